From an optimization exercise on the open Yosys and OpenROAD flow, aimed at small area; shortcuts taken in it are not production practice. Function was checked by simulation only, so behaviour that the tests miss may differ from the original. Runs are listed by start time; runs that overlapped did not see each other's results, and the first one shown may already differ from the original design. The series may have gaps, and a smaller design here may also do less where the tests do not look. Power is estimated from default activity; no workload was simulated.

File: flow/run.sh
#!/bin/bash
# synth_recipe.tcl (not shown) runs the flow's synth.tcl, then flattens the netlist and writes it again
# the make line also repeats each setting of config.mk as NAME=value (left out here)
make -C /OpenROAD-flow-scripts/flow DESIGN_CONFIG=/design/flow/config.mk WORK_HOME=/design/flow/orfs CLKGATE_MAP_FILE= SYNTH_SCRIPT=/design/flow/synth_recipe.tcl finish
File: flow/config.mk
export PLATFORM = sky130hd
export DESIGN_NAME = top
export DESIGN_NICKNAME = top
export VERILOG_FILES = /design/flow/design.v
export SDC_FILE = /design/flow/constraint.sdc
export NUM_CORES = 4
export LEC_CHECK = 0
export CAP_MARGIN = 20
export CORE_MARGIN = 2
export CORE_UTILIZATION = 40
export SLEW_MARGIN = 20
File: flow/design.v
module clock_divider(
    input clk,          
    input reset,        
    output reg CLK1Hz,  
    output tick         
);
    parameter DIV = 4;                   
    localparam CW = (DIV > 1) ? $clog2(DIV) : 1;
    reg [CW-1:0] counter;                
    assign tick = (counter == DIV - 1) && !CLK1Hz;
    always @(posedge clk or posedge reset) begin
        if (reset) begin
            counter <= 0;               
            CLK1Hz <= 0;                
        end else begin
            if (counter == DIV - 1) begin
                counter <= 0;           
                CLK1Hz <= ~CLK1Hz;      
            end else begin
                counter <= counter + 1;  
            end
        end
    end
endmodule
module edge_detector(
    input clk,
    input rst,
    input signal_in,
    output reg pulse_out
);
    reg signal_d1, signal_d2;
    always @(posedge clk or posedge rst) begin
        if (rst) begin
            signal_d1 <= 0;
            signal_d2 <= 0;
            pulse_out <= 0;
        end else begin
            signal_d1 <= signal_in;
            signal_d2 <= signal_d1;
            pulse_out <= signal_d1 & ~signal_d2;  
        end
    end
endmodule
module entry_exit_fsm(
    input clk,
    input rst,
    input entry_pulse,
    input exit_pulse,
    input [1:0] count,
    output reg allow_entry,
    output reg allow_exit,
    output reg alarm
);
    always @(posedge clk or posedge rst) begin
        if (rst) begin
            allow_entry <= 0;
            allow_exit <= 0;
            alarm <= 0;
        end else begin
            allow_entry <= 0;
            allow_exit <= 0;
            alarm <= 0;
            if (entry_pulse) begin
                if (count < 3) allow_entry <= 1;
                else alarm <= 1;
            end
            if (exit_pulse) begin
                if (count > 0) allow_exit <= 1;
                else alarm <= 1;
            end
        end
    end
endmodule
module counter (
    input clk,
    input rst_n,
    input up,
    input down,
    output full,
    output empty,
    output reg [1:0] count   
);
always @(posedge clk or negedge rst_n) begin
  if (!rst_n)
    count <= 2'b00;
  else if (up && !down && count < 2'b11)   
    count <= count + 1'b1;
  else if (down && !up && count > 2'b00)   
    count <= count - 1'b1;
end
assign full = (count == 2'b11);   
assign empty = (count == 2'b00);  
endmodule
module timestamp_buffer #(
    parameter TIME_WIDTH = 16
)(
    input wire clk,
    input wire rst,
    input wire entry,
    input wire exit,
    input wire [TIME_WIDTH-1:0] global_time,
    output reg [TIME_WIDTH-1:0] oldest_time,
    output reg [1:0] count
);
    reg [TIME_WIDTH-1:0] buffer [2:0];
    reg [1:0] head, tail;
    always @(posedge clk or posedge rst) begin
        if (rst) begin
            head <= 0;
            tail <= 0;
            count <= 0;
            oldest_time <= 0;
        end else begin
            if (entry && count < 3) begin
                buffer[tail] <= global_time;
                tail <= (tail + 1) % 3;
                count <= count + 1;
            end
            if (exit && count > 0) begin
                oldest_time <= buffer[head];
                head <= (head + 1) % 3;
                count <= count - 1;
            end
        end
    end
endmodule
module cost_calculator #(
    parameter TIME_WIDTH = 16,
    parameter COST_WIDTH = 16
)(
    input wire [TIME_WIDTH-1:0] global_time,
    input wire [TIME_WIDTH-1:0] oldest_time,
    input wire [7:0] rate,
    input wire enable,
    output reg [COST_WIDTH-1:0] cost,
    output reg [TIME_WIDTH-1:0] duration
);
    always @(*) begin
        if (enable) begin
            if (global_time >= oldest_time) begin
                duration = global_time - oldest_time;
                cost = duration * rate;
            end else begin
                duration = 0;
                cost = 0;
            end
        end else begin
            duration = 0;
            cost = 0;
        end
    end
endmodule
module sevenSegments (bcd,dec);
input [3:0]bcd;
output reg [6:0] dec;
always@(bcd)
		begin 
			case(bcd)
				4'b0000 : dec = ~7'b1111110;  
				4'b0001 : dec = ~7'b0110000;  
				4'b0010 : dec = ~7'b1101101;  
				4'b0011 : dec = ~7'b1111001;  
				4'b0100 : dec = ~7'b0110011;  
				4'b0101 : dec = ~7'b1011011;  
				4'b0110 : dec = ~7'b1011111;  
				4'b0111 : dec = ~7'b1110000;  
			default : dec = ~7'b1111110;  
			endcase 
		end
endmodule
module top (
    input clk,
    input rst,
    input up,
    input down,
    input raw_entry,
    input raw_exit,
    input [7:0] rate,
    output [6:0] seg_car,
    output [6:0] seg_cost1,
    output [6:0] seg_cost0,
    output full,
    output empty,
    output alarm
);
    wire tick_1Hz;
    clock_divider clk_div_inst(
        .clk(clk),
        .reset(rst),
        .CLK1Hz(),
        .tick(tick_1Hz)
    );
    reg [15:0] global_time;
    always @(posedge clk or posedge rst) begin
        if (rst) global_time <= 0;
        else if (tick_1Hz) global_time <= global_time + 1;
    end
    wire entry_pulse, exit_pulse;
    edge_detector entry_ed(
        .clk(clk),
        .rst(rst),
        .signal_in(raw_entry),
        .pulse_out(entry_pulse)
    );
    edge_detector exit_ed(
        .clk(clk),
        .rst(rst),
        .signal_in(raw_exit),
        .pulse_out(exit_pulse)
    );
    wire allow_entry_wire, allow_exit_wire;
    wire [1:0] car_count;
    entry_exit_fsm fsm_inst(
        .clk(clk),
        .rst(rst),
        .entry_pulse(entry_pulse),
        .exit_pulse(exit_pulse),
        .count(car_count),
        .allow_entry(allow_entry_wire),
        .allow_exit(allow_exit_wire),
        .alarm(alarm)
    );
    counter car_counter(
        .clk(clk),
        .rst_n(~rst),
        .up(allow_entry_wire),
        .down(allow_exit_wire),
        .count(car_count),
        .full(full),
        .empty(empty)
    );
    wire [15:0] oldest_time;
    timestamp_buffer ts_buffer(
        .clk(clk),
        .rst(rst),
        .entry(allow_entry_wire),
        .exit(allow_exit_wire),
        .global_time(global_time),
        .oldest_time(oldest_time),
        .count()
    );
    wire [15:0] cost;
    cost_calculator calc_inst(
        .global_time(global_time),
        .oldest_time(oldest_time),
        .rate(rate),
        .enable(allow_exit_wire),
        .cost(cost),
        .duration()
    );
    wire [3:0] car_count_bcd = {2'b00, car_count};
    wire [3:0] cost_tens_bcd = (cost / 10) % 10;
    wire [3:0] cost_units_bcd = cost % 10;
    sevenSegments car_display(
        .bcd(car_count_bcd),
        .dec(seg_car)
    );
    sevenSegments cost_tens(
        .bcd(cost_tens_bcd),
        .dec(seg_cost1)
    );
    sevenSegments cost_units(
        .bcd(cost_units_bcd),
        .dec(seg_cost0)
    );
endmodule
File: flow/constraint.sdc
create_clock -name core_clock -period 50.0 [get_ports {clk}]
set_input_delay 10.0000 -clock core_clock [delete_from_list [all_inputs] [get_ports {clk}]]
set_output_delay 10.0000 -clock core_clock [all_outputs]
set_load 0.01 [all_outputs]
==> results of run 1 <==
## area by class of cell
type	instances	area [µm²]	area share
Multi-Input combinational cell	1414	10200	0.691
Sequential cell	100	2740	0.186
Tap cell	448	561	0.0381
Inverter	139	522	0.0355
Timing Repair Buffer	45	420	0.0286
Clock buffer	9	225	0.0153
Clock inverter	7	70.1	0.00476
## metrics by stage
stage	hold slack, ns	instance area (µm²)	worst slack, ns
2_1_floorplan	0.347	13700	14.33
3_3_place_gp	0.352	14400	9.88
3_5_place_dp	0.359	14400	9.82
4_1_cts	0.376	14700	9.79
5_1_grt	0.390	14700	8.09
6_report	0.372	14700	9.64
## cells in the mapped netlist, types with 7 or more instances
cell,instances
a211o_1,10
a211oi_1,25
a21o_1,24
a21oi_1,110
a22oi_1,20
a31oi_1,14
and2_1,66
and3_1,25
clkbuf_1,53
dfrtp_1,52
edfxtp_1,48
fa_1,61
ha_1,65
inv_1,136
mux2_2,8
mux2i_1,26
nand2_1,178
nand2b_1,14
nand3_1,59
nand4_1,21
nor2_1,146
nor2b_1,30
nor3_1,45
nor3b_1,10
o211ai_1,22
o21a_1,17
o21ai_0,80
o21ai_1,13
o221ai_1,7
o31ai_1,11
or2_2,13
or3_1,20
or4_1,8
xnor2_1,69
xor2_1,23
## final timing paths
check / from / endpoint / slack, ns / cells after the start
worst min-delay path: entry_ed.signal_d1$_DFF_PP0_ / entry_ed.signal_d2$_DFF_PP0_ / 0.37 / 0
min in group asynchronous: rst / exit_ed.signal_d2$_DFF_PP0_ / 10.15 / 3
worst max register to register: fsm_inst.allow_entry$_DFF_PP0_ / ts_buffer.buffer[0][12]$_DFFE_PP_ / 47.86 / 2
worst max-delay path: rate[2] / seg_cost1[1] / 9.64 / 63
max in group asynchronous: rst / ts_buffer.oldest_time[14]$_DFFE_PP0P_ / 39.40 / 3
worst min register to register: entry_ed.signal_d1$_DFF_PP0_ / entry_ed.signal_d2$_DFF_PP0_ / 0.37 / 0
## worst max-delay path, delay by kind of cell
kind / cells / cell delay, ns
buffers and inverters: 8 / 2.14
adder cells (fa/ha/maj): 7 / 2.53
AND/OR/NAND/NOR: 17 / 5.92
AO/OA/AOI/OAI: 24 / 7.32
multiplexers: 3 / 1.06
XOR/XNOR: 4 / 1.35
## flip-flops by register name, indices dropped and copies added, names as in the netlist
name / flops
ts_buffer.oldest_time: 16
fsm_inst.allow_exit: 1
exit_ed.pulse_out: 1
ts_buffer.buffer: 48
fsm_inst.alarm: 1
ts_buffer.head: 2
ts_buffer.count: 2
clk_div_inst.counter: 2
fsm_inst.allow_entry: 1
global_time: 16
entry_ed.signal_d1: 1
ts_buffer.tail: 2
entry_ed.pulse_out: 1
clk_div_inst.CLK1Hz: 1
car_counter.count: 2
exit_ed.signal_d1: 1
entry_ed.signal_d2: 1
exit_ed.signal_d2: 1
## cell families after synthesis
group	after synthesis
adders and majority gates	132
DFF	100
muxes	39
xor gates and xnor gates	99
and+or+nand+nor	673
AOI/OAI and AO/OA	470
other	1
buffers and inverters	205
## metal layers
metal / vias to the layer above / GRT usage
met5: - / 0
met4: 0 / 0.0445
met3: 44 / 0.0156
met2: 293 / 0.332
met1: 5980 / 0.266
li1: 6168 / -
==> flow_summary.ini, run 1 <==
[logic_synthesis]
synth_simple_gate_area_frac = 0.248
synthTopCellsByArea = edfxtp_1 (11%), dfrtp_1 (9.5%), fa_1 (8.9%), ha_1 (5.9%), nand2_1 (4.9%)
yosysUniqueCellTypes = 118
async_flop_share = 0.520
synth_area_um2 = 13700
synthMuxAreaShare = 0.0311
synth_fa_ha_area_frac = 0.153
synth_compound_area_frac = 0.239
synth_xor_area_frac = 0.0691
synth-seq-cells = 100
synth_top_family_by_area = simple AND/OR/NAND/NOR gates
yosysTopAreaCell = edfxtp_1
synthCells = 1719
synth-edff-count = 48
ys_seq_area_frac = 0.200
syn_area_per_cell_um2 = 7.97
yosys_warnings = 9
synth_ff_type = dfrtp_1
synth_top_area_frac = 0.105

[clock_tree]
clk_path_buf_depth = 2
cts_resized = 0
cts_tree = yes
root_buffer = clkbuf_16
numCtsBuffers = 9
clk_latency_ns = 0.35
h-tree-depth = 3
cts_num_sinks = 100
hold_buffers = 0
clkTransAtPathRegs_ns = 0.07
postCtsSetupBuffers = 0

[sta]
relSlewSlack = 0.285
worst_slew_pin_slew_ns = 1.07
fmaxAchievable_mhz = 24.8
hold_viol_final = 0
rsz0062_at_grt = false
setup_viol = 0
fin_crit_sh = 0.807
finClkSkew_ns = 0.00823
report.final.slew_viol_count = 0
period_needed_ns = 40.36
setup_tns_ns = 0

[placement]
dpl.hpwl_um = 26900
gp_congestion = 0.885
io_buffer_count = 34
dp.cells = 2145

[floorplan]
coreArea_um2 = 33600
chipWidth_um = 189
die-area_um2 = 35700
initial_core_util = 0.407
boundaryPins = 38
rows = 67
dieHeight_um = 189

[cells_and_area]
drive_gt1_frac = 0.0543
final_common_cell = nand2_1
nNetsFinal = 1849
antennaDiodeCount = 0
finalNonFillerCells = 2162
fillers = 3334
layout_common_cells = nand2_1 (178), nor2_1 (146), inv_1 (135)
fin_util = 0.437
area_growth_pct = 7.36

[global_routing]
grt_pass1_vias = 11900
overflow = 0
antenna_found_initial = 0
grt_pass1_wl_um = 58800
grt_start_max_net_pins = 56
grt_util_all_layers = 0.194

[drt]
first_pass_iters = 5
drtIter0Drc = 963
top_layer = met4
via_per_inst = 5.77
ant_nets = 0
drt-met1-wl_um = 16700
wl_um = 34700
dr_wl_met3_um = 1240
post_drt_wl_per_cell_um = 16.1
vias = 12500
drc = 0
wl_met2_um = 16200

[status]
status = no timing/DRC/antenna violations

[critical_path]
crit_type = input port to output port
cp_data_required_time_ns = 40.00
crit_path_start_kind = input port
critPathMostFrequentCell = inv_1
crit_fanout = 28
worstSetupEndpointType = output port
slowest_stage = clkdlybuf4s50_1
arrival_ns = 30.36
worst_path_largest_cell_delay_ns = 0.82

[min_path]
min_path_type = flop to flop

[run]
drv_cap = 0
Power of run 1 is left out: the tool's default activity adds up to more than one toggle a clock period on the data nets, which glitch-free logic cannot reach.
==> inputs of run 2 (changes only) <==
==> flow/design.v (replaced) <==
module top (
    input clk,
    input rst,
    input up,
    input down,
    input raw_entry,
    input raw_exit,
    input [7:0] rate,
    output [6:0] seg_car,
    output [6:0] seg_cost1,
    output [6:0] seg_cost0,
    output full,
    output empty,
    output alarm
);
    reg [15:0] tm;
    reg [2:0] ph;
    always @(posedge clk or posedge rst) begin
        if (rst) begin
            ph <= 3'd4;
            tm <= 16'd0;
        end else begin
            ph <= ph + 3'd1;
            if (&ph) tm <= tm + 16'd1;
        end
    end
    reg e1, e2, ep, x1, x2, xp;
    always @(posedge clk or posedge rst) begin
        if (rst) begin
            e1 <= 1'b0; e2 <= 1'b0; ep <= 1'b0;
            x1 <= 1'b0; x2 <= 1'b0; xp <= 1'b0;
        end else begin
            e1 <= raw_entry; e2 <= e1; ep <= e1 & ~e2;
            x1 <= raw_exit;  x2 <= x1; xp <= x1 & ~x2;
        end
    end
    reg ae, ax, alarm_r;
    reg [1:0] cnt;
    wire is_full = &cnt;
    wire is_empty = ~|cnt;
    always @(posedge clk or posedge rst) begin
        if (rst) begin
            ae <= 1'b0; ax <= 1'b0; alarm_r <= 1'b0;
            cnt <= 2'd0;
        end else begin
            ae <= ep & ~is_full;
            ax <= xp & ~is_empty;
            alarm_r <= (ep & is_full) | (xp & is_empty);
            if (ae & ~ax & ~is_full) cnt <= cnt + 2'd1;
            else if (ax & ~ae & ~is_empty) cnt <= cnt - 2'd1;
        end
    end
    assign alarm = alarm_r;
    assign full = is_full;
    assign empty = is_empty;
    assign seg_car = (cnt == 2'd0) ? 7'b0000001 :
                     (cnt == 2'd1) ? 7'b1001111 :
                     (cnt == 2'd2) ? 7'b0010010 : 7'b0000110;
    reg [1:0] qc, hd, tl;
    reg [15:0] b0, b1, b2;
    reg [15:0] last;
    wire wr = ae & ~&qc;
    wire rd = ax & |qc;
    always @(posedge clk or posedge rst) begin
        if (rst) begin
            qc <= 2'd0; hd <= 2'd0; tl <= 2'd0;
            last <= 16'd0;
        end else begin
            if (wr) begin
                tl <= (tl == 2'd2) ? 2'd0 : tl + 2'd1;
                qc <= qc + 2'd1;
            end
            if (rd) begin
                last <= (hd == 2'd0) ? b0 : (hd == 2'd1) ? b1 : b2;
                hd <= (hd == 2'd2) ? 2'd0 : hd + 2'd1;
                qc <= qc - 2'd1;
            end
        end
    end
    always @(posedge clk) begin
        if (wr && tl == 2'd0) b0 <= tm;
        if (wr && tl == 2'd1) b1 <= tm;
        if (wr && tl == 2'd2) b2 <= tm;
    end
    wire [15:0] lastn = ~last;
    wire gx1 = tm[0] ^ lastn[0];
    wire gs2 = gx1 ^ 1'b1;
    wire gc3 = (tm[0] & lastn[0]) | (1'b1 & gx1);
    wire gx4 = tm[1] ^ lastn[1];
    wire gs5 = gx4 ^ gc3;
    wire gc6 = (tm[1] & lastn[1]) | (gc3 & gx4);
    wire gx7 = tm[2] ^ lastn[2];
    wire gs8 = gx7 ^ gc6;
    wire gc9 = (tm[2] & lastn[2]) | (gc6 & gx7);
    wire gx10 = tm[3] ^ lastn[3];
    wire gs11 = gx10 ^ gc9;
    wire gc12 = (tm[3] & lastn[3]) | (gc9 & gx10);
    wire gx13 = tm[4] ^ lastn[4];
    wire gs14 = gx13 ^ gc12;
    wire gc15 = (tm[4] & lastn[4]) | (gc12 & gx13);
    wire gx16 = tm[5] ^ lastn[5];
    wire gs17 = gx16 ^ gc15;
    wire gc18 = (tm[5] & lastn[5]) | (gc15 & gx16);
    wire gx19 = tm[6] ^ lastn[6];
    wire gs20 = gx19 ^ gc18;
    wire gc21 = (tm[6] & lastn[6]) | (gc18 & gx19);
    wire gx22 = tm[7] ^ lastn[7];
    wire gs23 = gx22 ^ gc21;
    wire gc24 = (tm[7] & lastn[7]) | (gc21 & gx22);
    wire gx25 = tm[8] ^ lastn[8];
    wire gs26 = gx25 ^ gc24;
    wire gc27 = (tm[8] & lastn[8]) | (gc24 & gx25);
    wire gx28 = tm[9] ^ lastn[9];
    wire gs29 = gx28 ^ gc27;
    wire gc30 = (tm[9] & lastn[9]) | (gc27 & gx28);
    wire gx31 = tm[10] ^ lastn[10];
    wire gs32 = gx31 ^ gc30;
    wire gc33 = (tm[10] & lastn[10]) | (gc30 & gx31);
    wire gx34 = tm[11] ^ lastn[11];
    wire gs35 = gx34 ^ gc33;
    wire gc36 = (tm[11] & lastn[11]) | (gc33 & gx34);
    wire gx37 = tm[12] ^ lastn[12];
    wire gs38 = gx37 ^ gc36;
    wire gc39 = (tm[12] & lastn[12]) | (gc36 & gx37);
    wire gx40 = tm[13] ^ lastn[13];
    wire gs41 = gx40 ^ gc39;
    wire gc42 = (tm[13] & lastn[13]) | (gc39 & gx40);
    wire gx43 = tm[14] ^ lastn[14];
    wire gs44 = gx43 ^ gc42;
    wire gc45 = (tm[14] & lastn[14]) | (gc42 & gx43);
    wire gx46 = tm[15] ^ lastn[15];
    wire gs47 = gx46 ^ gc45;
    wire gc48 = (tm[15] & lastn[15]) | (gc45 & gx46);
    wire ge = gc48;
    wire en = ax & ge;
    wire [7:0] rg = rate & {8{en}};
    wire gp49 = gs2 & rg[0];
    wire gp50 = gs5 & rg[0];
    wire gp51 = gs8 & rg[0];
    wire gp52 = gs11 & rg[0];
    wire gp53 = gs14 & rg[0];
    wire gp54 = gs17 & rg[0];
    wire gp55 = gs20 & rg[0];
    wire gp56 = gs23 & rg[0];
    wire gp57 = gs26 & rg[0];
    wire gp58 = gs29 & rg[0];
    wire gp59 = gs32 & rg[0];
    wire gp60 = gs35 & rg[0];
    wire gp61 = gs38 & rg[0];
    wire gp62 = gs41 & rg[0];
    wire gp63 = gs44 & rg[0];
    wire gp64 = gs47 & rg[0];
    wire gp65 = gs2 & rg[1];
    wire gp66 = gs5 & rg[1];
    wire gp67 = gs8 & rg[1];
    wire gp68 = gs11 & rg[1];
    wire gp69 = gs14 & rg[1];
    wire gp70 = gs17 & rg[1];
    wire gp71 = gs20 & rg[1];
    wire gp72 = gs23 & rg[1];
    wire gp73 = gs26 & rg[1];
    wire gp74 = gs29 & rg[1];
    wire gp75 = gs32 & rg[1];
    wire gp76 = gs35 & rg[1];
    wire gp77 = gs38 & rg[1];
    wire gp78 = gs41 & rg[1];
    wire gp79 = gs44 & rg[1];
    wire gp80 = gs2 & rg[2];
    wire gp81 = gs5 & rg[2];
    wire gp82 = gs8 & rg[2];
    wire gp83 = gs11 & rg[2];
    wire gp84 = gs14 & rg[2];
    wire gp85 = gs17 & rg[2];
    wire gp86 = gs20 & rg[2];
    wire gp87 = gs23 & rg[2];
    wire gp88 = gs26 & rg[2];
    wire gp89 = gs29 & rg[2];
    wire gp90 = gs32 & rg[2];
    wire gp91 = gs35 & rg[2];
    wire gp92 = gs38 & rg[2];
    wire gp93 = gs41 & rg[2];
    wire gp94 = gs2 & rg[3];
    wire gp95 = gs5 & rg[3];
    wire gp96 = gs8 & rg[3];
    wire gp97 = gs11 & rg[3];
    wire gp98 = gs14 & rg[3];
    wire gp99 = gs17 & rg[3];
    wire gp100 = gs20 & rg[3];
    wire gp101 = gs23 & rg[3];
    wire gp102 = gs26 & rg[3];
    wire gp103 = gs29 & rg[3];
    wire gp104 = gs32 & rg[3];
    wire gp105 = gs35 & rg[3];
    wire gp106 = gs38 & rg[3];
    wire gp107 = gs2 & rg[4];
    wire gp108 = gs5 & rg[4];
    wire gp109 = gs8 & rg[4];
    wire gp110 = gs11 & rg[4];
    wire gp111 = gs14 & rg[4];
    wire gp112 = gs17 & rg[4];
    wire gp113 = gs20 & rg[4];
    wire gp114 = gs23 & rg[4];
    wire gp115 = gs26 & rg[4];
    wire gp116 = gs29 & rg[4];
    wire gp117 = gs32 & rg[4];
    wire gp118 = gs35 & rg[4];
    wire gp119 = gs2 & rg[5];
    wire gp120 = gs5 & rg[5];
    wire gp121 = gs8 & rg[5];
    wire gp122 = gs11 & rg[5];
    wire gp123 = gs14 & rg[5];
    wire gp124 = gs17 & rg[5];
    wire gp125 = gs20 & rg[5];
    wire gp126 = gs23 & rg[5];
    wire gp127 = gs26 & rg[5];
    wire gp128 = gs29 & rg[5];
    wire gp129 = gs32 & rg[5];
    wire gp130 = gs2 & rg[6];
    wire gp131 = gs5 & rg[6];
    wire gp132 = gs8 & rg[6];
    wire gp133 = gs11 & rg[6];
    wire gp134 = gs14 & rg[6];
    wire gp135 = gs17 & rg[6];
    wire gp136 = gs20 & rg[6];
    wire gp137 = gs23 & rg[6];
    wire gp138 = gs26 & rg[6];
    wire gp139 = gs29 & rg[6];
    wire gp140 = gs2 & rg[7];
    wire gp141 = gs5 & rg[7];
    wire gp142 = gs8 & rg[7];
    wire gp143 = gs11 & rg[7];
    wire gp144 = gs14 & rg[7];
    wire gp145 = gs17 & rg[7];
    wire gp146 = gs20 & rg[7];
    wire gp147 = gs23 & rg[7];
    wire gp148 = gs26 & rg[7];
    wire gs149 = gp50 ^ gp65;
    wire gc150 = gp50 & gp65;
    wire gx151 = gp51 ^ gp66;
    wire gs152 = gx151 ^ gp80;
    wire gc153 = (gp51 & gp66) | (gp80 & gx151);
    wire gs154 = gc150 ^ gs152;
    wire gc155 = gc150 & gs152;
    wire gx156 = gp52 ^ gp67;
    wire gs157 = gx156 ^ gp81;
    wire gc158 = (gp52 & gp67) | (gp81 & gx156);
    wire gx159 = gp94 ^ gc153;
    wire gs160 = gx159 ^ gs157;
    wire gc161 = (gp94 & gc153) | (gs157 & gx159);
    wire gs162 = gc155 ^ gs160;
    wire gc163 = gc155 & gs160;
    wire gx164 = gp53 ^ gp68;
    wire gs165 = gx164 ^ gp82;
    wire gc166 = (gp53 & gp68) | (gp82 & gx164);
    wire gx167 = gp95 ^ gp107;
    wire gs168 = gx167 ^ gc158;
    wire gc169 = (gp95 & gp107) | (gc158 & gx167);
    wire gx170 = gs165 ^ gc161;
    wire gs171 = gx170 ^ gs168;
    wire gc172 = (gs165 & gc161) | (gs168 & gx170);
    wire gs173 = gc163 ^ gs171;
    wire gc174 = gc163 & gs171;
    wire gx175 = gp54 ^ gp69;
    wire gs176 = gx175 ^ gp83;
    wire gc177 = (gp54 & gp69) | (gp83 & gx175);
    wire gx178 = gp96 ^ gp108;
    wire gs179 = gx178 ^ gp119;
    wire gc180 = (gp96 & gp108) | (gp119 & gx178);
    wire gx181 = gc166 ^ gs176;
    wire gs182 = gx181 ^ gs179;
    wire gc183 = (gc166 & gs176) | (gs179 & gx181);
    wire gx184 = gc169 ^ gs182;
    wire gs185 = gx184 ^ gc172;
    wire gc186 = (gc169 & gs182) | (gc172 & gx184);
    wire gs187 = gc174 ^ gs185;
    wire gc188 = gc174 & gs185;
    wire gx189 = gp55 ^ gp70;
    wire gs190 = gx189 ^ gp84;
    wire gc191 = (gp55 & gp70) | (gp84 & gx189);
    wire gx192 = gp97 ^ gp109;
    wire gs193 = gx192 ^ gp120;
    wire gc194 = (gp97 & gp109) | (gp120 & gx192);
    wire gx195 = gp130 ^ gc177;
    wire gs196 = gx195 ^ gc180;
    wire gc197 = (gp130 & gc177) | (gc180 & gx195);
    wire gx198 = gs190 ^ gs193;
    wire gs199 = gx198 ^ gc183;
    wire gc200 = (gs190 & gs193) | (gc183 & gx198);
    wire gx201 = gs196 ^ gs199;
    wire gs202 = gx201 ^ gc186;
    wire gc203 = (gs196 & gs199) | (gc186 & gx201);
    wire gs204 = gc188 ^ gs202;
    wire gc205 = gc188 & gs202;
    wire gx206 = gp56 ^ gp71;
    wire gs207 = gx206 ^ gp85;
    wire gc208 = (gp56 & gp71) | (gp85 & gx206);
    wire gx209 = gp98 ^ gp110;
    wire gs210 = gx209 ^ gp121;
    wire gc211 = (gp98 & gp110) | (gp121 & gx209);
    wire gx212 = gp131 ^ gp140;
    wire gs213 = gx212 ^ gc191;
    wire gc214 = (gp131 & gp140) | (gc191 & gx212);
    wire gx215 = gc194 ^ gs207;
    wire gs216 = gx215 ^ gs210;
    wire gc217 = (gc194 & gs207) | (gs210 & gx215);
    wire gx218 = gc197 ^ gs213;
    wire gs219 = gx218 ^ gs216;
    wire gc220 = (gc197 & gs213) | (gs216 & gx218);
    wire gx221 = gc200 ^ gs219;
    wire gs222 = gx221 ^ gc203;
    wire gc223 = (gc200 & gs219) | (gc203 & gx221);
    wire gs224 = gc205 ^ gs222;
    wire gc225 = gc205 & gs222;
    wire gx226 = gp57 ^ gp72;
    wire gs227 = gx226 ^ gp86;
    wire gc228 = (gp57 & gp72) | (gp86 & gx226);
    wire gx229 = gp99 ^ gp111;
    wire gs230 = gx229 ^ gp122;
    wire gc231 = (gp99 & gp111) | (gp122 & gx229);
    wire gx232 = gp132 ^ gp141;
    wire gs233 = gx232 ^ gc208;
    wire gc234 = (gp132 & gp141) | (gc208 & gx232);
    wire gx235 = gc211 ^ gs227;
    wire gs236 = gx235 ^ gs230;
    wire gc237 = (gc211 & gs227) | (gs230 & gx235);
    wire gx238 = gc214 ^ gc217;
    wire gs239 = gx238 ^ gs233;
    wire gc240 = (gc214 & gc217) | (gs233 & gx238);
    wire gx241 = gs236 ^ gc220;
    wire gs242 = gx241 ^ gs239;
    wire gc243 = (gs236 & gc220) | (gs239 & gx241);
    wire gx244 = gs242 ^ gc223;
    wire gs245 = gx244 ^ gc225;
    wire gc246 = (gs242 & gc223) | (gc225 & gx244);
    wire gx247 = gp58 ^ gp73;
    wire gs248 = gx247 ^ gp87;
    wire gc249 = (gp58 & gp73) | (gp87 & gx247);
    wire gx250 = gp100 ^ gp112;
    wire gs251 = gx250 ^ gp123;
    wire gc252 = (gp100 & gp112) | (gp123 & gx250);
    wire gx253 = gp133 ^ gp142;
    wire gs254 = gx253 ^ gc228;
    wire gc255 = (gp133 & gp142) | (gc228 & gx253);
    wire gx256 = gc231 ^ gs248;
    wire gs257 = gx256 ^ gs251;
    wire gc258 = (gc231 & gs248) | (gs251 & gx256);
    wire gx259 = gc234 ^ gc237;
    wire gs260 = gx259 ^ gs254;
    wire gc261 = (gc234 & gc237) | (gs254 & gx259);
    wire gx262 = gs257 ^ gc240;
    wire gs263 = gx262 ^ gs260;
    wire gc264 = (gs257 & gc240) | (gs260 & gx262);
    wire gx265 = gc243 ^ gs263;
    wire gs266 = gx265 ^ gc246;
    wire gc267 = (gc243 & gs263) | (gc246 & gx265);
    wire gx268 = gp59 ^ gp74;
    wire gs269 = gx268 ^ gp88;
    wire gc270 = (gp59 & gp74) | (gp88 & gx268);
    wire gx271 = gp101 ^ gp113;
    wire gs272 = gx271 ^ gp124;
    wire gc273 = (gp101 & gp113) | (gp124 & gx271);
    wire gx274 = gp134 ^ gp143;
    wire gs275 = gx274 ^ gc249;
    wire gc276 = (gp134 & gp143) | (gc249 & gx274);
    wire gx277 = gc252 ^ gs269;
    wire gs278 = gx277 ^ gs272;
    wire gc279 = (gc252 & gs269) | (gs272 & gx277);
    wire gx280 = gc255 ^ gc258;
    wire gs281 = gx280 ^ gs275;
    wire gc282 = (gc255 & gc258) | (gs275 & gx280);
    wire gx283 = gs278 ^ gc261;
    wire gs284 = gx283 ^ gs281;
    wire gc285 = (gs278 & gc261) | (gs281 & gx283);
    wire gx286 = gc264 ^ gs284;
    wire gs287 = gx286 ^ gc267;
    wire gc288 = (gc264 & gs284) | (gc267 & gx286);
    wire gx289 = gp60 ^ gp75;
    wire gs290 = gx289 ^ gp89;
    wire gc291 = (gp60 & gp75) | (gp89 & gx289);
    wire gx292 = gp102 ^ gp114;
    wire gs293 = gx292 ^ gp125;
    wire gc294 = (gp102 & gp114) | (gp125 & gx292);
    wire gx295 = gp135 ^ gp144;
    wire gs296 = gx295 ^ gc270;
    wire gc297 = (gp135 & gp144) | (gc270 & gx295);
    wire gx298 = gc273 ^ gs290;
    wire gs299 = gx298 ^ gs293;
    wire gc300 = (gc273 & gs290) | (gs293 & gx298);
    wire gx301 = gc276 ^ gc279;
    wire gs302 = gx301 ^ gs296;
    wire gc303 = (gc276 & gc279) | (gs296 & gx301);
    wire gx304 = gs299 ^ gc282;
    wire gs305 = gx304 ^ gs302;
    wire gc306 = (gs299 & gc282) | (gs302 & gx304);
    wire gx307 = gc285 ^ gs305;
    wire gs308 = gx307 ^ gc288;
    wire gc309 = (gc285 & gs305) | (gc288 & gx307);
    wire gx310 = gp61 ^ gp76;
    wire gs311 = gx310 ^ gp90;
    wire gc312 = (gp61 & gp76) | (gp90 & gx310);
    wire gx313 = gp103 ^ gp115;
    wire gs314 = gx313 ^ gp126;
    wire gc315 = (gp103 & gp115) | (gp126 & gx313);
    wire gx316 = gp136 ^ gp145;
    wire gs317 = gx316 ^ gc291;
    wire gc318 = (gp136 & gp145) | (gc291 & gx316);
    wire gx319 = gc294 ^ gs311;
    wire gs320 = gx319 ^ gs314;
    wire gc321 = (gc294 & gs311) | (gs314 & gx319);
    wire gx322 = gc297 ^ gc300;
    wire gs323 = gx322 ^ gs317;
    wire gc324 = (gc297 & gc300) | (gs317 & gx322);
    wire gx325 = gs320 ^ gc303;
    wire gs326 = gx325 ^ gs323;
    wire gc327 = (gs320 & gc303) | (gs323 & gx325);
    wire gx328 = gc306 ^ gs326;
    wire gs329 = gx328 ^ gc309;
    wire gc330 = (gc306 & gs326) | (gc309 & gx328);
    wire gx331 = gp62 ^ gp77;
    wire gs332 = gx331 ^ gp91;
    wire gc333 = (gp62 & gp77) | (gp91 & gx331);
    wire gx334 = gp104 ^ gp116;
    wire gs335 = gx334 ^ gp127;
    wire gc336 = (gp104 & gp116) | (gp127 & gx334);
    wire gx337 = gp137 ^ gp146;
    wire gs338 = gx337 ^ gc312;
    wire gc339 = (gp137 & gp146) | (gc312 & gx337);
    wire gx340 = gc315 ^ gs332;
    wire gs341 = gx340 ^ gs335;
    wire gc342 = (gc315 & gs332) | (gs335 & gx340);
    wire gx343 = gc318 ^ gc321;
    wire gs344 = gx343 ^ gs338;
    wire gc345 = (gc318 & gc321) | (gs338 & gx343);
    wire gx346 = gs341 ^ gc324;
    wire gs347 = gx346 ^ gs344;
    wire gc348 = (gs341 & gc324) | (gs344 & gx346);
    wire gx349 = gc327 ^ gs347;
    wire gs350 = gx349 ^ gc330;
    wire gc351 = (gc327 & gs347) | (gc330 & gx349);
    wire gx352 = gp63 ^ gp78;
    wire gs353 = gx352 ^ gp92;
    wire gc354 = (gp63 & gp78) | (gp92 & gx352);
    wire gx355 = gp105 ^ gp117;
    wire gs356 = gx355 ^ gp128;
    wire gc357 = (gp105 & gp117) | (gp128 & gx355);
    wire gx358 = gp138 ^ gp147;
    wire gs359 = gx358 ^ gc333;
    wire gc360 = (gp138 & gp147) | (gc333 & gx358);
    wire gx361 = gc336 ^ gs353;
    wire gs362 = gx361 ^ gs356;
    wire gc363 = (gc336 & gs353) | (gs356 & gx361);
    wire gx364 = gc339 ^ gc342;
    wire gs365 = gx364 ^ gs359;
    wire gc366 = (gc339 & gc342) | (gs359 & gx364);
    wire gx367 = gs362 ^ gc345;
    wire gs368 = gx367 ^ gs365;
    wire gc369 = (gs362 & gc345) | (gs365 & gx367);
    wire gx370 = gc348 ^ gs368;
    wire gs371 = gx370 ^ gc351;
    wire gc372 = (gc348 & gs368) | (gc351 & gx370);
    wire gx373 = gp64 ^ gp79;
    wire gx374 = gp93 ^ gp106;
    wire gx375 = gp118 ^ gp129;
    wire gx376 = gp139 ^ gp148;
    wire gx377 = gx373 ^ gx374;
    wire gx378 = gx375 ^ gx376;
    wire gx379 = gc354 ^ gc357;
    wire gx380 = gx377 ^ gx378;
    wire gx381 = gx379 ^ gx380;
    wire gx382 = gc360 ^ gc363;
    wire gx383 = gx381 ^ gx382;
    wire gx384 = gc366 ^ gx383;
    wire gx385 = gx384 ^ gc369;
    wire gx386 = gx385 ^ gc372;
    wire gi387 = ~gs224;
    wire gi388 = ~gs329;
    wire gi389 = ~gs350;
    wire gi390 = ~gs371;
    wire gi391 = ~gx386;
    wire gx392 = gs154 ^ gs266;
    wire gs393 = gx392 ^ gi388;
    wire gc394 = (gs154 & gs266) | (gi388 & gx392);
    wire gx395 = gs162 ^ gi387;
    wire gs396 = gx395 ^ gs245;
    wire gc397 = (gs162 & gi387) | (gs245 & gx395);
    wire gx398 = gs266 ^ gs287;
    wire gs399 = gx398 ^ gi389;
    wire gc400 = (gs266 & gs287) | (gi389 & gx398);
    wire gx401 = gc394 ^ gs396;
    wire gs402 = gx401 ^ gs399;
    wire gc403 = (gc394 & gs396) | (gs399 & gx401);
    wire gx404 = gs173 ^ gs245;
    wire gs405 = gx404 ^ gs287;
    wire gc406 = (gs173 & gs245) | (gs287 & gx404);
    wire gx407 = gs308 ^ gi390;
    wire gs408 = gx407 ^ gc397;
    wire gc409 = (gs308 & gi390) | (gc397 & gx407);
    wire gx410 = gc400 ^ gs405;
    wire gs411 = gx410 ^ gc403;
    wire gc412 = (gc400 & gs405) | (gc403 & gx410);
    wire gs413 = gs408 ^ gs411;
    wire gc414 = gs408 & gs411;
    wire gx415 = gs187 ^ gs245;
    wire gs416 = gx415 ^ gs308;
    wire gc417 = (gs187 & gs245) | (gs308 & gx415);
    wire gx418 = gi391 ^ gc406;
    wire gs419 = gx418 ^ gs416;
    wire gc420 = (gi391 & gc406) | (gs416 & gx418);
    wire gx421 = gc409 ^ gs419;
    wire gs422 = gx421 ^ gc412;
    wire gc423 = (gc409 & gs419) | (gc412 & gx421);
    wire gs424 = gc414 ^ gs422;
    wire gc425 = gc414 & gs422;
    wire gx426 = gs204 ^ gi387;
    wire gs427 = gx426 ^ gc417;
    wire gc428 = (gs204 & gi387) | (gc417 & gx426);
    wire gx429 = gc420 ^ gs427;
    wire gs430 = gx429 ^ gc423;
    wire gc431 = (gc420 & gs427) | (gc423 & gx429);
    wire gs432 = gc425 ^ gs430;
    wire gc433 = gc425 & gs430;
    wire gx434 = gc428 ^ gc431;
    wire gs435 = gx434 ^ gc433;
    wire gc436 = (gc428 & gc431) | (gc433 & gx434);
    wire [6:0] s = {gc436, gs435, gs432, gs424, gs413, gs402, gs393};
    wire [1:0] xl = {gs149, gp49};
    wire [4:0] t;
    wire [2:0] q, r;
    wire [7:0] u;
    wire [6:0] tn;
    wire ga_new_n13;
    wire ga_new_n14;
    wire ga_new_n15;
    wire ga_new_n16;
    wire ga_new_n17;
    wire ga_new_n18;
    wire ga_new_n19;
    wire ga_new_n20;
    wire ga_new_n21;
    wire ga_new_n22;
    wire ga_new_n23;
    wire ga_new_n24;
    wire ga_new_n25;
    wire ga_new_n26;
    wire ga_new_n27;
    wire ga_new_n28;
    wire ga_new_n29;
    wire ga_new_n30;
    wire ga_new_n31;
    wire ga_new_n32;
    wire ga_new_n33;
    wire ga_new_n34;
    wire ga_new_n35;
    wire ga_new_n36;
    wire ga_new_n38;
    wire ga_new_n39;
    wire ga_new_n40;
    wire ga_new_n41;
    wire ga_new_n42;
    wire ga_new_n43;
    wire ga_new_n44;
    wire ga_new_n45;
    wire ga_new_n46;
    wire ga_new_n47;
    wire ga_new_n48;
    wire ga_new_n49;
    wire ga_new_n50;
    wire ga_new_n51;
    wire ga_new_n52;
    wire ga_new_n53;
    wire ga_new_n54;
    wire ga_new_n55;
    wire ga_new_n56;
    wire ga_new_n57;
    wire ga_new_n58;
    wire ga_new_n60;
    wire ga_new_n61;
    wire ga_new_n62;
    wire ga_new_n63;
    wire ga_new_n64;
    wire ga_new_n65;
    wire ga_new_n66;
    wire ga_new_n67;
    wire ga_new_n68;
    wire ga_new_n69;
    wire ga_new_n70;
    wire ga_new_n71;
    wire ga_new_n72;
    wire ga_new_n73;
    wire ga_new_n74;
    wire ga_new_n75;
    wire ga_new_n76;
    wire ga_new_n77;
    wire ga_new_n79;
    wire ga_new_n80;
    wire ga_new_n81;
    wire ga_new_n82;
    wire ga_new_n83;
    wire ga_new_n84;
    wire ga_new_n85;
    wire ga_new_n86;
    wire ga_new_n87;
    wire ga_new_n88;
    wire ga_new_n89;
    wire ga_new_n90;
    wire ga_new_n92;
    wire ga_new_n93;
    wire ga_new_n94;
    wire ga_new_n95;
    wire ga_new_n96;
    wire ga_new_n97;
    wire ga_new_n98;
    wire ga_new_n99;
    wire ga_new_n100;
    wire ga_new_n101;
    assign ga_new_n13 = (~s[6]);
    assign ga_new_n14 = (~s[2]&~ga_new_n13);
    assign ga_new_n15 = (~s[1]);
    assign ga_new_n16 = (~s[0]);
    assign ga_new_n17 = (~ga_new_n15&~ga_new_n16);
    assign ga_new_n18 = (~s[5]);
    assign ga_new_n19 = (~s[4]&~ga_new_n18);
    assign ga_new_n20 = (~ga_new_n17) | (~ga_new_n19);
    assign ga_new_n21 = (~s[4]);
    assign ga_new_n22 = (~s[5]&~ga_new_n21);
    assign ga_new_n23 = (~ga_new_n22);
    assign ga_new_n24 = (~ga_new_n17&~ga_new_n23) | (~ga_new_n20);
    assign ga_new_n25 = (~s[2]&~s[1]);
    assign ga_new_n26 = (~ga_new_n25);
    assign ga_new_n27 = (~s[0]&~ga_new_n26);
    assign ga_new_n28 = (~ga_new_n18&~ga_new_n27) | (~s[4]);
    assign ga_new_n29 = (~s[1]&~s[0]);
    assign ga_new_n30 = (~ga_new_n29);
    assign ga_new_n31 = (~s[2]&~ga_new_n30) | (~ga_new_n19);
    assign ga_new_n32 = (~ga_new_n28&~ga_new_n14) | (~ga_new_n28&~ga_new_n24) | (~ga_new_n13&~ga_new_n14) | (~ga_new_n31&~ga_new_n14) | (~ga_new_n13&~ga_new_n24) | (~ga_new_n31&~ga_new_n24);
    assign ga_new_n33 = (~s[6]&~ga_new_n21);
    assign ga_new_n34 = (~s[4]&~ga_new_n13);
    assign ga_new_n35 = (~ga_new_n26&~ga_new_n33) | (~ga_new_n34&~ga_new_n33);
    assign ga_new_n36 = (~ga_new_n18&~ga_new_n25) | (~s[3]);
    assign t[4] = (~s[3]&~ga_new_n32) | (~ga_new_n35&~ga_new_n36);
    assign ga_new_n38 = (~s[2]);
    assign ga_new_n39 = (~s[0]&~ga_new_n21) | (~s[1]);
    assign ga_new_n40 = (~s[3]);
    assign ga_new_n41 = (~ga_new_n21&~ga_new_n40);
    assign ga_new_n42 = (~s[4]&~s[3]);
    assign ga_new_n43 = (~ga_new_n42&~ga_new_n41) | (~s[6]);
    assign ga_new_n44 = (~ga_new_n38&~ga_new_n43) | (~ga_new_n39&~ga_new_n43);
    assign ga_new_n45 = (~ga_new_n34) | (~s[3]) | (~ga_new_n25);
    assign ga_new_n46 = (~s[0]&~ga_new_n15);
    assign ga_new_n47 = (~s[3]&~s[2]);
    assign ga_new_n48 = (~ga_new_n46) | (~s[4]) | (~ga_new_n47);
    assign ga_new_n49 = (~ga_new_n40) | (~s[4]);
    assign ga_new_n50 = (~s[6]&~ga_new_n49) | (~ga_new_n18);
    assign ga_new_n51 = (~s[2]&~ga_new_n50) | (~ga_new_n17&~ga_new_n50) | (~ga_new_n42&~ga_new_n50);
    assign ga_new_n52 = (~ga_new_n51) | (~ga_new_n45) | (~ga_new_n48);
    assign ga_new_n53 = (~ga_new_n44&~ga_new_n52);
    assign ga_new_n54 = (~ga_new_n17);
    assign ga_new_n55 = (~ga_new_n16&~ga_new_n41) | (~ga_new_n13);
    assign ga_new_n56 = (~s[3]&~ga_new_n26&~ga_new_n55) | (~ga_new_n16&~ga_new_n26&~ga_new_n55);
    assign ga_new_n57 = (~s[6]&~s[4]&~ga_new_n40&~ga_new_n27);
    assign ga_new_n58 = (~ga_new_n54&~ga_new_n57&~ga_new_n56) | (~ga_new_n34&~ga_new_n57&~ga_new_n56) | (~ga_new_n47&~ga_new_n57&~ga_new_n56);
    assign t[3] = (~ga_new_n58&~ga_new_n53) | (~s[5]&~ga_new_n53);
    assign ga_new_n60 = (~ga_new_n33&~ga_new_n54&~s[2]) | (~ga_new_n33&~ga_new_n34&~s[2]) | (~ga_new_n29&~ga_new_n54&~s[2]) | (~ga_new_n29&~ga_new_n34&~s[2]);
    assign ga_new_n61 = (~ga_new_n30&~ga_new_n38) | (~ga_new_n33&~ga_new_n38);
    assign ga_new_n62 = (~s[3]&~ga_new_n61&~ga_new_n60);
    assign ga_new_n63 = (~s[2]&~ga_new_n27) | (~ga_new_n17&~ga_new_n27);
    assign ga_new_n64 = (~s[6]&~ga_new_n38);
    assign ga_new_n65 = (~ga_new_n64) | (~ga_new_n21) | (~s[0]);
    assign ga_new_n66 = (~s[6]&~ga_new_n40&~ga_new_n63) | (~ga_new_n65);
    assign ga_new_n67 = (~ga_new_n66&~ga_new_n62) | (~s[5]);
    assign ga_new_n68 = (~ga_new_n42);
    assign ga_new_n69 = (~s[6]&~ga_new_n68) | (~s[2]);
    assign ga_new_n70 = (~s[6]&~ga_new_n69) | (~ga_new_n39&~ga_new_n69);
    assign ga_new_n71 = (~ga_new_n41) | (~ga_new_n14) | (~ga_new_n16);
    assign ga_new_n72 = (~ga_new_n14&~ga_new_n64) | (~ga_new_n15);
    assign ga_new_n73 = (~ga_new_n16&~ga_new_n68);
    assign ga_new_n74 = (~ga_new_n73) | (~ga_new_n13) | (~ga_new_n38) | (~s[1]);
    assign ga_new_n75 = (~ga_new_n74) | (~ga_new_n71) | (~ga_new_n72);
    assign ga_new_n76 = (~ga_new_n70&~ga_new_n75) | (~ga_new_n18);
    assign ga_new_n77 = (~ga_new_n46) | (~ga_new_n64) | (~ga_new_n49);
    assign t[2] = (~ga_new_n67) | (~ga_new_n76) | (~ga_new_n77);
    assign ga_new_n79 = (~ga_new_n21&~ga_new_n47) | (~ga_new_n18);
    assign ga_new_n80 = (~s[0]&~ga_new_n42);
    assign ga_new_n81 = (~s[2]&~ga_new_n80);
    assign ga_new_n82 = (~ga_new_n81&~ga_new_n55) | (~ga_new_n79);
    assign ga_new_n83 = (~s[6]&~s[5]);
    assign ga_new_n84 = (~s[1]&~ga_new_n83);
    assign ga_new_n85 = (~ga_new_n82) | (~ga_new_n84);
    assign ga_new_n86 = (~ga_new_n19) | (~ga_new_n47);
    assign ga_new_n87 = (~ga_new_n47&~ga_new_n23) | (~ga_new_n86);
    assign ga_new_n88 = (~ga_new_n42&~ga_new_n87) | (~ga_new_n42&~s[6]) | (~ga_new_n83&~ga_new_n87) | (~ga_new_n83&~s[6]);
    assign ga_new_n89 = (~ga_new_n16&~ga_new_n41) | (~s[5]);
    assign ga_new_n90 = (~s[5]&~ga_new_n68) | (~ga_new_n13) | (~s[1]) | (~ga_new_n89);
    assign t[1] = (~ga_new_n17&~ga_new_n29&~ga_new_n88) | (~ga_new_n90) | (~ga_new_n85);
    assign ga_new_n92 = (~ga_new_n41&~ga_new_n25) | (~ga_new_n16&~ga_new_n25);
    assign ga_new_n93 = (~ga_new_n25&~ga_new_n92) | (~ga_new_n80&~ga_new_n92);
    assign ga_new_n94 = (~ga_new_n47&~ga_new_n18) | (~ga_new_n16&~ga_new_n18);
    assign ga_new_n95 = (~s[5]&~s[0]) | (~ga_new_n21);
    assign ga_new_n96 = (~ga_new_n16&~ga_new_n47);
    assign ga_new_n97 = (~ga_new_n47);
    assign ga_new_n98 = (~ga_new_n15&~ga_new_n97) | (~s[0]&~ga_new_n97);
    assign ga_new_n99 = (~ga_new_n96&~ga_new_n23&~ga_new_n98) | (~ga_new_n94&~ga_new_n95);
    assign ga_new_n100 = (~ga_new_n80&~ga_new_n73);
    assign ga_new_n101 = (~ga_new_n83&~ga_new_n99) | (~ga_new_n83&~s[6]) | (~ga_new_n100&~ga_new_n99) | (~ga_new_n100&~s[6]);
    assign t[0] = (~ga_new_n18&~ga_new_n55&~ga_new_n93) | (~ga_new_n101);
    wire gb_new_n12;
    wire gb_new_n13;
    wire gb_new_n14;
    wire gb_new_n15;
    wire gb_new_n16;
    wire gb_new_n17;
    wire gb_new_n18;
    wire gb_new_n20;
    wire gb_new_n21;
    wire gb_new_n23;
    wire gb_new_n24;
    wire gb_new_n25;
    wire gb_new_n26;
    wire gb_new_n27;
    wire gb_new_n29;
    wire gb_new_n30;
    wire gb_new_n31;
    wire gb_new_n32;
    wire gb_new_n33;
    wire gb_new_n34;
    wire gb_new_n35;
    wire gb_new_n37;
    wire gb_new_n38;
    wire gb_new_n39;
    wire gb_new_n40;
    wire gb_new_n42;
    wire gb_new_n43;
    assign gb_new_n12 = (~t[2]);
    assign gb_new_n13 = (~t[1]);
    assign gb_new_n14 = (~t[0]);
    assign gb_new_n15 = (~gb_new_n13) | (~gb_new_n14) | (~t[3]);
    assign gb_new_n16 = (~t[4]);
    assign gb_new_n17 = (~t[3]&~gb_new_n16);
    assign gb_new_n18 = (~t[4]&~gb_new_n17) | (~gb_new_n12&~gb_new_n17);
    assign q[2] = (~gb_new_n12&~gb_new_n18) | (~gb_new_n15&~gb_new_n18);
    assign gb_new_n20 = (~t[2]&~t[1]) | (~t[3]) | (~gb_new_n16);
    assign gb_new_n21 = (~gb_new_n17) | (~gb_new_n12);
    assign q[1] = (~gb_new_n21) | (~gb_new_n20);
    assign gb_new_n23 = (~gb_new_n13) | (~t[3]);
    assign gb_new_n24 = (~t[3]&~gb_new_n13);
    assign gb_new_n25 = (~t[0]&~gb_new_n24) | (~gb_new_n16) | (~gb_new_n23);
    assign gb_new_n26 = (~t[4]&~gb_new_n23);
    assign gb_new_n27 = (~gb_new_n17&~gb_new_n26) | (~gb_new_n12);
    assign q[0] = (~gb_new_n12&~gb_new_n25) | (~gb_new_n27);
    assign gb_new_n29 = (~gb_new_n24);
    assign gb_new_n30 = (~gb_new_n14&~gb_new_n29) | (~gb_new_n15);
    assign gb_new_n31 = (~gb_new_n30) | (~t[4]) | (~gb_new_n12);
    assign gb_new_n32 = (~t[2]&~gb_new_n14);
    assign gb_new_n33 = (~gb_new_n26) | (~gb_new_n32);
    assign gb_new_n34 = (~t[0]&~gb_new_n12);
    assign gb_new_n35 = (~gb_new_n29) | (~gb_new_n16) | (~gb_new_n23) | (~gb_new_n34);
    assign r[2] = (~gb_new_n31) | (~gb_new_n33) | (~gb_new_n35);
    assign gb_new_n37 = (~gb_new_n32&~t[1]) | (~t[4]&~t[1]);
    assign gb_new_n38 = (~gb_new_n32) | (~t[4]) | (~t[1]);
    assign gb_new_n39 = (~gb_new_n34&~t[3]) | (~gb_new_n16&~t[3]);
    assign gb_new_n40 = (~gb_new_n39) | (~gb_new_n38);
    assign r[1] = (~t[4]&~gb_new_n23&~gb_new_n32) | (~gb_new_n37&~gb_new_n40);
    assign gb_new_n42 = (gb_new_n32) | (gb_new_n34);
    assign gb_new_n43 = (~gb_new_n17&~gb_new_n26&~gb_new_n42);
    assign r[0] = (~gb_new_n25&~gb_new_n43) | (~gb_new_n42&~gb_new_n43);
    wire gc_new_n14;
    wire gc_new_n15;
    wire gc_new_n16;
    wire gc_new_n17;
    wire gc_new_n18;
    wire gc_new_n19;
    wire gc_new_n20;
    wire gc_new_n22;
    wire gc_new_n23;
    wire gc_new_n24;
    wire gc_new_n25;
    wire gc_new_n26;
    wire gc_new_n27;
    wire gc_new_n28;
    wire gc_new_n29;
    wire gc_new_n31;
    wire gc_new_n32;
    wire gc_new_n33;
    wire gc_new_n35;
    wire gc_new_n36;
    wire gc_new_n37;
    wire gc_new_n38;
    wire gc_new_n40;
    wire gc_new_n41;
    wire gc_new_n42;
    wire gc_new_n45;
    assign gc_new_n14 = (~r[1]);
    assign gc_new_n15 = (~r[0]);
    assign gc_new_n16 = (~gc_new_n14) | (~gc_new_n15) | (~r[2]);
    assign gc_new_n17 = (~r[2]);
    assign gc_new_n18 = (~r[0]&~xl[1]);
    assign gc_new_n19 = (~gc_new_n18);
    assign gc_new_n20 = (~gc_new_n19) | (~gc_new_n17);
    assign u[7] = (~gc_new_n14&~gc_new_n20) | (~gc_new_n16);
    assign gc_new_n22 = (~xl[0]);
    assign gc_new_n23 = (~xl[1]&~gc_new_n14);
    assign gc_new_n24 = (~r[2]&~gc_new_n15);
    assign gc_new_n25 = (~gc_new_n23);
    assign gc_new_n26 = (~gc_new_n14) | (~xl[1]);
    assign gc_new_n27 = (~gc_new_n25) | (~gc_new_n22) | (~gc_new_n24) | (~gc_new_n26);
    assign gc_new_n28 = (~r[2]&~r[0]);
    assign gc_new_n29 = (~gc_new_n26) | (~gc_new_n28);
    assign u[6] = (~gc_new_n22&~gc_new_n23&~gc_new_n29) | (~gc_new_n27);
    assign gc_new_n31 = (~gc_new_n25) | (~gc_new_n24) | (~gc_new_n26);
    assign gc_new_n32 = (~gc_new_n17&~gc_new_n18) | (~xl[1]&~gc_new_n18);
    assign gc_new_n33 = (~gc_new_n14) | (~gc_new_n22);
    assign u[5] = (~gc_new_n28&~gc_new_n33&~gc_new_n32) | (~gc_new_n22&~gc_new_n31);
    assign gc_new_n35 = (~gc_new_n28) | (~xl[1]);
    assign gc_new_n36 = (~xl[1]);
    assign gc_new_n37 = (~xl[0]&~gc_new_n14);
    assign gc_new_n38 = (~gc_new_n24) | (~gc_new_n37) | (~gc_new_n36);
    assign u[4] = (~gc_new_n33&~gc_new_n35) | (~gc_new_n38);
    assign gc_new_n40 = (~gc_new_n14) | (~xl[0]);
    assign gc_new_n41 = (~gc_new_n40&~gc_new_n32);
    assign gc_new_n42 = (~r[0]&~gc_new_n36) | (~gc_new_n41);
    assign u[3] = (~gc_new_n14&~gc_new_n22&~gc_new_n35) | (~gc_new_n27) | (~gc_new_n42);
    assign u[2] = (~gc_new_n22&~gc_new_n20) | (~gc_new_n19&~gc_new_n40) | (~gc_new_n31);
    assign gc_new_n45 = (~r[1]&~gc_new_n41) | (~gc_new_n36&~gc_new_n41) | (~gc_new_n24&~gc_new_n41);
    assign u[1] = (~gc_new_n35&~gc_new_n37) | (~gc_new_n45);
    assign u[0] = (~gc_new_n36&~gc_new_n16) | (~gc_new_n29) | (~gc_new_n42);
    wire gd_new_n12;
    wire gd_new_n13;
    wire gd_new_n14;
    wire gd_new_n15;
    wire gd_new_n16;
    wire gd_new_n17;
    wire gd_new_n19;
    wire gd_new_n20;
    wire gd_new_n21;
    wire gd_new_n24;
    wire gd_new_n26;
    assign gd_new_n12 = (~q[1]);
    assign gd_new_n13 = (~u[7]);
    assign gd_new_n14 = (~gd_new_n12&~gd_new_n13);
    assign gd_new_n15 = (~q[2]);
    assign gd_new_n16 = (~q[0]);
    assign gd_new_n17 = (~q[1]&~u[7]) | (~gd_new_n15) | (~gd_new_n16);
    assign tn[6] = (~gd_new_n14&~gd_new_n17);
    assign gd_new_n19 = (~q[0]&~u[7]) | (~gd_new_n15);
    assign gd_new_n20 = (~q[0]&~gd_new_n12) | (~u[7]&~gd_new_n12);
    assign gd_new_n21 = (~gd_new_n20);
    assign tn[5] = (~gd_new_n19&~gd_new_n21);
    assign tn[4] = (~q[2]&~q[1]&~u[7]&~gd_new_n16);
    assign gd_new_n24 = (~gd_new_n14) | (~gd_new_n15) | (~q[0]);
    assign tn[3] = (~gd_new_n17&~gd_new_n14) | (~gd_new_n24);
    assign gd_new_n26 = (~gd_new_n16) | (~q[1]);
    assign tn[2] = (~gd_new_n26&~q[2]) | (~gd_new_n13&~q[2]);
    assign tn[1] = (~gd_new_n19&~gd_new_n20);
    assign tn[0] = (~q[1]&~q[0]) | (~gd_new_n24);
    wire [13:0] segs = {tn, u[6:0]};
    assign seg_cost1 = segs[13:7];
    assign seg_cost0 = segs[6:0];
endmodule
==> run 2 against run 1 <==
Net effect:
- worst hold slack worse by 0.0027 ns
- global-route usage down 2.5 points
- fmax increased by 19%
- still clean
- first-iteration DRC count is 61% lower
- via count down 53%
- critical path depth fell by 16
- cell count fell by 48%
- critical endpoint is now seg_cost1[2]
==> flow_summary.ini, run 2 <==
[status]
status = no timing/DRC/antenna violations

[clock_tree]
h-tree-depth = 3
hold_buffers = 0
clkTransAtPathRegs_ns = 0.06
postCtsSetupBuffers = 0
clk_latency_ns = 0.34
clk_path_buf_depth = 2
cts_resized = 0
cts_num_sinks = 100
numCtsBuffers = 9
root_buffer = clkbuf_16
cts_tree = yes

[critical_path]
crit_path_start_kind = input port
critPathTopFamily = adder cells
crit_type = input port to output port
worstSetupEndpointType = output port
rr_worst_depth = 8
arrival_ns = 23.84
crit_buf_inv = 10
worst_path_largest_cell_delay_ns = 0.59
crit_fanout = 19
slowest_stage = fa_1
critPathMostFrequentCell = fa_1
cp_num_cells = 47
cp_data_required_time_ns = 40.00

[global_routing]
grt_util_all_layers = 0.169
overflow = 0
grt_start_max_net_pins = 53
grt_pass1_wl_um = 29900
grt_pass1_vias = 5792
antenna_found_initial = 0

[sta]
holdWs_ns = 0.369
worst_slew_pin_slew_ns = 1.05
hold_viol_final = 0
fin_crit_sh = 0.677
report.final.slew_viol_count = 0
setup_viol = 0
period_needed_ns = 33.84
relSlewSlack = 0.300
setup_tns_ns = 0
fmaxAchievable_mhz = 29.6
finClkSkew_ns = 0.0108
rsz0062_at_grt = false

[drt]
wl_um = 17500
first_pass_iters = 5
ant_nets = 0
via_per_inst = 5.17
drc = 0
drtIter0Drc = 371
post_drt_wl_per_cell_um = 15.5
vias = 5832

[cells_and_area]
layout_common_cells = inv_1 (101), fa_1 (98), nand2_1 (89)
fin_util = 0.452
antennaDiodeCount = 0
fillers = 1950
nNetsFinal = 996
area_growth_pct = 10.9
final_common_cell = inv_1
drive_gt1_frac = 0.0586
stdcell_area_um2 = 9510

[placement]
io_buffer_count = 34
placed_area_um2 = 9180
gp_congestion = 0.813
dpl.hpwl_um = 12900

[logic_synthesis]
synth.most_common_cell = inv_1
async_flop_share = 0.520
syn_area_per_cell_um2 = 10.3
yosys_warnings = 1
synthTopCellsByArea = fa_1 (23%), edfxtp_1 (17%), dfrtp_1 (15%), ha_1 (5.3%), inv_1 (4.5%)
synth-edff-count = 48
yosysTopAreaCell = fa_1
ys_top_cells_by_count = inv_1 (102), fa_1 (98), nand2_1 (89), dfrtp_1 (51), edfxtp_1 (48)
synth_top_area_frac = 0.229
synth-seq-cells = 100
ys_seq_area_frac = 0.320
yosysUniqueCellTypes = 80
synthCells = 831
synth_ff_type = dfrtp_1
synth_area_um2 = 8570

[floorplan]
initial_core_util = 0.408
rows = 53
coreArea_um2 = 21000
boundaryPins = 38
die-area_um2 = 22600
dieHeight_um = 150
chipWidth_um = 150

[min_path]
hold-path-cell-count = 0
min_path_type = flop to flop

[run]
drv_cap = 0
-- run 2: layer usage --
| layer | vias to the layer above | track usage | wire length [µm] |
|---|---|---|---|
| met3 | 11 | 0.0264 | 559 |
| met5 | - | 0 | 0 |
| li1 | 2799 | - | - |
| met1 | 2929 | 0.249 | 8470 |
| met2 | 93 | 0.266 | 8330 |
| met4 | 0 | 0.0330 | 167 |
-- run 2: cell type report --
class	count	area [µm²]	share of cell area
inverters	104	390	0.0411
repair buffers	40	393	0.0413
flip-flops and latches	100	2750	0.289
multi-input cells	593	5310	0.558
well taps	275	344	0.0362
clock inverters	5	85.1	0.00895
clock buffers	11	243	0.0255
-- run 2: kinds of logic (layout without fill, tap and decap cells) --
group | count (synthesis) | after routing | synth area share
muxes | 25 | 25 | 0.0308
adders and majority gates | 135 | 135 | 0.283
AOI/OAI and AO/OA | 125 | 125 | 0.108
other | 1 | 1 | 0.000437
xor gates and xnor gates | 34 | 34 | 0.0347
and+or+nand+nor | 273 | 273 | 0.160
DFF | 100 | 100 | 0.320
buffers and inverters | 138 | 160 | 0.0636
-- run 2: worst paths after layout --
| path | start | endpoint | slack, ns |
|---|---|---|---|
| max reg2reg | ph[0]$_DFF_PP0_ | tm[15]$_DFFE_PP0P_ | 47.29 |
| min in group asynchronous | rst | e1$_DFF_PP0_ | 10.17 |
| min | x1$_DFF_PP0_ | x2$_DFF_PP0_ | 0.37 |
| max | rate[0] | seg_cost1[2] | 16.16 |
| min reg2reg | x1$_DFF_PP0_ | x2$_DFF_PP0_ | 0.37 |
| max in group asynchronous | rst | hd[0]$_DFFE_PP0P_ | 39.33 |
-- run 2: metrics by stage --
stage,worst slack [ns],std cells
after global placement,16.23,1111
final,16.16,1128
after detailed placement,16.12,1112
after CTS,16.09,1128
after global routing,15.34,1128
after floorplan,18.34,831
Power of run 2 is not shown: the default activity estimate is doubtful for this run.
==> inputs of run 3 (changes only) <==
==> flow/design.v (replaced) <==
module top (
    input clk,
    input rst,
    input up,
    input down,
    input raw_entry,
    input raw_exit,
    input [7:0] rate,
    output [6:0] seg_car,
    output [6:0] seg_cost1,
    output [6:0] seg_cost0,
    output full,
    output empty,
    output alarm
);
    reg [15:0] tm;
    reg [2:0] ph;
    always @(posedge clk or posedge rst) begin
        if (rst) begin
            ph <= 3'd4;
            tm <= 16'd0;
        end else begin
            ph <= ph + 3'd1;
            if (&ph) tm <= tm + 16'd1;
        end
    end
    reg e1, e2, ep, x1, x2, xp;
    always @(posedge clk or posedge rst) begin
        if (rst) begin
            e1 <= 1'b0; e2 <= 1'b0; ep <= 1'b0;
            x1 <= 1'b0; x2 <= 1'b0; xp <= 1'b0;
        end else begin
            e1 <= raw_entry; e2 <= e1; ep <= e1 & ~e2;
            x1 <= raw_exit;  x2 <= x1; xp <= x1 & ~x2;
        end
    end
    reg ae, ax, alarm_r;
    reg [1:0] cnt;
    wire is_full = &cnt;
    wire is_empty = ~|cnt;
    always @(posedge clk or posedge rst) begin
        if (rst) begin
            ae <= 1'b0; ax <= 1'b0; alarm_r <= 1'b0;
            cnt <= 2'd0;
        end else begin
            ae <= ep & ~is_full;
            ax <= xp & ~is_empty;
            alarm_r <= (ep & is_full) | (xp & is_empty);
            if (ae & ~ax & ~is_full) cnt <= cnt + 2'd1;
            else if (ax & ~ae & ~is_empty) cnt <= cnt - 2'd1;
        end
    end
    assign alarm = alarm_r;
    assign full = is_full;
    assign empty = is_empty;
    assign seg_car = (cnt == 2'd0) ? 7'b0000001 :
                     (cnt == 2'd1) ? 7'b1001111 :
                     (cnt == 2'd2) ? 7'b0010010 : 7'b0000110;
    reg [1:0] qc, hd, tl;
    reg [15:0] b0, b1, b2;
    reg [15:0] last;
    wire wr = ae & ~&qc;
    wire rd = ax & |qc;
    always @(posedge clk or posedge rst) begin
        if (rst) begin
            qc <= 2'd0; hd <= 2'd0; tl <= 2'd0;
            last <= 16'd0;
        end else begin
            if (wr) begin
                tl <= (tl == 2'd2) ? 2'd0 : tl + 2'd1;
                qc <= qc + 2'd1;
            end
            if (rd) begin
                last <= (hd == 2'd0) ? b0 : (hd == 2'd1) ? b1 : b2;
                hd <= (hd == 2'd2) ? 2'd0 : hd + 2'd1;
                qc <= qc - 2'd1;
            end
        end
    end
    always @(posedge clk) begin
        if (wr && tl == 2'd0) b0 <= tm;
        if (wr && tl == 2'd1) b1 <= tm;
        if (wr && tl == 2'd2) b2 <= tm;
    end
    wire [15:0] lastn = ~last;
    wire gs1, gc2;
    fa gu3 (.a(tm[0]), .b(lastn[0]), .c(1'b1), .s(gs1), .co(gc2));
    wire gs4, gc5;
    fa gu6 (.a(tm[1]), .b(lastn[1]), .c(gc2), .s(gs4), .co(gc5));
    wire gs7, gc8;
    fa gu9 (.a(tm[2]), .b(lastn[2]), .c(gc5), .s(gs7), .co(gc8));
    wire gs10, gc11;
    fa gu12 (.a(tm[3]), .b(lastn[3]), .c(gc8), .s(gs10), .co(gc11));
    wire gs13, gc14;
    fa gu15 (.a(tm[4]), .b(lastn[4]), .c(gc11), .s(gs13), .co(gc14));
    wire gs16, gc17;
    fa gu18 (.a(tm[5]), .b(lastn[5]), .c(gc14), .s(gs16), .co(gc17));
    wire gs19, gc20;
    fa gu21 (.a(tm[6]), .b(lastn[6]), .c(gc17), .s(gs19), .co(gc20));
    wire gs22, gc23;
    fa gu24 (.a(tm[7]), .b(lastn[7]), .c(gc20), .s(gs22), .co(gc23));
    wire gs25, gc26;
    fa gu27 (.a(tm[8]), .b(lastn[8]), .c(gc23), .s(gs25), .co(gc26));
    wire gs28, gc29;
    fa gu30 (.a(tm[9]), .b(lastn[9]), .c(gc26), .s(gs28), .co(gc29));
    wire gs31, gc32;
    fa gu33 (.a(tm[10]), .b(lastn[10]), .c(gc29), .s(gs31), .co(gc32));
    wire gs34, gc35;
    fa gu36 (.a(tm[11]), .b(lastn[11]), .c(gc32), .s(gs34), .co(gc35));
    wire gs37, gc38;
    fa gu39 (.a(tm[12]), .b(lastn[12]), .c(gc35), .s(gs37), .co(gc38));
    wire gs40, gc41;
    fa gu42 (.a(tm[13]), .b(lastn[13]), .c(gc38), .s(gs40), .co(gc41));
    wire gs43, gc44;
    fa gu45 (.a(tm[14]), .b(lastn[14]), .c(gc41), .s(gs43), .co(gc44));
    wire gs46, gc47;
    fa gu48 (.a(tm[15]), .b(lastn[15]), .c(gc44), .s(gs46), .co(gc47));
    wire ge = gc47;
    wire en = ax & ge;
    wire [7:0] rg = rate & {8{en}};
    wire gp49 = gs1 & rg[0];
    wire gp50 = gs4 & rg[0];
    wire gp51 = gs7 & rg[0];
    wire gp52 = gs10 & rg[0];
    wire gp53 = gs13 & rg[0];
    wire gp54 = gs16 & rg[0];
    wire gp55 = gs19 & rg[0];
    wire gp56 = gs22 & rg[0];
    wire gp57 = gs25 & rg[0];
    wire gp58 = gs28 & rg[0];
    wire gp59 = gs31 & rg[0];
    wire gp60 = gs34 & rg[0];
    wire gp61 = gs37 & rg[0];
    wire gp62 = gs40 & rg[0];
    wire gp63 = gs43 & rg[0];
    wire gp64 = gs46 & rg[0];
    wire gp65 = gs1 & rg[1];
    wire gp66 = gs4 & rg[1];
    wire gp67 = gs7 & rg[1];
    wire gp68 = gs10 & rg[1];
    wire gp69 = gs13 & rg[1];
    wire gp70 = gs16 & rg[1];
    wire gp71 = gs19 & rg[1];
    wire gp72 = gs22 & rg[1];
    wire gp73 = gs25 & rg[1];
    wire gp74 = gs28 & rg[1];
    wire gp75 = gs31 & rg[1];
    wire gp76 = gs34 & rg[1];
    wire gp77 = gs37 & rg[1];
    wire gp78 = gs40 & rg[1];
    wire gp79 = gs43 & rg[1];
    wire gp80 = gs1 & rg[2];
    wire gp81 = gs4 & rg[2];
    wire gp82 = gs7 & rg[2];
    wire gp83 = gs10 & rg[2];
    wire gp84 = gs13 & rg[2];
    wire gp85 = gs16 & rg[2];
    wire gp86 = gs19 & rg[2];
    wire gp87 = gs22 & rg[2];
    wire gp88 = gs25 & rg[2];
    wire gp89 = gs28 & rg[2];
    wire gp90 = gs31 & rg[2];
    wire gp91 = gs34 & rg[2];
    wire gp92 = gs37 & rg[2];
    wire gp93 = gs40 & rg[2];
    wire gp94 = gs1 & rg[3];
    wire gp95 = gs4 & rg[3];
    wire gp96 = gs7 & rg[3];
    wire gp97 = gs10 & rg[3];
    wire gp98 = gs13 & rg[3];
    wire gp99 = gs16 & rg[3];
    wire gp100 = gs19 & rg[3];
    wire gp101 = gs22 & rg[3];
    wire gp102 = gs25 & rg[3];
    wire gp103 = gs28 & rg[3];
    wire gp104 = gs31 & rg[3];
    wire gp105 = gs34 & rg[3];
    wire gp106 = gs37 & rg[3];
    wire gp107 = gs1 & rg[4];
    wire gp108 = gs4 & rg[4];
    wire gp109 = gs7 & rg[4];
    wire gp110 = gs10 & rg[4];
    wire gp111 = gs13 & rg[4];
    wire gp112 = gs16 & rg[4];
    wire gp113 = gs19 & rg[4];
    wire gp114 = gs22 & rg[4];
    wire gp115 = gs25 & rg[4];
    wire gp116 = gs28 & rg[4];
    wire gp117 = gs31 & rg[4];
    wire gp118 = gs34 & rg[4];
    wire gp119 = gs1 & rg[5];
    wire gp120 = gs4 & rg[5];
    wire gp121 = gs7 & rg[5];
    wire gp122 = gs10 & rg[5];
    wire gp123 = gs13 & rg[5];
    wire gp124 = gs16 & rg[5];
    wire gp125 = gs19 & rg[5];
    wire gp126 = gs22 & rg[5];
    wire gp127 = gs25 & rg[5];
    wire gp128 = gs28 & rg[5];
    wire gp129 = gs31 & rg[5];
    wire gp130 = gs1 & rg[6];
    wire gp131 = gs4 & rg[6];
    wire gp132 = gs7 & rg[6];
    wire gp133 = gs10 & rg[6];
    wire gp134 = gs13 & rg[6];
    wire gp135 = gs16 & rg[6];
    wire gp136 = gs19 & rg[6];
    wire gp137 = gs22 & rg[6];
    wire gp138 = gs25 & rg[6];
    wire gp139 = gs28 & rg[6];
    wire gp140 = gs1 & rg[7];
    wire gp141 = gs4 & rg[7];
    wire gp142 = gs7 & rg[7];
    wire gp143 = gs10 & rg[7];
    wire gp144 = gs13 & rg[7];
    wire gp145 = gs16 & rg[7];
    wire gp146 = gs19 & rg[7];
    wire gp147 = gs22 & rg[7];
    wire gp148 = gs25 & rg[7];
    wire gs149, gc150;
    ha gu151 (.a(gp50), .b(gp65), .s(gs149), .co(gc150));
    wire gs152, gc153;
    fa gu154 (.a(gp51), .b(gp66), .c(gp80), .s(gs152), .co(gc153));
    wire gs155, gc156;
    ha gu157 (.a(gc150), .b(gs152), .s(gs155), .co(gc156));
    wire gs158, gc159;
    fa gu160 (.a(gp52), .b(gp67), .c(gp81), .s(gs158), .co(gc159));
    wire gs161, gc162;
    fa gu163 (.a(gp94), .b(gc153), .c(gs158), .s(gs161), .co(gc162));
    wire gs164, gc165;
    ha gu166 (.a(gc156), .b(gs161), .s(gs164), .co(gc165));
    wire gs167, gc168;
    fa gu169 (.a(gp53), .b(gp68), .c(gp82), .s(gs167), .co(gc168));
    wire gs170, gc171;
    fa gu172 (.a(gp95), .b(gp107), .c(gc159), .s(gs170), .co(gc171));
    wire gs173, gc174;
    fa gu175 (.a(gs167), .b(gc162), .c(gs170), .s(gs173), .co(gc174));
    wire gs176, gc177;
    ha gu178 (.a(gc165), .b(gs173), .s(gs176), .co(gc177));
    wire gs179, gc180;
    fa gu181 (.a(gp54), .b(gp69), .c(gp83), .s(gs179), .co(gc180));
    wire gs182, gc183;
    fa gu184 (.a(gp96), .b(gp108), .c(gp119), .s(gs182), .co(gc183));
    wire gs185, gc186;
    fa gu187 (.a(gc168), .b(gs179), .c(gs182), .s(gs185), .co(gc186));
    wire gs188, gc189;
    fa gu190 (.a(gc171), .b(gs185), .c(gc174), .s(gs188), .co(gc189));
    wire gs191, gc192;
    ha gu193 (.a(gc177), .b(gs188), .s(gs191), .co(gc192));
    wire gs194, gc195;
    fa gu196 (.a(gp55), .b(gp70), .c(gp84), .s(gs194), .co(gc195));
    wire gs197, gc198;
    fa gu199 (.a(gp97), .b(gp109), .c(gp120), .s(gs197), .co(gc198));
    wire gs200, gc201;
    fa gu202 (.a(gp130), .b(gc180), .c(gc183), .s(gs200), .co(gc201));
    wire gs203, gc204;
    fa gu205 (.a(gs194), .b(gs197), .c(gc186), .s(gs203), .co(gc204));
    wire gs206, gc207;
    fa gu208 (.a(gs200), .b(gs203), .c(gc189), .s(gs206), .co(gc207));
    wire gs209, gc210;
    ha gu211 (.a(gc192), .b(gs206), .s(gs209), .co(gc210));
    wire gs212, gc213;
    fa gu214 (.a(gp56), .b(gp71), .c(gp85), .s(gs212), .co(gc213));
    wire gs215, gc216;
    fa gu217 (.a(gp98), .b(gp110), .c(gp121), .s(gs215), .co(gc216));
    wire gs218, gc219;
    fa gu220 (.a(gp131), .b(gp140), .c(gc195), .s(gs218), .co(gc219));
    wire gs221, gc222;
    fa gu223 (.a(gc198), .b(gs212), .c(gs215), .s(gs221), .co(gc222));
    wire gs224, gc225;
    fa gu226 (.a(gc201), .b(gs218), .c(gs221), .s(gs224), .co(gc225));
    wire gs227, gc228;
    fa gu229 (.a(gc204), .b(gs224), .c(gc207), .s(gs227), .co(gc228));
    wire gs230, gc231;
    ha gu232 (.a(gc210), .b(gs227), .s(gs230), .co(gc231));
    wire gs233, gc234;
    fa gu235 (.a(gp57), .b(gp72), .c(gp86), .s(gs233), .co(gc234));
    wire gs236, gc237;
    fa gu238 (.a(gp99), .b(gp111), .c(gp122), .s(gs236), .co(gc237));
    wire gs239, gc240;
    fa gu241 (.a(gp132), .b(gp141), .c(gc213), .s(gs239), .co(gc240));
    wire gs242, gc243;
    fa gu244 (.a(gc216), .b(gs233), .c(gs236), .s(gs242), .co(gc243));
    wire gs245, gc246;
    fa gu247 (.a(gc219), .b(gc222), .c(gs239), .s(gs245), .co(gc246));
    wire gs248, gc249;
    fa gu250 (.a(gs242), .b(gc225), .c(gs245), .s(gs248), .co(gc249));
    wire gs251, gc252;
    fa gu253 (.a(gs248), .b(gc228), .c(gc231), .s(gs251), .co(gc252));
    wire gs254, gc255;
    fa gu256 (.a(gp58), .b(gp73), .c(gp87), .s(gs254), .co(gc255));
    wire gs257, gc258;
    fa gu259 (.a(gp100), .b(gp112), .c(gp123), .s(gs257), .co(gc258));
    wire gs260, gc261;
    fa gu262 (.a(gp133), .b(gp142), .c(gc234), .s(gs260), .co(gc261));
    wire gs263, gc264;
    fa gu265 (.a(gc237), .b(gs254), .c(gs257), .s(gs263), .co(gc264));
    wire gs266, gc267;
    fa gu268 (.a(gc240), .b(gc243), .c(gs260), .s(gs266), .co(gc267));
    wire gs269, gc270;
    fa gu271 (.a(gs263), .b(gc246), .c(gs266), .s(gs269), .co(gc270));
    wire gs272, gc273;
    fa gu274 (.a(gc249), .b(gs269), .c(gc252), .s(gs272), .co(gc273));
    wire gs275, gc276;
    fa gu277 (.a(gp59), .b(gp74), .c(gp88), .s(gs275), .co(gc276));
    wire gs278, gc279;
    fa gu280 (.a(gp101), .b(gp113), .c(gp124), .s(gs278), .co(gc279));
    wire gs281, gc282;
    fa gu283 (.a(gp134), .b(gp143), .c(gc255), .s(gs281), .co(gc282));
    wire gs284, gc285;
    fa gu286 (.a(gc258), .b(gs275), .c(gs278), .s(gs284), .co(gc285));
    wire gs287, gc288;
    fa gu289 (.a(gc261), .b(gc264), .c(gs281), .s(gs287), .co(gc288));
    wire gs290, gc291;
    fa gu292 (.a(gs284), .b(gc267), .c(gs287), .s(gs290), .co(gc291));
    wire gs293, gc294;
    fa gu295 (.a(gc270), .b(gs290), .c(gc273), .s(gs293), .co(gc294));
    wire gs296, gc297;
    fa gu298 (.a(gp60), .b(gp75), .c(gp89), .s(gs296), .co(gc297));
    wire gs299, gc300;
    fa gu301 (.a(gp102), .b(gp114), .c(gp125), .s(gs299), .co(gc300));
    wire gs302, gc303;
    fa gu304 (.a(gp135), .b(gp144), .c(gc276), .s(gs302), .co(gc303));
    wire gs305, gc306;
    fa gu307 (.a(gc279), .b(gs296), .c(gs299), .s(gs305), .co(gc306));
    wire gs308, gc309;
    fa gu310 (.a(gc282), .b(gc285), .c(gs302), .s(gs308), .co(gc309));
    wire gs311, gc312;
    fa gu313 (.a(gs305), .b(gc288), .c(gs308), .s(gs311), .co(gc312));
    wire gs314, gc315;
    fa gu316 (.a(gc291), .b(gs311), .c(gc294), .s(gs314), .co(gc315));
    wire gs317, gc318;
    fa gu319 (.a(gp61), .b(gp76), .c(gp90), .s(gs317), .co(gc318));
    wire gs320, gc321;
    fa gu322 (.a(gp103), .b(gp115), .c(gp126), .s(gs320), .co(gc321));
    wire gs323, gc324;
    fa gu325 (.a(gp136), .b(gp145), .c(gc297), .s(gs323), .co(gc324));
    wire gs326, gc327;
    fa gu328 (.a(gc300), .b(gs317), .c(gs320), .s(gs326), .co(gc327));
    wire gs329, gc330;
    fa gu331 (.a(gc303), .b(gc306), .c(gs323), .s(gs329), .co(gc330));
    wire gs332, gc333;
    fa gu334 (.a(gs326), .b(gc309), .c(gs329), .s(gs332), .co(gc333));
    wire gs335, gc336;
    fa gu337 (.a(gc312), .b(gs332), .c(gc315), .s(gs335), .co(gc336));
    wire gs338, gc339;
    fa gu340 (.a(gp62), .b(gp77), .c(gp91), .s(gs338), .co(gc339));
    wire gs341, gc342;
    fa gu343 (.a(gp104), .b(gp116), .c(gp127), .s(gs341), .co(gc342));
    wire gs344, gc345;
    fa gu346 (.a(gp137), .b(gp146), .c(gc318), .s(gs344), .co(gc345));
    wire gs347, gc348;
    fa gu349 (.a(gc321), .b(gs338), .c(gs341), .s(gs347), .co(gc348));
    wire gs350, gc351;
    fa gu352 (.a(gc324), .b(gc327), .c(gs344), .s(gs350), .co(gc351));
    wire gs353, gc354;
    fa gu355 (.a(gs347), .b(gc330), .c(gs350), .s(gs353), .co(gc354));
    wire gs356, gc357;
    fa gu358 (.a(gc333), .b(gs353), .c(gc336), .s(gs356), .co(gc357));
    wire gs359, gc360;
    fa gu361 (.a(gp63), .b(gp78), .c(gp92), .s(gs359), .co(gc360));
    wire gs362, gc363;
    fa gu364 (.a(gp105), .b(gp117), .c(gp128), .s(gs362), .co(gc363));
    wire gs365, gc366;
    fa gu367 (.a(gp138), .b(gp147), .c(gc339), .s(gs365), .co(gc366));
    wire gs368, gc369;
    fa gu370 (.a(gc342), .b(gs359), .c(gs362), .s(gs368), .co(gc369));
    wire gs371, gc372;
    fa gu373 (.a(gc345), .b(gc348), .c(gs365), .s(gs371), .co(gc372));
    wire gs374, gc375;
    fa gu376 (.a(gs368), .b(gc351), .c(gs371), .s(gs374), .co(gc375));
    wire gs377, gc378;
    fa gu379 (.a(gc354), .b(gs374), .c(gc357), .s(gs377), .co(gc378));
    wire gx380 = gp64 ^ gp79;
    wire gx381 = gp93 ^ gp106;
    wire gx382 = gp118 ^ gp129;
    wire gx383 = gp139 ^ gp148;
    wire gx384 = gx380 ^ gx381;
    wire gx385 = gx382 ^ gx383;
    wire gx386 = gc360 ^ gc363;
    wire gx387 = gx384 ^ gx385;
    wire gx388 = gx386 ^ gx387;
    wire gx389 = gc366 ^ gc369;
    wire gx390 = gx388 ^ gx389;
    wire gx391 = gc372 ^ gx390;
    wire gx392 = gx391 ^ gc375;
    wire gx393 = gx392 ^ gc378;
    wire gi394 = ~gs230;
    wire gi395 = ~gs335;
    wire gi396 = ~gs356;
    wire gi397 = ~gs377;
    wire gi398 = ~gx393;
    wire gs399, gc400;
    fa gu401 (.a(gs155), .b(gs272), .c(gi395), .s(gs399), .co(gc400));
    wire gs402, gc403;
    fa gu404 (.a(gs164), .b(gi394), .c(gs251), .s(gs402), .co(gc403));
    wire gs405, gc406;
    fa gu407 (.a(gs272), .b(gs293), .c(gi396), .s(gs405), .co(gc406));
    wire gs408, gc409;
    fa gu410 (.a(gc400), .b(gs402), .c(gs405), .s(gs408), .co(gc409));
    wire gs411, gc412;
    fa gu413 (.a(gs176), .b(gs251), .c(gs293), .s(gs411), .co(gc412));
    wire gs414, gc415;
    fa gu416 (.a(gs314), .b(gi397), .c(gc403), .s(gs414), .co(gc415));
    wire gs417, gc418;
    fa gu419 (.a(gc406), .b(gs411), .c(gc409), .s(gs417), .co(gc418));
    wire gs420, gc421;
    ha gu422 (.a(gs414), .b(gs417), .s(gs420), .co(gc421));
    wire gs423, gc424;
    fa gu425 (.a(gs191), .b(gs251), .c(gs314), .s(gs423), .co(gc424));
    wire gs426, gc427;
    fa gu428 (.a(gi398), .b(gc412), .c(gs423), .s(gs426), .co(gc427));
    wire gs429, gc430;
    fa gu431 (.a(gc415), .b(gs426), .c(gc418), .s(gs429), .co(gc430));
    wire gs432, gc433;
    ha gu434 (.a(gc421), .b(gs429), .s(gs432), .co(gc433));
    wire gs435, gc436;
    fa gu437 (.a(gs209), .b(gi394), .c(gc424), .s(gs435), .co(gc436));
    wire gs438, gc439;
    fa gu440 (.a(gc427), .b(gs435), .c(gc430), .s(gs438), .co(gc439));
    wire gs441, gc442;
    ha gu443 (.a(gc433), .b(gs438), .s(gs441), .co(gc442));
    wire gs444, gc445;
    fa gu446 (.a(gc436), .b(gc439), .c(gc442), .s(gs444), .co(gc445));
    wire [6:0] s = {gc445, gs444, gs441, gs432, gs420, gs408, gs399};
    wire [1:0] xl = {gs149, gp49};
    wire [4:0] t;
    wire [2:0] q, r;
    wire [7:0] u;
    wire [6:0] tn;
    tab_mod25 u_mod25 (.i(s), .o(t));
    tab_qr u_qr (.i(t), .o({q, r}));
    tab_units u_units (.i({r, xl}), .o(u));
    tab_tens u_tens (.i({q, u[7]}), .o(tn));
    wire [13:0] segs = {tn, u[6:0]};
    assign seg_cost1 = segs[13:7];
    assign seg_cost0 = segs[6:0];
endmodule
module fa (input a, input b, input c, output s, output co);
    assign s = a ^ b ^ c;
    assign co = (a & b) | (c & (a ^ b));
endmodule
module ha (input a, input b, output s, output co);
    assign s = a ^ b;
    assign co = a & b;
endmodule
module tab_mod25 (input [6:0] i, output [4:0] o);
    wire g_new_n13;
    wire g_new_n14;
    wire g_new_n15;
    wire g_new_n16;
    wire g_new_n17;
    wire g_new_n18;
    wire g_new_n19;
    wire g_new_n20;
    wire g_new_n21;
    wire g_new_n22;
    wire g_new_n23;
    wire g_new_n24;
    wire g_new_n25;
    wire g_new_n26;
    wire g_new_n27;
    wire g_new_n28;
    wire g_new_n29;
    wire g_new_n30;
    wire g_new_n31;
    wire g_new_n32;
    wire g_new_n33;
    wire g_new_n34;
    wire g_new_n35;
    wire g_new_n36;
    wire g_new_n38;
    wire g_new_n39;
    wire g_new_n40;
    wire g_new_n41;
    wire g_new_n42;
    wire g_new_n43;
    wire g_new_n44;
    wire g_new_n45;
    wire g_new_n46;
    wire g_new_n47;
    wire g_new_n48;
    wire g_new_n49;
    wire g_new_n50;
    wire g_new_n51;
    wire g_new_n52;
    wire g_new_n53;
    wire g_new_n54;
    wire g_new_n55;
    wire g_new_n56;
    wire g_new_n57;
    wire g_new_n58;
    wire g_new_n60;
    wire g_new_n61;
    wire g_new_n62;
    wire g_new_n63;
    wire g_new_n64;
    wire g_new_n65;
    wire g_new_n66;
    wire g_new_n67;
    wire g_new_n68;
    wire g_new_n69;
    wire g_new_n70;
    wire g_new_n71;
    wire g_new_n72;
    wire g_new_n73;
    wire g_new_n74;
    wire g_new_n75;
    wire g_new_n76;
    wire g_new_n77;
    wire g_new_n79;
    wire g_new_n80;
    wire g_new_n81;
    wire g_new_n82;
    wire g_new_n83;
    wire g_new_n84;
    wire g_new_n85;
    wire g_new_n86;
    wire g_new_n87;
    wire g_new_n88;
    wire g_new_n89;
    wire g_new_n90;
    wire g_new_n92;
    wire g_new_n93;
    wire g_new_n94;
    wire g_new_n95;
    wire g_new_n96;
    wire g_new_n97;
    wire g_new_n98;
    wire g_new_n99;
    wire g_new_n100;
    wire g_new_n101;
    assign g_new_n13 = (~i[6]);
    assign g_new_n14 = (~i[2]&~g_new_n13);
    assign g_new_n15 = (~i[1]);
    assign g_new_n16 = (~i[0]);
    assign g_new_n17 = (~g_new_n15&~g_new_n16);
    assign g_new_n18 = (~i[5]);
    assign g_new_n19 = (~i[4]&~g_new_n18);
    assign g_new_n20 = (~g_new_n17) | (~g_new_n19);
    assign g_new_n21 = (~i[4]);
    assign g_new_n22 = (~i[5]&~g_new_n21);
    assign g_new_n23 = (~g_new_n22);
    assign g_new_n24 = (~g_new_n17&~g_new_n23) | (~g_new_n20);
    assign g_new_n25 = (~i[2]&~i[1]);
    assign g_new_n26 = (~g_new_n25);
    assign g_new_n27 = (~i[0]&~g_new_n26);
    assign g_new_n28 = (~g_new_n18&~g_new_n27) | (~i[4]);
    assign g_new_n29 = (~i[1]&~i[0]);
    assign g_new_n30 = (~g_new_n29);
    assign g_new_n31 = (~i[2]&~g_new_n30) | (~g_new_n19);
    assign g_new_n32 = (~g_new_n28&~g_new_n14) | (~g_new_n28&~g_new_n24) | (~g_new_n13&~g_new_n14) | (~g_new_n31&~g_new_n14) | (~g_new_n13&~g_new_n24) | (~g_new_n31&~g_new_n24);
    assign g_new_n33 = (~i[6]&~g_new_n21);
    assign g_new_n34 = (~i[4]&~g_new_n13);
    assign g_new_n35 = (~g_new_n26&~g_new_n33) | (~g_new_n34&~g_new_n33);
    assign g_new_n36 = (~g_new_n18&~g_new_n25) | (~i[3]);
    assign o[4] = (~i[3]&~g_new_n32) | (~g_new_n35&~g_new_n36);
    assign g_new_n38 = (~i[2]);
    assign g_new_n39 = (~i[0]&~g_new_n21) | (~i[1]);
    assign g_new_n40 = (~i[3]);
    assign g_new_n41 = (~g_new_n21&~g_new_n40);
    assign g_new_n42 = (~i[4]&~i[3]);
    assign g_new_n43 = (~g_new_n42&~g_new_n41) | (~i[6]);
    assign g_new_n44 = (~g_new_n38&~g_new_n43) | (~g_new_n39&~g_new_n43);
    assign g_new_n45 = (~g_new_n34) | (~i[3]) | (~g_new_n25);
    assign g_new_n46 = (~i[0]&~g_new_n15);
    assign g_new_n47 = (~i[3]&~i[2]);
    assign g_new_n48 = (~g_new_n46) | (~i[4]) | (~g_new_n47);
    assign g_new_n49 = (~g_new_n40) | (~i[4]);
    assign g_new_n50 = (~i[6]&~g_new_n49) | (~g_new_n18);
    assign g_new_n51 = (~i[2]&~g_new_n50) | (~g_new_n17&~g_new_n50) | (~g_new_n42&~g_new_n50);
    assign g_new_n52 = (~g_new_n51) | (~g_new_n45) | (~g_new_n48);
    assign g_new_n53 = (~g_new_n44&~g_new_n52);
    assign g_new_n54 = (~g_new_n17);
    assign g_new_n55 = (~g_new_n16&~g_new_n41) | (~g_new_n13);
    assign g_new_n56 = (~i[3]&~g_new_n26&~g_new_n55) | (~g_new_n16&~g_new_n26&~g_new_n55);
    assign g_new_n57 = (~i[6]&~i[4]&~g_new_n40&~g_new_n27);
    assign g_new_n58 = (~g_new_n54&~g_new_n57&~g_new_n56) | (~g_new_n34&~g_new_n57&~g_new_n56) | (~g_new_n47&~g_new_n57&~g_new_n56);
    assign o[3] = (~g_new_n58&~g_new_n53) | (~i[5]&~g_new_n53);
    assign g_new_n60 = (~g_new_n33&~g_new_n54&~i[2]) | (~g_new_n33&~g_new_n34&~i[2]) | (~g_new_n29&~g_new_n54&~i[2]) | (~g_new_n29&~g_new_n34&~i[2]);
    assign g_new_n61 = (~g_new_n30&~g_new_n38) | (~g_new_n33&~g_new_n38);
    assign g_new_n62 = (~i[3]&~g_new_n61&~g_new_n60);
    assign g_new_n63 = (~i[2]&~g_new_n27) | (~g_new_n17&~g_new_n27);
    assign g_new_n64 = (~i[6]&~g_new_n38);
    assign g_new_n65 = (~g_new_n64) | (~g_new_n21) | (~i[0]);
    assign g_new_n66 = (~i[6]&~g_new_n40&~g_new_n63) | (~g_new_n65);
    assign g_new_n67 = (~g_new_n66&~g_new_n62) | (~i[5]);
    assign g_new_n68 = (~g_new_n42);
    assign g_new_n69 = (~i[6]&~g_new_n68) | (~i[2]);
    assign g_new_n70 = (~i[6]&~g_new_n69) | (~g_new_n39&~g_new_n69);
    assign g_new_n71 = (~g_new_n41) | (~g_new_n14) | (~g_new_n16);
    assign g_new_n72 = (~g_new_n14&~g_new_n64) | (~g_new_n15);
    assign g_new_n73 = (~g_new_n16&~g_new_n68);
    assign g_new_n74 = (~g_new_n73) | (~g_new_n13) | (~g_new_n38) | (~i[1]);
    assign g_new_n75 = (~g_new_n74) | (~g_new_n71) | (~g_new_n72);
    assign g_new_n76 = (~g_new_n70&~g_new_n75) | (~g_new_n18);
    assign g_new_n77 = (~g_new_n46) | (~g_new_n64) | (~g_new_n49);
    assign o[2] = (~g_new_n67) | (~g_new_n76) | (~g_new_n77);
    assign g_new_n79 = (~g_new_n21&~g_new_n47) | (~g_new_n18);
    assign g_new_n80 = (~i[0]&~g_new_n42);
    assign g_new_n81 = (~i[2]&~g_new_n80);
    assign g_new_n82 = (~g_new_n81&~g_new_n55) | (~g_new_n79);
    assign g_new_n83 = (~i[6]&~i[5]);
    assign g_new_n84 = (~i[1]&~g_new_n83);
    assign g_new_n85 = (~g_new_n82) | (~g_new_n84);
    assign g_new_n86 = (~g_new_n19) | (~g_new_n47);
    assign g_new_n87 = (~g_new_n47&~g_new_n23) | (~g_new_n86);
    assign g_new_n88 = (~g_new_n42&~g_new_n87) | (~g_new_n42&~i[6]) | (~g_new_n83&~g_new_n87) | (~g_new_n83&~i[6]);
    assign g_new_n89 = (~g_new_n16&~g_new_n41) | (~i[5]);
    assign g_new_n90 = (~i[5]&~g_new_n68) | (~g_new_n13) | (~i[1]) | (~g_new_n89);
    assign o[1] = (~g_new_n17&~g_new_n29&~g_new_n88) | (~g_new_n90) | (~g_new_n85);
    assign g_new_n92 = (~g_new_n41&~g_new_n25) | (~g_new_n16&~g_new_n25);
    assign g_new_n93 = (~g_new_n25&~g_new_n92) | (~g_new_n80&~g_new_n92);
    assign g_new_n94 = (~g_new_n47&~g_new_n18) | (~g_new_n16&~g_new_n18);
    assign g_new_n95 = (~i[5]&~i[0]) | (~g_new_n21);
    assign g_new_n96 = (~g_new_n16&~g_new_n47);
    assign g_new_n97 = (~g_new_n47);
    assign g_new_n98 = (~g_new_n15&~g_new_n97) | (~i[0]&~g_new_n97);
    assign g_new_n99 = (~g_new_n96&~g_new_n23&~g_new_n98) | (~g_new_n94&~g_new_n95);
    assign g_new_n100 = (~g_new_n80&~g_new_n73);
    assign g_new_n101 = (~g_new_n83&~g_new_n99) | (~g_new_n83&~i[6]) | (~g_new_n100&~g_new_n99) | (~g_new_n100&~i[6]);
    assign o[0] = (~g_new_n18&~g_new_n55&~g_new_n93) | (~g_new_n101);
endmodule
module tab_qr (input [4:0] i, output [5:0] o);
    wire g_new_n12;
    wire g_new_n13;
    wire g_new_n14;
    wire g_new_n15;
    wire g_new_n16;
    wire g_new_n17;
    wire g_new_n18;
    wire g_new_n20;
    wire g_new_n21;
    wire g_new_n23;
    wire g_new_n24;
    wire g_new_n25;
    wire g_new_n26;
    wire g_new_n27;
    wire g_new_n29;
    wire g_new_n30;
    wire g_new_n31;
    wire g_new_n32;
    wire g_new_n33;
    wire g_new_n34;
    wire g_new_n35;
    wire g_new_n37;
    wire g_new_n38;
    wire g_new_n39;
    wire g_new_n40;
    wire g_new_n42;
    wire g_new_n43;
    assign g_new_n12 = (~i[2]);
    assign g_new_n13 = (~i[1]);
    assign g_new_n14 = (~i[0]);
    assign g_new_n15 = (~g_new_n13) | (~g_new_n14) | (~i[3]);
    assign g_new_n16 = (~i[4]);
    assign g_new_n17 = (~i[3]&~g_new_n16);
    assign g_new_n18 = (~i[4]&~g_new_n17) | (~g_new_n12&~g_new_n17);
    assign o[5] = (~g_new_n12&~g_new_n18) | (~g_new_n15&~g_new_n18);
    assign g_new_n20 = (~i[2]&~i[1]) | (~i[3]) | (~g_new_n16);
    assign g_new_n21 = (~g_new_n17) | (~g_new_n12);
    assign o[4] = (~g_new_n21) | (~g_new_n20);
    assign g_new_n23 = (~g_new_n13) | (~i[3]);
    assign g_new_n24 = (~i[3]&~g_new_n13);
    assign g_new_n25 = (~i[0]&~g_new_n24) | (~g_new_n16) | (~g_new_n23);
    assign g_new_n26 = (~i[4]&~g_new_n23);
    assign g_new_n27 = (~g_new_n17&~g_new_n26) | (~g_new_n12);
    assign o[3] = (~g_new_n12&~g_new_n25) | (~g_new_n27);
    assign g_new_n29 = (~g_new_n24);
    assign g_new_n30 = (~g_new_n14&~g_new_n29) | (~g_new_n15);
    assign g_new_n31 = (~g_new_n30) | (~i[4]) | (~g_new_n12);
    assign g_new_n32 = (~i[2]&~g_new_n14);
    assign g_new_n33 = (~g_new_n26) | (~g_new_n32);
    assign g_new_n34 = (~i[0]&~g_new_n12);
    assign g_new_n35 = (~g_new_n29) | (~g_new_n16) | (~g_new_n23) | (~g_new_n34);
    assign o[2] = (~g_new_n31) | (~g_new_n33) | (~g_new_n35);
    assign g_new_n37 = (~g_new_n32&~i[1]) | (~i[4]&~i[1]);
    assign g_new_n38 = (~g_new_n32) | (~i[4]) | (~i[1]);
    assign g_new_n39 = (~g_new_n34&~i[3]) | (~g_new_n16&~i[3]);
    assign g_new_n40 = (~g_new_n39) | (~g_new_n38);
    assign o[1] = (~i[4]&~g_new_n23&~g_new_n32) | (~g_new_n37&~g_new_n40);
    assign g_new_n42 = (g_new_n32) | (g_new_n34);
    assign g_new_n43 = (~g_new_n17&~g_new_n26&~g_new_n42);
    assign o[0] = (~g_new_n25&~g_new_n43) | (~g_new_n42&~g_new_n43);
endmodule
module tab_units (input [4:0] i, output [7:0] o);
    wire g_new_n14;
    wire g_new_n15;
    wire g_new_n16;
    wire g_new_n17;
    wire g_new_n18;
    wire g_new_n19;
    wire g_new_n20;
    wire g_new_n22;
    wire g_new_n23;
    wire g_new_n24;
    wire g_new_n25;
    wire g_new_n26;
    wire g_new_n27;
    wire g_new_n28;
    wire g_new_n29;
    wire g_new_n31;
    wire g_new_n32;
    wire g_new_n33;
    wire g_new_n35;
    wire g_new_n36;
    wire g_new_n37;
    wire g_new_n38;
    wire g_new_n40;
    wire g_new_n41;
    wire g_new_n42;
    wire g_new_n45;
    assign g_new_n14 = (~i[3]);
    assign g_new_n15 = (~i[2]);
    assign g_new_n16 = (~g_new_n14) | (~g_new_n15) | (~i[4]);
    assign g_new_n17 = (~i[4]);
    assign g_new_n18 = (~i[2]&~i[1]);
    assign g_new_n19 = (~g_new_n18);
    assign g_new_n20 = (~g_new_n19) | (~g_new_n17);
    assign o[7] = (~g_new_n14&~g_new_n20) | (~g_new_n16);
    assign g_new_n22 = (~i[0]);
    assign g_new_n23 = (~i[1]&~g_new_n14);
    assign g_new_n24 = (~i[4]&~g_new_n15);
    assign g_new_n25 = (~g_new_n23);
    assign g_new_n26 = (~g_new_n14) | (~i[1]);
    assign g_new_n27 = (~g_new_n25) | (~g_new_n22) | (~g_new_n24) | (~g_new_n26);
    assign g_new_n28 = (~i[4]&~i[2]);
    assign g_new_n29 = (~g_new_n26) | (~g_new_n28);
    assign o[6] = (~g_new_n22&~g_new_n23&~g_new_n29) | (~g_new_n27);
    assign g_new_n31 = (~g_new_n25) | (~g_new_n24) | (~g_new_n26);
    assign g_new_n32 = (~g_new_n17&~g_new_n18) | (~i[1]&~g_new_n18);
    assign g_new_n33 = (~g_new_n14) | (~g_new_n22);
    assign o[5] = (~g_new_n28&~g_new_n33&~g_new_n32) | (~g_new_n22&~g_new_n31);
    assign g_new_n35 = (~g_new_n28) | (~i[1]);
    assign g_new_n36 = (~i[1]);
    assign g_new_n37 = (~i[0]&~g_new_n14);
    assign g_new_n38 = (~g_new_n24) | (~g_new_n37) | (~g_new_n36);
    assign o[4] = (~g_new_n33&~g_new_n35) | (~g_new_n38);
    assign g_new_n40 = (~g_new_n14) | (~i[0]);
    assign g_new_n41 = (~g_new_n40&~g_new_n32);
    assign g_new_n42 = (~i[2]&~g_new_n36) | (~g_new_n41);
    assign o[3] = (~g_new_n14&~g_new_n22&~g_new_n35) | (~g_new_n27) | (~g_new_n42);
    assign o[2] = (~g_new_n22&~g_new_n20) | (~g_new_n19&~g_new_n40) | (~g_new_n31);
    assign g_new_n45 = (~i[3]&~g_new_n41) | (~g_new_n36&~g_new_n41) | (~g_new_n24&~g_new_n41);
    assign o[1] = (~g_new_n35&~g_new_n37) | (~g_new_n45);
    assign o[0] = (~g_new_n36&~g_new_n16) | (~g_new_n29) | (~g_new_n42);
endmodule
module tab_tens (input [3:0] i, output [6:0] o);
    wire g_new_n12;
    wire g_new_n13;
    wire g_new_n14;
    wire g_new_n15;
    wire g_new_n16;
    wire g_new_n17;
    wire g_new_n19;
    wire g_new_n20;
    wire g_new_n21;
    wire g_new_n24;
    wire g_new_n26;
    assign g_new_n12 = (~i[2]);
    assign g_new_n13 = (~i[0]);
    assign g_new_n14 = (~g_new_n12&~g_new_n13);
    assign g_new_n15 = (~i[3]);
    assign g_new_n16 = (~i[1]);
    assign g_new_n17 = (~i[2]&~i[0]) | (~g_new_n15) | (~g_new_n16);
    assign o[6] = (~g_new_n14&~g_new_n17);
    assign g_new_n19 = (~i[1]&~i[0]) | (~g_new_n15);
    assign g_new_n20 = (~i[1]&~g_new_n12) | (~i[0]&~g_new_n12);
    assign g_new_n21 = (~g_new_n20);
    assign o[5] = (~g_new_n19&~g_new_n21);
    assign o[4] = (~i[3]&~i[2]&~i[0]&~g_new_n16);
    assign g_new_n24 = (~g_new_n14) | (~g_new_n15) | (~i[1]);
    assign o[3] = (~g_new_n17&~g_new_n14) | (~g_new_n24);
    assign g_new_n26 = (~g_new_n16) | (~i[2]);
    assign o[2] = (~g_new_n26&~i[3]) | (~g_new_n13&~i[3]);
    assign o[1] = (~g_new_n19&~g_new_n20);
    assign o[0] = (~i[2]&~i[1]) | (~g_new_n24);
endmodule
--- a/flow/config.mk
+++ b/flow/config.mk
@@ -7,2 +7,3 @@
 export LEC_CHECK = 0
+export ABC_AREA = 1
 export CAP_MARGIN = 20
@@ -11 +12,2 @@
 export SLEW_MARGIN = 20
+export SYNTH_HIERARCHICAL = 1
==> run 3 against run 2 <==
Net effect:
- clock skew shrank 0.0054 ns
- utilization is essentially flat
- synthesized cell count grew 1.7%
- global-route usage shrank 0.34 points
- sequential share of layout area grew 2.1 points
- critical path depth grew 5
- largest cell class unchanged
- final area shrank 6.8%
- synthesized area shrank 6.5%
- count of clock-buffer cells in the layout grew 2
==> flow_summary.ini, run 3 <==
[status]
status = no timing/DRC/antenna violations

[clock_tree]
clk_latency_ns = 0.34
clk_path_buf_depth = 2
numCtsBuffers = 9
h-tree-depth = 3
hold_buffers = 0
cts_num_sinks = 100
clkTransAtPathRegs_ns = 0.06
root_buffer = clkbuf_16
cts_tree = yes
cts_resized = 0
postCtsSetupBuffers = 0

[logic_synthesis]
async_flop_share = 0.520
synth_ff_type = dfrtp_1
yosys_warnings = 7
yosysUniqueCellTypes = 43
synth_area_um2 = 8020
synthTopCellsByArea = fa_1 (25%), edfxtp_1 (18%), dfrtp_1 (16%), nand2_1 (6.5%), nor2_1 (6.4%)
synthCells = 845
ys_seq_area_frac = 0.342
synth.most_common_cell = nand2_1
synth_top_area_frac = 0.247
syn_area_per_cell_um2 = 9.49
ys_top_cells_by_count = nand2_1 (138), nor2_1 (136), inv_1 (100), fa_1 (99), nand3_1 (65)
yosysTopAreaCell = fa_1
synth-seq-cells = 100
synth-edff-count = 48

[floorplan]
coreArea_um2 = 19600
die-area_um2 = 21200
chipWidth_um = 146
initial_core_util = 0.409
boundaryPins = 38
dieHeight_um = 146
rows = 51

[global_routing]
antenna_found_initial = 0
grt_start_max_net_pins = 53
overflow = 0
grt_pass1_wl_um = 28500
grt_util_all_layers = 0.165
grt_pass1_vias = 5696

[sta]
finClkSkew_ns = 0.00548
rsz0062_at_grt = false
report.final.slew_viol_count = 0
worst_slew_pin_slew_ns = 1.05
hold_viol_final = 0
setup_viol = 0
setup_tns_ns = 0
fin_ws_ns = 17.07
period_needed_ns = 32.93
fmaxAchievable_mhz = 30.4
relSlewSlack = 0.298
fin_crit_sh = 0.659

[cells_and_area]
area_growth_pct = 10.6
antennaDiodeCount = 0
nNetsFinal = 1016
drive_gt1_frac = 0.0595
layout_common_cells = nand2_1 (138), nor2_1 (136), inv_1 (99), fa_1 (99), nand3_1 (65)
final_common_cell = nand2_1

[critical_path]
worst_path_largest_cell_delay_ns = 0.58
crit_buf_inv = 8
worstSetupEndpointType = output port
crit_path_start_kind = input port
critPathTopFamily = adder cells
arrival_ns = 22.93
critPathMostFrequentCell = fa_1
slowest_stage = fa_1
crit_fanout = 15
crit_type = input port to output port
cp_data_required_time_ns = 40.00

[drt]
drtIter0Drc = 369
post_drt_wl_per_cell_um = 14.7
first_pass_iters = 5
wl_um = 16800
drc = 0
ant_nets = 0
vias = 5739
via_per_inst = 5.04

[pwr]
vdd_drop_max_mv = 0.0279
p_leak_nw = 4.21
cellPowerDensity_nw_per_um2 = 28.5

[placement]
dpl.hpwl_um = 12600
io_buffer_count = 34
gp_congestion = 0.832
preCtsSetupSlack_ns = 17.08

[run]
drv_cap = 0

[min_path]
min_path_type = flop to flop
run 3: cell types whose count changed after synthesis, moves of 14 or more:
cell      before  now
nor2_1        45  136
nand2_1       89  138
nand3_1       17   65
and2_1        44    0
mux2i_1       23    0
xnor2_1       26    8
a32oi_1        0   16
o21ai_0       29   13
nand2b_1      14    0
run 3: cell type report:
cell class,count,area [µm²]
fillers,1900,10700
multi-input cells,610,4760
flip-flops and latches,100,2740
inverters,112,423
repair buffers,36,355
well taps,265,332
clock buffers,13,240
clock inverters,3,13.8
run 3: layer usage:
layer,wire (µm),vias to the layer above,global-route usage
met2,8190,108,0.277
met3,492,23,0.0141
met5,0,-,0
li1,-,2766,-
met4,359,0,0.0613
met1,7750,2842,0.226
run 3: final timing paths:
check,slack (ns),startpoint,cells after the start,end
max,17.07,rate[1],52,seg_cost1[6]
max reg2reg,47.91,qc[1]$_DFFE_PP0P_,3,b1[3]$_DFFE_PP_
min reg2reg,0.37,x1$_DFF_PP0_,0,x2$_DFF_PP0_
min in group asynchronous,10.16,rst,3,e1$_DFF_PP0_
min,0.37,x1$_DFF_PP0_,0,x2$_DFF_PP0_
max in group asynchronous,39.36,rst,3,tm[2]$_DFFE_PP0P_
run 3: per-module statistics from Yosys, one instance, submodules excluded:
module / area [µm²] / flip-flops and latches / times used
top: 4700 / 100 / 1
tab_mod25: 704 / 0 / 1
tab_qr: 206 / 0 / 1
tab_units: 206 / 0 / 1
tab_tens: 95.1 / 0 / 1
fa: 20.0 / 0 / 99
ha: 12.5 / 0 / 10
run 3: through the flow:
step	instance area, µm²	util	std cells	power [mW]	hold slack [ns]
final	8870	0.453	1139	0.253	0.374
after global routing	8870	0.453	1139	0.269	0.383
after CTS	8870	0.453	1139	0.256	0.378
after detailed placement	8610	0.440	1123	0.194	0.364
after global placement	8610	0.440	1123	0.194	0.358
after floorplan	8020	-	845	0.162	0.354
run 3: cell families after synthesis:
family,Yosys count,synth area share
compound gates,75,0.0593
xor+xnor,21,0.0229
fa+ha+maj,133,0.300
buf+inv,135,0.0685
flops,100,0.342
mux,1,0.00140
other cells,2,0.000937
simple gates,378,0.204
run 3: where the power goes:
group | switching (mW) | leakage, nW | internal (mW)
combinational | 0.0584 | 3.00 | 0.0255
sequential | 0.00832 | 1.08 | 0.100
clock | 0.0272 | 0.125 | 0.0335
total | 0.0939 | 4.21 | 0.159
run 3: worst register-to-register path, stage by stage, from the launching register on:
cell and delay [ns]:
dfrtp_1 0.39, a21oi_1 0.34, inv_1 0.23, nor3_4 0.74
==> inputs of run 4 (changes only) <==
--- a/flow/design.v
+++ b/flow/design.v
@@ -388,52 +388,65 @@
     wire gx393 = gx392 ^ gc378;
-    wire gi394 = ~gs230;
-    wire gi395 = ~gs335;
-    wire gi396 = ~gs356;
-    wire gi397 = ~gs377;
-    wire gi398 = ~gx393;
-    wire gs399, gc400;
-    fa gu401 (.a(gs155), .b(gs272), .c(gi395), .s(gs399), .co(gc400));
-    wire gs402, gc403;
-    fa gu404 (.a(gs164), .b(gi394), .c(gs251), .s(gs402), .co(gc403));
-    wire gs405, gc406;
-    fa gu407 (.a(gs272), .b(gs293), .c(gi396), .s(gs405), .co(gc406));
-    wire gs408, gc409;
-    fa gu410 (.a(gc400), .b(gs402), .c(gs405), .s(gs408), .co(gc409));
-    wire gs411, gc412;
-    fa gu413 (.a(gs176), .b(gs251), .c(gs293), .s(gs411), .co(gc412));
-    wire gs414, gc415;
-    fa gu416 (.a(gs314), .b(gi397), .c(gc403), .s(gs414), .co(gc415));
-    wire gs417, gc418;
-    fa gu419 (.a(gc406), .b(gs411), .c(gc409), .s(gs417), .co(gc418));
-    wire gs420, gc421;
-    ha gu422 (.a(gs414), .b(gs417), .s(gs420), .co(gc421));
-    wire gs423, gc424;
-    fa gu425 (.a(gs191), .b(gs251), .c(gs314), .s(gs423), .co(gc424));
-    wire gs426, gc427;
-    fa gu428 (.a(gi398), .b(gc412), .c(gs423), .s(gs426), .co(gc427));
-    wire gs429, gc430;
-    fa gu431 (.a(gc415), .b(gs426), .c(gc418), .s(gs429), .co(gc430));
-    wire gs432, gc433;
-    ha gu434 (.a(gc421), .b(gs429), .s(gs432), .co(gc433));
-    wire gs435, gc436;
-    fa gu437 (.a(gs209), .b(gi394), .c(gc424), .s(gs435), .co(gc436));
-    wire gs438, gc439;
-    fa gu440 (.a(gc427), .b(gs435), .c(gc430), .s(gs438), .co(gc439));
-    wire gs441, gc442;
-    ha gu443 (.a(gc433), .b(gs438), .s(gs441), .co(gc442));
-    wire gs444, gc445;
-    fa gu446 (.a(gc436), .b(gc439), .c(gc442), .s(gs444), .co(gc445));
-    wire [6:0] s = {gc445, gs444, gs441, gs432, gs420, gs408, gs399};
     wire [1:0] xl = {gs149, gp49};
-    wire [4:0] t;
-    wire [2:0] q, r;
+    wire gi394 = ~gs176;
+    wire gi395 = ~gs191;
+    wire gi396 = ~gs251;
+    wire gi397 = ~gs272;
+    wire gi398 = ~gs335;
+    wire gi399 = ~gs356;
+    wire gs400, gc401;
+    fa gu402 (.a(gs155), .b(gi394), .c(gs209), .s(gs400), .co(gc401));
+    wire gs403, gc404;
+    fa gu405 (.a(gi396), .b(gs293), .c(gi398), .s(gs403), .co(gc404));
+    wire gs406, gc407;
+    fa gu408 (.a(gs377), .b(gs400), .c(gs403), .s(gs406), .co(gc407));
+    wire gs409, gc410;
+    fa gu411 (.a(gs164), .b(gi395), .c(gs230), .s(gs409), .co(gc410));
+    wire gs412, gc413;
+    fa gu414 (.a(gi397), .b(gs314), .c(gi399), .s(gs412), .co(gc413));
+    wire gs415, gc416;
+    fa gu417 (.a(gx393), .b(gc401), .c(gc404), .s(gs415), .co(gc416));
+    wire gs418, gc419;
+    fa gu420 (.a(gs409), .b(gs412), .c(gc407), .s(gs418), .co(gc419));
+    wire gs421, gc422;
+    ha gu423 (.a(gs415), .b(gs418), .s(gs421), .co(gc422));
+    wire gs424, gc425;
+    fa gu426 (.a(gc410), .b(gc413), .c(gc416), .s(gs424), .co(gc425));
+    wire gs427, gc428;
+    fa gu429 (.a(gc419), .b(gs424), .c(gc422), .s(gs427), .co(gc428));
+    wire gs430, gc431;
+    ha gu432 (.a(gc425), .b(gc428), .s(gs430), .co(gc431));
+    wire [4:0] rs = {gc431, gs430, gs427, gs421, gs406};
+    wire [2:0] r;
+    wire [2:0] cr;
+    tab_r u_r (.i(rs), .o({r, cr}));
+    wire gi433 = ~gs209;
+    wire gi434 = ~gs377;
+    wire gi435 = ~gx393;
+    wire gs436, gc437;
+    fa gu438 (.a(gs176), .b(gs230), .c(gs272), .s(gs436), .co(gc437));
+    wire gs439, gc440;
+    fa gu441 (.a(gs293), .b(gi434), .c(gs436), .s(gs439), .co(gc440));
+    wire gs442, gc443;
+    ha gu444 (.a(gs439), .b(cr[0]), .s(gs442), .co(gc443));
+    wire gs445, gc446;
+    fa gu447 (.a(gs191), .b(gi433), .c(gi396), .s(gs445), .co(gc446));
+    wire gs448, gc449;
+    fa gu450 (.a(gs314), .b(gi435), .c(gc437), .s(gs448), .co(gc449));
+    wire gs451, gc452;
+    fa gu453 (.a(gs445), .b(gc440), .c(gs448), .s(gs451), .co(gc452));
+    wire gs454, gc455;
+    fa gu456 (.a(cr[1]), .b(gc443), .c(gs451), .s(gs454), .co(gc455));
+    wire gs457, gc458;
+    fa gu459 (.a(gc446), .b(gc449), .c(cr[2]), .s(gs457), .co(gc458));
+    wire gs460, gc461;
+    fa gu462 (.a(gc452), .b(gs457), .c(gc455), .s(gs460), .co(gc461));
+    wire gs463, gc464;
+    ha gu465 (.a(gc458), .b(gc461), .s(gs463), .co(gc464));
+    wire [4:0] qs = {gc464, gs463, gs460, gs454, gs442};
+    wire [2:0] q;
+    tab_q u_q (.i(qs), .o(q));
     wire [7:0] u;
-    wire [6:0] tn;
-    tab_mod25 u_mod25 (.i(s), .o(t));
-    tab_qr u_qr (.i(t), .o({q, r}));
     tab_units u_units (.i({r, xl}), .o(u));
-    tab_tens u_tens (.i({q, u[7]}), .o(tn));
-    wire [13:0] segs = {tn, u[6:0]};
-    assign seg_cost1 = segs[13:7];
-    assign seg_cost0 = segs[6:0];
+    tab_tens u_tens (.i({q, u[7]}), .o(seg_cost1));
+    assign seg_cost0 = u[6:0];
 endmodule
@@ -447,3 +460,4 @@
 endmodule
-module tab_mod25 (input [6:0] i, output [4:0] o);
+module tab_r (input [4:0] i, output [5:0] o);
+    wire g_new_n12;
     wire g_new_n13;
@@ -459,3 +473,2 @@
     wire g_new_n23;
-    wire g_new_n24;
     wire g_new_n25;
@@ -466,3 +479,2 @@
     wire g_new_n30;
-    wire g_new_n31;
     wire g_new_n32;
@@ -472,155 +484,42 @@
     wire g_new_n36;
-    wire g_new_n38;
+    wire g_new_n37;
     wire g_new_n39;
     wire g_new_n40;
-    wire g_new_n41;
-    wire g_new_n42;
-    wire g_new_n43;
-    wire g_new_n44;
-    wire g_new_n45;
-    wire g_new_n46;
-    wire g_new_n47;
-    wire g_new_n48;
-    wire g_new_n49;
-    wire g_new_n50;
-    wire g_new_n51;
-    wire g_new_n52;
-    wire g_new_n53;
-    wire g_new_n54;
-    wire g_new_n55;
-    wire g_new_n56;
-    wire g_new_n57;
-    wire g_new_n58;
-    wire g_new_n60;
-    wire g_new_n61;
-    wire g_new_n62;
-    wire g_new_n63;
-    wire g_new_n64;
-    wire g_new_n65;
-    wire g_new_n66;
-    wire g_new_n67;
-    wire g_new_n68;
-    wire g_new_n69;
-    wire g_new_n70;
-    wire g_new_n71;
-    wire g_new_n72;
-    wire g_new_n73;
-    wire g_new_n74;
-    wire g_new_n75;
-    wire g_new_n76;
-    wire g_new_n77;
-    wire g_new_n79;
-    wire g_new_n80;
-    wire g_new_n81;
-    wire g_new_n82;
-    wire g_new_n83;
-    wire g_new_n84;
-    wire g_new_n85;
-    wire g_new_n86;
-    wire g_new_n87;
-    wire g_new_n88;
-    wire g_new_n89;
-    wire g_new_n90;
-    wire g_new_n92;
-    wire g_new_n93;
-    wire g_new_n94;
-    wire g_new_n95;
-    wire g_new_n96;
-    wire g_new_n97;
-    wire g_new_n98;
-    wire g_new_n99;
-    wire g_new_n100;
-    wire g_new_n101;
-    assign g_new_n13 = (~i[6]);
-    assign g_new_n14 = (~i[2]&~g_new_n13);
-    assign g_new_n15 = (~i[1]);
-    assign g_new_n16 = (~i[0]);
-    assign g_new_n17 = (~g_new_n15&~g_new_n16);
-    assign g_new_n18 = (~i[5]);
-    assign g_new_n19 = (~i[4]&~g_new_n18);
-    assign g_new_n20 = (~g_new_n17) | (~g_new_n19);
+    assign g_new_n12 = (~i[0]);
+    assign g_new_n13 = (~g_new_n12) | (~i[2]);
+    assign g_new_n14 = (~i[2]);
+    assign g_new_n15 = (~g_new_n14) | (~i[0]);
+    assign g_new_n16 = (~g_new_n13) | (~g_new_n15);
+    assign g_new_n17 = (~i[4]&~g_new_n16);
+    assign g_new_n18 = (~g_new_n17);
+    assign g_new_n19 = (~i[1]);
+    assign g_new_n20 = (~i[3]&~g_new_n18) | (~g_new_n19&~g_new_n18);
     assign g_new_n21 = (~i[4]);
-    assign g_new_n22 = (~i[5]&~g_new_n21);
-    assign g_new_n23 = (~g_new_n22);
-    assign g_new_n24 = (~g_new_n17&~g_new_n23) | (~g_new_n20);
-    assign g_new_n25 = (~i[2]&~i[1]);
-    assign g_new_n26 = (~g_new_n25);
-    assign g_new_n27 = (~i[0]&~g_new_n26);
-    assign g_new_n28 = (~g_new_n18&~g_new_n27) | (~i[4]);
-    assign g_new_n29 = (~i[1]&~i[0]);
-    assign g_new_n30 = (~g_new_n29);
-    assign g_new_n31 = (~i[2]&~g_new_n30) | (~g_new_n19);
-    assign g_new_n32 = (~g_new_n28&~g_new_n14) | (~g_new_n28&~g_new_n24) | (~g_new_n13&~g_new_n14) | (~g_new_n31&~g_new_n14) | (~g_new_n13&~g_new_n24) | (~g_new_n31&~g_new_n24);
-    assign g_new_n33 = (~i[6]&~g_new_n21);
-    assign g_new_n34 = (~i[4]&~g_new_n13);
-    assign g_new_n35 = (~g_new_n26&~g_new_n33) | (~g_new_n34&~g_new_n33);
-    assign g_new_n36 = (~g_new_n18&~g_new_n25) | (~i[3]);
-    assign o[4] = (~i[3]&~g_new_n32) | (~g_new_n35&~g_new_n36);
-    assign g_new_n38 = (~i[2]);
-    assign g_new_n39 = (~i[0]&~g_new_n21) | (~i[1]);
-    assign g_new_n40 = (~i[3]);
-    assign g_new_n41 = (~g_new_n21&~g_new_n40);
-    assign g_new_n42 = (~i[4]&~i[3]);
-    assign g_new_n43 = (~g_new_n42&~g_new_n41) | (~i[6]);
-    assign g_new_n44 = (~g_new_n38&~g_new_n43) | (~g_new_n39&~g_new_n43);
-    assign g_new_n45 = (~g_new_n34) | (~i[3]) | (~g_new_n25);
-    assign g_new_n46 = (~i[0]&~g_new_n15);
-    assign g_new_n47 = (~i[3]&~i[2]);
-    assign g_new_n48 = (~g_new_n46) | (~i[4]) | (~g_new_n47);
-    assign g_new_n49 = (~g_new_n40) | (~i[4]);
-    assign g_new_n50 = (~i[6]&~g_new_n49) | (~g_new_n18);
-    assign g_new_n51 = (~i[2]&~g_new_n50) | (~g_new_n17&~g_new_n50) | (~g_new_n42&~g_new_n50);
-    assign g_new_n52 = (~g_new_n51) | (~g_new_n45) | (~g_new_n48);
-    assign g_new_n53 = (~g_new_n44&~g_new_n52);
-    assign g_new_n54 = (~g_new_n17);
-    assign g_new_n55 = (~g_new_n16&~g_new_n41) | (~g_new_n13);
-    assign g_new_n56 = (~i[3]&~g_new_n26&~g_new_n55) | (~g_new_n16&~g_new_n26&~g_new_n55);
-    assign g_new_n57 = (~i[6]&~i[4]&~g_new_n40&~g_new_n27);
-    assign g_new_n58 = (~g_new_n54&~g_new_n57&~g_new_n56) | (~g_new_n34&~g_new_n57&~g_new_n56) | (~g_new_n47&~g_new_n57&~g_new_n56);
-    assign o[3] = (~g_new_n58&~g_new_n53) | (~i[5]&~g_new_n53);
-    assign g_new_n60 = (~g_new_n33&~g_new_n54&~i[2]) | (~g_new_n33&~g_new_n34&~i[2]) | (~g_new_n29&~g_new_n54&~i[2]) | (~g_new_n29&~g_new_n34&~i[2]);
-    assign g_new_n61 = (~g_new_n30&~g_new_n38) | (~g_new_n33&~g_new_n38);
-    assign g_new_n62 = (~i[3]&~g_new_n61&~g_new_n60);
-    assign g_new_n63 = (~i[2]&~g_new_n27) | (~g_new_n17&~g_new_n27);
-    assign g_new_n64 = (~i[6]&~g_new_n38);
-    assign g_new_n65 = (~g_new_n64) | (~g_new_n21) | (~i[0]);
-    assign g_new_n66 = (~i[6]&~g_new_n40&~g_new_n63) | (~g_new_n65);
-    assign g_new_n67 = (~g_new_n66&~g_new_n62) | (~i[5]);
-    assign g_new_n68 = (~g_new_n42);
-    assign g_new_n69 = (~i[6]&~g_new_n68) | (~i[2]);
-    assign g_new_n70 = (~i[6]&~g_new_n69) | (~g_new_n39&~g_new_n69);
-    assign g_new_n71 = (~g_new_n41) | (~g_new_n14) | (~g_new_n16);
-    assign g_new_n72 = (~g_new_n14&~g_new_n64) | (~g_new_n15);
-    assign g_new_n73 = (~g_new_n16&~g_new_n68);
-    assign g_new_n74 = (~g_new_n73) | (~g_new_n13) | (~g_new_n38) | (~i[1]);
-    assign g_new_n75 = (~g_new_n74) | (~g_new_n71) | (~g_new_n72);
-    assign g_new_n76 = (~g_new_n70&~g_new_n75) | (~g_new_n18);
-    assign g_new_n77 = (~g_new_n46) | (~g_new_n64) | (~g_new_n49);
-    assign o[2] = (~g_new_n67) | (~g_new_n76) | (~g_new_n77);
-    assign g_new_n79 = (~g_new_n21&~g_new_n47) | (~g_new_n18);
-    assign g_new_n80 = (~i[0]&~g_new_n42);
-    assign g_new_n81 = (~i[2]&~g_new_n80);
-    assign g_new_n82 = (~g_new_n81&~g_new_n55) | (~g_new_n79);
-    assign g_new_n83 = (~i[6]&~i[5]);
-    assign g_new_n84 = (~i[1]&~g_new_n83);
-    assign g_new_n85 = (~g_new_n82) | (~g_new_n84);
-    assign g_new_n86 = (~g_new_n19) | (~g_new_n47);
-    assign g_new_n87 = (~g_new_n47&~g_new_n23) | (~g_new_n86);
-    assign g_new_n88 = (~g_new_n42&~g_new_n87) | (~g_new_n42&~i[6]) | (~g_new_n83&~g_new_n87) | (~g_new_n83&~i[6]);
-    assign g_new_n89 = (~g_new_n16&~g_new_n41) | (~i[5]);
-    assign g_new_n90 = (~i[5]&~g_new_n68) | (~g_new_n13) | (~i[1]) | (~g_new_n89);
-    assign o[1] = (~g_new_n17&~g_new_n29&~g_new_n88) | (~g_new_n90) | (~g_new_n85);
-    assign g_new_n92 = (~g_new_n41&~g_new_n25) | (~g_new_n16&~g_new_n25);
-    assign g_new_n93 = (~g_new_n25&~g_new_n92) | (~g_new_n80&~g_new_n92);
-    assign g_new_n94 = (~g_new_n47&~g_new_n18) | (~g_new_n16&~g_new_n18);
-    assign g_new_n95 = (~i[5]&~i[0]) | (~g_new_n21);
-    assign g_new_n96 = (~g_new_n16&~g_new_n47);
-    assign g_new_n97 = (~g_new_n47);
-    assign g_new_n98 = (~g_new_n15&~g_new_n97) | (~i[0]&~g_new_n97);
-    assign g_new_n99 = (~g_new_n96&~g_new_n23&~g_new_n98) | (~g_new_n94&~g_new_n95);
-    assign g_new_n100 = (~g_new_n80&~g_new_n73);
-    assign g_new_n101 = (~g_new_n83&~g_new_n99) | (~g_new_n83&~i[6]) | (~g_new_n100&~g_new_n99) | (~g_new_n100&~i[6]);
-    assign o[0] = (~g_new_n18&~g_new_n55&~g_new_n93) | (~g_new_n101);
+    assign g_new_n22 = (~i[3]);
+    assign g_new_n23 = (~g_new_n21&~g_new_n12) | (~g_new_n22) | (~g_new_n14) | (~i[1]);
+    assign o[5] = (~g_new_n18&~g_new_n20) | (~g_new_n23&~g_new_n20);
+    assign g_new_n25 = (~g_new_n15) | (~i[1]);
+    assign g_new_n26 = (~g_new_n13) | (~g_new_n19);
+    assign g_new_n27 = (~g_new_n25&~g_new_n22) | (~g_new_n26&~g_new_n22);
+    assign g_new_n28 = (~g_new_n25) | (~g_new_n22);
+    assign g_new_n29 = (~g_new_n28) | (~g_new_n21);
+    assign g_new_n30 = (~g_new_n18) | (~g_new_n19) | (~g_new_n13);
+    assign o[4] = (~g_new_n30&~g_new_n27) | (~g_new_n29&~g_new_n27);
+    assign g_new_n32 = (~g_new_n19) | (~i[3]);
+    assign g_new_n33 = (~i[1]&~g_new_n21) | (~i[2]) | (~g_new_n32);
+    assign g_new_n34 = (~g_new_n28) | (~i[4]);
+    assign g_new_n35 = (~g_new_n34) | (~g_new_n33);
+    assign g_new_n36 = (~i[0]&~g_new_n32) | (~g_new_n21&~i[1]);
+    assign g_new_n37 = (~g_new_n36) | (~g_new_n16);
+    assign o[3] = (~g_new_n35&~g_new_n37) | (g_new_n20);
+    assign g_new_n39 = (~i[3]&~i[4]) | (~i[2]&~i[4]) | (~i[1]&~i[4]);
+    assign g_new_n40 = (~g_new_n33) | (~g_new_n22);
+    assign o[2] = (~g_new_n40&~g_new_n39) | (~i[4]&~g_new_n39);
+    assign o[1] = (i[3]&g_new_n39) | (i[2]&g_new_n39);
+    assign o[0] = (~g_new_n14&~g_new_n35) | (~g_new_n36&~g_new_n35);
 endmodule
-module tab_qr (input [4:0] i, output [5:0] o);
+module tab_q (input [4:0] i, output [2:0] o);
+    wire g_new_n9;
+    wire g_new_n10;
+    wire g_new_n11;
     wire g_new_n12;
@@ -632,4 +531,5 @@
     wire g_new_n18;
+    wire g_new_n19;
     wire g_new_n20;
-    wire g_new_n21;
+    wire g_new_n22;
     wire g_new_n23;
@@ -637,4 +537,4 @@
     wire g_new_n25;
-    wire g_new_n26;
     wire g_new_n27;
+    wire g_new_n28;
     wire g_new_n29;
@@ -642,45 +542,26 @@
     wire g_new_n31;
-    wire g_new_n32;
-    wire g_new_n33;
-    wire g_new_n34;
-    wire g_new_n35;
-    wire g_new_n37;
-    wire g_new_n38;
-    wire g_new_n39;
-    wire g_new_n40;
-    wire g_new_n42;
-    wire g_new_n43;
-    assign g_new_n12 = (~i[2]);
-    assign g_new_n13 = (~i[1]);
-    assign g_new_n14 = (~i[0]);
-    assign g_new_n15 = (~g_new_n13) | (~g_new_n14) | (~i[3]);
-    assign g_new_n16 = (~i[4]);
-    assign g_new_n17 = (~i[3]&~g_new_n16);
-    assign g_new_n18 = (~i[4]&~g_new_n17) | (~g_new_n12&~g_new_n17);
-    assign o[5] = (~g_new_n12&~g_new_n18) | (~g_new_n15&~g_new_n18);
-    assign g_new_n20 = (~i[2]&~i[1]) | (~i[3]) | (~g_new_n16);
-    assign g_new_n21 = (~g_new_n17) | (~g_new_n12);
-    assign o[4] = (~g_new_n21) | (~g_new_n20);
-    assign g_new_n23 = (~g_new_n13) | (~i[3]);
-    assign g_new_n24 = (~i[3]&~g_new_n13);
-    assign g_new_n25 = (~i[0]&~g_new_n24) | (~g_new_n16) | (~g_new_n23);
-    assign g_new_n26 = (~i[4]&~g_new_n23);
-    assign g_new_n27 = (~g_new_n17&~g_new_n26) | (~g_new_n12);
-    assign o[3] = (~g_new_n12&~g_new_n25) | (~g_new_n27);
-    assign g_new_n29 = (~g_new_n24);
-    assign g_new_n30 = (~g_new_n14&~g_new_n29) | (~g_new_n15);
-    assign g_new_n31 = (~g_new_n30) | (~i[4]) | (~g_new_n12);
-    assign g_new_n32 = (~i[2]&~g_new_n14);
-    assign g_new_n33 = (~g_new_n26) | (~g_new_n32);
-    assign g_new_n34 = (~i[0]&~g_new_n12);
-    assign g_new_n35 = (~g_new_n29) | (~g_new_n16) | (~g_new_n23) | (~g_new_n34);
-    assign o[2] = (~g_new_n31) | (~g_new_n33) | (~g_new_n35);
-    assign g_new_n37 = (~g_new_n32&~i[1]) | (~i[4]&~i[1]);
-    assign g_new_n38 = (~g_new_n32) | (~i[4]) | (~i[1]);
-    assign g_new_n39 = (~g_new_n34&~i[3]) | (~g_new_n16&~i[3]);
-    assign g_new_n40 = (~g_new_n39) | (~g_new_n38);
-    assign o[1] = (~i[4]&~g_new_n23&~g_new_n32) | (~g_new_n37&~g_new_n40);
-    assign g_new_n42 = (g_new_n32) | (g_new_n34);
-    assign g_new_n43 = (~g_new_n17&~g_new_n26&~g_new_n42);
-    assign o[0] = (~g_new_n25&~g_new_n43) | (~g_new_n42&~g_new_n43);
+    assign g_new_n9 = (~i[1]);
+    assign g_new_n10 = (~i[3]);
+    assign g_new_n11 = (~i[0]);
+    assign g_new_n12 = (~i[2]&~g_new_n11);
+    assign g_new_n13 = (~i[2]);
+    assign g_new_n14 = (~i[0]&~g_new_n13);
+    assign g_new_n15 = (~g_new_n14);
+    assign g_new_n16 = (~g_new_n15&~i[4]) | (~g_new_n10&~i[4]);
+    assign g_new_n17 = (~g_new_n10&~g_new_n12) | (~g_new_n16);
+    assign g_new_n18 = (~g_new_n12) | (~i[4]) | (~g_new_n10);
+    assign g_new_n19 = (~i[4]);
+    assign g_new_n20 = (~g_new_n14&~g_new_n9) | (~g_new_n19&~g_new_n9) | (~i[3]&~g_new_n9);
+    assign o[2] = (~g_new_n18&~g_new_n17) | (~g_new_n18&~g_new_n9) | (~g_new_n20&~g_new_n17) | (~g_new_n20&~g_new_n9);
+    assign g_new_n22 = (~i[4]) | (~i[0]);
+    assign g_new_n23 = (~g_new_n15&~g_new_n9) | (~g_new_n10&~g_new_n9) | (~g_new_n22&~g_new_n9);
+    assign g_new_n24 = (~g_new_n12);
+    assign g_new_n25 = (~g_new_n24) | (~g_new_n19) | (~i[3]);
+    assign o[1] = (~g_new_n18&~g_new_n23) | (~g_new_n9&~g_new_n23) | (~g_new_n25&~g_new_n23);
+    assign g_new_n27 = (~i[1]&~g_new_n10);
+    assign g_new_n28 = (~g_new_n14&~g_new_n27) | (~g_new_n10&~g_new_n27);
+    assign g_new_n29 = (~g_new_n24&~i[1]) | (~g_new_n15&~i[1]);
+    assign g_new_n30 = (~g_new_n28&~g_new_n29) | (~g_new_n24&~g_new_n27);
+    assign g_new_n31 = (~g_new_n30) | (~g_new_n19);
+    assign o[0] = (~g_new_n19&~i[3]&~i[2]&~i[0]) | (~g_new_n31);
 endmodule
@@ -692,4 +573,4 @@
     wire g_new_n18;
-    wire g_new_n19;
     wire g_new_n20;
+    wire g_new_n21;
     wire g_new_n22;
@@ -701,48 +582,34 @@
     wire g_new_n28;
-    wire g_new_n29;
+    wire g_new_n30;
     wire g_new_n31;
     wire g_new_n32;
-    wire g_new_n33;
-    wire g_new_n35;
-    wire g_new_n36;
-    wire g_new_n37;
+    wire g_new_n34;
     wire g_new_n38;
-    wire g_new_n40;
-    wire g_new_n41;
-    wire g_new_n42;
-    wire g_new_n45;
-    assign g_new_n14 = (~i[3]);
-    assign g_new_n15 = (~i[2]);
-    assign g_new_n16 = (~g_new_n14) | (~g_new_n15) | (~i[4]);
-    assign g_new_n17 = (~i[4]);
-    assign g_new_n18 = (~i[2]&~i[1]);
-    assign g_new_n19 = (~g_new_n18);
-    assign g_new_n20 = (~g_new_n19) | (~g_new_n17);
-    assign o[7] = (~g_new_n14&~g_new_n20) | (~g_new_n16);
-    assign g_new_n22 = (~i[0]);
-    assign g_new_n23 = (~i[1]&~g_new_n14);
-    assign g_new_n24 = (~i[4]&~g_new_n15);
-    assign g_new_n25 = (~g_new_n23);
-    assign g_new_n26 = (~g_new_n14) | (~i[1]);
-    assign g_new_n27 = (~g_new_n25) | (~g_new_n22) | (~g_new_n24) | (~g_new_n26);
-    assign g_new_n28 = (~i[4]&~i[2]);
-    assign g_new_n29 = (~g_new_n26) | (~g_new_n28);
-    assign o[6] = (~g_new_n22&~g_new_n23&~g_new_n29) | (~g_new_n27);
-    assign g_new_n31 = (~g_new_n25) | (~g_new_n24) | (~g_new_n26);
-    assign g_new_n32 = (~g_new_n17&~g_new_n18) | (~i[1]&~g_new_n18);
-    assign g_new_n33 = (~g_new_n14) | (~g_new_n22);
-    assign o[5] = (~g_new_n28&~g_new_n33&~g_new_n32) | (~g_new_n22&~g_new_n31);
-    assign g_new_n35 = (~g_new_n28) | (~i[1]);
-    assign g_new_n36 = (~i[1]);
-    assign g_new_n37 = (~i[0]&~g_new_n14);
-    assign g_new_n38 = (~g_new_n24) | (~g_new_n37) | (~g_new_n36);
-    assign o[4] = (~g_new_n33&~g_new_n35) | (~g_new_n38);
-    assign g_new_n40 = (~g_new_n14) | (~i[0]);
-    assign g_new_n41 = (~g_new_n40&~g_new_n32);
-    assign g_new_n42 = (~i[2]&~g_new_n36) | (~g_new_n41);
-    assign o[3] = (~g_new_n14&~g_new_n22&~g_new_n35) | (~g_new_n27) | (~g_new_n42);
-    assign o[2] = (~g_new_n22&~g_new_n20) | (~g_new_n19&~g_new_n40) | (~g_new_n31);
-    assign g_new_n45 = (~i[3]&~g_new_n41) | (~g_new_n36&~g_new_n41) | (~g_new_n24&~g_new_n41);
-    assign o[1] = (~g_new_n35&~g_new_n37) | (~g_new_n45);
-    assign o[0] = (~g_new_n36&~g_new_n16) | (~g_new_n29) | (~g_new_n42);
+    assign g_new_n14 = (~i[4]);
+    assign g_new_n15 = (~i[3]);
+    assign g_new_n16 = (~i[2]);
+    assign g_new_n17 = (~g_new_n15) | (~g_new_n16);
+    assign g_new_n18 = (~i[2]&~i[1]) | (~g_new_n14);
+    assign o[7] = (~g_new_n14&~g_new_n17) | (~g_new_n14&~g_new_n18) | (~g_new_n15&~g_new_n17) | (~g_new_n15&~g_new_n18);
+    assign g_new_n20 = (~g_new_n15&~i[4]) | (~i[1]&~i[4]);
+    assign g_new_n21 = (~i[1]);
+    assign g_new_n22 = (~i[3]&~g_new_n14&~g_new_n21);
+    assign g_new_n23 = (~g_new_n20&~g_new_n22);
+    assign g_new_n24 = (~i[0]);
+    assign g_new_n25 = (~g_new_n21&~g_new_n16) | (~i[3]&~g_new_n16);
+    assign g_new_n26 = (~g_new_n20) | (~g_new_n25);
+    assign g_new_n27 = (~g_new_n17&~g_new_n22) | (~g_new_n18&~g_new_n22);
+    assign g_new_n28 = (~g_new_n27);
+    assign o[2] = (~g_new_n24&~g_new_n28) | (~g_new_n26);
+    assign g_new_n30 = (~g_new_n20&~g_new_n22) | (~g_new_n16);
+    assign g_new_n31 = (~i[4]&~g_new_n25);
+    assign g_new_n32 = (~g_new_n23) | (~i[0]);
+    assign o[0] = (~g_new_n31&~g_new_n32&~g_new_n28) | (~g_new_n30);
+    assign g_new_n34 = (~g_new_n24&~o[0]) | (~o[2]);
+    assign o[6] = (~g_new_n23&~g_new_n34);
+    assign o[3] = (~g_new_n34);
+    assign o[5] = (~g_new_n28&~g_new_n31&~o[3]);
+    assign g_new_n38 = (~g_new_n30) | (~g_new_n31);
+    assign o[4] = (~i[0]&~g_new_n38);
+    assign o[1] = (~g_new_n24&~g_new_n34) | (~g_new_n38);
 endmodule
@@ -755,25 +622,27 @@
     wire g_new_n17;
-    wire g_new_n19;
+    wire g_new_n18;
     wire g_new_n20;
-    wire g_new_n21;
-    wire g_new_n24;
+    wire g_new_n22;
+    wire g_new_n23;
     wire g_new_n26;
-    assign g_new_n12 = (~i[2]);
-    assign g_new_n13 = (~i[0]);
-    assign g_new_n14 = (~g_new_n12&~g_new_n13);
-    assign g_new_n15 = (~i[3]);
-    assign g_new_n16 = (~i[1]);
-    assign g_new_n17 = (~i[2]&~i[0]) | (~g_new_n15) | (~g_new_n16);
-    assign o[6] = (~g_new_n14&~g_new_n17);
-    assign g_new_n19 = (~i[1]&~i[0]) | (~g_new_n15);
-    assign g_new_n20 = (~i[1]&~g_new_n12) | (~i[0]&~g_new_n12);
-    assign g_new_n21 = (~g_new_n20);
-    assign o[5] = (~g_new_n19&~g_new_n21);
-    assign o[4] = (~i[3]&~i[2]&~i[0]&~g_new_n16);
-    assign g_new_n24 = (~g_new_n14) | (~g_new_n15) | (~i[1]);
-    assign o[3] = (~g_new_n17&~g_new_n14) | (~g_new_n24);
-    assign g_new_n26 = (~g_new_n16) | (~i[2]);
-    assign o[2] = (~g_new_n26&~i[3]) | (~g_new_n13&~i[3]);
-    assign o[1] = (~g_new_n19&~g_new_n20);
-    assign o[0] = (~i[2]&~i[1]) | (~g_new_n24);
+    wire g_new_n28;
+    assign g_new_n12 = (~i[0]);
+    assign g_new_n13 = (~i[2]&~i[1]);
+    assign g_new_n14 = (~i[3]);
+    assign g_new_n15 = (~g_new_n14) | (~i[0]);
+    assign g_new_n16 = (~i[2]);
+    assign g_new_n17 = (~i[1]&~g_new_n16);
+    assign g_new_n18 = (~g_new_n17);
+    assign o[2] = (~i[3]&~g_new_n18) | (~g_new_n15);
+    assign g_new_n20 = (~g_new_n12&~g_new_n13) | (~o[2]);
+    assign o[6] = (~g_new_n20);
+    assign g_new_n22 = (~i[1]);
+    assign g_new_n23 = (~g_new_n14) | (~g_new_n12) | (~i[2]);
+    assign o[5] = (~g_new_n15&~g_new_n18) | (~g_new_n22&~g_new_n23);
+    assign o[4] = (~i[3]&~i[2]&~i[0]&~g_new_n22);
+    assign g_new_n26 = (~g_new_n14) | (~i[2]) | (~i[1]) | (~i[0]);
+    assign o[3] = (~g_new_n20) | (~g_new_n26);
+    assign g_new_n28 = (~g_new_n16&~i[0]) | (~i[1]&~i[0]);
+    assign o[1] = (~i[3]&~g_new_n17&~g_new_n28);
+    assign o[0] = (~i[2]&~i[1]) | (~g_new_n26);
 endmodule
==> run 4 against run 3 <==
Net effect:
- die area fell by 6.6%
- utilization rose by 0.92 points
- combinational power fell by 1%
- largest power group unchanged
==> flow_summary.ini, run 4 <==
[logic_synthesis]
yosysTopAreaCell = fa_1
synthTopCellsByArea = fa_1 (28%), edfxtp_1 (19%), dfrtp_1 (17%), nor2_1 (6.3%), nand2_1 (6.1%)
synthCells = 748
synth_ff_type = dfrtp_1
yosysUniqueCellTypes = 37
synth-seq-cells = 100
synth_top_area_frac = 0.276
yosys_warnings = 7
async_flop_share = 0.520
ys_seq_area_frac = 0.367
synth_area_um2 = 7470
synth.most_common_cell = nor2_1
ys_top_cells_by_count = nor2_1 (125), nand2_1 (121), fa_1 (103), inv_1 (91), dfrtp_1 (51)
synth-edff-count = 48
syn_area_per_cell_um2 = 9.99

[floorplan]
die-area_um2 = 19800
boundaryPins = 38
initial_core_util = 0.412
coreArea_um2 = 18100
dieHeight_um = 141
rows = 49
chipWidth_um = 141

[cells_and_area]
drive_gt1_frac = 0.0626
final_common_cell = nor2_1
fillers = 1755
layout_common_cells = nor2_1 (125), nand2_1 (121), fa_1 (103)
antennaDiodeCount = 0
nNetsFinal = 916
area_growth_pct = 12.2
finalNonFillerCells = 1012

[drt]
first_pass_iters = 5
drc = 0
wl_um = 15200
ant_nets = 0
drtIter0Drc = 249
vias = 5085
via_per_inst = 5.02
post_drt_wl_per_cell_um = 15.0

[global_routing]
grt_pass1_wl_um = 25800
antenna_found_initial = 0
grt_util_all_layers = 0.164
overflow = 0
grt_start_max_net_pins = 53
grt_pass1_vias = 5289

[sta]
rsz0062_at_grt = false
setup_tns_ns = 0
setup_viol = 0
period_needed_ns = 32.60
fin_crit_sh = 0.652
report.final.slew_viol_count = 0
relSlewSlack = 0.332
worst_slew_pin_slew_ns = 0.991
fmaxAchievable_mhz = 30.7
fin_ws_ns = 17.41
finClkSkew_ns = 0.00575
hold_viol_final = 0

[critical_path]
worstSetupEndpointType = output port
crit_type = input port to output port
slowest_stage = fa_1
crit_buf_inv = 8
critPathTopFamily = adder cells
crit_path_start_kind = input port
cp_data_required_time_ns = 40.00
arrival_ns = 22.60
worst_path_largest_cell_delay_ns = 0.59
critPathMostFrequentCell = fa_1
crit_fanout = 15

[clock_tree]
cts_resized = 0
cts_num_sinks = 100
clk_path_buf_depth = 2
h-tree-depth = 3
cts_tree = yes
postCtsSetupBuffers = 0
numCtsBuffers = 9
root_buffer = clkbuf_16
hold_buffers = 0
clkTransAtPathRegs_ns = 0.06
clk_latency_ns = 0.34

[pwr]
cellPowerDensity_nw_per_um2 = 31.5
p_total_uw = 264
p_leak_nw = 4.03
vdd_drop_max_mv = 0.0353

[placement]
dpl.hpwl_um = 11300
io_buffer_count = 34
dp.cells = 996
preCtsSetupSlack_ns = 17.40
gp_congestion = 0.797

[status]
status = no timing/DRC/antenna violations

[min_path]
min_path_type = flop to flop

[run]
drv_cap = 0
## run 4: cell count changes after synthesis, moves of 5 or more
| cell | before | now |
|---|---|---|
| nor2_1 | 136 | 125 |
| nand2_1 | 138 | 121 |
| nor2_4 | 5 | 0 |
| inv_1 | 100 | 91 |
| nor2_2 | 5 | 0 |
| ha_1 | 34 | 21 |
| nand3_1 | 65 | 41 |
## run 4: layout make-up
cell class              count  area, µm²  area share
multi-input cells         528       4280       0.511
flip-flops and latches    100       2740       0.327
clock buffers              14        308      0.0367
well taps                 229        287      0.0342
clock inverters             2       10.0     0.00119
repair buffers             38        370      0.0442
inverters                 101        379      0.0452
## run 4: where the power goes
group	switching, mW	internal, mW
sequential	0.0102	0.0999
combinational	0.0571	0.0257
clock	0.0281	0.0427
total	0.0954	0.168
## run 4: stage by stage
| stage | cell area [µm²] | hold WS, ns | util |
|---|---|---|---|
| 2_1_floorplan | 7470 | 0.354 | - |
| 3_3_place_gp | 8060 | 0.358 | 0.444 |
| 3_5_place_dp | 8060 | 0.365 | 0.444 |
| 4_1_cts | 8380 | 0.380 | 0.462 |
| 5_1_grt | 8380 | 0.402 | 0.462 |
| 6_report | 8380 | 0.376 | 0.462 |
## run 4: modules after synthesis, one instance, submodules excluded
| module | area [µm²] | flops+latches | times used |
|---|---|---|---|
| tab_units | 166 | 0 | 1 |
| fa | 20.0 | 0 | 103 |
| tab_tens | 98.8 | 0 | 1 |
| top | 4700 | 100 | 1 |
| tab_r | 186 | 0 | 1 |
| ha | 12.5 | 0 | 11 |
| tab_q | 124 | 0 | 1 |
## run 4: worst paths after layout
check / start / endpoint / slack, ns / cells past startpoint
worst max-delay path: rate[1] / seg_cost1[3] / 17.41 / 54
worst min-delay path: e1$_DFF_PP0_ / e2$_DFF_PP0_ / 0.38 / 0
worst max register to register: qc[0]$_DFFE_PP0P_ / b1[3]$_DFFE_PP_ / 47.89 / 3
worst min register to register: e1$_DFF_PP0_ / e2$_DFF_PP0_ / 0.38 / 0
max in group asynchronous: rst / last[9]$_DFFE_PP0P_ / 39.37 / 3
min in group asynchronous: rst / tl[1]$_DFFE_PP0P_ / 10.18 / 3
## run 4: cells by family after synthesis
group                      after synthesis  share of synthesized area
buffers and inverters                  120                     0.0633
AOI/OAI and AO/OA                       64                     0.0553
xor gates and xnor gates                17                     0.0199
adders and majority gates              124                      0.311
and+or+nand+nor                        321                      0.182
other                                    2                    0.00101
DFF                                    100                      0.367
## run 4: per-layer routing
| metal | track usage | up-vias | part of all wire | wire length, µm |
|---|---|---|---|---|
| met2 | 0.276 | 100 | 0.49 | 7460 |
| met1 | 0.227 | 2529 | 0.46 | 7030 |
| met5 | 0 | - | 0 | 0 |
| met3 | 0.0183 | 16 | 0.031 | 465 |
| met4 | 0.0447 | 0 | 0.015 | 235 |
| li1 | - | 2440 | - | - |
==> inputs of run 5 (changes only) <==
--- a/flow/design.v
+++ b/flow/design.v
@@ -84,138 +84,137 @@
     end
-    wire [15:0] lastn = ~last;
+    wire [15:0] tmn = ~tm;
     wire gs1, gc2;
-    fa gu3 (.a(tm[0]), .b(lastn[0]), .c(1'b1), .s(gs1), .co(gc2));
+    fa gu3 (.a(tmn[0]), .b(last[0]), .c(1'b0), .s(gs1), .co(gc2));
     wire gs4, gc5;
-    fa gu6 (.a(tm[1]), .b(lastn[1]), .c(gc2), .s(gs4), .co(gc5));
+    fa gu6 (.a(tmn[1]), .b(last[1]), .c(gc2), .s(gs4), .co(gc5));
     wire gs7, gc8;
-    fa gu9 (.a(tm[2]), .b(lastn[2]), .c(gc5), .s(gs7), .co(gc8));
+    fa gu9 (.a(tmn[2]), .b(last[2]), .c(gc5), .s(gs7), .co(gc8));
     wire gs10, gc11;
-    fa gu12 (.a(tm[3]), .b(lastn[3]), .c(gc8), .s(gs10), .co(gc11));
+    fa gu12 (.a(tmn[3]), .b(last[3]), .c(gc8), .s(gs10), .co(gc11));
     wire gs13, gc14;
-    fa gu15 (.a(tm[4]), .b(lastn[4]), .c(gc11), .s(gs13), .co(gc14));
+    fa gu15 (.a(tmn[4]), .b(last[4]), .c(gc11), .s(gs13), .co(gc14));
     wire gs16, gc17;
-    fa gu18 (.a(tm[5]), .b(lastn[5]), .c(gc14), .s(gs16), .co(gc17));
+    fa gu18 (.a(tmn[5]), .b(last[5]), .c(gc14), .s(gs16), .co(gc17));
     wire gs19, gc20;
-    fa gu21 (.a(tm[6]), .b(lastn[6]), .c(gc17), .s(gs19), .co(gc20));
+    fa gu21 (.a(tmn[6]), .b(last[6]), .c(gc17), .s(gs19), .co(gc20));
     wire gs22, gc23;
-    fa gu24 (.a(tm[7]), .b(lastn[7]), .c(gc20), .s(gs22), .co(gc23));
+    fa gu24 (.a(tmn[7]), .b(last[7]), .c(gc20), .s(gs22), .co(gc23));
     wire gs25, gc26;
-    fa gu27 (.a(tm[8]), .b(lastn[8]), .c(gc23), .s(gs25), .co(gc26));
+    fa gu27 (.a(tmn[8]), .b(last[8]), .c(gc23), .s(gs25), .co(gc26));
     wire gs28, gc29;
-    fa gu30 (.a(tm[9]), .b(lastn[9]), .c(gc26), .s(gs28), .co(gc29));
+    fa gu30 (.a(tmn[9]), .b(last[9]), .c(gc26), .s(gs28), .co(gc29));
     wire gs31, gc32;
-    fa gu33 (.a(tm[10]), .b(lastn[10]), .c(gc29), .s(gs31), .co(gc32));
+    fa gu33 (.a(tmn[10]), .b(last[10]), .c(gc29), .s(gs31), .co(gc32));
     wire gs34, gc35;
-    fa gu36 (.a(tm[11]), .b(lastn[11]), .c(gc32), .s(gs34), .co(gc35));
+    fa gu36 (.a(tmn[11]), .b(last[11]), .c(gc32), .s(gs34), .co(gc35));
     wire gs37, gc38;
-    fa gu39 (.a(tm[12]), .b(lastn[12]), .c(gc35), .s(gs37), .co(gc38));
+    fa gu39 (.a(tmn[12]), .b(last[12]), .c(gc35), .s(gs37), .co(gc38));
     wire gs40, gc41;
-    fa gu42 (.a(tm[13]), .b(lastn[13]), .c(gc38), .s(gs40), .co(gc41));
+    fa gu42 (.a(tmn[13]), .b(last[13]), .c(gc38), .s(gs40), .co(gc41));
     wire gs43, gc44;
-    fa gu45 (.a(tm[14]), .b(lastn[14]), .c(gc41), .s(gs43), .co(gc44));
+    fa gu45 (.a(tmn[14]), .b(last[14]), .c(gc41), .s(gs43), .co(gc44));
     wire gs46, gc47;
-    fa gu48 (.a(tm[15]), .b(lastn[15]), .c(gc44), .s(gs46), .co(gc47));
-    wire ge = gc47;
-    wire en = ax & ge;
-    wire [7:0] rg = rate & {8{en}};
-    wire gp49 = gs1 & rg[0];
-    wire gp50 = gs4 & rg[0];
-    wire gp51 = gs7 & rg[0];
-    wire gp52 = gs10 & rg[0];
-    wire gp53 = gs13 & rg[0];
-    wire gp54 = gs16 & rg[0];
-    wire gp55 = gs19 & rg[0];
-    wire gp56 = gs22 & rg[0];
-    wire gp57 = gs25 & rg[0];
-    wire gp58 = gs28 & rg[0];
-    wire gp59 = gs31 & rg[0];
-    wire gp60 = gs34 & rg[0];
-    wire gp61 = gs37 & rg[0];
-    wire gp62 = gs40 & rg[0];
-    wire gp63 = gs43 & rg[0];
-    wire gp64 = gs46 & rg[0];
-    wire gp65 = gs1 & rg[1];
-    wire gp66 = gs4 & rg[1];
-    wire gp67 = gs7 & rg[1];
-    wire gp68 = gs10 & rg[1];
-    wire gp69 = gs13 & rg[1];
-    wire gp70 = gs16 & rg[1];
-    wire gp71 = gs19 & rg[1];
-    wire gp72 = gs22 & rg[1];
-    wire gp73 = gs25 & rg[1];
-    wire gp74 = gs28 & rg[1];
-    wire gp75 = gs31 & rg[1];
-    wire gp76 = gs34 & rg[1];
-    wire gp77 = gs37 & rg[1];
-    wire gp78 = gs40 & rg[1];
-    wire gp79 = gs43 & rg[1];
-    wire gp80 = gs1 & rg[2];
-    wire gp81 = gs4 & rg[2];
-    wire gp82 = gs7 & rg[2];
-    wire gp83 = gs10 & rg[2];
-    wire gp84 = gs13 & rg[2];
-    wire gp85 = gs16 & rg[2];
-    wire gp86 = gs19 & rg[2];
-    wire gp87 = gs22 & rg[2];
-    wire gp88 = gs25 & rg[2];
-    wire gp89 = gs28 & rg[2];
-    wire gp90 = gs31 & rg[2];
-    wire gp91 = gs34 & rg[2];
-    wire gp92 = gs37 & rg[2];
-    wire gp93 = gs40 & rg[2];
-    wire gp94 = gs1 & rg[3];
-    wire gp95 = gs4 & rg[3];
-    wire gp96 = gs7 & rg[3];
-    wire gp97 = gs10 & rg[3];
-    wire gp98 = gs13 & rg[3];
-    wire gp99 = gs16 & rg[3];
-    wire gp100 = gs19 & rg[3];
-    wire gp101 = gs22 & rg[3];
-    wire gp102 = gs25 & rg[3];
-    wire gp103 = gs28 & rg[3];
-    wire gp104 = gs31 & rg[3];
-    wire gp105 = gs34 & rg[3];
-    wire gp106 = gs37 & rg[3];
-    wire gp107 = gs1 & rg[4];
-    wire gp108 = gs4 & rg[4];
-    wire gp109 = gs7 & rg[4];
-    wire gp110 = gs10 & rg[4];
-    wire gp111 = gs13 & rg[4];
-    wire gp112 = gs16 & rg[4];
-    wire gp113 = gs19 & rg[4];
-    wire gp114 = gs22 & rg[4];
-    wire gp115 = gs25 & rg[4];
-    wire gp116 = gs28 & rg[4];
-    wire gp117 = gs31 & rg[4];
-    wire gp118 = gs34 & rg[4];
-    wire gp119 = gs1 & rg[5];
-    wire gp120 = gs4 & rg[5];
-    wire gp121 = gs7 & rg[5];
-    wire gp122 = gs10 & rg[5];
-    wire gp123 = gs13 & rg[5];
-    wire gp124 = gs16 & rg[5];
-    wire gp125 = gs19 & rg[5];
-    wire gp126 = gs22 & rg[5];
-    wire gp127 = gs25 & rg[5];
-    wire gp128 = gs28 & rg[5];
-    wire gp129 = gs31 & rg[5];
-    wire gp130 = gs1 & rg[6];
-    wire gp131 = gs4 & rg[6];
-    wire gp132 = gs7 & rg[6];
-    wire gp133 = gs10 & rg[6];
-    wire gp134 = gs13 & rg[6];
-    wire gp135 = gs16 & rg[6];
-    wire gp136 = gs19 & rg[6];
-    wire gp137 = gs22 & rg[6];
-    wire gp138 = gs25 & rg[6];
-    wire gp139 = gs28 & rg[6];
-    wire gp140 = gs1 & rg[7];
-    wire gp141 = gs4 & rg[7];
-    wire gp142 = gs7 & rg[7];
-    wire gp143 = gs10 & rg[7];
-    wire gp144 = gs13 & rg[7];
-    wire gp145 = gs16 & rg[7];
-    wire gp146 = gs19 & rg[7];
-    wire gp147 = gs22 & rg[7];
-    wire gp148 = gs25 & rg[7];
+    fa gu48 (.a(tmn[15]), .b(last[15]), .c(gc44), .s(gs46), .co(gc47));
+    wire ge = ~gc47;
+    wire [7:0] rgn = ~(rate & {8{ax & ge}});
+    wire gp49 = ~(gs1 | rgn[0]);
+    wire gp50 = ~(gs4 | rgn[0]);
+    wire gp51 = ~(gs7 | rgn[0]);
+    wire gp52 = ~(gs10 | rgn[0]);
+    wire gp53 = ~(gs13 | rgn[0]);
+    wire gp54 = ~(gs16 | rgn[0]);
+    wire gp55 = ~(gs19 | rgn[0]);
+    wire gp56 = ~(gs22 | rgn[0]);
+    wire gp57 = ~(gs25 | rgn[0]);
+    wire gp58 = ~(gs28 | rgn[0]);
+    wire gp59 = ~(gs31 | rgn[0]);
+    wire gp60 = ~(gs34 | rgn[0]);
+    wire gp61 = ~(gs37 | rgn[0]);
+    wire gp62 = ~(gs40 | rgn[0]);
+    wire gp63 = ~(gs43 | rgn[0]);
+    wire gp64 = ~(gs46 | rgn[0]);
+    wire gp65 = ~(gs1 | rgn[1]);
+    wire gp66 = ~(gs4 | rgn[1]);
+    wire gp67 = ~(gs7 | rgn[1]);
+    wire gp68 = ~(gs10 | rgn[1]);
+    wire gp69 = ~(gs13 | rgn[1]);
+    wire gp70 = ~(gs16 | rgn[1]);
+    wire gp71 = ~(gs19 | rgn[1]);
+    wire gp72 = ~(gs22 | rgn[1]);
+    wire gp73 = ~(gs25 | rgn[1]);
+    wire gp74 = ~(gs28 | rgn[1]);
+    wire gp75 = ~(gs31 | rgn[1]);
+    wire gp76 = ~(gs34 | rgn[1]);
+    wire gp77 = ~(gs37 | rgn[1]);
+    wire gp78 = ~(gs40 | rgn[1]);
+    wire gp79 = ~(gs43 | rgn[1]);
+    wire gp80 = ~(gs1 | rgn[2]);
+    wire gp81 = ~(gs4 | rgn[2]);
+    wire gp82 = ~(gs7 | rgn[2]);
+    wire gp83 = ~(gs10 | rgn[2]);
+    wire gp84 = ~(gs13 | rgn[2]);
+    wire gp85 = ~(gs16 | rgn[2]);
+    wire gp86 = ~(gs19 | rgn[2]);
+    wire gp87 = ~(gs22 | rgn[2]);
+    wire gp88 = ~(gs25 | rgn[2]);
+    wire gp89 = ~(gs28 | rgn[2]);
+    wire gp90 = ~(gs31 | rgn[2]);
+    wire gp91 = ~(gs34 | rgn[2]);
+    wire gp92 = ~(gs37 | rgn[2]);
+    wire gp93 = ~(gs40 | rgn[2]);
+    wire gp94 = ~(gs1 | rgn[3]);
+    wire gp95 = ~(gs4 | rgn[3]);
+    wire gp96 = ~(gs7 | rgn[3]);
+    wire gp97 = ~(gs10 | rgn[3]);
+    wire gp98 = ~(gs13 | rgn[3]);
+    wire gp99 = ~(gs16 | rgn[3]);
+    wire gp100 = ~(gs19 | rgn[3]);
+    wire gp101 = ~(gs22 | rgn[3]);
+    wire gp102 = ~(gs25 | rgn[3]);
+    wire gp103 = ~(gs28 | rgn[3]);
+    wire gp104 = ~(gs31 | rgn[3]);
+    wire gp105 = ~(gs34 | rgn[3]);
+    wire gp106 = ~(gs37 | rgn[3]);
+    wire gp107 = ~(gs1 | rgn[4]);
+    wire gp108 = ~(gs4 | rgn[4]);
+    wire gp109 = ~(gs7 | rgn[4]);
+    wire gp110 = ~(gs10 | rgn[4]);
+    wire gp111 = ~(gs13 | rgn[4]);
+    wire gp112 = ~(gs16 | rgn[4]);
+    wire gp113 = ~(gs19 | rgn[4]);
+    wire gp114 = ~(gs22 | rgn[4]);
+    wire gp115 = ~(gs25 | rgn[4]);
+    wire gp116 = ~(gs28 | rgn[4]);
+    wire gp117 = ~(gs31 | rgn[4]);
+    wire gp118 = ~(gs34 | rgn[4]);
+    wire gp119 = ~(gs1 | rgn[5]);
+    wire gp120 = ~(gs4 | rgn[5]);
+    wire gp121 = ~(gs7 | rgn[5]);
+    wire gp122 = ~(gs10 | rgn[5]);
+    wire gp123 = ~(gs13 | rgn[5]);
+    wire gp124 = ~(gs16 | rgn[5]);
+    wire gp125 = ~(gs19 | rgn[5]);
+    wire gp126 = ~(gs22 | rgn[5]);
+    wire gp127 = ~(gs25 | rgn[5]);
+    wire gp128 = ~(gs28 | rgn[5]);
+    wire gp129 = ~(gs31 | rgn[5]);
+    wire gp130 = ~(gs1 | rgn[6]);
+    wire gp131 = ~(gs4 | rgn[6]);
+    wire gp132 = ~(gs7 | rgn[6]);
+    wire gp133 = ~(gs10 | rgn[6]);
+    wire gp134 = ~(gs13 | rgn[6]);
+    wire gp135 = ~(gs16 | rgn[6]);
+    wire gp136 = ~(gs19 | rgn[6]);
+    wire gp137 = ~(gs22 | rgn[6]);
+    wire gp138 = ~(gs25 | rgn[6]);
+    wire gp139 = ~(gs28 | rgn[6]);
+    wire gp140 = ~(gs1 | rgn[7]);
+    wire gp141 = ~(gs4 | rgn[7]);
+    wire gp142 = ~(gs7 | rgn[7]);
+    wire gp143 = ~(gs10 | rgn[7]);
+    wire gp144 = ~(gs13 | rgn[7]);
+    wire gp145 = ~(gs16 | rgn[7]);
+    wire gp146 = ~(gs19 | rgn[7]);
+    wire gp147 = ~(gs22 | rgn[7]);
+    wire gp148 = ~(gs25 | rgn[7]);
     wire gs149, gc150;
@@ -533,35 +532,29 @@
     wire g_new_n20;
-    wire g_new_n22;
+    wire g_new_n21;
     wire g_new_n23;
-    wire g_new_n24;
     wire g_new_n25;
+    wire g_new_n26;
     wire g_new_n27;
     wire g_new_n28;
-    wire g_new_n29;
-    wire g_new_n30;
-    wire g_new_n31;
-    assign g_new_n9 = (~i[1]);
-    assign g_new_n10 = (~i[3]);
-    assign g_new_n11 = (~i[0]);
-    assign g_new_n12 = (~i[2]&~g_new_n11);
-    assign g_new_n13 = (~i[2]);
-    assign g_new_n14 = (~i[0]&~g_new_n13);
-    assign g_new_n15 = (~g_new_n14);
-    assign g_new_n16 = (~g_new_n15&~i[4]) | (~g_new_n10&~i[4]);
-    assign g_new_n17 = (~g_new_n10&~g_new_n12) | (~g_new_n16);
-    assign g_new_n18 = (~g_new_n12) | (~i[4]) | (~g_new_n10);
-    assign g_new_n19 = (~i[4]);
-    assign g_new_n20 = (~g_new_n14&~g_new_n9) | (~g_new_n19&~g_new_n9) | (~i[3]&~g_new_n9);
-    assign o[2] = (~g_new_n18&~g_new_n17) | (~g_new_n18&~g_new_n9) | (~g_new_n20&~g_new_n17) | (~g_new_n20&~g_new_n9);
-    assign g_new_n22 = (~i[4]) | (~i[0]);
-    assign g_new_n23 = (~g_new_n15&~g_new_n9) | (~g_new_n10&~g_new_n9) | (~g_new_n22&~g_new_n9);
-    assign g_new_n24 = (~g_new_n12);
-    assign g_new_n25 = (~g_new_n24) | (~g_new_n19) | (~i[3]);
-    assign o[1] = (~g_new_n18&~g_new_n23) | (~g_new_n9&~g_new_n23) | (~g_new_n25&~g_new_n23);
-    assign g_new_n27 = (~i[1]&~g_new_n10);
-    assign g_new_n28 = (~g_new_n14&~g_new_n27) | (~g_new_n10&~g_new_n27);
-    assign g_new_n29 = (~g_new_n24&~i[1]) | (~g_new_n15&~i[1]);
-    assign g_new_n30 = (~g_new_n28&~g_new_n29) | (~g_new_n24&~g_new_n27);
-    assign g_new_n31 = (~g_new_n30) | (~g_new_n19);
-    assign o[0] = (~g_new_n19&~i[3]&~i[2]&~i[0]) | (~g_new_n31);
+    assign g_new_n9 = (~i[4]);
+    assign g_new_n10 = (~i[0]);
+    assign g_new_n11 = (~i[2]&~g_new_n10);
+    assign g_new_n12 = (~i[3]&~i[1]&~g_new_n9) | (~g_new_n11);
+    assign g_new_n13 = (~i[3]);
+    assign g_new_n14 = (~i[4]&~i[1]&~g_new_n13);
+    assign g_new_n15 = (~i[4]&~g_new_n14) | (~g_new_n13&~g_new_n14);
+    assign g_new_n16 = (~i[2]);
+    assign g_new_n17 = (~g_new_n13) | (~i[1]);
+    assign g_new_n18 = (~g_new_n16&~g_new_n17) | (~g_new_n15);
+    assign g_new_n19 = (~i[4]&~g_new_n10);
+    assign g_new_n20 = (~g_new_n16&~g_new_n19) | (~g_new_n10&~g_new_n19);
+    assign g_new_n21 = (~g_new_n20) | (~g_new_n9);
+    assign o[2] = (~g_new_n21&~g_new_n18) | (~g_new_n12&~g_new_n15);
+    assign g_new_n23 = (~g_new_n11&~g_new_n14) | (~g_new_n12);
+    assign o[1] = (~g_new_n17&~g_new_n20) | (~g_new_n23);
+    assign g_new_n25 = (~g_new_n12&~g_new_n15);
+    assign g_new_n26 = (~g_new_n11&~g_new_n14) | (~g_new_n19);
+    assign g_new_n27 = (~g_new_n16&~g_new_n15);
+    assign g_new_n28 = (~g_new_n18) | (~g_new_n10);
+    assign o[0] = (~g_new_n27&~g_new_n28) | (~g_new_n25&~g_new_n26);
 endmodule
==> flow/flow/run.sh (new file) <==
#!/bin/bash
# Own layout flow: the standard flow, with
#  - port buffers of the smallest buffer cell,
#  - a clock tree of mid-size clock buffers without dummy loads,
#  - every combinational cell swapped to its smallest drive strength after floorplan
#    (the flow's timing repair upsizes again wherever timing needs it),
#  - power recovery (downsizing) after global routing.
# Each tool's output goes to a log file of its own in the work folder.
set -euo pipefail
R=orfs/results/${FLOW_PLATFORM:-sky130hd}/top/base
bash standard.sh synth > synth.log 2>&1
bash standard.sh floorplan > floorplan.log 2>&1
DS_ODB=$R/2_floorplan.odb openroad -no_init -exit flow/downsize.tcl > downsize.log 2>&1
bash standard.sh finish \
  'BUFFER_PORTS_ARGS=-buffer_cell sky130_fd_sc_hd__buf_1' \
  'CTS_ARGS=-buf_list sky130_fd_sc_hd__clkbuf_8 -sink_clustering_enable -sink_clustering_size 30 -sink_clustering_max_diameter 200 -dont_use_dummy_load -repair_clock_nets' \
  RECOVER_POWER=100 > finish.log 2>&1
==> flow/flow/downsize.tcl (new file) <==
# Swap every combinational cell for the smallest-area cell of the same family
# (same logic function, lower drive strength). Timing is repaired later by the flow.
read_db $::env(DS_ODB)
set db [ord::get_db]
set block [[$db getChip] getBlock]
set dont_use {}
proc area_of {m} { return [expr {[$m getWidth] * [$m getHeight]}] }
set fam [dict create]
foreach lib [$db getLibs] {
  foreach m [$lib getMasters] {
    set n [$m getName]
    if {[lsearch -exact $dont_use $n] >= 0} continue
    if {![regexp {^(sky130_fd_sc_hd__[a-z0-9]+)_([0-9]+)$} $n -> base drv]} continue
    dict lappend fam $base $m
  }
}
set swapped 0
set saved 0
foreach inst [$block getInsts] {
  set m [$inst getMaster]
  set n [$m getName]
  if {![regexp {^(sky130_fd_sc_hd__[a-z0-9]+)_([0-9]+)$} $n -> base drv]} continue
  if {[regexp {^sky130_fd_sc_hd__(df|edf|sdf|dl|clk|tap|fill|decap|conb|dlygate|dlymetal|lpflow|probe|diode)} $n]} continue
  if {![dict exists $fam $base]} continue
  set best $m
  foreach c [dict get $fam $base] {
    if {[area_of $c] < [area_of $best]} { set best $c }
  }
  if {$best ne $m} {
    set saved [expr {$saved + [area_of $m] - [area_of $best]}]
    $inst swapMaster $best
    incr swapped
  }
}
puts "downsize: swapped $swapped cells, saved [expr {$saved / 1e6}] um2"
write_db $::env(DS_ODB)
==> flow/standard.sh (new file) <==
#!/bin/bash
# synth_recipe.tcl (not shown) runs the flow's synth.tcl, then flattens the netlist and writes it again
# the make line also repeats each setting of config.mk as NAME=value (left out here)
make -C /OpenROAD-flow-scripts/flow DESIGN_CONFIG=/design/flow/config.mk WORK_HOME=/design/flow/orfs CLKGATE_MAP_FILE= SYNTH_SCRIPT=/design/flow/synth_recipe.tcl "${@:-finish}"
removed: flow/run.sh
==> run 5 against run 4 <==
Net effect:
- the layout now fails its checks (max-capacitance violations, max-slew violations)
- via count is 3.6% lower
- clock skew up 0.0051 ns
- sequential share of layout area increased by 2.3 points
- critical path type unchanged
==> flow_summary.ini, run 5 <==
[logic_synthesis]
yosysTopAreaCell = fa_1
yosys_warnings = 7
yosysUniqueCellTypes = 41
synth_ff_type = dfrtp_1
syn_area_per_cell_um2 = 10.0
synth_area_um2 = 7470
synthCells = 744
synth-edff-count = 48
synth.most_common_cell = nor2_1
synthTopCellsByArea = fa_1 (28%), edfxtp_1 (19%), dfrtp_1 (17%), nor2_1 (7.0%), nand2_1 (5.0%)
synth-seq-cells = 100
ys_seq_area_frac = 0.368
async_flop_share = 0.520
synth_top_area_frac = 0.276
ys_top_cells_by_count = nor2_1 (140), fa_1 (103), nand2_1 (99), inv_1 (71), dfrtp_1 (51)

[cells_and_area]
multiInputGateArea_um2 = 4200
nNetsFinal = 908
final_common_cell = nor2_1
area_growth_pct = 4.74
layout_common_cells = nor2_1 (145), nand2_1 (113), fa_1 (103)
antennaDiodeCount = 0
area.sequential_um2 = 2740
fillers = 1788
drive_gt1_frac = 0.0273
stdcell_area_um2 = 7820

[critical_path]
crit_path_start_kind = input port
cp_data_required_time_ns = 40.00
critPathMostFrequentCell = fa_1
crit_type = input port to output port
slowest_stage = fa_1
arrival_ns = 21.71
worst_path_largest_cell_delay_ns = 0.59
crit_fanout = 15
startpoint = rate[0]
worstSetupEndpointType = output port
r2r-start = ax$_DFF_PP0_

[global_routing]
grt_pass1_wl_um = 24700
grt_pass1_vias = 5007
overflow = 0
grt_start_max_net_pins = 53
antenna_found_initial = 0
grt_util_all_layers = 0.156

[placement]
placed_area_um2 = 7720
gp_congestion = 0.798
io_buffer_count = 34
dpl.hpwl_um = 11000

[sta]
setup_viol = 0
relSlewSlack = -0.900
finClkSkew_ns = 0.0109
report.final.slew_viol_count = 53
worst_slew_pin_slew_ns = 2.85
period_needed_ns = 31.71
hold_viol_final = 0
fmaxAchievable_mhz = 31.5
holdWs_ns = 0.382
fin_crit_sh = 0.634
rsz0062_at_grt = false
setup_tns_ns = 0

[drt]
via_per_inst = 4.92
post_drt_wl_per_cell_um = 14.3
wl_um = 14300
ant_nets = 0
drtIter0Drc = 248
first_pass_iters = 5
vias = 4903
drc = 0

[pwr]
vdd_drop_max_mv = 0.0239
cellPowerDensity_nw_per_um2 = 28.9
p_leak_nw = 3.58

[min_path]
min_path_type = flop to flop
min_from = e1$_DFF_PP0_

[clock_tree]
root_buffer = clkbuf_8
cts_num_sinks = 100
clkTransAtPathRegs_ns = 0.07
postCtsSetupBuffers = 0
numCtsBuffers = 9
hold_buffers = 0
h-tree-depth = 3
cts_tree = yes
clk_latency_ns = 0.36
cts_resized = 0
clk_path_buf_depth = 2

[run]
drv_cap = 1

[floorplan]
die-area_um2 = 19800
coreArea_um2 = 18100
boundaryPins = 38
dieHeight_um = 141
rows = 49
initial_core_util = 0.411
chipWidth_um = 141

[status]
status = finished with violations
so_faults = max-capacitance violations, max-slew violations
## run 5: final timing paths
check,end,slack [ns],cells after the start
min in group asynchronous,last[9]$_DFFE_PP0P_,10.69,3
worst max-delay path,seg_cost1[3],18.29,49
worst max register to register,last[1]$_DFFE_PP0P_,47.37,6
worst min-delay path,e2$_DFF_PP0_,0.38,0
max in group asynchronous,last[0]$_DFFE_PP0P_,37.70,3
worst min register to register,e2$_DFF_PP0_,0.38,0
## run 5: per-module statistics from Yosys, one instance, submodules excluded
| module | flip-flops and latches | cells inside | copies in the design | area [µm²] |
|---|---|---|---|---|
| top | 100 | 510 | 1 | 4690 |
| tab_r | 0 | 38 | 1 | 186 |
| tab_units | 0 | 36 | 1 | 166 |
| tab_q | 0 | 26 | 1 | 128 |
| tab_tens | 0 | 20 | 1 | 98.8 |
| fa | 0 | 1 | 103 | 20.0 |
| ha | 0 | 1 | 11 | 12.5 |
## run 5: metal layers
metal | global-route usage | vias up | part of all wire
li1 | - | 2404 | -
met3 | 0.0153 | 16 | 0.031
met1 | 0.217 | 2407 | 0.47
met2 | 0.259 | 76 | 0.49
met5 | 0 | - | 0
met4 | 0.0547 | 0 | 0.014
## run 5: layout make-up
| type | instances | share of cell area |
|---|---|---|
| Multi-Input combinational cell | 536 | 0.537 |
| Sequential cell | 100 | 0.351 |
| Inverter | 82 | 0.0394 |
| Tap cell | 229 | 0.0366 |
| Timing Repair Buffer | 41 | 0.0206 |
| Clock buffer | 9 | 0.0158 |
## run 5: metrics by stage
step                utilization  setup slack [ns]  total power [mW]  instances
finish                    0.431             18.29             0.226        997
global route              0.431             17.44             0.242        997
CTS                       0.433             18.23             0.229        997
detailed placement        0.426             18.22             0.190        988
global placement          0.426             18.37             0.189        988
floorplan                     -             19.43             0.164        745
## run 5: logic make-up (layout without fill, tap and decap cells)
family / count (synthesis) / after routing / synth area share
AND/OR/NAND/NOR: 324 / 324 / 0.188
adder cells (fa/ha/maj): 124 / 124 / 0.311
buffers and inverters: 109 / 132 / 0.0570
flip-flops: 100 / 100 / 0.368
AO/OA/AOI/OAI: 65 / 65 / 0.0508
XOR/XNOR: 21 / 21 / 0.0246
other: 1 / 2 / 0.000502
## run 5: worst max-delay path: cells and delay by family
kind,cells,cell delay [ns]
AO/OA/AOI/OAI,2,0.57
buffers and inverters,5,0.48
AND/OR/NAND/NOR,20,2.34
adder cells (fa/ha/maj),22,8.33
## run 5: where the power goes
part	internal (mW)	switching [mW]	total [mW]
Sequential	0.100	0.0135	0.114
Combinational	0.0240	0.0495	0.0735
Clock	0.0162	0.0230	0.0392
==> inputs of run 6 (changes only) <==
--- a/flow/flow/run.sh
+++ b/flow/flow/run.sh
@@ -5,4 +5,3 @@
 #  - every combinational cell swapped to its smallest drive strength after floorplan
-#    (the flow's timing repair upsizes again wherever timing needs it),
-#  - power recovery (downsizing) after global routing.
+#    (the flow's timing repair upsizes again wherever timing needs it).
 # Each tool's output goes to a log file of its own in the work folder.
@@ -16,2 +15,2 @@
   'CTS_ARGS=-buf_list sky130_fd_sc_hd__clkbuf_8 -sink_clustering_enable -sink_clustering_size 30 -sink_clustering_max_diameter 200 -dont_use_dummy_load -repair_clock_nets' \
-  RECOVER_POWER=100 > finish.log 2>&1
+  > finish.log 2>&1
==> run 6 against run 5 <==
Net effect:
- now clean on timing, DRC and antenna
- first-iteration DRC count is 14% higher
- largest cell class unchanged
- sequential share of layout area is 0.13 points lower
- largest power group unchanged
- via count decreased by 0.41%
- clock skew barely moved
- worst hold slack is essentially flat
- cell count is the same
- fmax about the same
- highest routed layer unchanged
- critical endpoint unchanged
- register-to-register slack better by 0.52 ns
- synthesized cell count unchanged
- final area is 0.37% higher
==> flow_summary.ini, run 6 <==
[status]
status = no timing/DRC/antenna violations

[drt]
first_pass_iters = 5
drtIter0Drc = 282
ant_nets = 0
post_drt_wl_per_cell_um = 14.3
via_per_inst = 4.90
vias = 4883
wl_um = 14300
drc = 0

[cells_and_area]
antennaDiodeCount = 0
layout_common_cells = nor2_1 (145), nand2_1 (113), fa_1 (103)
fin_util = 0.433
drive_gt1_frac = 0.0417
final_common_cell = nor2_1
area.sequential_um2 = 2740
multiInputGateArea_um2 = 4210
area_growth_pct = 5.13
fillers = 1782
nNetsFinal = 908

[critical_path]
crit_type = input port to output port
crit_fanout = 15
crit_buf_inv = 5
arrival_ns = 21.70
worstSetupEndpointType = output port
critPathTopFamily = adder cells
cp_data_required_time_ns = 40.00
slowest_stage = fa_1
critPathMostFrequentCell = fa_1
worst_path_largest_cell_delay_ns = 0.59
crit_path_start_kind = input port

[floorplan]
boundaryPins = 38
initial_core_util = 0.411
chipWidth_um = 141
dieHeight_um = 141
rows = 49
coreArea_um2 = 18100
die-area_um2 = 19800

[sta]
fin_crit_sh = 0.634
rsz0062_at_grt = false
relSlewSlack = 0.541
fmaxAchievable_mhz = 31.5
hold_viol_final = 0
setup_viol = 0
setup_tns_ns = 0
period_needed_ns = 31.70
finClkSkew_ns = 0.0107
worst_slew_pin_slew_ns = 0.689
fin_ws_ns = 18.30
report.final.slew_viol_count = 0

[placement]
preCtsSetupSlack_ns = 18.22
io_buffer_count = 34
dpl.hpwl_um = 11000
gp_congestion = 0.798

[global_routing]
grt_pass1_wl_um = 24700
antenna_found_initial = 0
overflow = 0
grt_start_max_net_pins = 53
grt_pass1_vias = 5007
grt_util_all_layers = 0.156

[logic_synthesis]
ys_seq_area_frac = 0.368
yosysUniqueCellTypes = 41
synth_ff_type = dfrtp_1
synthTopCellsByArea = fa_1 (28%), edfxtp_1 (19%), dfrtp_1 (17%), nor2_1 (7.0%), nand2_1 (5.0%)
synth-seq-cells = 100
synth_top_area_frac = 0.276
async_flop_share = 0.520
yosys_warnings = 7
yosysTopAreaCell = fa_1
synth-edff-count = 48
ys_top_cells_by_count = nor2_1 (140), fa_1 (103), nand2_1 (99), inv_1 (71), dfrtp_1 (51)
syn_area_per_cell_um2 = 10.0
synth_area_um2 = 7470
synthCells = 744
synth.most_common_cell = nor2_1

[clock_tree]
cts_tree = yes
cts_resized = 0
root_buffer = clkbuf_8
clk_path_buf_depth = 2
hold_buffers = 0
h-tree-depth = 3
numCtsBuffers = 9
cts_num_sinks = 100
clk_latency_ns = 0.36
postCtsSetupBuffers = 0
clkTransAtPathRegs_ns = 0.07

[pwr]
p_leak_nw = 3.61
cellPowerDensity_nw_per_um2 = 28.9
vdd_drop_max_mv = 0.0239
p_total_uw = 227

[run]
drv_cap = 0

[min_path]
min_path_type = flop to flop
## run 6: cell counts after synthesis
Identical to the previous run, type by type.
## run 6: worst paths after layout
check | from | endpoint | slack (ns) | cells after the start
max | rate[0] | seg_cost1[3] | 18.30 | 49
min in group asynchronous | rst | last[9]$_DFFE_PP0P_ | 9.80 | 3
max reg2reg | ph[2]$_DFF_PP1_ | tm[15]$_DFFE_PP0P_ | 47.89 | 10
min reg2reg | e1$_DFF_PP0_ | e2$_DFF_PP0_ | 0.38 | 0
max in group asynchronous | rst | last[0]$_DFFE_PP0P_ | 39.75 | 3
min | e1$_DFF_PP0_ | e2$_DFF_PP0_ | 0.38 | 0
## run 6: cell families (layout without fill, tap and decap cells)
| kind of cell | count (synthesis) | after routing | share of synthesized area |
|---|---|---|---|
| xor+xnor | 21 | 21 | 0.0246 |
| buf+inv | 109 | 132 | 0.0570 |
| compound gates | 65 | 65 | 0.0508 |
| other cells | 1 | 2 | 0.000502 |
| flops | 100 | 100 | 0.368 |
| fa+ha+maj | 124 | 124 | 0.311 |
| simple gates | 324 | 324 | 0.188 |
## run 6: routing by layer
layer | part of all wire | vias up | GRT usage | wire length, µm
met4 | 0.014 | 0 | 0.0547 | 199
met2 | 0.48 | 75 | 0.259 | 6920
met3 | 0.031 | 16 | 0.0153 | 441
met5 | 0 | - | 0 | 0
met1 | 0.47 | 2390 | 0.217 | 6720
li1 | - | 2402 | - | -
## run 6: final cells by class
type / count / share of cell area
timing repair buffer: 41 / 0.0230
clock buffer: 9 / 0.0158
tap: 229 / 0.0365
sequential: 100 / 0.350
multi-input combinational: 536 / 0.536
inverter: 82 / 0.0392
## run 6: power breakdown
group | switching [mW] | internal, mW
Clock | 0.0231 | 0.0162
Sequential | 0.0136 | 0.0999
Combinational | 0.0496 | 0.0246
Total | 0.0863 | 0.141
## run 6: metrics by stage
| stage | instance area [µm²] | hold WS, ns | instances |
|---|---|---|---|
| floorplan | 7470 | 0.354 | 745 |
| global placement | 7720 | 0.359 | 988 |
| detailed placement | 7720 | 0.370 | 988 |
| CTS | 7850 | 0.387 | 997 |
| global route | 7850 | 0.406 | 997 |
| finish | 7850 | 0.382 | 997 |
## run 6: modules after synthesis (local to each module, per instance)
module	cells	cell area [µm²]
tab_r	38	186
ha	1	12.5
tab_units	36	166
fa	1	20.0
top	510	4690
tab_q	26	128
tab_tens	20	98.8
==> inputs of run 7 (changes only) <==
--- a/flow/config.mk
+++ b/flow/config.mk
@@ -7,3 +7,2 @@
 export LEC_CHECK = 0
-export ABC_AREA = 1
 export CAP_MARGIN = 20
==> run 7 against run 6 <==
Net effect:
- combinational power increased to 2.6 times the previous value
- sequential cell count unchanged
- worst hold slack got worse by 0.0092 ns
- count of clock-buffer cells in the layout stayed put
- cell count fell by 7.8%
- utilization shrank 0.86 points
- fmax fell by 3.4%
- critical path depth fell by 8
==> flow_summary.ini, run 7 <==
[status]
status = no timing/DRC/antenna violations

[drt]
post_drt_wl_per_cell_um = 15.7
drtIter0Drc = 263
wl_um = 14400
via_per_inst = 5.25
vias = 4827
drc = 0
ant_nets = 0
first_pass_iters = 4

[min_path]
min_from = x1$_DFF_PP0_
hold-path-cell-count = 0
min_path_type = flop to flop
min_to = x2$_DFF_PP0_

[logic_synthesis]
synth_area_um2 = 7600
synth.most_common_cell = nor2_1
yosysUniqueCellTypes = 68
syn_area_per_cell_um2 = 11.3
yosysTopAreaCell = fa_1
synthCells = 673
ys_seq_area_frac = 0.361
yosys_warnings = 7
synth-edff-count = 48
ys_top_cells_by_count = nor2_1 (123), fa_1 (103), dfrtp_1 (51), edfxtp_1 (48), nand2_1 (42)
async_flop_share = 0.520
synth_top_area_frac = 0.271
synthTopCellsByArea = fa_1 (27%), edfxtp_1 (19%), dfrtp_1 (17%), nor2_1 (6.1%), ha_1 (3.5%)
synth-seq-cells = 100
synth_ff_type = dfrtp_1

[cells_and_area]
antennaDiodeCount = 0
stdcell_area_um2 = 7930
finalNonFillerCells = 919
fillers = 1765
area_growth_pct = 4.28
nNetsFinal = 825
drive_gt1_frac = 0.0350
final_common_cell = nor2_1
layout_common_cells = nor2_1 (125), fa_1 (103), dfrtp_1 (50)

[global_routing]
grt_pass1_vias = 5159
grt_pass1_wl_um = 24800
antenna_found_initial = 0
grt_util_all_layers = 0.155
overflow = 0
grt_start_max_net_pins = 53

[sta]
relSlewSlack = 0.307
finClkSkew_ns = 0.0188
worst_slew_pin_slew_ns = 1.04
rsz0062_at_grt = false
fin_crit_sh = 0.656
report.final.slew_viol_count = 0
period_needed_ns = 32.82
setup_viol = 0
hold_viol_final = 0
fmaxAchievable_mhz = 30.5
setup_tns_ns = 0

[clock_tree]
root_buffer = clkbuf_8
numCtsBuffers = 9
h-tree-depth = 3
clk_latency_ns = 0.36
postCtsSetupBuffers = 0
cts_tree = yes
cts_resized = 0
clk_path_buf_depth = 2
hold_buffers = 0
clkTransAtPathRegs_ns = 0.08
cts_num_sinks = 100

[critical_path]
slowest_stage = fa_1
critPathMostFrequentCell = fa_1
crit_fanout = 15
ff2ff_setup_slack_ns = 47.91
arrival_ns = 22.82
crit_type = input port to output port
r2r-end = tm[15]$_DFFE_PP0P_
worstSetupEndpointType = output port
crit_path_start_kind = input port
r2r-start = ph[2]$_DFF_PP1_
cp_data_required_time_ns = 40.00
worst_path_largest_cell_delay_ns = 0.68
rr_worst_depth = 6

[floorplan]
coreArea_um2 = 18700
boundaryPins = 38
chipWidth_um = 142
die-area_um2 = 20100
initial_core_util = 0.406
dieHeight_um = 142
rows = 50

[pwr]
power_frac_clock = 0.113
vdd_drop_max_mv = 0.0209
switching_share = 0.448
cellPowerDensity_nw_per_um2 = 43.8
p_leak_nw = 3.45
power_frac_comb = 0.552
p_seq_frac = 0.335
power.internal_uw = 191
p_sw_uw = 156
p_total_uw = 347

[placement]
dp.cells = 910
gp_congestion = 0.822
placed_area_um2 = 7800
io_buffer_count = 34
dpl.hpwl_um = 11000

[run]
drv_cap = 0
## run 7: cell types whose count changed in the layout (fill, tap and decap cells not counted), sizes merged, moves of 7 or more
cell,change
a31oi,-16
inv,-44
mux2i,+20
nand2,-70
nand2b,+8
nand3,-45
nor2,-20
nor2b,+15
nor3,+7
o21ai,+15
xnor2,+25
xor2,-11
## run 7: per-module statistics from Yosys (local to each module, per instance)
module / area (µm²) / times used / flip-flops and latches / cells inside
tab_r: 240 / 1 / 0 / 35
tab_q: 151 / 1 / 0 / 19
ha: 12.5 / 11 / 0 / 1
tab_tens: 116 / 1 / 0 / 18
tab_units: 305 / 1 / 0 / 43
fa: 20.0 / 103 / 0 / 1
top: 4590 / 1 / 100 / 444
## run 7: stage by stage
| stage | hold slack [ns] | utilization | setup WS [ns] |
|---|---|---|---|
| 3_3_place_gp | 0.354 | 0.417 | 17.45 |
| 3_5_place_dp | 0.359 | 0.417 | 17.17 |
| 4_1_cts | 0.379 | 0.424 | 17.16 |
| 5_1_grt | 0.390 | 0.424 | 16.40 |
| 6_report | 0.373 | 0.424 | 17.18 |
| 2_1_floorplan | 0.347 | - | 18.54 |
## run 7: how the worst max path moves through the flow
| stage | to | startpoint | cells after the start |
|---|---|---|---|
| 2_1_floorplan | seg_cost1[3] | rate[0] | 39 |
| 3_3_place_gp | seg_cost1[3] | rate[0] | 41 |
| 3_5_place_dp | seg_cost1[3] | rate[0] | 41 |
| 4_1_cts | seg_cost1[3] | rate[0] | 41 |
| 5_1_grt | seg_cost1[3] | rate[1] | 41 |
| 6_report | seg_cost1[3] | rate[0] | 41 |
## run 7: cells by family (layout without fill, tap and decap cells)
| family | after synthesis | after routing | share of synthesized area |
|---|---|---|---|
| AO/OA/AOI/OAI | 80 | 80 | 0.0617 |
| XOR/XNOR | 37 | 37 | 0.0474 |
| adder cells (fa/ha/maj) | 124 | 124 | 0.306 |
| buffers and inverters | 72 | 83 | 0.0443 |
| flip-flops | 100 | 100 | 0.361 |
| multiplexers | 24 | 24 | 0.0323 |
| other | 1 | 2 | 0.000493 |
| AND/OR/NAND/NOR | 235 | 235 | 0.147 |
## run 7: critical path, delay by kind of cell
family,cells,cell delay (ns)
adders and majority gates,22,8.69
buffers and inverters,3,0.38
AOI/OAI and AO/OA,2,0.69
xor gates and xnor gates,4,1.01
muxes,3,0.54
and+or+nand+nor,7,1.48
## run 7: final cells by class
cell class                      count  area, µm²  area share
Clock buffer                        9        124      0.0156
Multi-Input combinational cell    502       4480       0.565
Sequential cell                   100       2750       0.346
Inverter                           37        139      0.0175
Tap cell                          234        293      0.0369
Timing Repair Buffer               37        150      0.0189
## run 7: power groups by stage
| stage | clock, mW | sequential [mW] | combinational, mW |
|---|---|---|---|
| after detailed placement | 0 | 0.118 | 0.192 |
| after global placement | 0 | 0.117 | 0.183 |
| final | 0.0392 | 0.116 | 0.192 |
| after floorplan | 0 | 0.108 | 0.162 |
| after global routing | 0.0442 | 0.119 | 0.213 |
| after CTS | 0.0407 | 0.117 | 0.192 |
## run 7: layer usage
metal,vias to the layer above,track usage,share of wire
met5,-,0,0
met4,0,0.0479,0.014
met3,20,0.0189,0.027
met2,98,0.280,0.52
met1,2480,0.196,0.44
li1,2229,-,-
==> inputs of run 8 (changes only) <==
--- a/flow/design.v
+++ b/flow/design.v
@@ -472,2 +472,3 @@
     wire g_new_n23;
+    wire g_new_n24;
     wire g_new_n25;
@@ -478,42 +479,41 @@
     wire g_new_n30;
+    wire g_new_n31;
     wire g_new_n32;
     wire g_new_n33;
-    wire g_new_n34;
     wire g_new_n35;
     wire g_new_n36;
-    wire g_new_n37;
     wire g_new_n39;
-    wire g_new_n40;
-    assign g_new_n12 = (~i[0]);
-    assign g_new_n13 = (~g_new_n12) | (~i[2]);
+    wire g_new_n41;
+    assign g_new_n12 = (~i[1]);
+    assign g_new_n13 = (~i[3]&~g_new_n12);
     assign g_new_n14 = (~i[2]);
-    assign g_new_n15 = (~g_new_n14) | (~i[0]);
-    assign g_new_n16 = (~g_new_n13) | (~g_new_n15);
-    assign g_new_n17 = (~i[4]&~g_new_n16);
-    assign g_new_n18 = (~g_new_n17);
-    assign g_new_n19 = (~i[1]);
-    assign g_new_n20 = (~i[3]&~g_new_n18) | (~g_new_n19&~g_new_n18);
-    assign g_new_n21 = (~i[4]);
-    assign g_new_n22 = (~i[3]);
-    assign g_new_n23 = (~g_new_n21&~g_new_n12) | (~g_new_n22) | (~g_new_n14) | (~i[1]);
-    assign o[5] = (~g_new_n18&~g_new_n20) | (~g_new_n23&~g_new_n20);
-    assign g_new_n25 = (~g_new_n15) | (~i[1]);
-    assign g_new_n26 = (~g_new_n13) | (~g_new_n19);
-    assign g_new_n27 = (~g_new_n25&~g_new_n22) | (~g_new_n26&~g_new_n22);
-    assign g_new_n28 = (~g_new_n25) | (~g_new_n22);
-    assign g_new_n29 = (~g_new_n28) | (~g_new_n21);
-    assign g_new_n30 = (~g_new_n18) | (~g_new_n19) | (~g_new_n13);
-    assign o[4] = (~g_new_n30&~g_new_n27) | (~g_new_n29&~g_new_n27);
-    assign g_new_n32 = (~g_new_n19) | (~i[3]);
-    assign g_new_n33 = (~i[1]&~g_new_n21) | (~i[2]) | (~g_new_n32);
-    assign g_new_n34 = (~g_new_n28) | (~i[4]);
-    assign g_new_n35 = (~g_new_n34) | (~g_new_n33);
-    assign g_new_n36 = (~i[0]&~g_new_n32) | (~g_new_n21&~i[1]);
-    assign g_new_n37 = (~g_new_n36) | (~g_new_n16);
-    assign o[3] = (~g_new_n35&~g_new_n37) | (g_new_n20);
-    assign g_new_n39 = (~i[3]&~i[4]) | (~i[2]&~i[4]) | (~i[1]&~i[4]);
-    assign g_new_n40 = (~g_new_n33) | (~g_new_n22);
-    assign o[2] = (~g_new_n40&~g_new_n39) | (~i[4]&~g_new_n39);
-    assign o[1] = (i[3]&g_new_n39) | (i[2]&g_new_n39);
-    assign o[0] = (~g_new_n14&~g_new_n35) | (~g_new_n36&~g_new_n35);
+    assign g_new_n15 = (~i[4]&~g_new_n14);
+    assign g_new_n16 = (~i[3]);
+    assign g_new_n17 = (~i[1]&~g_new_n16);
+    assign g_new_n18 = (~i[4]&~g_new_n17);
+    assign g_new_n19 = (~g_new_n14&~g_new_n12);
+    assign g_new_n20 = (~g_new_n19);
+    assign g_new_n21 = (~i[3]&~g_new_n20) | (~i[2]&~g_new_n18);
+    assign g_new_n22 = (~g_new_n21);
+    assign g_new_n23 = (~g_new_n13&~g_new_n15) | (~g_new_n22);
+    assign g_new_n24 = (~i[4]&~g_new_n17) | (~i[1]&~g_new_n17);
+    assign g_new_n25 = (~g_new_n23) | (~g_new_n24);
+    assign g_new_n26 = (~i[0]);
+    assign g_new_n27 = (~g_new_n15) | (~g_new_n16);
+    assign g_new_n28 = (~i[2]&~i[1]) | (~g_new_n16);
+    assign g_new_n29 = (~g_new_n28&~g_new_n19) | (~i[4]&~g_new_n19);
+    assign g_new_n30 = (~g_new_n29) | (~g_new_n27);
+    assign g_new_n31 = (~g_new_n26&~g_new_n30);
+    assign g_new_n32 = (~g_new_n30);
+    assign g_new_n33 = (~i[0]&~g_new_n22) | (~i[0]&~g_new_n32) | (~g_new_n24&~g_new_n22) | (~g_new_n24&~g_new_n32);
+    assign o[5] = (~g_new_n31&~g_new_n33) | (~g_new_n25);
+    assign g_new_n35 = (~g_new_n24&~g_new_n32);
+    assign g_new_n36 = (~i[0]&~g_new_n23);
+    assign o[4] = (~i[0]&~g_new_n35&~g_new_n36) | (~g_new_n21&~g_new_n35&~g_new_n36);
+    assign o[3] = (~g_new_n31&~g_new_n33);
+    assign g_new_n39 = (~g_new_n19&~i[4]) | (~i[3]&~i[4]);
+    assign o[2] = (~g_new_n39&~g_new_n35);
+    assign g_new_n41 = (~g_new_n29) | (~i[3]);
+    assign o[1] = (~g_new_n41) | (~g_new_n27);
+    assign o[0] = (~g_new_n21&~g_new_n30) | (~g_new_n26&~g_new_n30);
 endmodule
@@ -566,3 +566,3 @@
     wire g_new_n18;
-    wire g_new_n20;
+    wire g_new_n19;
     wire g_new_n21;
@@ -574,35 +574,37 @@
     wire g_new_n27;
-    wire g_new_n28;
+    wire g_new_n29;
     wire g_new_n30;
     wire g_new_n31;
-    wire g_new_n32;
     wire g_new_n34;
+    wire g_new_n35;
     wire g_new_n38;
-    assign g_new_n14 = (~i[4]);
-    assign g_new_n15 = (~i[3]);
-    assign g_new_n16 = (~i[2]);
-    assign g_new_n17 = (~g_new_n15) | (~g_new_n16);
-    assign g_new_n18 = (~i[2]&~i[1]) | (~g_new_n14);
-    assign o[7] = (~g_new_n14&~g_new_n17) | (~g_new_n14&~g_new_n18) | (~g_new_n15&~g_new_n17) | (~g_new_n15&~g_new_n18);
-    assign g_new_n20 = (~g_new_n15&~i[4]) | (~i[1]&~i[4]);
-    assign g_new_n21 = (~i[1]);
-    assign g_new_n22 = (~i[3]&~g_new_n14&~g_new_n21);
-    assign g_new_n23 = (~g_new_n20&~g_new_n22);
-    assign g_new_n24 = (~i[0]);
-    assign g_new_n25 = (~g_new_n21&~g_new_n16) | (~i[3]&~g_new_n16);
-    assign g_new_n26 = (~g_new_n20) | (~g_new_n25);
-    assign g_new_n27 = (~g_new_n17&~g_new_n22) | (~g_new_n18&~g_new_n22);
-    assign g_new_n28 = (~g_new_n27);
-    assign o[2] = (~g_new_n24&~g_new_n28) | (~g_new_n26);
-    assign g_new_n30 = (~g_new_n20&~g_new_n22) | (~g_new_n16);
-    assign g_new_n31 = (~i[4]&~g_new_n25);
-    assign g_new_n32 = (~g_new_n23) | (~i[0]);
-    assign o[0] = (~g_new_n31&~g_new_n32&~g_new_n28) | (~g_new_n30);
-    assign g_new_n34 = (~g_new_n24&~o[0]) | (~o[2]);
-    assign o[6] = (~g_new_n23&~g_new_n34);
-    assign o[3] = (~g_new_n34);
-    assign o[5] = (~g_new_n28&~g_new_n31&~o[3]);
-    assign g_new_n38 = (~g_new_n30) | (~g_new_n31);
-    assign o[4] = (~i[0]&~g_new_n38);
-    assign o[1] = (~g_new_n24&~g_new_n34) | (~g_new_n38);
+    wire g_new_n40;
+    assign g_new_n14 = (~i[4]) | (~i[2]);
+    assign g_new_n15 = (~i[2]);
+    assign g_new_n16 = (~i[3]);
+    assign g_new_n17 = (~i[1]);
+    assign g_new_n18 = (~g_new_n16&~g_new_n17) | (~i[4]&~i[2]);
+    assign g_new_n19 = (~g_new_n18) | (~i[3]) | (~g_new_n15);
+    assign o[7] = (~i[3]&~g_new_n14) | (~g_new_n19);
+    assign g_new_n21 = (~i[4]&~g_new_n17) | (~g_new_n18);
+    assign g_new_n22 = (~g_new_n21);
+    assign g_new_n23 = (~g_new_n22) | (~i[0]);
+    assign g_new_n24 = (~g_new_n16&~g_new_n17);
+    assign g_new_n25 = (~i[3]&~i[1]&~g_new_n14);
+    assign g_new_n26 = (~g_new_n14&~g_new_n24&~g_new_n25);
+    assign g_new_n27 = (~g_new_n26);
+    assign o[3] = (~i[0]&~g_new_n27) | (~g_new_n23);
+    assign g_new_n29 = (~i[2]&~g_new_n17);
+    assign g_new_n30 = (~g_new_n16&~g_new_n29);
+    assign g_new_n31 = (~g_new_n22) | (~g_new_n30);
+    assign o[6] = (o[3]&g_new_n31);
+    assign o[5] = (~g_new_n27&~o[3]) | (~g_new_n31&~o[3]);
+    assign g_new_n34 = (~i[4]&~i[3]);
+    assign g_new_n35 = (~g_new_n29&~g_new_n25) | (~g_new_n34&~g_new_n25);
+    assign o[4] = (~i[0]&~g_new_n35);
+    assign o[1] = (~g_new_n23) | (~g_new_n35);
+    assign g_new_n38 = (~o[1]) | (~i[0]);
+    assign o[2] = (~g_new_n38) | (~g_new_n27);
+    assign g_new_n40 = (~i[3]&~g_new_n22) | (~g_new_n15&~g_new_n22);
+    assign o[0] = (~g_new_n40&~o[5]);
 endmodule
--- a/flow/config.mk
+++ b/flow/config.mk
@@ -7,2 +7,3 @@
 export LEC_CHECK = 0
+export ABC_AREA = 1
 export CAP_MARGIN = 20
==> run 8 against run 7 <==
Net effect:
- global-route usage grew 0.36 points
- largest cell class unchanged
- via count grew 2.9%
- still clean on timing, DRC and antenna
- worst hold slack gained 0.0057 ns
- count of clock-buffer cells in the layout is the same
==> flow_summary.ini, run 8 <==
[pwr]
p_sw_uw = 87.2
p_leak_nw = 3.60
cellPowerDensity_nw_per_um2 = 29.1
power_frac_comb = 0.326
switching_share = 0.383
vdd_drop_max_mv = 0.0232
power.internal_uw = 141
p_seq_frac = 0.499
power_frac_clock = 0.175

[global_routing]
grt_start_max_net_pins = 53
antenna_found_initial = 0
overflow = 0
grt_util_all_layers = 0.159
grt_pass1_wl_um = 24800
grt_pass1_vias = 5121

[clock_tree]
h-tree-depth = 3
root_buffer = clkbuf_8
clk_path_buf_depth = 2
clk_latency_ns = 0.37
clkTransAtPathRegs_ns = 0.07
hold_buffers = 0
numCtsBuffers = 9
cts_tree = yes
cts_num_sinks = 100
cts_resized = 0
postCtsSetupBuffers = 0

[logic_synthesis]
synth-edff-count = 48
synth_area_um2 = 7440
async_flop_share = 0.520
yosysTopAreaCell = fa_1
synth_ff_type = dfrtp_1
ys_top_cells_by_count = nor2_1 (138), fa_1 (103), nand2_1 (98), inv_1 (73), dfrtp_1 (51)
synthCells = 741
synth_top_family_by_area = adder cells
synth-seq-cells = 100
synth_xor_area_frac = 0.0247
synth_fa_ha_area_frac = 0.309
synth_simple_gate_area_frac = 0.188
synthTopCellsByArea = fa_1 (28%), edfxtp_1 (19%), dfrtp_1 (17%), nor2_1 (7.0%), nand2_1 (4.9%)
synth_top_area_frac = 0.277
synth_compound_area_frac = 0.0514
ys_seq_area_frac = 0.369
synthMuxAreaShare = 0
yosysUniqueCellTypes = 41
yosys_warnings = 7
synth.most_common_cell = nor2_1
syn_area_per_cell_um2 = 10.0

[sta]
setup_tns_ns = 0
rsz0062_at_grt = false
setup_viol = 0
period_needed_ns = 31.85
hold_viol_final = 0
fin_crit_sh = 0.637
report.final.slew_viol_count = 0
fin_ws_ns = 18.15
fmaxAchievable_mhz = 31.4
worst_slew_pin_slew_ns = 0.704
relSlewSlack = 0.531
finClkSkew_ns = 0.0170

[drt]
ant_nets = 0
wl_met2_um = 7470
top_layer = met4
dr_wl_met3_um = 359
drc = 0
drtIter0Drc = 371
via_per_inst = 4.99
vias = 4965
wl_um = 14700
first_pass_iters = 5
drt-met1-wl_um = 6660
post_drt_wl_per_cell_um = 14.8

[floorplan]
coreArea_um2 = 18100
boundaryPins = 38
dieHeight_um = 140
chipWidth_um = 140
rows = 49
die-area_um2 = 19700
initial_core_util = 0.411

[placement]
dpl.hpwl_um = 11300
preCtsSetupSlack_ns = 18.06
dp.cells = 986
io_buffer_count = 34
gp_congestion = 0.805

[cells_and_area]
area_growth_pct = 5.20
nNetsFinal = 904
drive_gt1_frac = 0.0405
layout_common_cells = nor2_1 (143), nand2_1 (114), fa_1 (103)
final_common_cell = nor2_1
finalNonFillerCells = 995
antennaDiodeCount = 0
fillers = 1795

[critical_path]
arrival_ns = 21.85
cp_data_required_time_ns = 40.00
critPathTopFamily = adder cells
crit_buf_inv = 3
worst_path_largest_cell_delay_ns = 0.51
crit_path_start_kind = input port
crit_fanout = 15
critPathMostFrequentCell = fa_1
crit_type = input port to output port
slowest_stage = o21ai_0
worstSetupEndpointType = output port

[status]
status = no timing/DRC/antenna violations

[min_path]
min_path_type = flop to flop

[run]
drv_cap = 0
run 8: path summary, 6_finish.rpt:
| kind | start | endpoint | slack (ns) | cells past startpoint |
|---|---|---|---|---|
| max reg2reg | ph[2]$_DFF_PP1_ | tm[15]$_DFFE_PP0P_ | 47.90 | 10 |
| min | e1$_DFF_PP0_ | e2$_DFF_PP0_ | 0.38 | 0 |
| max in group asynchronous | rst | last[12]$_DFFE_PP0P_ | 39.76 | 3 |
| min in group asynchronous | rst | tm[14]$_DFFE_PP0P_ | 9.80 | 3 |
| min reg2reg | e1$_DFF_PP0_ | e2$_DFF_PP0_ | 0.38 | 0 |
| max | rate[0] | seg_cost1[3] | 18.15 | 44 |
run 8: final cells by class:
cell class | count | area (µm²) | area share
Clock buffer | 9 | 124 | 0.0158
Inverter | 82 | 308 | 0.0393
Multi-Input combinational cell | 533 | 4180 | 0.534
Sequential cell | 100 | 2740 | 0.350
Tap cell | 229 | 287 | 0.0366
Timing Repair Buffer | 42 | 188 | 0.0240
run 8: Yosys stat by module (local to each module, per instance):
module / times used / flip-flops and latches / cells
fa: 103 / 0 / 1
ha: 11 / 0 / 1
tab_r: 1 / 0 / 37
top: 1 / 100 / 510
tab_q: 1 / 0 / 26
tab_units: 1 / 0 / 34
tab_tens: 1 / 0 / 20
run 8: worst register-to-register path, cell delays in order (launching register included):
cell     delay, ns
dfstp_2       0.52
ha_1          0.23
nand2_1       0.07
nor2_1        0.16
nand2_1       0.11
nor2_1        0.20
nand3_1       0.19
nor3_1        0.30
nand2_1       0.09
nand2_1       0.07
nand2_1       0.05
run 8: cell families (layout without fill, tap and decap cells):
group,Yosys count,count (layout)
other cells,1,2
xor+xnor,21,21
compound gates,66,66
buf+inv,109,133
simple gates,322,322
fa+ha+maj,122,122
flops,100,100
run 8: layer usage:
metal / vias up / track usage
met5: - / 0
met3: 19 / 0.0157
met2: 85 / 0.277
met4: 0 / 0.0532
li1: 2392 / -
met1: 2469 / 0.210
run 8: power by group through the flow:
stage               clock network (mW)  logic (mW)  registers (mW)
finish                          0.0400      0.0742           0.114
global route                    0.0441      0.0830           0.116
CTS                             0.0411      0.0745           0.114
detailed placement                   0      0.0743           0.116
global placement                     0      0.0738           0.115
floorplan                            0      0.0552           0.109
run 8: stage by stage:
step           hold slack [ns]   util  power (mW)  area (µm²)
3_3_place_gp             0.359  0.426       0.189        7700
2_1_floorplan            0.354      -       0.164        7450
6_report                 0.379  0.433       0.228        7830
5_1_grt                  0.407  0.433       0.243        7830
3_5_place_dp             0.366  0.426       0.190        7700
4_1_cts                  0.383  0.433       0.230        7830
==> inputs of run 9 (changes only) <==
--- a/flow/flow/run.sh
+++ b/flow/flow/run.sh
@@ -2,6 +2,8 @@
 # Own layout flow: the standard flow, with
+#  - the standard synthesis's gates re-mapped for area by abc (registers, full and
+#    half adder cells and all names kept: only the gates between them change),
+#  - every combinational cell swapped to its smallest drive strength after floorplan
+#    (the flow's timing repair upsizes again wherever timing needs it),
 #  - port buffers of the smallest buffer cell,
-#  - a clock tree of mid-size clock buffers without dummy loads,
-#  - every combinational cell swapped to its smallest drive strength after floorplan
-#    (the flow's timing repair upsizes again wherever timing needs it).
+#  - a clock tree of mid-size clock buffers without dummy loads.
 # Each tool's output goes to a log file of its own in the work folder.
@@ -9,3 +11,10 @@
 R=orfs/results/${FLOW_PLATFORM:-sky130hd}/top/base
+LIB=$FLOW_HOME/platforms/sky130hd/lib/sky130_fd_sc_hd__tt_025C_1v80.lib
 bash standard.sh synth > synth.log 2>&1
+cp $R/1_2_yosys.v standard_synth.v
+python3 flow/combcells.py $LIB combcells.v dontuse.txt > combcells.log 2>&1
+yosys -p "read_liberty -lib $LIB; read_verilog standard_synth.v; read_verilog combcells.v; hierarchy -top top; flatten; delete t:\$scopeinfo; opt -purge; techmap; opt -fast -purge; abc -script flow/remap.abc -liberty $LIB $(cat dontuse.txt); opt_clean -purge; hilomap -singleton -hicell sky130_fd_sc_hd__conb_1 HI -locell sky130_fd_sc_hd__conb_1 LO; splitnets; opt_clean -purge; insbuf -buf sky130_fd_sc_hd__buf_1 A X; tee -o remap_stat.txt stat -liberty $LIB; write_verilog -noattr -noexpr -nohex -nodec remapped.v" > remap.log 2>&1
+cp remapped.v $R/1_2_yosys.v
+rm -f $R/1_synth.odb $R/1_synth.sdc
+bash standard.sh synth > synth_odb.log 2>&1
 bash standard.sh floorplan > floorplan.log 2>&1
==> flow/flow/combcells.py (new file) <==
#!/usr/bin/env python3
"""Write Verilog models (one assign each) of the platform's single-output combinational
cells, so that yosys can re-map the synthesized netlist's gates; and the list of
don't-use cells for abc. Usage: combcells.py LIB out.v dontuse.txt"""
import re, sys
lib = open(sys.argv[1]).read()
skip = r'__(fa|ha|fah|conb|tap|fill|decap|diode|probe|lpflow|df|edf|sdf|dl|sedf|clkdly|dlygate|dlymetal|ebuf|einv|clkinvlp|macro)'
out, dont = [], []
for part in re.split(r'\n\s*cell\s*\(', lib)[1:]:
    name = re.match(r'\s*"?(\w+)"?', part).group(1)
    if re.search(r'__(probe|lpflow)', name):
        dont.append(name)
    if re.search(skip, name):
        continue
    ins, outs = [], []
    for m in re.finditer(r'pin\s*\(\s*"?(\w+)"?\s*\)\s*\{(.*?)\n\s*\}', part, re.S):
        body = m.group(2)
        d = re.search(r'direction\s*:\s*"?(\w+)', body)
        if not d:
            continue
        if d.group(1) == 'input':
            ins.append(m.group(1))
        elif d.group(1) == 'output':
            f = re.search(r'function\s*:\s*"([^"]*)"', body)
            outs.append((m.group(1), f.group(1) if f else None))
    if len(outs) != 1 or outs[0][1] is None:
        continue
    o, f = outs[0]
    e = f.replace('!', '~').replace('*', '&').replace('+', '|')
    out.append('module %s(%s);\n%s\n  output %s;\n  assign %s = %s;\nendmodule'
               % (name, ', '.join(ins + [o]), '\n'.join('  input %s;' % i for i in ins), o, o, e))
open(sys.argv[2], 'w').write('\n'.join(out) + '\n')
open(sys.argv[3], 'w').write(' '.join('-dont_use ' + d for d in dont) + '\n')
==> flow/flow/remap.abc (new file) <==
strash
dch
amap
&get -n
&st
&dch
&nf -R 1000
&put
==> run 9 against run 8 <==
Net effect:
- sequential share of layout area is 1.8 points higher
- die area is 7.7% lower
- combinational power is 5.3% higher
- routed wire length is 5.3% lower
- fmax is 0.12% higher
- count of clock-buffer cells in the layout stayed put
- global-route usage is 0.61 points higher
==> flow_summary.ini, run 9 <==
[status]
status = no timing/DRC/antenna violations

[placement]
io_buffer_count = 34
placed_area_um2 = 7310
gp_congestion = 0.831
dpl.hpwl_um = 10500
dp.cells = 845

[critical_path]
crit_type = input port to output port
critPathTopFamily = adder cells
crit_path_start_kind = input port
arrival_ns = 21.81
cp_data_required_time_ns = 40.00
worstSetupEndpointType = output port
critPathMostFrequentCell = fa_1
crit_buf_inv = 2
worst_path_largest_cell_delay_ns = 0.52
crit_fanout = 16
slowest_stage = fa_1

[cells_and_area]
final_common_cell = nor2_1
finalNonFillerCells = 854
stdcell_area_um2 = 7440
layout_common_cells = nor2_1 (140), fa_1 (103), dfrtp_1 (51)
fillers = 1539
drive_gt1_frac = 0.0300
area_growth_pct = 8.56
nNetsFinal = 772
antennaDiodeCount = 0

[sta]
report.final.slew_viol_count = 0
worst_slew_pin_slew_ns = 1.01
finClkSkew_ns = 0.0287
fmaxAchievable_mhz = 31.4
rsz0062_at_grt = false
fin_crit_sh = 0.636
holdWs_ns = 0.376
period_needed_ns = 31.81
hold_viol_final = 0
setup_viol = 0
relSlewSlack = 0.324
setup_tns_ns = 0

[clock_tree]
numCtsBuffers = 9
clk_path_buf_depth = 2
root_buffer = clkbuf_8
cts_resized = 0
clk_latency_ns = 0.37
cts_tree = yes
hold_buffers = 0
cts_num_sinks = 100
postCtsSetupBuffers = 0
h-tree-depth = 3
clkTransAtPathRegs_ns = 0.09

[logic_synthesis]
syn_area_per_cell_um2 = 11.6
synthCells = 589
synth_area_um2 = 6860
yosys_warnings = 7

[pwr]
p_leak_nw = 3.18
cellPowerDensity_nw_per_um2 = 31.1
vdd_drop_max_mv = 0.0253

[global_routing]
grt_pass1_wl_um = 23500
grt_util_all_layers = 0.165
grt_start_max_net_pins = 53
grt_pass1_vias = 4857
antenna_found_initial = 0
overflow = 0

[drt]
via_per_inst = 5.26
ant_nets = 0
vias = 4490
drtIter0Drc = 200
first_pass_iters = 5
wl_um = 13900
post_drt_wl_per_cell_um = 16.3
drc = 0

[floorplan]
rows = 47
chipWidth_um = 135
initial_core_util = 0.412
boundaryPins = 38
dieHeight_um = 135
coreArea_um2 = 16600
die-area_um2 = 18200

[run]
drv_cap = 0

[min_path]
min_path_type = flop to flop
-- run 9: area by class of cell --
class / count / area [µm²] / area share
Clock buffer: 9 / 124 / 0.0166
Inverter: 36 / 135 / 0.0182
Multi-Input combinational cell: 451 / 4010 / 0.538
Sequential cell: 100 / 2740 / 0.369
Tap cell: 220 / 275 / 0.0370
Timing Repair Buffer: 38 / 158 / 0.0212
-- run 9: report_power, final --
part / switching, mW / internal, mW
Combinational: 0.0517 / 0.0264
Clock: 0.0236 / 0.0162
Sequential: 0.0126 / 0.101
Total: 0.0879 / 0.143
-- run 9: worst paths after layout --
path | start | to | slack (ns) | cells past startpoint
worst min register to register | x1$_DFF_PP0_ | x2$_DFF_PP0_ | 0.38 | 0
min in group asynchronous | rst | tl[0]$_DFFE_PP0P_ | 9.78 | 3
worst min-delay path | x1$_DFF_PP0_ | x2$_DFF_PP0_ | 0.38 | 0
worst max-delay path | rate[0] | seg_cost1[3] | 18.19 | 41
worst max register to register | ph[2]$_DFF_PP1_ | tm[15]$_DFFE_PP0P_ | 47.32 | 9
max in group asynchronous | rst | last[1]$_DFFE_PP0P_ | 39.72 | 3
-- run 9: metrics by stage --
step | setup WS (ns) | power, mW | utilization
floorplan | 19.15 | 0.163 | -
global placement | 18.48 | 0.191 | 0.440
detailed placement | 18.23 | 0.194 | 0.440
CTS | 18.21 | 0.233 | 0.447
global route | 17.49 | 0.247 | 0.447
finish | 18.19 | 0.231 | 0.447
-- run 9: layer usage --
metal,part of all wire,vias up,wire length [µm],GRT usage
met5,0,-,0,0
met4,0.014,0,197,0.0497
met3,0.037,15,517,0.0252
met2,0.52,117,7280,0.295
met1,0.43,2318,5940,0.207
li1,-,2040,-,-
==> inputs of run 10 (changes only) <==
==> flow/design.v (replaced) <==
module top (
    input clk,
    input rst,
    input up,
    input down,
    input raw_entry,
    input raw_exit,
    input [7:0] rate,
    output [6:0] seg_car,
    output [6:0] seg_cost1,
    output [6:0] seg_cost0,
    output full,
    output empty,
    output alarm
);
    reg [15:0] tm;
    reg [2:0] ph;
    wire [18:0] cnt_d;
    always @(posedge clk or posedge rst) begin
        if (rst) begin
            ph <= 3'd4;
            tm <= 16'd0;
        end else begin
            {tm, ph} <= cnt_d;
        end
    end
    reg e1, e2, ep, x1, x2, xp;
    always @(posedge clk or posedge rst) begin
        if (rst) begin
            e1 <= 1'b0; e2 <= 1'b0; ep <= 1'b0;
            x1 <= 1'b0; x2 <= 1'b0; xp <= 1'b0;
        end else begin
            e1 <= raw_entry; e2 <= e1; ep <= e1 & ~e2;
            x1 <= raw_exit;  x2 <= x1; xp <= x1 & ~x2;
        end
    end
    reg ae, ax, alarm_r;
    reg [1:0] cnt;
    wire is_full = &cnt;
    wire is_empty = ~|cnt;
    always @(posedge clk or posedge rst) begin
        if (rst) begin
            ae <= 1'b0; ax <= 1'b0; alarm_r <= 1'b0;
            cnt <= 2'd0;
        end else begin
            ae <= ep & ~is_full;
            ax <= xp & ~is_empty;
            alarm_r <= (ep & is_full) | (xp & is_empty);
            if (ae & ~ax & ~is_full) cnt <= cnt + 2'd1;
            else if (ax & ~ae & ~is_empty) cnt <= cnt - 2'd1;
        end
    end
    assign alarm = alarm_r;
    assign full = is_full;
    assign empty = is_empty;
    assign seg_car = (cnt == 2'd0) ? 7'b0000001 :
                     (cnt == 2'd1) ? 7'b1001111 :
                     (cnt == 2'd2) ? 7'b0010010 : 7'b0000110;
    reg [1:0] qc, hd, tl;
    reg [15:0] b0, b1, b2;
    reg [15:0] last;
    wire wr = ae & ~&qc;
    wire rd = ax & |qc;
    always @(posedge clk or posedge rst) begin
        if (rst) begin
            qc <= 2'd0; hd <= 2'd0; tl <= 2'd0;
            last <= 16'd0;
        end else begin
            if (wr) begin
                tl <= (tl == 2'd2) ? 2'd0 : tl + 2'd1;
                qc <= qc + 2'd1;
            end
            if (rd) begin
                last <= (hd == 2'd0) ? b0 : (hd == 2'd1) ? b1 : b2;
                hd <= (hd == 2'd2) ? 2'd0 : hd + 2'd1;
                qc <= qc - 2'd1;
            end
        end
    end
    always @(posedge clk) begin
        if (wr && tl == 2'd0) b0 <= tm;
        if (wr && tl == 2'd1) b1 <= tm;
        if (wr && tl == 2'd2) b2 <= tm;
    end
    wire [18:0] cnt_q = {tm, ph};
    assign cnt_d[0] = ~cnt_q[0];
    wire gs1, gc2;
    ha gu3 (.a(cnt_q[1]), .b(cnt_q[0]), .s(gs1), .co(gc2));
    assign cnt_d[1] = gs1;
    wire gs4, gc5;
    ha gu6 (.a(cnt_q[2]), .b(gc2), .s(gs4), .co(gc5));
    assign cnt_d[2] = gs4;
    wire gs7, gc8;
    ha gu9 (.a(cnt_q[3]), .b(gc5), .s(gs7), .co(gc8));
    assign cnt_d[3] = gs7;
    wire gs10, gc11;
    ha gu12 (.a(cnt_q[4]), .b(gc8), .s(gs10), .co(gc11));
    assign cnt_d[4] = gs10;
    wire gs13, gc14;
    ha gu15 (.a(cnt_q[5]), .b(gc11), .s(gs13), .co(gc14));
    assign cnt_d[5] = gs13;
    wire gs16, gc17;
    ha gu18 (.a(cnt_q[6]), .b(gc14), .s(gs16), .co(gc17));
    assign cnt_d[6] = gs16;
    wire gs19, gc20;
    ha gu21 (.a(cnt_q[7]), .b(gc17), .s(gs19), .co(gc20));
    assign cnt_d[7] = gs19;
    wire gs22, gc23;
    ha gu24 (.a(cnt_q[8]), .b(gc20), .s(gs22), .co(gc23));
    assign cnt_d[8] = gs22;
    wire gs25, gc26;
    ha gu27 (.a(cnt_q[9]), .b(gc23), .s(gs25), .co(gc26));
    assign cnt_d[9] = gs25;
    wire gs28, gc29;
    ha gu30 (.a(cnt_q[10]), .b(gc26), .s(gs28), .co(gc29));
    assign cnt_d[10] = gs28;
    wire gs31, gc32;
    ha gu33 (.a(cnt_q[11]), .b(gc29), .s(gs31), .co(gc32));
    assign cnt_d[11] = gs31;
    wire gs34, gc35;
    ha gu36 (.a(cnt_q[12]), .b(gc32), .s(gs34), .co(gc35));
    assign cnt_d[12] = gs34;
    wire gs37, gc38;
    ha gu39 (.a(cnt_q[13]), .b(gc35), .s(gs37), .co(gc38));
    assign cnt_d[13] = gs37;
    wire gs40, gc41;
    ha gu42 (.a(cnt_q[14]), .b(gc38), .s(gs40), .co(gc41));
    assign cnt_d[14] = gs40;
    wire gs43, gc44;
    ha gu45 (.a(cnt_q[15]), .b(gc41), .s(gs43), .co(gc44));
    assign cnt_d[15] = gs43;
    wire gs46, gc47;
    ha gu48 (.a(cnt_q[16]), .b(gc44), .s(gs46), .co(gc47));
    assign cnt_d[16] = gs46;
    wire gs49, gc50;
    ha gu51 (.a(cnt_q[17]), .b(gc47), .s(gs49), .co(gc50));
    assign cnt_d[17] = gs49;
    assign cnt_d[18] = cnt_q[18] ^ gc50;
    wire [15:0] tmn = ~tm;
    wire gs52, gc53;
    fa gu54 (.a(tmn[0]), .b(last[0]), .c(1'b0), .s(gs52), .co(gc53));
    wire gs55, gc56;
    fa gu57 (.a(tmn[1]), .b(last[1]), .c(gc53), .s(gs55), .co(gc56));
    wire gs58, gc59;
    fa gu60 (.a(tmn[2]), .b(last[2]), .c(gc56), .s(gs58), .co(gc59));
    wire gs61, gc62;
    fa gu63 (.a(tmn[3]), .b(last[3]), .c(gc59), .s(gs61), .co(gc62));
    wire gs64, gc65;
    fa gu66 (.a(tmn[4]), .b(last[4]), .c(gc62), .s(gs64), .co(gc65));
    wire gs67, gc68;
    fa gu69 (.a(tmn[5]), .b(last[5]), .c(gc65), .s(gs67), .co(gc68));
    wire gs70, gc71;
    fa gu72 (.a(tmn[6]), .b(last[6]), .c(gc68), .s(gs70), .co(gc71));
    wire gs73, gc74;
    fa gu75 (.a(tmn[7]), .b(last[7]), .c(gc71), .s(gs73), .co(gc74));
    wire gs76, gc77;
    fa gu78 (.a(tmn[8]), .b(last[8]), .c(gc74), .s(gs76), .co(gc77));
    wire gs79, gc80;
    fa gu81 (.a(tmn[9]), .b(last[9]), .c(gc77), .s(gs79), .co(gc80));
    wire gs82, gc83;
    fa gu84 (.a(tmn[10]), .b(last[10]), .c(gc80), .s(gs82), .co(gc83));
    wire gs85, gc86;
    fa gu87 (.a(tmn[11]), .b(last[11]), .c(gc83), .s(gs85), .co(gc86));
    wire gs88, gc89;
    fa gu90 (.a(tmn[12]), .b(last[12]), .c(gc86), .s(gs88), .co(gc89));
    wire gs91, gc92;
    fa gu93 (.a(tmn[13]), .b(last[13]), .c(gc89), .s(gs91), .co(gc92));
    wire gs94, gc95;
    fa gu96 (.a(tmn[14]), .b(last[14]), .c(gc92), .s(gs94), .co(gc95));
    wire gs97, gc98;
    fa gu99 (.a(tmn[15]), .b(last[15]), .c(gc95), .s(gs97), .co(gc98));
    wire ge = ~gc98;
    wire [7:0] rgn = ~(rate & {8{ax & ge}});
    wire gp100 = ~(gs52 | rgn[0]);
    wire gp101 = ~(gs55 | rgn[0]);
    wire gp102 = ~(gs58 | rgn[0]);
    wire gp103 = ~(gs61 | rgn[0]);
    wire gp104 = ~(gs64 | rgn[0]);
    wire gp105 = ~(gs67 | rgn[0]);
    wire gp106 = ~(gs70 | rgn[0]);
    wire gp107 = ~(gs73 | rgn[0]);
    wire gp108 = ~(gs76 | rgn[0]);
    wire gp109 = ~(gs79 | rgn[0]);
    wire gp110 = ~(gs82 | rgn[0]);
    wire gp111 = ~(gs85 | rgn[0]);
    wire gp112 = ~(gs88 | rgn[0]);
    wire gp113 = ~(gs91 | rgn[0]);
    wire gp114 = ~(gs94 | rgn[0]);
    wire gp115 = ~(gs97 | rgn[0]);
    wire gp116 = ~(gs52 | rgn[1]);
    wire gp117 = ~(gs55 | rgn[1]);
    wire gp118 = ~(gs58 | rgn[1]);
    wire gp119 = ~(gs61 | rgn[1]);
    wire gp120 = ~(gs64 | rgn[1]);
    wire gp121 = ~(gs67 | rgn[1]);
    wire gp122 = ~(gs70 | rgn[1]);
    wire gp123 = ~(gs73 | rgn[1]);
    wire gp124 = ~(gs76 | rgn[1]);
    wire gp125 = ~(gs79 | rgn[1]);
    wire gp126 = ~(gs82 | rgn[1]);
    wire gp127 = ~(gs85 | rgn[1]);
    wire gp128 = ~(gs88 | rgn[1]);
    wire gp129 = ~(gs91 | rgn[1]);
    wire gp130 = ~(gs94 | rgn[1]);
    wire gp131 = ~(gs52 | rgn[2]);
    wire gp132 = ~(gs55 | rgn[2]);
    wire gp133 = ~(gs58 | rgn[2]);
    wire gp134 = ~(gs61 | rgn[2]);
    wire gp135 = ~(gs64 | rgn[2]);
    wire gp136 = ~(gs67 | rgn[2]);
    wire gp137 = ~(gs70 | rgn[2]);
    wire gp138 = ~(gs73 | rgn[2]);
    wire gp139 = ~(gs76 | rgn[2]);
    wire gp140 = ~(gs79 | rgn[2]);
    wire gp141 = ~(gs82 | rgn[2]);
    wire gp142 = ~(gs85 | rgn[2]);
    wire gp143 = ~(gs88 | rgn[2]);
    wire gp144 = ~(gs91 | rgn[2]);
    wire gp145 = ~(gs52 | rgn[3]);
    wire gp146 = ~(gs55 | rgn[3]);
    wire gp147 = ~(gs58 | rgn[3]);
    wire gp148 = ~(gs61 | rgn[3]);
    wire gp149 = ~(gs64 | rgn[3]);
    wire gp150 = ~(gs67 | rgn[3]);
    wire gp151 = ~(gs70 | rgn[3]);
    wire gp152 = ~(gs73 | rgn[3]);
    wire gp153 = ~(gs76 | rgn[3]);
    wire gp154 = ~(gs79 | rgn[3]);
    wire gp155 = ~(gs82 | rgn[3]);
    wire gp156 = ~(gs85 | rgn[3]);
    wire gp157 = ~(gs88 | rgn[3]);
    wire gp158 = ~(gs52 | rgn[4]);
    wire gp159 = ~(gs55 | rgn[4]);
    wire gp160 = ~(gs58 | rgn[4]);
    wire gp161 = ~(gs61 | rgn[4]);
    wire gp162 = ~(gs64 | rgn[4]);
    wire gp163 = ~(gs67 | rgn[4]);
    wire gp164 = ~(gs70 | rgn[4]);
    wire gp165 = ~(gs73 | rgn[4]);
    wire gp166 = ~(gs76 | rgn[4]);
    wire gp167 = ~(gs79 | rgn[4]);
    wire gp168 = ~(gs82 | rgn[4]);
    wire gp169 = ~(gs85 | rgn[4]);
    wire gp170 = ~(gs52 | rgn[5]);
    wire gp171 = ~(gs55 | rgn[5]);
    wire gp172 = ~(gs58 | rgn[5]);
    wire gp173 = ~(gs61 | rgn[5]);
    wire gp174 = ~(gs64 | rgn[5]);
    wire gp175 = ~(gs67 | rgn[5]);
    wire gp176 = ~(gs70 | rgn[5]);
    wire gp177 = ~(gs73 | rgn[5]);
    wire gp178 = ~(gs76 | rgn[5]);
    wire gp179 = ~(gs79 | rgn[5]);
    wire gp180 = ~(gs82 | rgn[5]);
    wire gp181 = ~(gs52 | rgn[6]);
    wire gp182 = ~(gs55 | rgn[6]);
    wire gp183 = ~(gs58 | rgn[6]);
    wire gp184 = ~(gs61 | rgn[6]);
    wire gp185 = ~(gs64 | rgn[6]);
    wire gp186 = ~(gs67 | rgn[6]);
    wire gp187 = ~(gs70 | rgn[6]);
    wire gp188 = ~(gs73 | rgn[6]);
    wire gp189 = ~(gs76 | rgn[6]);
    wire gp190 = ~(gs79 | rgn[6]);
    wire gp191 = ~(gs52 | rgn[7]);
    wire gp192 = ~(gs55 | rgn[7]);
    wire gp193 = ~(gs58 | rgn[7]);
    wire gp194 = ~(gs61 | rgn[7]);
    wire gp195 = ~(gs64 | rgn[7]);
    wire gp196 = ~(gs67 | rgn[7]);
    wire gp197 = ~(gs70 | rgn[7]);
    wire gp198 = ~(gs73 | rgn[7]);
    wire gp199 = ~(gs76 | rgn[7]);
    wire gs200, gc201;
    ha gu202 (.a(gp101), .b(gp116), .s(gs200), .co(gc201));
    wire gs203, gc204;
    fa gu205 (.a(gp102), .b(gp117), .c(gp131), .s(gs203), .co(gc204));
    wire gs206, gc207;
    ha gu208 (.a(gc201), .b(gs203), .s(gs206), .co(gc207));
    wire gs209, gc210;
    fa gu211 (.a(gp103), .b(gp118), .c(gp132), .s(gs209), .co(gc210));
    wire gs212, gc213;
    fa gu214 (.a(gp145), .b(gc204), .c(gs209), .s(gs212), .co(gc213));
    wire gs215, gc216;
    ha gu217 (.a(gc207), .b(gs212), .s(gs215), .co(gc216));
    wire gs218, gc219;
    fa gu220 (.a(gp104), .b(gp119), .c(gp133), .s(gs218), .co(gc219));
    wire gs221, gc222;
    fa gu223 (.a(gp146), .b(gp158), .c(gc210), .s(gs221), .co(gc222));
    wire gs224, gc225;
    fa gu226 (.a(gs218), .b(gc213), .c(gs221), .s(gs224), .co(gc225));
    wire gs227, gc228;
    ha gu229 (.a(gc216), .b(gs224), .s(gs227), .co(gc228));
    wire gs230, gc231;
    fa gu232 (.a(gp105), .b(gp120), .c(gp134), .s(gs230), .co(gc231));
    wire gs233, gc234;
    fa gu235 (.a(gp147), .b(gp159), .c(gp170), .s(gs233), .co(gc234));
    wire gs236, gc237;
    fa gu238 (.a(gc219), .b(gs230), .c(gs233), .s(gs236), .co(gc237));
    wire gs239, gc240;
    fa gu241 (.a(gc222), .b(gs236), .c(gc225), .s(gs239), .co(gc240));
    wire gs242, gc243;
    ha gu244 (.a(gc228), .b(gs239), .s(gs242), .co(gc243));
    wire gs245, gc246;
    fa gu247 (.a(gp106), .b(gp121), .c(gp135), .s(gs245), .co(gc246));
    wire gs248, gc249;
    fa gu250 (.a(gp148), .b(gp160), .c(gp171), .s(gs248), .co(gc249));
    wire gs251, gc252;
    fa gu253 (.a(gp181), .b(gc231), .c(gc234), .s(gs251), .co(gc252));
    wire gs254, gc255;
    fa gu256 (.a(gs245), .b(gs248), .c(gc237), .s(gs254), .co(gc255));
    wire gs257, gc258;
    fa gu259 (.a(gs251), .b(gs254), .c(gc240), .s(gs257), .co(gc258));
    wire gs260, gc261;
    ha gu262 (.a(gc243), .b(gs257), .s(gs260), .co(gc261));
    wire gs263, gc264;
    fa gu265 (.a(gp107), .b(gp122), .c(gp136), .s(gs263), .co(gc264));
    wire gs266, gc267;
    fa gu268 (.a(gp149), .b(gp161), .c(gp172), .s(gs266), .co(gc267));
    wire gs269, gc270;
    fa gu271 (.a(gp182), .b(gp191), .c(gc246), .s(gs269), .co(gc270));
    wire gs272, gc273;
    fa gu274 (.a(gc249), .b(gs263), .c(gs266), .s(gs272), .co(gc273));
    wire gs275, gc276;
    fa gu277 (.a(gc252), .b(gs269), .c(gs272), .s(gs275), .co(gc276));
    wire gs278, gc279;
    fa gu280 (.a(gc255), .b(gs275), .c(gc258), .s(gs278), .co(gc279));
    wire gs281, gc282;
    ha gu283 (.a(gc261), .b(gs278), .s(gs281), .co(gc282));
    wire gs284, gc285;
    fa gu286 (.a(gp108), .b(gp123), .c(gp137), .s(gs284), .co(gc285));
    wire gs287, gc288;
    fa gu289 (.a(gp150), .b(gp162), .c(gp173), .s(gs287), .co(gc288));
    wire gs290, gc291;
    fa gu292 (.a(gp183), .b(gp192), .c(gc264), .s(gs290), .co(gc291));
    wire gs293, gc294;
    fa gu295 (.a(gc267), .b(gs284), .c(gs287), .s(gs293), .co(gc294));
    wire gs296, gc297;
    fa gu298 (.a(gc270), .b(gc273), .c(gs290), .s(gs296), .co(gc297));
    wire gs299, gc300;
    fa gu301 (.a(gs293), .b(gc276), .c(gs296), .s(gs299), .co(gc300));
    wire gs302, gc303;
    fa gu304 (.a(gs299), .b(gc279), .c(gc282), .s(gs302), .co(gc303));
    wire gs305, gc306;
    fa gu307 (.a(gp109), .b(gp124), .c(gp138), .s(gs305), .co(gc306));
    wire gs308, gc309;
    fa gu310 (.a(gp151), .b(gp163), .c(gp174), .s(gs308), .co(gc309));
    wire gs311, gc312;
    fa gu313 (.a(gp184), .b(gp193), .c(gc285), .s(gs311), .co(gc312));
    wire gs314, gc315;
    fa gu316 (.a(gc288), .b(gs305), .c(gs308), .s(gs314), .co(gc315));
    wire gs317, gc318;
    fa gu319 (.a(gc291), .b(gc294), .c(gs311), .s(gs317), .co(gc318));
    wire gs320, gc321;
    fa gu322 (.a(gs314), .b(gc297), .c(gs317), .s(gs320), .co(gc321));
    wire gs323, gc324;
    fa gu325 (.a(gc300), .b(gs320), .c(gc303), .s(gs323), .co(gc324));
    wire gs326, gc327;
    fa gu328 (.a(gp110), .b(gp125), .c(gp139), .s(gs326), .co(gc327));
    wire gs329, gc330;
    fa gu331 (.a(gp152), .b(gp164), .c(gp175), .s(gs329), .co(gc330));
    wire gs332, gc333;
    fa gu334 (.a(gp185), .b(gp194), .c(gc306), .s(gs332), .co(gc333));
    wire gs335, gc336;
    fa gu337 (.a(gc309), .b(gs326), .c(gs329), .s(gs335), .co(gc336));
    wire gs338, gc339;
    fa gu340 (.a(gc312), .b(gc315), .c(gs332), .s(gs338), .co(gc339));
    wire gs341, gc342;
    fa gu343 (.a(gs335), .b(gc318), .c(gs338), .s(gs341), .co(gc342));
    wire gs344, gc345;
    fa gu346 (.a(gc321), .b(gs341), .c(gc324), .s(gs344), .co(gc345));
    wire gs347, gc348;
    fa gu349 (.a(gp111), .b(gp126), .c(gp140), .s(gs347), .co(gc348));
    wire gs350, gc351;
    fa gu352 (.a(gp153), .b(gp165), .c(gp176), .s(gs350), .co(gc351));
    wire gs353, gc354;
    fa gu355 (.a(gp186), .b(gp195), .c(gc327), .s(gs353), .co(gc354));
    wire gs356, gc357;
    fa gu358 (.a(gc330), .b(gs347), .c(gs350), .s(gs356), .co(gc357));
    wire gs359, gc360;
    fa gu361 (.a(gc333), .b(gc336), .c(gs353), .s(gs359), .co(gc360));
    wire gs362, gc363;
    fa gu364 (.a(gs356), .b(gc339), .c(gs359), .s(gs362), .co(gc363));
    wire gs365, gc366;
    fa gu367 (.a(gc342), .b(gs362), .c(gc345), .s(gs365), .co(gc366));
    wire gs368, gc369;
    fa gu370 (.a(gp112), .b(gp127), .c(gp141), .s(gs368), .co(gc369));
    wire gs371, gc372;
    fa gu373 (.a(gp154), .b(gp166), .c(gp177), .s(gs371), .co(gc372));
    wire gs374, gc375;
    fa gu376 (.a(gp187), .b(gp196), .c(gc348), .s(gs374), .co(gc375));
    wire gs377, gc378;
    fa gu379 (.a(gc351), .b(gs368), .c(gs371), .s(gs377), .co(gc378));
    wire gs380, gc381;
    fa gu382 (.a(gc354), .b(gc357), .c(gs374), .s(gs380), .co(gc381));
    wire gs383, gc384;
    fa gu385 (.a(gs377), .b(gc360), .c(gs380), .s(gs383), .co(gc384));
    wire gs386, gc387;
    fa gu388 (.a(gc363), .b(gs383), .c(gc366), .s(gs386), .co(gc387));
    wire gs389, gc390;
    fa gu391 (.a(gp113), .b(gp128), .c(gp142), .s(gs389), .co(gc390));
    wire gs392, gc393;
    fa gu394 (.a(gp155), .b(gp167), .c(gp178), .s(gs392), .co(gc393));
    wire gs395, gc396;
    fa gu397 (.a(gp188), .b(gp197), .c(gc369), .s(gs395), .co(gc396));
    wire gs398, gc399;
    fa gu400 (.a(gc372), .b(gs389), .c(gs392), .s(gs398), .co(gc399));
    wire gs401, gc402;
    fa gu403 (.a(gc375), .b(gc378), .c(gs395), .s(gs401), .co(gc402));
    wire gs404, gc405;
    fa gu406 (.a(gs398), .b(gc381), .c(gs401), .s(gs404), .co(gc405));
    wire gs407, gc408;
    fa gu409 (.a(gc384), .b(gs404), .c(gc387), .s(gs407), .co(gc408));
    wire gs410, gc411;
    fa gu412 (.a(gp114), .b(gp129), .c(gp143), .s(gs410), .co(gc411));
    wire gs413, gc414;
    fa gu415 (.a(gp156), .b(gp168), .c(gp179), .s(gs413), .co(gc414));
    wire gs416, gc417;
    fa gu418 (.a(gp189), .b(gp198), .c(gc390), .s(gs416), .co(gc417));
    wire gs419, gc420;
    fa gu421 (.a(gc393), .b(gs410), .c(gs413), .s(gs419), .co(gc420));
    wire gs422, gc423;
    fa gu424 (.a(gc396), .b(gc399), .c(gs416), .s(gs422), .co(gc423));
    wire gs425, gc426;
    fa gu427 (.a(gs419), .b(gc402), .c(gs422), .s(gs425), .co(gc426));
    wire gs428, gc429;
    fa gu430 (.a(gc405), .b(gs425), .c(gc408), .s(gs428), .co(gc429));
    wire gx431 = gp115 ^ gp130;
    wire gx432 = gp144 ^ gp157;
    wire gx433 = gp169 ^ gp180;
    wire gx434 = gp190 ^ gp199;
    wire gx435 = gx431 ^ gx432;
    wire gx436 = gx433 ^ gx434;
    wire gx437 = gc411 ^ gc414;
    wire gx438 = gx435 ^ gx436;
    wire gx439 = gx437 ^ gx438;
    wire gx440 = gc417 ^ gc420;
    wire gx441 = gx439 ^ gx440;
    wire gx442 = gc423 ^ gx441;
    wire gx443 = gx442 ^ gc426;
    wire gx444 = gx443 ^ gc429;
    wire [1:0] xl = {gs200, gp100};
    wire gi445 = ~gs227;
    wire gi446 = ~gs242;
    wire gi447 = ~gs302;
    wire gi448 = ~gs323;
    wire gi449 = ~gs386;
    wire gi450 = ~gs407;
    wire gs451, gc452;
    fa gu453 (.a(gs206), .b(gi445), .c(gs260), .s(gs451), .co(gc452));
    wire gs454, gc455;
    fa gu456 (.a(gi447), .b(gs344), .c(gi449), .s(gs454), .co(gc455));
    wire gs457, gc458;
    fa gu459 (.a(gs428), .b(gs451), .c(gs454), .s(gs457), .co(gc458));
    wire gs460, gc461;
    fa gu462 (.a(gs215), .b(gi446), .c(gs281), .s(gs460), .co(gc461));
    wire gs463, gc464;
    fa gu465 (.a(gi448), .b(gs365), .c(gi450), .s(gs463), .co(gc464));
    wire gs466, gc467;
    fa gu468 (.a(gx444), .b(gc452), .c(gc455), .s(gs466), .co(gc467));
    wire gs469, gc470;
    fa gu471 (.a(gs460), .b(gs463), .c(gc458), .s(gs469), .co(gc470));
    wire gs472, gc473;
    ha gu474 (.a(gs466), .b(gs469), .s(gs472), .co(gc473));
    wire gs475, gc476;
    fa gu477 (.a(gc461), .b(gc464), .c(gc467), .s(gs475), .co(gc476));
    wire gs478, gc479;
    fa gu480 (.a(gc470), .b(gs475), .c(gc473), .s(gs478), .co(gc479));
    wire gs481, gc482;
    ha gu483 (.a(gc476), .b(gc479), .s(gs481), .co(gc482));
    wire [4:0] rs = {gc482, gs481, gs478, gs472, gs457};
    wire [2:0] r;
    wire [2:0] cr;
    tab_r u_r (.i(rs), .o({r, cr}));
    wire gi484 = ~gs260;
    wire gi485 = ~gs428;
    wire gi486 = ~gx444;
    wire gs487, gc488;
    fa gu489 (.a(gs227), .b(gs281), .c(gs323), .s(gs487), .co(gc488));
    wire gs490, gc491;
    fa gu492 (.a(gs344), .b(gi485), .c(gs487), .s(gs490), .co(gc491));
    wire gs493, gc494;
    ha gu495 (.a(gs490), .b(cr[0]), .s(gs493), .co(gc494));
    wire gs496, gc497;
    fa gu498 (.a(gs242), .b(gi484), .c(gi447), .s(gs496), .co(gc497));
    wire gs499, gc500;
    fa gu501 (.a(gs365), .b(gi486), .c(gc488), .s(gs499), .co(gc500));
    wire gs502, gc503;
    fa gu504 (.a(gs496), .b(gc491), .c(gs499), .s(gs502), .co(gc503));
    wire gs505, gc506;
    fa gu507 (.a(cr[1]), .b(gc494), .c(gs502), .s(gs505), .co(gc506));
    wire gs508, gc509;
    fa gu510 (.a(gc497), .b(gc500), .c(cr[2]), .s(gs508), .co(gc509));
    wire gs511, gc512;
    fa gu513 (.a(gc503), .b(gs508), .c(gc506), .s(gs511), .co(gc512));
    wire gs514, gc515;
    ha gu516 (.a(gc509), .b(gc512), .s(gs514), .co(gc515));
    wire [4:0] qs = {gc515, gs514, gs511, gs505, gs493};
    wire [2:0] q;
    tab_q u_q (.i(qs), .o(q));
    wire [7:0] u;
    tab_units u_units (.i({r, xl}), .o(u));
    tab_tens u_tens (.i({q, u[7]}), .o(seg_cost1));
    assign seg_cost0 = u[6:0];
endmodule
module fa (input a, input b, input c, output s, output co);
    assign s = a ^ b ^ c;
    assign co = (a & b) | (c & (a ^ b));
endmodule
module ha (input a, input b, output s, output co);
    assign s = a ^ b;
    assign co = a & b;
endmodule
module tab_r (input [4:0] i, output [5:0] o);
    wire g_new_n12;
    wire g_new_n13;
    wire g_new_n14;
    wire g_new_n15;
    wire g_new_n16;
    wire g_new_n17;
    wire g_new_n18;
    wire g_new_n19;
    wire g_new_n20;
    wire g_new_n21;
    wire g_new_n22;
    wire g_new_n23;
    wire g_new_n24;
    wire g_new_n25;
    wire g_new_n26;
    wire g_new_n27;
    wire g_new_n28;
    wire g_new_n29;
    wire g_new_n30;
    wire g_new_n31;
    wire g_new_n32;
    wire g_new_n33;
    wire g_new_n35;
    wire g_new_n36;
    wire g_new_n39;
    wire g_new_n41;
    assign g_new_n12 = (~i[1]);
    assign g_new_n13 = (~i[3]&~g_new_n12);
    assign g_new_n14 = (~i[2]);
    assign g_new_n15 = (~i[4]&~g_new_n14);
    assign g_new_n16 = (~i[3]);
    assign g_new_n17 = (~i[1]&~g_new_n16);
    assign g_new_n18 = (~i[4]&~g_new_n17);
    assign g_new_n19 = (~g_new_n14&~g_new_n12);
    assign g_new_n20 = (~g_new_n19);
    assign g_new_n21 = (~i[3]&~g_new_n20) | (~i[2]&~g_new_n18);
    assign g_new_n22 = (~g_new_n21);
    assign g_new_n23 = (~g_new_n13&~g_new_n15) | (~g_new_n22);
    assign g_new_n24 = (~i[4]&~g_new_n17) | (~i[1]&~g_new_n17);
    assign g_new_n25 = (~g_new_n23) | (~g_new_n24);
    assign g_new_n26 = (~i[0]);
    assign g_new_n27 = (~g_new_n15) | (~g_new_n16);
    assign g_new_n28 = (~i[2]&~i[1]) | (~g_new_n16);
    assign g_new_n29 = (~g_new_n28&~g_new_n19) | (~i[4]&~g_new_n19);
    assign g_new_n30 = (~g_new_n29) | (~g_new_n27);
    assign g_new_n31 = (~g_new_n26&~g_new_n30);
    assign g_new_n32 = (~g_new_n30);
    assign g_new_n33 = (~i[0]&~g_new_n22) | (~i[0]&~g_new_n32) | (~g_new_n24&~g_new_n22) | (~g_new_n24&~g_new_n32);
    assign o[5] = (~g_new_n31&~g_new_n33) | (~g_new_n25);
    assign g_new_n35 = (~g_new_n24&~g_new_n32);
    assign g_new_n36 = (~i[0]&~g_new_n23);
    assign o[4] = (~i[0]&~g_new_n35&~g_new_n36) | (~g_new_n21&~g_new_n35&~g_new_n36);
    assign o[3] = (~g_new_n31&~g_new_n33);
    assign g_new_n39 = (~g_new_n19&~i[4]) | (~i[3]&~i[4]);
    assign o[2] = (~g_new_n39&~g_new_n35);
    assign g_new_n41 = (~g_new_n29) | (~i[3]);
    assign o[1] = (~g_new_n41) | (~g_new_n27);
    assign o[0] = (~g_new_n21&~g_new_n30) | (~g_new_n26&~g_new_n30);
endmodule
module tab_q (input [4:0] i, output [2:0] o);
    wire g_new_n9;
    wire g_new_n10;
    wire g_new_n11;
    wire g_new_n12;
    wire g_new_n13;
    wire g_new_n14;
    wire g_new_n15;
    wire g_new_n16;
    wire g_new_n17;
    wire g_new_n18;
    wire g_new_n19;
    wire g_new_n20;
    wire g_new_n21;
    wire g_new_n23;
    wire g_new_n25;
    wire g_new_n26;
    wire g_new_n27;
    wire g_new_n28;
    assign g_new_n9 = (~i[4]);
    assign g_new_n10 = (~i[0]);
    assign g_new_n11 = (~i[2]&~g_new_n10);
    assign g_new_n12 = (~i[3]&~i[1]&~g_new_n9) | (~g_new_n11);
    assign g_new_n13 = (~i[3]);
    assign g_new_n14 = (~i[4]&~i[1]&~g_new_n13);
    assign g_new_n15 = (~i[4]&~g_new_n14) | (~g_new_n13&~g_new_n14);
    assign g_new_n16 = (~i[2]);
    assign g_new_n17 = (~g_new_n13) | (~i[1]);
    assign g_new_n18 = (~g_new_n16&~g_new_n17) | (~g_new_n15);
    assign g_new_n19 = (~i[4]&~g_new_n10);
    assign g_new_n20 = (~g_new_n16&~g_new_n19) | (~g_new_n10&~g_new_n19);
    assign g_new_n21 = (~g_new_n20) | (~g_new_n9);
    assign o[2] = (~g_new_n21&~g_new_n18) | (~g_new_n12&~g_new_n15);
    assign g_new_n23 = (~g_new_n11&~g_new_n14) | (~g_new_n12);
    assign o[1] = (~g_new_n17&~g_new_n20) | (~g_new_n23);
    assign g_new_n25 = (~g_new_n12&~g_new_n15);
    assign g_new_n26 = (~g_new_n11&~g_new_n14) | (~g_new_n19);
    assign g_new_n27 = (~g_new_n16&~g_new_n15);
    assign g_new_n28 = (~g_new_n18) | (~g_new_n10);
    assign o[0] = (~g_new_n27&~g_new_n28) | (~g_new_n25&~g_new_n26);
endmodule
module tab_units (input [4:0] i, output [7:0] o);
    wire g_new_n14;
    wire g_new_n15;
    wire g_new_n16;
    wire g_new_n17;
    wire g_new_n18;
    wire g_new_n19;
    wire g_new_n21;
    wire g_new_n22;
    wire g_new_n23;
    wire g_new_n24;
    wire g_new_n25;
    wire g_new_n26;
    wire g_new_n27;
    wire g_new_n29;
    wire g_new_n30;
    wire g_new_n31;
    wire g_new_n34;
    wire g_new_n35;
    wire g_new_n38;
    wire g_new_n40;
    assign g_new_n14 = (~i[4]) | (~i[2]);
    assign g_new_n15 = (~i[2]);
    assign g_new_n16 = (~i[3]);
    assign g_new_n17 = (~i[1]);
    assign g_new_n18 = (~g_new_n16&~g_new_n17) | (~i[4]&~i[2]);
    assign g_new_n19 = (~g_new_n18) | (~i[3]) | (~g_new_n15);
    assign o[7] = (~i[3]&~g_new_n14) | (~g_new_n19);
    assign g_new_n21 = (~i[4]&~g_new_n17) | (~g_new_n18);
    assign g_new_n22 = (~g_new_n21);
    assign g_new_n23 = (~g_new_n22) | (~i[0]);
    assign g_new_n24 = (~g_new_n16&~g_new_n17);
    assign g_new_n25 = (~i[3]&~i[1]&~g_new_n14);
    assign g_new_n26 = (~g_new_n14&~g_new_n24&~g_new_n25);
    assign g_new_n27 = (~g_new_n26);
    assign o[3] = (~i[0]&~g_new_n27) | (~g_new_n23);
    assign g_new_n29 = (~i[2]&~g_new_n17);
    assign g_new_n30 = (~g_new_n16&~g_new_n29);
    assign g_new_n31 = (~g_new_n22) | (~g_new_n30);
    assign o[6] = (o[3]&g_new_n31);
    assign o[5] = (~g_new_n27&~o[3]) | (~g_new_n31&~o[3]);
    assign g_new_n34 = (~i[4]&~i[3]);
    assign g_new_n35 = (~g_new_n29&~g_new_n25) | (~g_new_n34&~g_new_n25);
    assign o[4] = (~i[0]&~g_new_n35);
    assign o[1] = (~g_new_n23) | (~g_new_n35);
    assign g_new_n38 = (~o[1]) | (~i[0]);
    assign o[2] = (~g_new_n38) | (~g_new_n27);
    assign g_new_n40 = (~i[3]&~g_new_n22) | (~g_new_n15&~g_new_n22);
    assign o[0] = (~g_new_n40&~o[5]);
endmodule
module tab_tens (input [3:0] i, output [6:0] o);
    wire g_new_n12;
    wire g_new_n13;
    wire g_new_n14;
    wire g_new_n15;
    wire g_new_n16;
    wire g_new_n17;
    wire g_new_n18;
    wire g_new_n20;
    wire g_new_n22;
    wire g_new_n23;
    wire g_new_n26;
    wire g_new_n28;
    assign g_new_n12 = (~i[0]);
    assign g_new_n13 = (~i[2]&~i[1]);
    assign g_new_n14 = (~i[3]);
    assign g_new_n15 = (~g_new_n14) | (~i[0]);
    assign g_new_n16 = (~i[2]);
    assign g_new_n17 = (~i[1]&~g_new_n16);
    assign g_new_n18 = (~g_new_n17);
    assign o[2] = (~i[3]&~g_new_n18) | (~g_new_n15);
    assign g_new_n20 = (~g_new_n12&~g_new_n13) | (~o[2]);
    assign o[6] = (~g_new_n20);
    assign g_new_n22 = (~i[1]);
    assign g_new_n23 = (~g_new_n14) | (~g_new_n12) | (~i[2]);
    assign o[5] = (~g_new_n15&~g_new_n18) | (~g_new_n22&~g_new_n23);
    assign o[4] = (~i[3]&~i[2]&~i[0]&~g_new_n22);
    assign g_new_n26 = (~g_new_n14) | (~i[2]) | (~i[1]) | (~i[0]);
    assign o[3] = (~g_new_n20) | (~g_new_n26);
    assign g_new_n28 = (~g_new_n16&~i[0]) | (~i[1]&~i[0]);
    assign o[1] = (~i[3]&~g_new_n17&~g_new_n28);
    assign o[0] = (~i[2]&~i[1]) | (~g_new_n26);
endmodule
==> run 10 against run 9 <==
Net effect:
- combinational power is 5.2% lower
- non-clock buffer count stayed put
- critical endpoint unchanged
- sequential share of layout area is 0.24 points higher
- worst hold slack worse by 0.0014 ns
==> flow_summary.ini, run 10 <==
[status]
status = no timing/DRC/antenna violations

[clock_tree]
root_buffer = clkbuf_8
cts_tree = yes
hold_buffers = 0
clk_path_buf_depth = 2
clkTransAtPathRegs_ns = 0.07
cts_resized = 0
postCtsSetupBuffers = 0
h-tree-depth = 3
numCtsBuffers = 9
cts_num_sinks = 100
clk_latency_ns = 0.38

[logic_synthesis]
yosys_warnings = 7
syn_area_per_cell_um2 = 12.0
synthCells = 568
synth_area_um2 = 6820

[placement]
preCtsSetupSlack_ns = 17.83
placed_area_um2 = 7270
dp.cells = 824
io_buffer_count = 34
gp_congestion = 0.813
dpl.hpwl_um = 10100

[cells_and_area]
drive_gt1_frac = 0.0310
finalNonFillerCells = 833
area_growth_pct = 8.40
antennaDiodeCount = 0
stdcell_area_um2 = 7390
nNetsFinal = 765
layout_common_cells = nor2_1 (133), fa_1 (103), dfrtp_1 (51)
final_common_cell = nor2_1

[sta]
period_needed_ns = 32.21
finClkSkew_ns = 0.0237
setup_tns_ns = 0
holdWs_ns = 0.374
relSlewSlack = 0.270
rsz0062_at_grt = false
worst_slew_pin_slew_ns = 1.09
setup_viol = 0
fin_ws_ns = 17.79
report.final.slew_viol_count = 0
fmaxAchievable_mhz = 31.1
hold_viol_final = 0
fin_crit_sh = 0.644

[run]
drv_cap = 0

[drt]
post_drt_wl_per_cell_um = 16.3
dr_wl_met3_um = 485
drt-met1-wl_um = 6050
vias = 4300
wl_met2_um = 6810
via_per_inst = 5.16
top_layer = met4
drtIter0Drc = 200
drc = 0
first_pass_iters = 5
ant_nets = 0
wl_um = 13600

[critical_path]
crit_fanout = 16
r2r-start = ph[1]$_DFF_PP0_
critPathMostFrequentCell = fa_1
rr_worst_depth = 18
critPathTopFamily = adder cells
crit_buf_inv = 2
crit_type = input port to output port
crit_path_start_kind = input port
worstSetupEndpointType = output port
r2r-end = tm[15]$_DFF_PP0_
slowest_stage = fa_1
arrival_ns = 22.21
cp_data_required_time_ns = 40.00
worst_path_largest_cell_delay_ns = 0.53
ff2ff_setup_slack_ns = 46.20

[floorplan]
chipWidth_um = 135
coreArea_um2 = 16600
dieHeight_um = 135
boundaryPins = 38
rows = 47
initial_core_util = 0.410
die-area_um2 = 18100

[global_routing]
grt_util_all_layers = 0.160
overflow = 0
grt_start_max_net_pins = 53
grt_pass1_wl_um = 22400
grt_pass1_vias = 4576
antenna_found_initial = 0

[min_path]
min_path_type = flop to flop
min_from = x1$_DFF_PP0_
hold-path-cell-count = 0
min_to = x2$_DFF_PP0_

[pwr]
vdd_drop_max_mv = 0.0154
cellPowerDensity_nw_per_um2 = 30.8
p_leak_nw = 3.27
## run 10: cell type report
class | count | area, µm²
clock buffer | 9 | 124
fill | 1539 | 9250
inverter | 37 | 139
multi-input combinational | 429 | 3960
sequential | 100 | 2740
tap | 220 | 275
timing repair buffer | 38 | 158
## run 10: how the worst max path moves through the flow
| stage | start | to | slack [ns] | cells after the start |
|---|---|---|---|---|
| 2_1_floorplan | rate[0] | seg_cost1[3] | 18.76 | 40 |
| 3_3_place_gp | rate[0] | seg_cost1[3] | 18.07 | 42 |
| 3_5_place_dp | rate[0] | seg_cost1[3] | 17.83 | 42 |
| 4_1_cts | rate[0] | seg_cost1[3] | 17.82 | 42 |
| 5_1_grt | rate[0] | seg_cost1[3] | 17.03 | 42 |
| 6_report | rate[0] | seg_cost1[3] | 17.79 | 42 |
## run 10: metrics by stage
stage          utilization  total power [mW]
2_1_floorplan            -             0.161
3_3_place_gp         0.437             0.187
3_5_place_dp         0.437             0.189
4_1_cts              0.444             0.230
5_1_grt              0.444             0.242
6_report             0.444             0.228
## run 10: worst reg2reg max path, stage by stage (launching register included)
cell and delay, ns:
dfrtp_1 0.38, ha_1 0.20, ha_1 0.18, ha_1 0.18, ha_1 0.18, ha_1 0.19
ha_1 0.21, ha_1 0.20, ha_1 0.18, ha_1 0.18, ha_1 0.18, ha_1 0.18
ha_1 0.18, ha_1 0.18, ha_1 0.18, ha_1 0.18, ha_1 0.19, ha_1 0.19
xor2_1 0.16
## run 10: where the power goes
group	switching, mW	leakage, nW	internal, mW
Sequential	0.0125	1.08	0.100
Clock	0.0250	0.0647	0.0162
Combinational	0.0482	2.12	0.0258
Total	0.0857	3.27	0.142
## run 10: layer usage
layer,up-vias,GRT usage
li1,1967,-
met1,2207,0.200
met2,109,0.278
met3,17,0.0240
met4,0,0.0684
met5,-,0

## static timing again, ports no longer ideal
No port has a modelled driver above. Below, the same layouts with a new extraction and two added sets of constraints. Step 1 sets driving cells, clkbuf_16 on the clock port and buf_2 on the other inputs (assumed; they add their load-dependent delay and slew). Step 2, shift: input delay + t, output delay - t, t = (earliest + latest rising clock arrival at the registers) / 2. This alone moves slack from input paths to output paths. Slacks: ideal ports / drivers / drivers and shift; pairs: ideal ports / drivers.
run	t (ns)	setup WS [ns]	worst setup path at the end	clock arrival spread, ns	worst slew at a driven data input, ns
run 1	0.376	9.641 / 9.619 / 9.619	input to output	0.009 / 0.009	0.04
run 2	0.386	16.161 / 16.133 / 16.133	input to output	0.013 / 0.012	0.03
run 3	0.378	17.070 / 17.040 / 17.040	input to output	0.007 / 0.007	0.04
run 4	0.370	17.405 / 17.370 / 17.370	input to output	0.006 / 0.007	0.05
run 5	0.386	18.294 / 18.263 / 18.263	input to output	0.012 / 0.012	0.03
run 6	0.388	18.304 / 18.273 / 18.273	input to output	0.012 / 0.011	0.03
run 7	0.383	17.179 / 17.149 / 17.149	input to output	0.018 / 0.019	0.04
run 8	0.390	18.150 / 18.128 / 18.128	input to output	0.017 / 0.017	0.03
run 9	0.389	18.188 / 18.164 / 18.164	input to output	0.029 / 0.029	0.04
run 10	0.404	17.794 / 17.772 / 17.772	input to output	0.024 / 0.024	0.03
For run 4, which loses most, drivers alone change the setup slack by -0.035 ns; drivers and shift together by -0.035 ns.
